Context: an optimization exercise on an open-source flow, tuned for small area and a short achievable clock period. The choices shown serve that exercise and are no tape-out recipe.
Where RTL was checked, it was by simulation tests only, not by an equivalence proof against the original.
The runs stand in the order in which they began. Some may have run side by side, so a run need not build on the results above it, and the first need not be the original design.
The series may have gaps, and a smaller design here may also do less where the tests do not look.
The RTL of runs 2, 3 and 12 was laid out without a check of its function.
In runs 7, 8 and 10 to 25 the design's own scripts or RTL, not TritonCTS, make the clock network.
No driver is modelled on the clock port, so clock power and skew are understated where the tree is cut down; a real chip needs a root buffer or a tree.
Power and IR drop assume default switching activity.

**flow/run.sh**
```bash
#!/bin/bash
# synth_recipe.tcl (not shown) runs the flow's synth.tcl, then flattens the netlist and writes it again
# the make line also repeats each setting of config.mk as NAME=value (left out here)
make -C /OpenROAD-flow-scripts/flow DESIGN_CONFIG=/design/flow/config.mk WORK_HOME=/design/flow/orfs CLKGATE_MAP_FILE= SYNTH_SCRIPT=/design/flow/synth_recipe.tcl finish
```
**flow/config.mk**
```make
export PLATFORM = sky130hd
export DESIGN_NAME = SPI_Wrapper
export DESIGN_NICKNAME = SPI_Wrapper
export VERILOG_FILES = /design/flow/design.v
export SDC_FILE = /design/flow/constraint.sdc
export NUM_CORES = 4
export LEC_CHECK = 0
export CAP_MARGIN = 30
export CORE_MARGIN = 2
export CORE_UTILIZATION = 30
export SETUP_SLACK_MARGIN = 0.4
export SLEW_MARGIN = 30
```
**flow/constraint.sdc**
```tcl
create_clock -name core_clock -period 6.0 [get_ports {wclk}]
set_input_delay 1.2000 -clock core_clock [delete_from_list [all_inputs] [get_ports {wclk}]]
set_output_delay 1.2000 -clock core_clock [all_outputs]
set_load 0.01 [all_outputs]
```
**flow/design.v**
```verilog
module SPI_SLAVE (
    input            MOSI,
    input            SS_n,
    input            clk,
    input            rst_n,
    input      [7:0] rd_data,    
    output reg       MISO,
    output reg       act,        
    output reg [9:0] word
);
    localparam IC = 2'd0, WR = 2'd1, RA = 2'd2, RD = 2'd3;
    reg [1:0] mode;
    reg [4:0] k;
    reg       flag;              
    reg [7:0] dout;              
    always @(posedge clk)
        word <= {word[8:0], MOSI};
    always @(posedge clk or negedge rst_n) begin
        if (!rst_n) begin
            mode <= IC;
            k    <= 5'd3;
            flag <= 1'b0;
            act  <= 1'b0;
            MISO <= 1'b0;
            dout <= 8'd0;
        end else begin
            act  <= 1'b0;
            MISO <= 1'b0;
            if (act && word[9:8] == 2'b11)
                dout <= rd_data;
            if (SS_n) begin
                mode <= IC;
                k    <= 5'd3;
                if (mode == IC || mode == WR)
                    flag <= 1'b0;
            end else begin
                case (mode)
                    IC: begin
                        if (k == 5'd3) begin
                            k <= 5'd4;
                        end else begin
                            k    <= 5'd5;
                            mode <= MOSI ? (flag ? RD : RA) : WR;
                        end
                    end
                    WR, RA: begin
                        if (k != 5'd15)
                            k <= k + 5'd1;
                        if (mode == WR)
                            flag <= 1'b0;
                        if (k == 5'd14) begin
                            act <= 1'b1;
                            if (mode == RA)
                                flag <= 1'b1;
                        end
                    end
                    RD: begin
                        k <= (k == 5'd24) ? 5'd3 : k + 5'd1;
                        if (k == 5'd14) begin
                            act  <= 1'b1;
                            flag <= 1'b0;
                        end
                        if (k[4:3] == 2'b10)
                            MISO <= dout[k[2:0]];
                    end
                endcase
            end
        end
    end
endmodule
module RAM (
    input             clk,
    input             rst_n,
    input             act,
    input      [9:0]  din,
    output reg [7:0]  P
);
    localparam NR = 22;
    reg [1:0] c3, c4;
    reg [4:0] R;
    reg [1:0] H, lo;
    reg       z;             
    reg       pend;          
    reg [7:0] pdata;
    always @(posedge clk) begin
        c3 <= (c3[1]) ? 2'd0 : c3 + 2'd1;
        c4 <= c4 + 2'd1;
    end
    wire [5:0] x  = din[7:2];
    wire [11:0] x43 = x * 12'd43;
    wire [4:0] q  = x43[11:7];
    wire [1:0] hq = x - q * 2'd3;
    wire addr_op  = act && !din[8];
    wire write_op = act && din[9:8] == 2'b01;
    always @(posedge clk or negedge rst_n) begin
        if (!rst_n)
            z <= 1'b1;
        else if (act)
            z <= 1'b0;
    end
    always @(posedge clk) begin
        if (addr_op) begin
            R  <= q;
            H  <= hq;
            lo <= din[1:0];
        end else if (act && z) begin
            R  <= 5'd0;
            H  <= 2'd0;
            lo <= 2'd0;
        end
    end
    wire commit = pend && c4 == lo && (R == 5'd21 || c3 == H);
    always @(posedge clk) begin
        if (write_op)
            pdata <= din[7:0];
        if (write_op)
            pend <= 1'b1;
        else if (commit)
            pend <= 1'b0;
    end
    wire [8*NR-1:0] tap;
    genvar r;
    generate
        for (r = 0; r < NR; r = r + 1) begin : g_ring
            localparam L = (r == NR - 1) ? 4 : 12;
            reg [8*L-1:0] f;
            wire we = commit && R == r;
            always @(posedge clk)
                f <= {f[8*L-9:0], we ? pdata : f[8*L-1:8*L-8]};
            assign tap[8*r +: 8] = f[8*L-1:8*L-8];
        end
    endgenerate
    wire [4:0] eR  = z ? 5'd0 : R;
    wire [1:0] eH  = z ? 2'd0 : H;
    wire [1:0] elo = z ? 2'd0 : lo;
    wire cap = c4 == elo && (eR == 5'd21 || c3 == eH);
    wire hit = pend && (!z || (R == 5'd0 && H == 2'd0 && lo == 2'd0));
    wire [7:0] rd = tap[8*eR +: 8];
    always @(posedge clk) begin
        if (cap)
            P <= hit ? pdata : rd;
    end
endmodule
module SPI_Wrapper (
    input   MOSI,
    input   wclk,
    input   wrst_n,
    input   SS_n,
    output  MISO
);
    wire       act;
    wire [9:0] word;
    wire [7:0] rd_data;
    SPI_SLAVE SPI (
        .MOSI(MOSI),
        .SS_n(SS_n),
        .clk(wclk),
        .rst_n(wrst_n),
        .rd_data(rd_data),
        .MISO(MISO),
        .act(act),
        .word(word)
    );
    RAM Ram (
        .clk(wclk),
        .rst_n(wrst_n),
        .act(act),
        .din(word),
        .P(rd_data)
    );
endmodule
```
==> impl_metrics.yaml, run 1 <==
worst_setup_path:
  r2r_setup_slack_ns: 1.82
  timing.critical_path.from: "SPI.word[3]"
  endpoint: "Ram.H[1]"
  critPathMaxFanout: 9
  worst-setup-path-type: "flip-flop to flip-flop"
  rr_startpoint: "SPI.word[3]"
  critPathLaunchType: "flip-flop"
  worst_setup_path_end_kind: "flip-flop"
  worstPathArrival_ns: 4.78
  timing.critical_path.required_ns: 6.61
  reg2reg_depth: 17
  critical_path.reg2reg.endpoint: "Ram.H[1]"
logic_synthesis:
  synthCells: 2765
  flops_latches_synth: 2107
  synth_edf_count: 25
  yosys_warn_count: 2
  post_synth_num_cell_types: 65
  mappedNetlistNets: 2810
  synth-seq-area-share_pct: 88.5
  syn_area_per_cell_sq_um: 17.4
  synth_top_flop_cell: "sky130_fd_sc_hd__dfxtp_1"
  ys_async_sr_fraction_pct: 0.902
  synth.cell_area_sq_um: 48100
timing:
  min_period_over_period_pct: 69.6
  clock.fmax_mhz: 239
  relSlewSlack_pct: 33.1
  slew_violations: 0
  final-hold-violation-count: 0
  setup_total_negative_slack_ns: 0
  finClkSkew_ns: 0.0326
  setup_violations: 0
  rsz0062_at_grt: "no"
  timing_worst_slew_pin_value_ns: 1.00
  period_needed_ns: 4.18
floorplan:
  dieArea_sq_um: 163000
  floorplan.die.width_um: 404
  initial_core_utilization_pct: 30.3
  floorplan.io_pins: 5
  die_h_um: 404
  cell_rows: 146
  core_area_sq_um: 159000
route:
  total_wirelength_mm: 72.5
  detail_route.first_pass.iterations: 5
  detail_route.iter0.violations: 1074
  drc_violations_left: 0
  post_drt_via_cell_ratio: 3.70
  detail_route.wl_per_cell_um: 14.1
  detailroute.via_count: 19041
  final_antenna_net_count: 0
power:
  internal-power_uw: 21200
  power.density_nw_per_um2: 463
  switching_share_of_power_pct: 19.6
  totalPowerFinal_uw: 26400
  clock_share_of_power_pct: 45.7
  power.static_leakage_uw: 0.0226
  seq_power_share_pct: 53.2
  p_switching_uw: 5180
  ir_worst_vdd_uv: 267
  combPwrFrac_pct: 1.0
grt:
  grt_pass1_vias: 19001
  global_route.overflow_total: 0
  grt_pass1_wl_mm: 111
  antenna_violations_before_repair: 0
  grt_usage_pct: 8.94
  grt_max_degree: 51
clock_network:
  cts_buffers: 184
  post_cts_setup_buffers: 0
  cts_hold_repair.buffers: 0
  max-clock-path-buffers: 3
  clk_root_buf: "sky130_fd_sc_hd__clkbuf_16"
  clkSinkCount: 2107
  h-tree-depth: 4
  clk_pin_slew_ns: 0.07
  cts.repair.resized: 0
  cts_tree: "done"
  clkLatencyLatePin_ns: 0.77
cells_and_area:
  most-common-layout-cells: "sky130_fd_sc_hd__dfxtp_1 (2,063), sky130_fd_sc_hd__mux2_2 (200), sky130_fd_sc_hd__clkbuf_16 (187)"
  areaGrowthSynthToFinish_pct: 18.7
  multiInputGateArea_sq_um: 5190
  layout_commonest_cell: "sky130_fd_sc_hd__dfxtp_1"
  drive_above_1_share_pct: 18.2
  nNetsFinal: 2963
  fill_cells: 14639
  ff_latch_area_sq_um: 42500
flow_run:
  cap_violations: 0
placed_design:
  dp.final_hpwl_mm: 43.1
  port_buffers: 4
  gp_routability_congestion: 0.803
status:
  status: "finished clean"
min_path:
  holdCritPathClass: "flip-flop to flip-flop"
layer usage:
layer | GRT usage (%) | vias to the layer above | part of all wire [%]
li1 | - | 9375 | -
met1 | 12.5 | 9173 | 51
met2 | 13.3 | 335 | 43
met3 | 2.09 | 158 | 4.3
met4 | 3.52 | 0 | 2.5
met5 | 0 | - | 0
stage by stage:
stage / hold WS [ns] / std cells / worst slack [ns] / area, sq um / util, %
floorplan: 0.310 / 2765 / 2.21 / 48100 / -
global placement: 0.309 / 4803 / 1.81 / 50500 / 31.8
detailed placement: 0.312 / 4804 / 1.82 / 50600 / 31.9
CTS: 0.295 / 5141 / 1.79 / 57000 / 35.9
global route: 0.307 / 5141 / 1.54 / 57000 / 35.9
finish: 0.304 / 5142 / 1.82 / 57000 / 35.9
critical path: stages, from the launching register on:
cell	delay, ns
sky130_fd_sc_hd__dfxtp_1	0.52
sky130_fd_sc_hd__ha_1	0.29
sky130_fd_sc_hd__inv_1	0.07
sky130_fd_sc_hd__fa_1	0.41
sky130_fd_sc_hd__inv_1	0.08
sky130_fd_sc_hd__fa_1	0.41
sky130_fd_sc_hd__ha_1	0.33
sky130_fd_sc_hd__and3_1	0.19
sky130_fd_sc_hd__a221oi_1	0.29
sky130_fd_sc_hd__xnor2_1	0.23
sky130_fd_sc_hd__inv_1	0.08
sky130_fd_sc_hd__ha_1	0.30
sky130_fd_sc_hd__inv_1	0.05
sky130_fd_sc_hd__ha_1	0.16
sky130_fd_sc_hd__nor2_1	0.13
sky130_fd_sc_hd__xnor2_1	0.14
sky130_fd_sc_hd__xnor3_1	0.23
sky130_fd_sc_hd__nor2_1	0.11
cell families (layout without fill, tap and decap cells):
logic type	count (synthesis)	in the layout	synth area share, %
compound gates	132	132	1.91
xor+xnor	9	9	0.193
fa+ha+maj	41	41	1.13
buf+inv	79	383	0.716
flops	2107	2107	88.5
mux	246	246	5.70
other cells	0	1	0
simple gates	151	151	1.84
registers in the layout, summed over array words and instances, names as in the netlist:
| name | flops |
|---|---|
| Ram.g_ring.f | 2048 |
| SPI.word | 10 |
| Ram.P | 8 |
| Ram.pdata | 8 |
| SPI.dout | 8 |
| Ram.R | 5 |
| SPI.k | 5 |
| Ram.H | 2 |
| Ram.c3 | 2 |
| Ram.c4 | 2 |
| Ram.lo | 2 |
| SPI.mode | 2 |
| Ram.pend | 1 |
| Ram.z | 1 |
| SPI.MISO | 1 |
| SPI.act | 1 |
| SPI.flag | 1 |
cells in the mapped netlist, types with 6 or more instances:
cell type,count,area [sq um]
sky130_fd_sc_hd__a211oi_1,16,120
sky130_fd_sc_hd__a21oi_1,10,50.1
sky130_fd_sc_hd__a221oi_1,17,149
sky130_fd_sc_hd__a22oi_1,18,135
sky130_fd_sc_hd__a31oi_1,19,119
sky130_fd_sc_hd__and3b_1,8,70.1
sky130_fd_sc_hd__buf_2,17,85.1
sky130_fd_sc_hd__clkbuf_1,31,116
sky130_fd_sc_hd__dfrtp_1,16,400
sky130_fd_sc_hd__dfxtp_1,2063,41300
sky130_fd_sc_hd__edfxtp_1,25,751
sky130_fd_sc_hd__ha_1,37,463
sky130_fd_sc_hd__inv_1,26,97.6
sky130_fd_sc_hd__mux2_2,200,2250
sky130_fd_sc_hd__mux2i_1,44,440
sky130_fd_sc_hd__nand2_1,26,97.6
sky130_fd_sc_hd__nand2b_1,6,37.5
sky130_fd_sc_hd__nand3_1,12,60.1
sky130_fd_sc_hd__nor2_1,26,97.6
sky130_fd_sc_hd__nor2_2,22,138
sky130_fd_sc_hd__nor2b_1,13,81.3
sky130_fd_sc_hd__o21ai_0,25,125
sky130_fd_sc_hd__o32ai_1,8,70.1
layout make-up:
| type | instances | area share (%) |
|---|---|---|
| diodes | 1 | 0.00439 |
| well taps | 2072 | 4.55 |
| inverters | 26 | 0.171 |
| clock buffers | 255 | 9.25 |
| multi-input cells | 579 | 9.10 |
| clock inverters | 82 | 2.08 |
| repair buffers | 20 | 0.285 |
| flip-flops and latches | 2107 | 74.6 |
power by group through the flow:
| stage | combinational [uW] | clock, uW | sequential [uW] |
|---|---|---|---|
| detailed placement | 274 | 0 | 14400 |
| global route | 313 | 13000 | 14100 |
| floorplan | 222 | 0 | 14400 |
| finish | 274 | 12100 | 14100 |
| CTS | 274 | 12400 | 14100 |
| global placement | 271 | 0 | 14400 |
how the worst min path moves through the flow:
stage                                end  depth (start not counted)           startpoint  slack, ns
floorplan            Ram.g_ring[0].f[10]                          0   Ram.g_ring[0].f[2]       0.31
global placement     Ram.g_ring[7].f[71]                          0  Ram.g_ring[7].f[63]       0.31
detailed placement   Ram.g_ring[0].f[92]                          0  Ram.g_ring[0].f[84]       0.31
CTS                 Ram.g_ring[19].f[10]                          0  Ram.g_ring[19].f[2]       0.29
global route        Ram.g_ring[19].f[10]                          0  Ram.g_ring[19].f[2]       0.31
finish              Ram.g_ring[19].f[10]                          0  Ram.g_ring[19].f[2]       0.30
==> run 2: changes to the inputs <==
--- a/flow/design.v
+++ b/flow/design.v
@@ -87,9 +87,23 @@
         c4 <= c4 + 2'd1;
     end
     wire [5:0] x  = din[7:2];
-    wire [11:0] x43 = x * 12'd43;
-    wire [4:0] q  = x43[11:7];
-    wire [1:0] hq = x - q * 2'd3;
+    reg  [4:0] q;
+    reg  [1:0] hq;
+    always @(*) begin
+        if (x[1:0] != 2'd3) begin
+            q  = {1'b0, x[5:2]};
+            hq = x[1:0];
+        end else if (x[3:2] != 2'd3) begin
+            q  = {3'b100, x[5:4]};
+            hq = x[3:2];
+        end else if (x[5:4] != 2'd3) begin
+            q  = 5'd20;
+            hq = x[5:4];
+        end else begin
+            q  = 5'd21;
+            hq = 2'd0;
+        end
+    end
     wire addr_op  = act && !din[8];
     wire write_op = act && din[9:8] == 2'b01;
     always @(posedge clk or negedge rst_n) begin
@@ -130,12 +144,11 @@
             assign tap[8*r +: 8] = f[8*L-1:8*L-8];
         end
     endgenerate
-    wire [4:0] eR  = z ? 5'd0 : R;
-    wire [1:0] eH  = z ? 2'd0 : H;
-    wire [1:0] elo = z ? 2'd0 : lo;
-    wire cap = c4 == elo && (eR == 5'd21 || c3 == eH);
-    wire hit = pend && (!z || (R == 5'd0 && H == 2'd0 && lo == 2'd0));
-    wire [7:0] rd = tap[8*eR +: 8];
+    wire cap_raw = c4 == lo && (R == 5'd21 || c3 == H);
+    wire cap0    = c4 == 2'd0 && c3 == 2'd0;
+    wire cap     = z ? cap0 : cap_raw;
+    wire hit     = pend && (!z || (R == 5'd0 && H == 2'd0 && lo == 2'd0));
+    wire [7:0] rd = z ? tap[7:0] : tap[8*R +: 8];
     always @(posedge clk) begin
         if (cap)
             P <= hit ? pdata : rd;
--- a/flow/config.mk
+++ b/flow/config.mk
@@ -7,6 +7,9 @@
 export LEC_CHECK = 0
 export CAP_MARGIN = 30
 export CORE_MARGIN = 2
-export CORE_UTILIZATION = 30
-export SETUP_SLACK_MARGIN = 0.4
+export CORE_UTILIZATION = 50
+export CTS_BUF_LIST = sky130_fd_sc_hd__clkbuf_16
+export CTS_CLUSTER_DIAMETER = 80
+export CTS_CLUSTER_SIZE = 30
+export SETUP_SLACK_MARGIN = 3.5
 export SLEW_MARGIN = 30
==> impl_metrics.yaml, run 2 <==
status:
  status: "finished clean"
power:
  power.density_nw_per_um2: 400
  ir_worst_vdd_uv: 197
  totalPowerFinal_uw: 20700
  power.static_leakage_uw: 0.0205
timing:
  period_needed_ns: 2.45
  rsz0062_at_grt: "no"
  setup_total_negative_slack_ns: 0
  setup_violations: 0
  final-hold-violation-count: 0
  min_period_over_period_pct: 40.8
  finClkSkew_ns: 0.0430
  layout_setup_ws_ns: 3.55
  slew_violations: 0
  clock.fmax_mhz: 408
  timing_worst_slew_pin_value_ns: 0.952
  relSlewSlack_pct: 36.2
logic_synthesis:
  yosys.area.top_type: "sky130_fd_sc_hd__dfxtp_1"
  mappedNetlistNets: 2653
  synth.cell_area_sq_um: 47600
  most_common_cell_in_the_netlist: "sky130_fd_sc_hd__dfxtp_1"
  synth_top_flop_cell: "sky130_fd_sc_hd__dfxtp_1"
  synthTopCellsByArea: "sky130_fd_sc_hd__dfxtp_1 (87%), sky130_fd_sc_hd__mux2_2 (3.8%), sky130_fd_sc_hd__mux4_2 (1.6%)"
  post_synth_num_cell_types: 68
  ys_async_sr_fraction_pct: 0.902
  flops_latches_synth: 2107
  synthCells: 2639
  yosys_warn_count: 2
  most_frequent_cells_after_synthesis: "sky130_fd_sc_hd__dfxtp_1 (2,063), sky130_fd_sc_hd__mux2_2 (162), sky130_fd_sc_hd__mux2_1 (46)"
  synth_edf_count: 25
  syn_area_per_cell_sq_um: 18.0
  synth-seq-area-share_pct: 89.4
  synth_top_area_share_pct: 86.8
placed_design:
  dp_worst_setup_slack_ns: 2.62
  port_buffers: 4
  placement.cell_area_sq_um: 49100
  gp_routability_congestion: 0.878
  dp.final_hpwl_mm: 43.5
clock_network:
  clk_root_buf: "sky130_fd_sc_hd__clkbuf_16"
  cts_tree: "done"
  clkSinkCount: 2107
  cts_buffers: 82
  max-clock-path-buffers: 3
  h-tree-depth: 3
  cts_hold_repair.buffers: 0
  clkLatencyLatePin_ns: 0.69
  clk_pin_slew_ns: 0.12
floorplan:
  initial_core_utilization_pct: 50.2
  floorplan.io_pins: 5
  die_h_um: 313
  floorplan.die.width_um: 313
  dieArea_sq_um: 97700
  core_area_sq_um: 94700
  cell_rows: 113
grt:
  grt_pass1_vias: 17761
  grt_usage_pct: 14.4
  global_route.overflow_total: 0
  antenna_violations_before_repair: 0
  grt_pass1_wl_mm: 106
  grt_max_degree: 35
flow_run:
  cap_violations: 0
worst_setup_path:
  critPathLaunchType: "flip-flop"
  worst_setup_path_end_kind: "flip-flop"
  worst-setup-path-type: "flip-flop to flip-flop"
  timing.critical_path.required_ns: 6.45
  critPathMaxFanout: 14
  worstPathArrival_ns: 2.90
route:
  detailroute.via_count: 17638
  post_drt_via_cell_ratio: 4.42
  drc_violations_left: 0
  detail_route.wl_per_cell_um: 17.4
  detail_route.first_pass.iterations: 6
  final_antenna_net_count: 0
  total_wirelength_mm: 69.4
  detail_route.iter0.violations: 1192
cells_and_area:
  nNetsFinal: 2720
  most-common-layout-cells: "sky130_fd_sc_hd__dfxtp_1 (2,063), sky130_fd_sc_hd__mux2_2 (162), sky130_fd_sc_hd__clkbuf_16 (84)"
  areaGrowthSynthToFinish_pct: 8.68
  layout_top_registers: "Ram.g_ring.f: 2048 flops, SPI.word: 10 flops"
  final_area_sq_um: 51700
  registers.top_by_ff_count: "Ram.g_ring.f"
  layout_commonest_cell: "sky130_fd_sc_hd__dfxtp_1"
  drive_above_1_share_pct: 13.5
  largest_register_ff_count: 2048
min_path:
  holdCritPathClass: "flip-flop to flip-flop"
[run 2: cell types whose count changed after synthesis, moves of 17 or more]
cell and delta:
sky130_fd_sc_hd__o21ai_0 -18, sky130_fd_sc_hd__mux4_2 +32, sky130_fd_sc_hd__mux2_2 -38, sky130_fd_sc_hd__nor2_2 -21, sky130_fd_sc_hd__a22oi_1 -17, sky130_fd_sc_hd__mux2i_1 -36
sky130_fd_sc_hd__mux2_1 +46, sky130_fd_sc_hd__ha_1 -27
[run 2: final timing paths]
kind | from | end | slack (ns) | cells after the start
worst min-delay path | Ram.g_ring[14].f[57] | Ram.g_ring[14].f[65] | 0.31 | 0
max in group asynchronous | wrst_n | SPI.k[1] | 5.13 | 1
min in group asynchronous | wrst_n | SPI.dout[4] | 0.47 | 1
worst min register to register | Ram.g_ring[14].f[57] | Ram.g_ring[14].f[65] | 0.31 | 0
worst max-delay path | Ram.R[0] | Ram.P[5] | 3.55 | 6
worst max register to register | Ram.R[0] | Ram.P[5] | 3.55 | 6
[run 2: cell families after synthesis]
family / after synthesis / synth area share (%)
fa+ha+maj: 10 / 0.263
mux: 250 / 6.70
compound gates: 68 / 1.10
buf+inv: 67 / 0.636
flops: 2107 / 89.4
xor+xnor: 4 / 0.137
simple gates: 133 / 1.79
[run 2: through the flow]
| step | instances | hold WS (ns) | utilization [%] |
|---|---|---|---|
| final | 3988 | 0.310 | 54.6 |
| after global routing | 3986 | 0.308 | 54.6 |
| after CTS | 3981 | 0.305 | 54.5 |
| after detailed placement | 3871 | 0.312 | 51.8 |
| after global placement | 3870 | 0.309 | 51.8 |
| after floorplan | 2639 | 0.310 | - |
[run 2: cell type report]
type	count	area, sq um
repair buffers	34	367
multi-input cells	465	4890
flip-flops and latches	2107	42500
inverters	16	60.1
diodes	2	5.00
clock inverters	15	184
fillers	7380	43000
well taps	1265	1580
clock buffers	84	2100
[run 2: metal layers]
metal	vias up	global-route usage, %	share of wire, %
met4	0	5.12	2.9
met5	-	0	0
met3	140	2.93	4.4
met2	288	22.0	43
met1	8571	20.6	50
li1	8639	-	-
[run 2: worst max-delay path, stage by stage (launching register included)]
cell,delay (ns)
sky130_fd_sc_hd__edfxtp_1,0.47
sky130_fd_sc_hd__buf_4,0.17
sky130_fd_sc_hd__buf_6,0.18
sky130_fd_sc_hd__mux2_2,0.40
sky130_fd_sc_hd__a221oi_2,0.49
sky130_fd_sc_hd__o211ai_1,0.19
sky130_fd_sc_hd__a221o_1,0.33
[run 2: report_power, final]
| part | total [uW] | internal, uW | switching, uW | leakage, uW |
|---|---|---|---|---|
| registers | 14100 | 14000 | 32.5 | 0.0171 |
| logic | 146 | 61.8 | 84.2 | 0.00232 |
| clock network | 6500 | 2600 | 3900 | 0.00113 |
[run 2: what timing repair did]
action,CTS,global route
endpoints found under the setup margin,193,111
resized for setup,22,10
buffers inserted,11,5
cloned,0,0
pin swaps,6,0
==> run 3: changes to the inputs <==
--- a/flow/config.mk
+++ b/flow/config.mk
@@ -11,5 +11,5 @@
 export CTS_BUF_LIST = sky130_fd_sc_hd__clkbuf_16
 export CTS_CLUSTER_DIAMETER = 80
 export CTS_CLUSTER_SIZE = 30
-export SETUP_SLACK_MARGIN = 3.5
+export SETUP_SLACK_MARGIN = 4.0
 export SLEW_MARGIN = 30
==> impl_metrics.yaml, run 3 <==
status:
  status: "finished clean"
logic_synthesis:
  synth.cell_area_sq_um: 47600
  most_frequent_cells_after_synthesis: "sky130_fd_sc_hd__dfxtp_1 (2,063), sky130_fd_sc_hd__mux2_2 (162), sky130_fd_sc_hd__mux2_1 (46)"
  yosys.area.top_type: "sky130_fd_sc_hd__dfxtp_1"
  syn_area_per_cell_sq_um: 18.0
  synth_top_flop_cell: "sky130_fd_sc_hd__dfxtp_1"
  synth_top_area_share_pct: 86.8
  post_synth_num_cell_types: 68
  synthCells: 2639
  most_common_cell_in_the_netlist: "sky130_fd_sc_hd__dfxtp_1"
  synth_edf_count: 25
  flops_latches_synth: 2107
  yosys_warn_count: 2
  synth-seq-area-share_pct: 89.4
  synthTopCellsByArea: "sky130_fd_sc_hd__dfxtp_1 (87%), sky130_fd_sc_hd__mux2_2 (3.8%), sky130_fd_sc_hd__mux4_2 (1.6%)"
  mappedNetlistNets: 2653
  ys_async_sr_fraction_pct: 0.902
timing:
  setup_violations: 0
  min_period_over_period_pct: 40.5
  clock.fmax_mhz: 412
  timing_worst_slew_pin_value_ns: 0.860
  final-hold-violation-count: 0
  setup_total_negative_slack_ns: 0
  finClkSkew_ns: 0.0318
  rsz0062_at_grt: "yes"
  relSlewSlack_pct: 42.5
  slew_violations: 0
  period_needed_ns: 2.43
power:
  seq_power_share_pct: 68.0
  combPwrFrac_pct: 0.8
  clock_share_of_power_pct: 31.2
  power.static_leakage_uw: 0.0212
  ir_worst_vdd_uv: 246
  switching_share_of_power_pct: 19.1
  internal-power_uw: 16700
  power.density_nw_per_um2: 387
  p_switching_uw: 3950
clock_network:
  cts_buffers: 81
  clk_pin_slew_ns: 0.11
  h-tree-depth: 3
  clkLatencyLatePin_ns: 0.68
  cts_tree: "done"
  clkSinkCount: 2107
  max-clock-path-buffers: 3
  clk_root_buf: "sky130_fd_sc_hd__clkbuf_16"
  cts_hold_repair.buffers: 0
placed_design:
  dp.final_hpwl_mm: 42.8
  placement.cell_area_sq_um: 49100
  gp_routability_congestion: 0.823
  port_buffers: 4
grt:
  gr-max-usage-layer: "met1"
  grt_use_met1_pct: 22.4
  global_route.overflow_total: 0
  grt_usage_pct: 14.6
  grtUsageMet3_pct: 2.04
  grt_util_met2_pct: 21.4
  grt_pass1_vias: 17707
  grt_pass1_wl_mm: 108
  antenna_violations_before_repair: 0
  grt_max_degree: 32
route:
  detail_route.first_pass.iterations: 6
  post_drt_via_cell_ratio: 4.47
  detailroute.via_count: 18078
  drc_violations_left: 0
  total_wirelength_mm: 72.1
  detail_route.iter0.violations: 1281
  final_antenna_net_count: 0
  detail_route.wl_per_cell_um: 17.8
floorplan:
  die_h_um: 313
  floorplan.die.width_um: 313
  floorplan.io_pins: 5
  initial_core_utilization_pct: 50.2
  dieArea_sq_um: 97700
  core_area_sq_um: 94700
  cell_rows: 113
cells_and_area:
  drive_above_1_share_pct: 18.0
  largest_register_ff_count: 2048
  final_area_sq_um: 53400
  most-common-layout-cells: "sky130_fd_sc_hd__dfxtp_1 (2,063), sky130_fd_sc_hd__mux2_4 (128), sky130_fd_sc_hd__clkbuf_16 (88)"
  multiInputGateArea_sq_um: 5700
  layout_top_registers: "Ram.g_ring.f: 2048 flops, SPI.word: 10 flops"
  nNetsFinal: 2778
  areaGrowthSynthToFinish_pct: 12.1
  registers.top_by_ff_count: "Ram.g_ring.f"
  layout_commonest_cell: "sky130_fd_sc_hd__dfxtp_1"
  fill_cells: 7118
  ff_latch_area_sq_um: 42500
worst_setup_path:
  worstPathArrival_ns: 1.23
  endpoint: "MISO"
  critical_path_cell_count: 1
  timing.critical_path.max_delay_family: "flip-flops"
  worst-setup-path-type: "flip-flop to output pin"
  critPathBufInv: 1
  timing.critical_path.from: "SPI.MISO"
  critPathMaxFanout: 1
  critical_path.reg2reg.endpoint: "Ram.P[6]"
  worst_setup_path_end_kind: "output pin"
  timing.critical_path.required_ns: 4.80
  critPathSlowestCell: "sky130_fd_sc_hd__dfrtp_1"
  path_cells: "buf_2"
  cp_slowest_stage_delay_ns: 0.42
  rr_startpoint: "Ram.R[0]"
  reg2reg_depth: 6
  critPathLaunchType: "flip-flop"
  r2r_setup_slack_ns: 3.64
min_path:
  holdCritPathClass: "flip-flop to flip-flop"
  min_delay_path_depth: 0
flow_run:
  cap_violations: 0
[run 3: changes by cell type in the layout (fill, tap and decap cells not counted), sizes merged]
cell,before,now
buf,32,87
bufbuf,0,1
clkbuf,84,89
clkinv,4,2
[run 3: logic make-up (layout without fill, tap and decap cells)]
family	count (synthesis)	after routing	share of synthesized area (%)
AO/OA/AOI/OAI	68	68	1.10
XOR/XNOR	4	4	0.137
adder cells (fa/ha/maj)	10	10	0.263
buffers and inverters	67	208	0.636
flip-flops	2107	2107	89.4
multiplexers	250	250	6.70
other	0	2	0
AND/OR/NAND/NOR	133	133	1.79
[run 3: metrics by stage]
stage	setup slack (ns)	utilization (%)	hold WS, ns	power, uW	std cells
6_report	3.57	56.3	0.312	20700	4047
5_1_grt	3.53	56.3	0.323	21400	4045
4_1_cts	3.51	55.7	0.313	20900	4020
3_5_place_dp	3.13	51.8	0.312	14500	3871
3_3_place_gp	3.18	51.8	0.310	14500	3871
2_1_floorplan	4.02	-	0.310	14500	2639
[run 3: metal layers]
layer | vias to the layer above | wire [um]
met5 | - | 0
met4 | 0 | 2010
met3 | 146 | 2820
met2 | 343 | 30300
met1 | 8846 | 36900
li1 | 8743 | -
[run 3: worst min path at each step]
stage	start	endpoint
CTS	Ram.g_ring[14].f[70]	Ram.g_ring[14].f[78]
global route	Ram.g_ring[14].f[70]	Ram.g_ring[14].f[78]
finish	Ram.g_ring[19].f[59]	Ram.g_ring[19].f[67]
detailed placement	Ram.g_ring[11].f[83]	Ram.g_ring[11].f[91]
floorplan	Ram.g_ring[0].f[2]	Ram.g_ring[0].f[10]
global placement	Ram.g_ring[14].f[69]	Ram.g_ring[14].f[77]
[run 3: area by class of cell]
class | count | share of cell area [%]
tap | 1265 | 2.97
clock inverter | 13 | 0.183
antenna | 2 | 0.00938
clock buffer | 86 | 4.03
inverter | 16 | 0.113
timing repair buffer | 93 | 2.34
multi-input combinational | 465 | 10.7
sequential | 2107 | 79.7
[run 3: timing repair]
item                       in CTS  in global routing
pin swaps                      35                 30
setup endpoints to repair     198                169
gates cloned                    7                  2
resized for setup             172                 92
buffers inserted               43                 22
[run 3: worst reg2reg max path: cells and delay by family, from the launching register on]
family          cells  cell delay [ns]
buf+inv             2             0.36
compound gates      2             0.48
flops               1             0.45
mux                 2             0.83
[run 3: power by group through the flow]
stage          sequential [uW]  clock, uW  combinational (uW)
2_1_floorplan            14400          0                 110
3_3_place_gp             14400          0                 120
3_5_place_dp             14400          0                 139
4_1_cts                  14000       6650                 157
5_1_grt                  14100       7120                 186
6_report                 14000       6440                 170
==> run 4: changes to the inputs <==
==> flow/design.v (replaced) <==
module SPI_SLAVE (
    input            MOSI,
    input            SS_n,
    input            clk,
    input            rst_n,
    input      [7:0] rd_data,    
    output reg       MISO,
    output           pre,        
    output reg       act,        
    output reg [9:0] word
);
    localparam IC = 2'd0, WR = 2'd1, RA = 2'd2, RD = 2'd3;
    reg [1:0] mode;
    reg [4:0] k;
    reg       flag;              
    reg [7:0] dout;              
    assign pre = !SS_n && mode != IC && k == 5'd14;
    always @(posedge clk)
        word <= {word[8:0], MOSI};
    always @(posedge clk or negedge rst_n) begin
        if (!rst_n) begin
            mode <= IC;
            k    <= 5'd3;
            flag <= 1'b0;
            act  <= 1'b0;
            MISO <= 1'b0;
            dout <= 8'd0;
        end else begin
            act  <= pre;
            MISO <= 1'b0;
            if (act && word[9:8] == 2'b11)
                dout <= rd_data;
            if (SS_n) begin
                mode <= IC;
                k    <= 5'd3;
                if (mode == IC || mode == WR)
                    flag <= 1'b0;
            end else begin
                case (mode)
                    IC: begin
                        if (k == 5'd3) begin
                            k <= 5'd4;
                        end else begin
                            k    <= 5'd5;
                            mode <= MOSI ? (flag ? RD : RA) : WR;
                        end
                    end
                    WR, RA: begin
                        if (k != 5'd15)
                            k <= k + 5'd1;
                        if (mode == WR)
                            flag <= 1'b0;
                        else if (k == 5'd14)
                            flag <= 1'b1;
                    end
                    RD: begin
                        k <= (k == 5'd24) ? 5'd3 : k + 5'd1;
                        if (k == 5'd14)
                            flag <= 1'b0;
                        if (k[4:3] == 2'b10)
                            MISO <= dout[k[2:0]];
                    end
                endcase
            end
        end
    end
endmodule
module RAM (
    input             clk,
    input             rst_n,
    input             pre,       
    input             MOSI,
    input             act,       
    input      [9:0]  din,
    output reg [7:0]  P
);
    localparam NR = 22;
    reg [1:0] c3, c4;
    reg       rho;
    reg [4:0] R;
    reg [1:0] H, lo;
    reg       z;
    reg       pend;          
    reg       cmr;           
    reg       capr;          
    reg       cap0r;         
    reg [7:0] pdata;
    reg [7:0] T;             
    wire [1:0] n3 = c3[1] ? 2'd0 : c3 + 2'd1;
    wire [1:0] n4 = c4 + 2'd1;
    always @(posedge clk) begin
        c3  <= n3;
        c4  <= n4;
        rho <= rho ^ (n3 == 2'd0 && n4 == 2'd0);
    end
    wire [5:0] x = din[6:1];
    reg  [4:0] q;
    reg  [1:0] hq;
    always @(*) begin
        if (x[1:0] != 2'd3) begin
            q  = {1'b0, x[5:2]};
            hq = x[1:0];
        end else if (x[3:2] != 2'd3) begin
            q  = {3'b100, x[5:4]};
            hq = x[3:2];
        end else if (x[5:4] != 2'd3) begin
            q  = 5'd20;
            hq = x[5:4];
        end else begin
            q  = 5'd21;
            hq = 2'd0;
        end
    end
    always @(posedge clk) begin
        if (pre && !din[7]) begin
            R  <= q;
            H  <= hq;
            lo <= {din[0], MOSI};
        end else if (pre && z) begin
            R  <= 5'd0;
            H  <= 2'd0;
            lo <= 2'd0;
        end
    end
    always @(posedge clk or negedge rst_n) begin
        if (!rst_n)
            z <= 1'b1;
        else if (act)
            z <= 1'b0;
    end
    wire write_op = act && din[9:8] == 2'b01;
    wire pend_n   = write_op || (pend && !cmr);
    wire match_n  = n4 == lo && (R == 5'd21 || n3 == H);
    always @(posedge clk) begin
        if (write_op)
            pdata <= din[7:0];
        pend  <= pend_n;
        cmr   <= pend_n && match_n;
        capr  <= match_n;
        cap0r <= n3 == 2'd0 && n4 == 2'd0;
    end
    wire [8*NR-1:0] tap;
    wire [8*NR-1:0] tap1;
    wire [7:0] wd = pdata ^ {8{rho}};
    genvar r;
    generate
        for (r = 0; r < NR; r = r + 1) begin : g_ring
            localparam L = (r == NR - 1) ? 4 : 12;
            reg [8*L-1:0] f;
            wire we = cmr && R == r;
            wire [7:0] last = f[8*L-1:8*L-8];
            if (r == NR - 1) begin : g_plain
                always @(posedge clk)
                    f <= {f[8*L-9:0], we ? pdata : last};
            end else begin : g_inv
                always @(posedge clk)
                    f <= {f[8*L-9:0], ~(we ? wd : last)};
            end
            assign tap[8*r +: 8]  = last;
            assign tap1[8*r +: 8] = f[8*L-9:8*L-16];
        end
    endgenerate
    always @(posedge clk)
        T <= tap1[8*R +: 8];
    wire       rz  = R == 5'd0 && H == 2'd0 && lo == 2'd0;
    wire [7:0] tv  = T ^ {8{rho && R != 5'd21}};
    wire [7:0] t0v = tap[7:0] ^ {8{rho}};
    always @(posedge clk) begin
        if (z) begin
            if (cap0r)
                P <= (cmr && rz) ? pdata : t0v;
        end else begin
            if (capr)
                P <= cmr ? pdata : tv;
        end
    end
endmodule
module SPI_Wrapper (
    input   MOSI,
    input   wclk,
    input   wrst_n,
    input   SS_n,
    output  MISO
);
    wire       pre;
    wire       act;
    wire [9:0] word;
    wire [7:0] rd_data;
    SPI_SLAVE SPI (
        .MOSI(MOSI),
        .SS_n(SS_n),
        .clk(wclk),
        .rst_n(wrst_n),
        .rd_data(rd_data),
        .MISO(MISO),
        .pre(pre),
        .act(act),
        .word(word)
    );
    RAM Ram (
        .clk(wclk),
        .rst_n(wrst_n),
        .pre(pre),
        .MOSI(MOSI),
        .act(act),
        .din(word),
        .P(rd_data)
    );
endmodule
--- a/flow/config.mk
+++ b/flow/config.mk
@@ -7,9 +7,9 @@
 export LEC_CHECK = 0
 export CAP_MARGIN = 30
 export CORE_MARGIN = 2
-export CORE_UTILIZATION = 50
+export CORE_UTILIZATION = 70
 export CTS_BUF_LIST = sky130_fd_sc_hd__clkbuf_16
-export CTS_CLUSTER_DIAMETER = 80
+export CTS_CLUSTER_DIAMETER = 60
 export CTS_CLUSTER_SIZE = 30
-export SETUP_SLACK_MARGIN = 4.0
+export SETUP_SLACK_MARGIN = 3.75
 export SLEW_MARGIN = 30
==> impl_metrics.yaml, run 4 <==
grt:
  global_route.overflow_total: 0
  grt_use_met1_pct: 31.4
  gr-max-usage-layer: "met2"
  grt_max_degree: 32
  grt_util_met2_pct: 32.0
  grt_pass1_vias: 19337
  grtUsageMet3_pct: 3.38
  grt_usage_pct: 21.2
  antenna_violations_before_repair: 1
  grt_pass1_wl_mm: 112
clock_network:
  clk_root_buf: "sky130_fd_sc_hd__clkbuf_16"
  max-clock-path-buffers: 3
  clkLatencyLatePin_ns: 0.67
  clk_pin_slew_ns: 0.10
  cts_tree: "done"
  clkSinkCount: 2119
  cts_buffers: 86
  cts_hold_repair.buffers: 0
  h-tree-depth: 3
floorplan:
  floorplan.die.width_um: 265
  core_area_sq_um: 67300
  dieArea_sq_um: 70200
  initial_core_utilization_pct: 70.8
  die_h_um: 265
  floorplan.io_pins: 5
  cell_rows: 95
logic_synthesis:
  yosys.area.top_type: "sky130_fd_sc_hd__dfxtp_1"
  flops_latches_synth: 2119
  synth_top_flop_cell: "sky130_fd_sc_hd__dfxtp_1"
  synthCells: 2903
  synthTopCellsByArea: "sky130_fd_sc_hd__dfxtp_1 (87%), sky130_fd_sc_hd__edfxtp_1 (1.6%), sky130_fd_sc_hd__a21oi_1 (1.3%)"
  post_synth_num_cell_types: 64
  syn_area_per_cell_sq_um: 16.4
  synth_edf_count: 25
  ys_async_sr_fraction_pct: 0.897
  most_common_cell_in_the_netlist: "sky130_fd_sc_hd__dfxtp_1"
  synth_top_area_share_pct: 87.2
  yosys_warn_count: 2
  mappedNetlistNets: 2915
  most_frequent_cells_after_synthesis: "sky130_fd_sc_hd__dfxtp_1 (2,075), sky130_fd_sc_hd__nor2_1 (144), sky130_fd_sc_hd__a21oi_1 (124)"
  synth-seq-area-share_pct: 89.8
  synth.cell_area_sq_um: 47600
cells_and_area:
  registers.top_by_ff_count: "Ram.g_ring.f"
  nNetsFinal: 2975
  postLayoutCoreUtil_pct: 76.6
  layout_top_registers: "Ram.g_ring.f: 2048 flops, SPI.word: 10 flops"
  layout_commonest_cell: "sky130_fd_sc_hd__dfxtp_1"
  most-common-layout-cells: "sky130_fd_sc_hd__dfxtp_1 (2,075), sky130_fd_sc_hd__nor2_1 (142), sky130_fd_sc_hd__a21oi_1 (123)"
  drive_above_1_share_pct: 8.32
  largest_register_ff_count: 2048
  areaGrowthSynthToFinish_pct: 8.16
timing:
  final-hold-violation-count: 0
  rsz0062_at_grt: "yes"
  period_needed_ns: 2.37
  relSlewSlack_pct: 41.7
  setup_total_negative_slack_ns: 0
  min_period_over_period_pct: 39.4
  setup_violations: 0
  finClkSkew_ns: 0.0201
  timing_worst_slew_pin_value_ns: 0.863
  clock.fmax_mhz: 423
  slew_violations: 0
route:
  detailroute.via_count: 18868
  detail_route.iter0.violations: 1101
  drc_violations_left: 0
  detail_route.wl_per_cell_um: 18.7
  post_drt_via_cell_ratio: 4.88
  total_wirelength_mm: 72.2
  detail_route.first_pass.iterations: 7
  final_antenna_net_count: 0
worst_setup_path:
  path_cells: "buf_2"
  timing.critical_path.required_ns: 4.80
  critPathLaunchType: "flip-flop"
  worst-setup-path-type: "flip-flop to output pin"
  timing.critical_path.max_delay_family: "flip-flops"
  worstPathArrival_ns: 1.17
  worst_setup_path_end_kind: "output pin"
  critPathMaxFanout: 1
  cp_slowest_stage_delay_ns: 0.37
  critPathSlowestCell: "sky130_fd_sc_hd__dfrtp_1"
  critPathBufInv: 1
power:
  ir_worst_vdd_uv: 301
  power.density_nw_per_um2: 410
  totalPowerFinal_uw: 21100
  power.static_leakage_uw: 0.0205
placed_design:
  port_buffers: 4
  gp_routability_congestion: 0.804
  dp.final_hpwl_mm: 43.8
min_path:
  holdCritPathClass: "flip-flop to flip-flop"
status:
  status: "finished clean"
flow_run:
  cap_violations: 0
-- run 4: changes by cell type after synthesis, sizes merged, moves of 38 or more --
cell   before  now
o21ai       7   61
mux2i       8   46
nor2       17  145
nand2      36   93
a21oi       7  124
mux2      208   30
-- run 4: metrics by stage --
stage	setup slack (ns)	hold slack [ns]	cell area, sq um	instances
floorplan	3.77	0.310	47700	2903
global placement	2.94	0.309	48700	3728
detailed placement	2.91	0.312	48700	3728
CTS	3.55	0.325	51400	3860
global route	3.57	0.322	51500	3865
finish	3.63	0.320	51500	3866
-- run 4: path summary, 6_finish.rpt --
check | start | slack (ns) | cells past startpoint | to
setup / recovery | SPI.MISO | 3.63 | 1 | MISO
hold reg to reg | Ram.g_ring[18].f[54] | 0.32 | 0 | Ram.g_ring[18].f[62]
setup reg to reg | Ram.cmr | 3.81 | 5 | Ram.g_ring[11].f[4]
max in group asynchronous | wrst_n | 5.20 | 1 | SPI.k[0]
min in group asynchronous | wrst_n | 0.46 | 1 | SPI.dout[0]
hold / removal | Ram.g_ring[18].f[54] | 0.32 | 0 | Ram.g_ring[18].f[62]
-- run 4: metal layers --
| layer | vias to the layer above | wire length [um] | share of wire [%] |
|---|---|---|---|
| li1 | 9402 | - | - |
| met1 | 9033 | 35900 | 50 |
| met2 | 287 | 31400 | 44 |
| met3 | 144 | 2630 | 3.6 |
| met4 | 2 | 2170 | 3.0 |
| met5 | - | 103 | 0.14 |
-- run 4: what timing repair did --
| action | 4_1_cts | 5_1_grt |
|---|---|---|
| gates resized for setup | 29 | 13 |
| endpoints found under the setup margin | 197 | 60 |
| buffers inserted | 15 | 5 |
| endpoints found under the hold margin | 0 | 0 |
| pin swaps | 3 | 4 |
| gates cloned | 0 | 0 |
-- run 4: area by class of cell --
class | instances | area, sq um
clock inverter | 29 | 314
timing repair buffer | 44 | 373
inverter | 14 | 52.6
clock buffer | 88 | 2200
antenna | 1 | 2.50
fill | 3823 | 15800
sequential | 2119 | 42800
tap | 873 | 1090
multi-input combinational | 698 | 4720
-- run 4: logic make-up after synthesis --
logic type	Yosys count	share of synthesized area [%]
AOI/OAI and AO/OA	258	3.18
and+or+nand+nor	311	2.97
adders and majority gates	8	0.210
xor gates and xnor gates	27	0.496
DFF	2119	89.8
muxes	94	2.53
buffers and inverters	86	0.835
-- run 4: power by group --
group | internal (uW) | switching [uW]
combinational | 55.7 | 67.3
clock | 2800 | 4050
sequential | 14100 | 29.2
total | 17000 | 4150
==> run 5: changes to the inputs <==
==> flow/config.mk (replaced) <==
export PLATFORM = sky130hd
export DESIGN_NAME = SPI_Wrapper
export DESIGN_NICKNAME = SPI_Wrapper
export VERILOG_FILES = /design/flow/design.v
export SDC_FILE = /design/flow/constraint.sdc
export NUM_CORES = 4
export LEC_CHECK = 0
export CAP_MARGIN = 30
export CORE_MARGIN = 2
export CORE_UTILIZATION = 60
export CTS_BUF_LIST = sky130_fd_sc_hd__clkbuf_8
export CTS_CLUSTER_DIAMETER = 50
export CTS_CLUSTER_SIZE = 18
export SETUP_SLACK_MARGIN = 3.75
export SLEW_MARGIN = 30
==> impl_metrics.yaml, run 5 <==
status:
  status: "finished clean"
timing:
  final-hold-violation-count: 0
  setup_total_negative_slack_ns: 0
  setup_violations: 0
  min_period_over_period_pct: 41.2
  rsz0062_at_grt: "yes"
  slew_violations: 0
  clock.fmax_mhz: 404
  finClkSkew_ns: 0.0544
  relSlewSlack_pct: 39.7
  timing_worst_slew_pin_value_ns: 0.893
  period_needed_ns: 2.47
logic_synthesis:
  synth_xor_xnor_area_share_pct: 0.496
  synth_simple_gate_area_share_pct: 2.97
  synth-compound-area-share_pct: 3.18
  synth_edf_count: 25
  mappedNetlistNets: 2915
  most_common_cell_in_the_netlist: "sky130_fd_sc_hd__dfxtp_1"
  most_frequent_cells_after_synthesis: "sky130_fd_sc_hd__dfxtp_1 (2,075), sky130_fd_sc_hd__nor2_1 (144), sky130_fd_sc_hd__a21oi_1 (124)"
  ys_async_sr_fraction_pct: 0.897
  syn_area_per_cell_sq_um: 16.4
  share_of_synthesized_cell_area_in_full_adder_half_adder_and_majority_cells_pct: 0.210
  synth-seq-area-share_pct: 89.8
  yosys_warn_count: 2
  synth_top_family_by_area: "compound AO/OA/AOI/OAI gates"
  post_synth_num_cell_types: 64
  synthCells: 2903
  muxShareOfSynthArea_pct: 2.53
  yosys.area.top_type: "sky130_fd_sc_hd__dfxtp_1"
  synth_top_area_share_pct: 87.2
  flops_latches_synth: 2119
  synthTopCellsByArea: "sky130_fd_sc_hd__dfxtp_1 (87%), sky130_fd_sc_hd__edfxtp_1 (1.6%), sky130_fd_sc_hd__a21oi_1 (1.3%)"
  synth_top_flop_cell: "sky130_fd_sc_hd__dfxtp_1"
  synth.cell_area_sq_um: 47600
worst_setup_path:
  timing.critical_path.required_ns: 4.80
  worst-setup-path-type: "flip-flop to output pin"
  reg2reg_depth: 7
  worstPathArrival_ns: 1.27
  cp_slowest_stage_delay_ns: 0.37
  timing.critical_path.max_delay_family: "flip-flops"
  rr_startpoint: "Ram.R[0]"
  critPathMaxFanout: 1
  critPathSlowestCell: "sky130_fd_sc_hd__dfrtp_1"
  path_cells: "buf_2"
  critPathLaunchType: "flip-flop"
  r2r_setup_slack_ns: 3.74
  worst_setup_path_end_kind: "output pin"
  critical_path.reg2reg.endpoint: "Ram.T[4]"
  critPathBufInv: 1
clock_network:
  clkSinkCount: 2119
  h-tree-depth: 4
  cts_tree: "done"
  cts_buffers: 144
  clk_root_buf: "sky130_fd_sc_hd__clkbuf_8"
  max-clock-path-buffers: 3
  clkLatencyLatePin_ns: 0.81
  clk_pin_slew_ns: 0.11
floorplan:
  cell_rows: 103
  dieArea_sq_um: 81700
  initial_core_utilization_pct: 60.5
  floorplan.die.width_um: 286
  die_h_um: 286
  floorplan.io_pins: 5
  core_area_sq_um: 78700
route:
  total_wirelength_mm: 70.9
  detail_route.wl_per_cell_um: 17.2
  post_drt_via_cell_ratio: 4.63
  detailroute.via_count: 19080
  final_antenna_net_count: 0
  detail_route.first_pass.iterations: 5
  drc_violations_left: 0
  detail_route.iter0.violations: 1034
cells_and_area:
  drive_above_1_share_pct: 11.0
  layout_top_registers: "Ram.g_ring.f: 2048 flops, SPI.word: 10 flops"
  most-common-layout-cells: "sky130_fd_sc_hd__dfxtp_1 (2,074), sky130_fd_sc_hd__clkbuf_8 (154), sky130_fd_sc_hd__nor2_1 (142)"
  nNetsFinal: 3032
  layout_commonest_cell: "sky130_fd_sc_hd__dfxtp_1"
  multiInputGateArea_sq_um: 4760
  areaGrowthSynthToFinish_pct: 8.88
  registers.top_by_ff_count: "Ram.g_ring.f"
  postLayoutCoreUtil_pct: 65.9
  ff_latch_area_sq_um: 42800
  final_area_sq_um: 51900
  fill_cells: 5466
  largest_register_ff_count: 2048
placed_design:
  port_buffers: 4
  placement.cell_area_sq_um: 48900
  gp_routability_congestion: 0.775
  dp.final_hpwl_mm: 42.6
grt:
  antenna_violations_before_repair: 2
  grt_max_degree: 35
  grt_usage_pct: 17.8
  grt_pass1_wl_mm: 110
  global_route.overflow_total: 0
  grt_pass1_vias: 18977
flow_run:
  cap_violations: 0
power:
  ir_worst_vdd_uv: 278
  power.static_leakage_uw: 0.0206
  power.density_nw_per_um2: 404
min_path:
  holdCritPathClass: "flip-flop to flip-flop"
  min_delay_path_depth: 0
  worstHoldStart: "Ram.g_ring[3].f[14]"
  worst_min_delay_path_endpoint: "Ram.g_ring[3].f[22]"
-- run 5: cell counts after synthesis --
Identical to the previous run, type by type.
-- run 5: cells by family after synthesis --
| logic type | count (synthesis) |
|---|---|
| adders and majority gates | 8 |
| xor gates and xnor gates | 27 |
| DFF | 2119 |
| AOI/OAI and AO/OA | 258 |
| muxes | 94 |
| and+or+nand+nor | 311 |
| buffers and inverters | 86 |
-- run 5: worst max path at each step --
stage | startpoint | endpoint | slack, ns | cells past startpoint
finish | SPI.MISO | MISO | 3.53 | 1
global route | SPI.MISO | MISO | 3.44 | 1
CTS | SPI.MISO | MISO | 3.44 | 1
detailed placement | SS_n | Ram.R[2] | 2.89 | 3
global placement | SS_n | Ram.R[3] | 2.97 | 3
floorplan | SS_n | Ram.H[1] | 3.77 | 4
-- run 5: cell type report --
class	instances	area share (%)
well taps	1050	2.53
diodes	1	0.00482
clock buffers	154	4.09
multi-input cells	698	9.17
repair buffers	43	0.796
inverters	14	0.101
clock inverters	41	0.844
flip-flops and latches	2119	82.5
-- run 5: what timing repair did --
action | in CTS | in global routing
cloned | 0 | 1
resized for setup | 23 | 33
buffers inserted | 10 | 10
endpoints found under the hold margin | 0 | 0
pin swaps | 8 | 8
hold buffers | 0 | 0
endpoints found under the setup margin | 181 | 70
-- run 5: per-layer routing --
| metal | global-route usage (%) | up-vias | wire length, um |
|---|---|---|---|
| met5 | 0 | - | 0 |
| met4 | 6.56 | 0 | 1920 |
| met3 | 4.15 | 134 | 3140 |
| met2 | 26.2 | 309 | 30400 |
| met1 | 26.0 | 9109 | 35400 |
| li1 | - | 9528 | - |
-- run 5: power breakdown --
part | total, uW | switching (uW) | internal [uW]
combinational | 123 | 67.3 | 55.3
clock | 6680 | 4060 | 2620
sequential | 14100 | 29.1 | 14100
total | 20900 | 4160 | 16800
-- run 5: stage by stage --
step	hold slack, ns	setup WS [ns]	instances	total power [uW]
6_report	0.278	3.53	4120	20900
5_1_grt	0.296	3.44	4120	21700
4_1_cts	0.273	3.44	4108	21200
3_5_place_dp	0.312	2.89	3903	14600
2_1_floorplan	0.310	3.77	2903	14500
3_3_place_gp	0.310	2.97	3902	14600
==> run 6: changes to the inputs <==
==> flow/config.mk (replaced) <==
export PLATFORM = sky130hd
export DESIGN_NAME = SPI_Wrapper
export DESIGN_NICKNAME = SPI_Wrapper
export VERILOG_FILES = /design/flow/design.v
export SDC_FILE = /design/flow/constraint.sdc
export NUM_CORES = 4
export LEC_CHECK = 0
export CAP_MARGIN = 30
export CORE_MARGIN = 2
export CORE_UTILIZATION = 50
export CTS_BUF_LIST = sky130_fd_sc_hd__clkbuf_16
export CTS_CLUSTER_DIAMETER = 80
export CTS_CLUSTER_SIZE = 30
export SETUP_SLACK_MARGIN = 3.7
export SLEW_MARGIN = 30
==> impl_metrics.yaml, run 6 <==
status:
  status: "finished clean"
logic_synthesis:
  synth.cell_area_sq_um: 47600
  yosys.area.top_type: "sky130_fd_sc_hd__dfxtp_1"
  most_common_cell_in_the_netlist: "sky130_fd_sc_hd__dfxtp_1"
  synthCells: 2903
  flops_latches_synth: 2119
  synth-seq-area-share_pct: 89.8
  syn_area_per_cell_sq_um: 16.4
  synthTopCellsByArea: "sky130_fd_sc_hd__dfxtp_1 (87%), sky130_fd_sc_hd__edfxtp_1 (1.6%), sky130_fd_sc_hd__a21oi_1 (1.3%)"
  most_frequent_cells_after_synthesis: "sky130_fd_sc_hd__dfxtp_1 (2,075), sky130_fd_sc_hd__nor2_1 (144), sky130_fd_sc_hd__a21oi_1 (124)"
  mappedNetlistNets: 2915
  synth_edf_count: 25
  synth_top_area_share_pct: 87.2
  synth_top_flop_cell: "sky130_fd_sc_hd__dfxtp_1"
  post_synth_num_cell_types: 64
  ys_async_sr_fraction_pct: 0.897
  yosys_warn_count: 2
floorplan:
  die_h_um: 313
  floorplan.io_pins: 5
  floorplan.die.width_um: 313
  cell_rows: 113
  core_area_sq_um: 94700
  initial_core_utilization_pct: 50.3
  dieArea_sq_um: 97800
placed_design:
  gp_routability_congestion: 0.792
  dp.final_hpwl_mm: 43.3
  port_buffers: 4
min_path:
  min_delay_path_depth: 0
  holdCritPathClass: "flip-flop to flip-flop"
  worst_min_delay_path_endpoint: "Ram.g_ring[8].f[77]"
  worstHoldStart: "Ram.g_ring[8].f[69]"
timing:
  setup_total_negative_slack_ns: 0
  slew_violations: 0
  min_period_over_period_pct: 39.2
  fin_worst_hold_slack_ns: 0.320
  clock.fmax_mhz: 425
  rsz0062_at_grt: "yes"
  final-hold-violation-count: 0
  relSlewSlack_pct: 37.3
  period_needed_ns: 2.35
  timing_worst_slew_pin_value_ns: 0.929
  setup_violations: 0
  finClkSkew_ns: 0.0253
worst_setup_path:
  r2r_setup_slack_ns: 3.68
  worstPathArrival_ns: 1.15
  timing.critical_path.max_delay_family: "flip-flops"
  path_cells: "buf_2"
  rr_startpoint: "Ram.R[2]"
  critPathLaunchType: "flip-flop"
  critical_path.reg2reg.endpoint: "Ram.P[1]"
  critPathSlowestCell: "sky130_fd_sc_hd__dfrtp_1"
  timing.critical_path.required_ns: 4.80
  critPathBufInv: 1
  reg2reg_depth: 4
  worst_setup_path_end_kind: "output pin"
  cp_slowest_stage_delay_ns: 0.37
  worst-setup-path-type: "flip-flop to output pin"
  critPathMaxFanout: 1
route:
  final_antenna_net_count: 0
  post_drt_via_cell_ratio: 4.45
  m1WireLength_mm: 36.4
  total_wirelength_mm: 69.8
  drc_violations_left: 0
  met2_length_mm: 29.5
  detailroute.via_count: 18863
  detail_route.first_pass.iterations: 5
  top_signal_layer_used: "met4"
  dr_wl_met3_mm: 2.34
  detail_route.iter0.violations: 1165
  detail_route.wl_per_cell_um: 16.5
cells_and_area:
  most-common-layout-cells: "sky130_fd_sc_hd__dfxtp_1 (2,075), sky130_fd_sc_hd__nor2_1 (142), sky130_fd_sc_hd__a21oi_1 (123)"
  nNetsFinal: 2967
  largest_register_ff_count: 2048
  layout_top_registers: "Ram.g_ring.f: 2048 flops, SPI.word: 10 flops"
  registers.top_by_ff_count: "Ram.g_ring.f"
  drive_above_1_share_pct: 7.87
  layout_commonest_cell: "sky130_fd_sc_hd__dfxtp_1"
  areaGrowthSynthToFinish_pct: 8.52
grt:
  global_route.overflow_total: 0
  grt_usage_pct: 14.4
  grt_pass1_vias: 18452
  grt_pass1_wl_mm: 108
  grt_max_degree: 36
  antenna_violations_before_repair: 0
clock_network:
  cts_buffers: 81
  clkSinkCount: 2119
  h-tree-depth: 3
  cts_tree: "done"
  clk_pin_slew_ns: 0.10
  clk_root_buf: "sky130_fd_sc_hd__clkbuf_16"
  clkLatencyLatePin_ns: 0.67
  max-clock-path-buffers: 3
power:
  power.density_nw_per_um2: 400
  power.static_leakage_uw: 0.0203
  ir_worst_vdd_uv: 267
flow_run:
  cap_violations: 0
==> run 6: timing repair <==
action | CTS | global route
buffers inserted | 11 | 5
gates resized for setup | 28 | 21
endpoints found under the setup margin | 184 | 71
pin swaps | 4 | 2
hold buffers | 0 | 0
==> run 6: layout make-up <==
cell class                      count  area [sq um]
Sequential cell                  2119         42800
Clock buffer                       83          2080
Antenna cell                        1          2.50
Tap cell                         1265          1580
Inverter                           14          52.6
Fill cell                        7506         43000
Timing Repair Buffer               41           347
Multi-Input combinational cell    698          4720
Clock inverter                     17           146
==> run 6: cells by family (layout without fill, tap and decap cells) <==
| family | after synthesis | after routing | share of synthesized area (%) |
|---|---|---|---|
| mux | 94 | 94 | 2.53 |
| fa+ha+maj | 8 | 8 | 0.210 |
| simple gates | 311 | 311 | 2.97 |
| compound gates | 258 | 258 | 3.18 |
| other cells | 0 | 1 | 0 |
| xor+xnor | 27 | 27 | 0.496 |
| flops | 2119 | 2119 | 89.8 |
| buf+inv | 86 | 155 | 0.835 |
==> run 6: worst max path at each step <==
stage	end	cells after the start	start	slack, ns
detailed placement	Ram.H[1]	3	SS_n	2.86
CTS	MISO	1	SPI.MISO	3.59
global placement	Ram.R[0]	3	SS_n	2.98
floorplan	Ram.H[1]	4	SS_n	3.72
finish	MISO	1	SPI.MISO	3.65
global route	MISO	1	SPI.MISO	3.58
==> run 6: metrics by stage <==
stage          power [uW]  instances  setup slack (ns)  util, %  area [sq um]
2_1_floorplan       14500       2903              3.72        -         47700
3_3_place_gp        14600       4119              2.98     51.9         49100
3_5_place_dp        14600       4120              2.86     51.9         49100
4_1_cts             20900       4231              3.59     54.4         51600
5_1_grt             21400       4237              3.58     54.6         51700
6_report            20700       4238              3.65     54.6         51700
==> run 6: power by group <==
group          leakage, uW  total, uW  internal (uW)  switching, uW
Sequential          0.0174      14100          14100           28.4
Clock              0.00112       6410           2550           3860
Combinational      0.00183        122           55.8           65.8
==> run 6: per-layer routing <==
layer  global-route usage, %  vias to the layer above
met4                    3.98                        0
met5                       0                        -
met1                    21.9                     9144
li1                        -                     9364
met2                    21.2                      249
met3                    2.53                      106
==> run 7: changes to the inputs <==
==> flow/flow/run.sh (new file) <==
#!/bin/bash
# The standard layout, with the clock tree built by flow/cts_tree.tcl.
set -euo pipefail
here=$(pwd)
export PRE_CTS_TCL="$here/flow/cts_tree.tcl"
bash standard.sh > "$here/standard.log" 2>&1
==> flow/flow/cts_tree.tcl (new file) <==
# Sourced by ORFS's cts.tcl before clock tree synthesis (PRE_CTS_TCL).
# Replaces TritonCTS with a two-level tree: the clock port drives 4 root
# buffers; each root drives the leaf buffers of one quarter of the die; each
# leaf buffer drives about 32 nearby flip-flops. Sinks are split into groups
# of equal size by recursive bisection along the longer side, so every
# flip-flop sees the same two buffers and about the same load.

proc my_tree_bisect { items n } {
  if { $n <= 1 } { return [list $items] }
  set xs {}; set ys {}
  foreach p $items { lappend xs [lindex $p 1]; lappend ys [lindex $p 2] }
  set xs [lsort -integer $xs]; set ys [lsort -integer $ys]
  set key [expr { ([lindex $xs end] - [lindex $xs 0]) >= ([lindex $ys end] - [lindex $ys 0]) ? 1 : 2 }]
  set s [lsort -integer -index $key $items]
  set n1 [expr { $n / 2 }]
  set k [expr { int(round(double([llength $s]) * $n1 / $n)) }]
  return [concat [my_tree_bisect [lrange $s 0 [expr { $k - 1 }]] $n1] \
                 [my_tree_bisect [lrange $s $k end] [expr { $n - $n1 }]]]
}

proc my_tree_center { g } {
  set sx 0; set sy 0
  foreach p $g { incr sx [lindex $p 1]; incr sy [lindex $p 2] }
  set n [llength $g]
  return [list [expr { $sx / $n }] [expr { $sy / $n }]]
}

rename clock_tree_synthesis my_triton_cts
proc clock_tree_synthesis { args } {
  set leaf_size 32
  set nroot 4
  set buf sky130_fd_sc_hd__clkbuf_16
  set block [ord::get_db_block]
  set master [[ord::get_db] findMaster $buf]
  set src [lindex [get_property [lindex [all_clocks] 0] sources] 0]
  set clk [$block findNet [get_full_name $src]]
  set sinks {}
  foreach it [$clk getITerms] {
    set bb [[$it getInst] getBBox]
    lappend sinks [list $it [expr { ([$bb xMin] + [$bb xMax]) / 2 }] [expr { ([$bb yMin] + [$bb yMax]) / 2 }]]
  }
  set nleaf [expr { int(ceil(double([llength $sinks]) / $leaf_size)) }]
  set nleaf [expr { int(ceil(double($nleaf) / $nroot)) * $nroot }]
  set leaves {}
  set i 0
  foreach g [my_tree_bisect $sinks $nleaf] {
    lassign [my_tree_center $g] cx cy
    set inst [odb::dbInst_create $block $master "clkbuf_leaf_${i}_wclk"]
    $inst setLocation $cx $cy
    $inst setPlacementStatus PLACED
    set net [odb::dbNet_create $block "clknet_leaf_${i}_wclk"]
    $net setSigType CLOCK
    foreach p $g {
      set it [lindex $p 0]
      $it disconnect
      $it connect $net
    }
    [$inst findITerm X] connect $net
    lappend leaves [list $inst $cx $cy]
    incr i
  }
  set j 0
  foreach g [my_tree_bisect $leaves $nroot] {
    lassign [my_tree_center $g] cx cy
    set inst [odb::dbInst_create $block $master "clkbuf_root_${j}_wclk"]
    $inst setLocation $cx $cy
    $inst setPlacementStatus PLACED
    set net [odb::dbNet_create $block "clknet_root_${j}_wclk"]
    $net setSigType CLOCK
    foreach p $g { [[lindex $p 0] findITerm A] connect $net }
    [$inst findITerm X] connect $net
    [$inst findITerm A] connect $clk
    incr j
  }
  puts "bench clock tree: [llength $sinks] sinks, $nleaf leaf buffers, $nroot root buffers"
  set_propagated_clock [all_clocks]
}
==> flow/standard.sh (new file) <==
#!/bin/bash
# synth_recipe.tcl (not shown) runs the flow's synth.tcl, then flattens the netlist and writes it again
# the make line also repeats each setting of config.mk as NAME=value (left out here)
make -C /OpenROAD-flow-scripts/flow DESIGN_CONFIG=/design/flow/config.mk WORK_HOME=/design/flow/orfs CLKGATE_MAP_FILE= SYNTH_SCRIPT=/design/flow/synth_recipe.tcl "${@:-finish}"
removed: flow/run.sh
==> impl_metrics.yaml, run 7 <==
floorplan:
  floorplan.die.width_um: 313
  die_h_um: 313
  floorplan.io_pins: 5
  initial_core_utilization_pct: 50.3
  core_area_sq_um: 94700
  cell_rows: 113
  dieArea_sq_um: 97800
min_path:
  holdCritPathClass: "flip-flop to flip-flop"
  min_delay_path_depth: 0
  worst_min_delay_path_endpoint: "Ram.g_ring[9].f[67]"
  worstHoldStart: "Ram.g_ring[9].f[59]"
cells_and_area:
  layout_commonest_cell: "sky130_fd_sc_hd__dfxtp_1"
  fill_cells: 7556
  registers.top_by_ff_count: "Ram.g_ring.f"
  drive_above_1_share_pct: 6.84
  insertedDiodeCount: 0
  ff_latch_area_sq_um: 42800
  areaGrowthSynthToFinish_pct: 7.34
  multiInputGateArea_sq_um: 4640
  final_area_sq_um: 51100
  nNetsFinal: 2953
  postLayoutCoreUtil_pct: 54.0
  largest_register_ff_count: 2048
  finish.cell_count_without_fillers: 4204
  layout_top_registers: "Ram.g_ring.f: 2048 flops, SPI.word: 10 flops"
  most-common-layout-cells: "sky130_fd_sc_hd__dfxtp_1 (2,074), sky130_fd_sc_hd__nor2_1 (143), sky130_fd_sc_hd__a21oi_1 (123)"
worst_setup_path:
  timing.critical_path.required_ns: 6.24
  critPathBufInv: 1
  critPathSlowestCell: "sky130_fd_sc_hd__edfxtp_1"
  critPathMaxFanout: 17
  worst-setup-path-type: "flip-flop to flip-flop"
  timing.critical_path.max_delay_family: "simple AND/OR/NAND/NOR gates"
  cp_slowest_stage_delay_ns: 0.56
  worst_setup_path_end_kind: "flip-flop"
  critPathLaunchType: "flip-flop"
  r2r_setup_slack_ns: 3.66
  critical_path.reg2reg.endpoint: "Ram.P[7]"
  rr_startpoint: "Ram.R[0]"
  path_cells: "buf_4 > nor4b_4 > nand2_2 > o41ai_1 > a221oi_1"
  reg2reg_depth: 5
  worstPathArrival_ns: 2.58
flow_run:
  cap_violations: 0
logic_synthesis:
  syn_area_per_cell_sq_um: 16.4
  synth.cell_area_sq_um: 47600
  mappedNetlistNets: 2915
  yosys_warn_count: 2
  synth_edf_count: 25
  synthTopCellsByArea: "sky130_fd_sc_hd__dfxtp_1 (87%), sky130_fd_sc_hd__edfxtp_1 (1.6%), sky130_fd_sc_hd__a21oi_1 (1.3%)"
  synthCells: 2903
  synth-seq-area-share_pct: 89.8
  synth_top_area_share_pct: 87.2
  yosys.area.top_type: "sky130_fd_sc_hd__dfxtp_1"
  synth_top_flop_cell: "sky130_fd_sc_hd__dfxtp_1"
  most_frequent_cells_after_synthesis: "sky130_fd_sc_hd__dfxtp_1 (2,075), sky130_fd_sc_hd__nor2_1 (144), sky130_fd_sc_hd__a21oi_1 (124)"
  most_common_cell_in_the_netlist: "sky130_fd_sc_hd__dfxtp_1"
  flops_latches_synth: 2119
  post_synth_num_cell_types: 64
  ys_async_sr_fraction_pct: 0.897
grt:
  grt_usage_pct: 13.8
  grt_pass1_vias: 18068
  grt_max_degree: 36
  antenna_violations_before_repair: 0
  global_route.overflow_total: 0
  grt_pass1_wl_mm: 106
route:
  total_wirelength_mm: 68.8
  drc_violations_left: 0
  final_antenna_net_count: 0
  post_drt_via_cell_ratio: 4.42
  detailroute.via_count: 18586
  detail_route.iter0.violations: 1063
  detail_route.wl_per_cell_um: 16.4
  detail_route.first_pass.iterations: 4
timing:
  final-hold-violation-count: 0
  min_period_over_period_pct: 38.9
  rsz0062_at_grt: "yes"
  period_needed_ns: 2.34
  setup_total_negative_slack_ns: 0
  timing_worst_slew_pin_value_ns: 0.932
  setup_violations: 0
  finClkSkew_ns: 0.0186
  clock.fmax_mhz: 428
  relSlewSlack_pct: 37.0
  slew_violations: 0
placed_design:
  post-place-cells: 4120
  placement.cell_area_sq_um: 49100
  port_buffers: 4
  gp_routability_congestion: 0.792
  dp.final_hpwl_mm: 43.3
power:
  ir_worst_vdd_uv: 333
  power.density_nw_per_um2: 391
  power.static_leakage_uw: 0.0200
clock_network:
  clkLatencyLatePin_ns: 0.50
  clk_pin_slew_ns: 0.11
status:
  status: "finished clean"
run 7: cell counts after synthesis:
Identical to the previous run, type by type.
run 7: worst max path at each step:
stage	startpoint	endpoint	cells after the start
finish	Ram.R[0]	Ram.P[7]	5
global route	Ram.R[3]	Ram.P[6]	5
CTS	Ram.cmr	Ram.g_ring[2].f[4]	4
detailed placement	SS_n	Ram.H[1]	3
global placement	SS_n	Ram.R[0]	3
floorplan	SS_n	Ram.H[1]	4
run 7: timing repair:
| action | CTS | global route |
|---|---|---|
| buffers inserted | 9 | 2 |
| cloned | 0 | 0 |
| gates resized for setup | 26 | 11 |
| pin swaps | 5 | 1 |
| hold buffers | 0 | 0 |
| setup endpoints to repair | 188 | 64 |
run 7: layout make-up:
class / instances / share of cell area (%)
sequential: 2119 / 83.6
tap: 1265 / 3.10
buffer: 72 / 3.52
inverter: 14 / 0.103
multi-input combinational: 698 / 9.07
timing repair buffer: 36 / 0.565
run 7: cell families (layout without fill, tap and decap cells):
kind of cell,after synthesis,count (layout),share of synthesized area [%]
AOI/OAI and AO/OA,258,258,3.18
xor gates and xnor gates,27,27,0.496
adders and majority gates,8,8,0.210
buffers and inverters,86,122,0.835
DFF,2119,2119,89.8
muxes,94,94,2.53
and+or+nand+nor,311,311,2.97
run 7: where the power goes:
group | switching [uW] | internal (uW)
clock | 3610 | 2150
sequential | 28.3 | 14100
combinational | 66.1 | 55.5
total | 3700 | 16300
run 7: through the flow:
stage          setup slack [ns]  power (uW)  hold slack, ns
3_5_place_dp               2.86       14600           0.312
5_1_grt                    3.52       20700           0.335
6_report                   3.66       20000           0.328
4_1_cts                    3.69       20200           0.328
2_1_floorplan              3.72       14500           0.310
3_3_place_gp               2.98       14600           0.310
run 7: layer usage:
| layer | vias up | wire length, um | global-route usage (%) | share of wire, % |
|---|---|---|---|---|
| met5 | - | 0 | 0 | 0 |
| met4 | 0 | 1530 | 2.66 | 2.2 |
| met3 | 108 | 2150 | 1.30 | 3.1 |
| met2 | 223 | 29000 | 21.0 | 42 |
| met1 | 8943 | 36100 | 21.7 | 52 |
| li1 | 9312 | - | - | - |
==> run 8: changes to the inputs <==
--- a/flow/design.v
+++ b/flow/design.v
@@ -77,7 +77,8 @@
     localparam NR = 22;
     reg [1:0] c3, c4;
     reg       rho;
-    reg [4:0] R;
+    reg [3:0] ra;
+    reg [5:0] rb;
     reg [1:0] H, lo;
     reg       z;
     reg       pend;          
@@ -86,6 +87,7 @@
     reg       cap0r;         
     reg [7:0] pdata;
     reg [7:0] T;             
+    reg       rhoT;          
     wire [1:0] n3 = c3[1] ? 2'd0 : c3 + 2'd1;
     wire [1:0] n4 = c4 + 2'd1;
     always @(posedge clk) begin
@@ -113,15 +115,18 @@
     end
     always @(posedge clk) begin
         if (pre && !din[7]) begin
-            R  <= q;
+            ra <= 4'b0001 << q[1:0];
+            rb <= 6'b000001 << q[4:2];
             H  <= hq;
             lo <= {din[0], MOSI};
         end else if (pre && z) begin
-            R  <= 5'd0;
+            ra <= 4'b0001;
+            rb <= 6'b000001;
             H  <= 2'd0;
             lo <= 2'd0;
         end
     end
+    wire is21 = ra[1] && rb[5];
     always @(posedge clk or negedge rst_n) begin
         if (!rst_n)
             z <= 1'b1;
@@ -130,7 +135,7 @@
     end
     wire write_op = act && din[9:8] == 2'b01;
     wire pend_n   = write_op || (pend && !cmr);
-    wire match_n  = n4 == lo && (R == 5'd21 || n3 == H);
+    wire match_n  = n4 == lo && (is21 || n3 == H);
     always @(posedge clk) begin
         if (write_op)
             pdata <= din[7:0];
@@ -147,7 +152,7 @@
         for (r = 0; r < NR; r = r + 1) begin : g_ring
             localparam L = (r == NR - 1) ? 4 : 12;
             reg [8*L-1:0] f;
-            wire we = cmr && R == r;
+            wire we = cmr && ra[r % 4] && rb[r / 4];
             wire [7:0] last = f[8*L-1:8*L-8];
             if (r == NR - 1) begin : g_plain
                 always @(posedge clk)
@@ -160,10 +165,19 @@
             assign tap1[8*r +: 8] = f[8*L-9:8*L-16];
         end
     endgenerate
-    always @(posedge clk)
-        T <= tap1[8*R +: 8];
-    wire       rz  = R == 5'd0 && H == 2'd0 && lo == 2'd0;
-    wire [7:0] tv  = T ^ {8{rho && R != 5'd21}};
+    reg [7:0] tsel;
+    integer i;
+    always @(*) begin
+        tsel = 8'd0;
+        for (i = 0; i < NR; i = i + 1)
+            tsel = tsel | (tap1[8*i +: 8] & {8{ra[i % 4] && rb[i / 4]}});
+    end
+    always @(posedge clk) begin
+        T    <= tsel;
+        rhoT <= (rho ^ (n3 == 2'd0 && n4 == 2'd0)) && !is21;
+    end
+    wire       rz  = ra[0] && rb[0] && H == 2'd0 && lo == 2'd0;
+    wire [7:0] tv  = T ^ {8{rhoT}};
     wire [7:0] t0v = tap[7:0] ^ {8{rho}};
     always @(posedge clk) begin
         if (z) begin
==> impl_metrics.yaml, run 8 <==
placed_design:
  gp_routability_congestion: 0.796
  dp.final_hpwl_mm: 44.8
  port_buffers: 4
  dp_worst_setup_slack_ns: 2.74
cells_and_area:
  areaGrowthSynthToFinish_pct: 7.27
  layout_commonest_cell: "sky130_fd_sc_hd__dfxtp_1"
  fill_cells: 7476
  registers.top_by_ff_count: "Ram.g_ring.f"
  largest_register_ff_count: 2048
  drive_above_1_share_pct: 5.04
  layout_top_registers: "Ram.g_ring.f: 2048 flops, SPI.word: 10 flops"
  most-common-layout-cells: "sky130_fd_sc_hd__dfxtp_1 (2,076), sky130_fd_sc_hd__a21oi_1 (197), sky130_fd_sc_hd__nor2_1 (190)"
  nNetsFinal: 2950
power:
  ir_worst_vdd_uv: 246
  totalPowerFinal_uw: 20300
  power.static_leakage_uw: 0.0203
  power.density_nw_per_um2: 399
grt:
  grt_max_degree: 35
  grt_usage_pct: 14.7
  global_route.overflow_total: 0
  grt_pass1_wl_mm: 111
  grt_pass1_vias: 18452
  grt_util_met2_pct: 22.9
  grtUsageMet3_pct: 1.61
  gr-max-usage-layer: "met2"
  grt_use_met1_pct: 22.5
  antenna_violations_before_repair: 2
worst_setup_path:
  worstPathArrival_ns: 2.52
  critPathMaxFanout: 34
  cp_slowest_stage_delay_ns: 0.46
  crit_path_frequent_cell: "sky130_fd_sc_hd__mux2i_1"
  timing.critical_path.required_ns: 6.25
  critPathSlowestCell: "sky130_fd_sc_hd__and2_1"
  critPathLaunchType: "flip-flop"
  path_cells: "buf_4 > and2_1 > nand3_2 > mux2i_1 > mux2i_1"
  worst_setup_path_end_kind: "flip-flop"
  worst-setup-path-type: "flip-flop to flip-flop"
timing:
  final-hold-violation-count: 0
  finClkSkew_ns: 0.0304
  setup_total_negative_slack_ns: 0
  relSlewSlack_pct: 36.6
  slew_violations: 0
  rsz0062_at_grt: "yes"
  layout_setup_ws_ns: 3.73
  min_period_over_period_pct: 37.8
  setup_violations: 0
  period_needed_ns: 2.27
  timing_worst_slew_pin_value_ns: 0.949
  clock.fmax_mhz: 441
  fin_worst_hold_slack_ns: 0.319
logic_synthesis:
  yosys.area.top_type: "sky130_fd_sc_hd__dfxtp_1"
  ys_async_sr_fraction_pct: 0.894
  synth.cell_area_sq_um: 47400
  synth_edf_count: 30
  post_synth_num_cell_types: 64
  synthCells: 2907
  synthTopCellsByArea: "sky130_fd_sc_hd__dfxtp_1 (88%), sky130_fd_sc_hd__a21oi_1 (2.1%), sky130_fd_sc_hd__edfxtp_1 (1.9%)"
  most_frequent_cells_after_synthesis: "sky130_fd_sc_hd__dfxtp_1 (2,076), sky130_fd_sc_hd__a21oi_1 (197), sky130_fd_sc_hd__nor2_1 (190)"
  synth-seq-area-share_pct: 90.6
  syn_area_per_cell_sq_um: 16.3
  most_common_cell_in_the_netlist: "sky130_fd_sc_hd__dfxtp_1"
  flops_latches_synth: 2125
  yosys_warn_count: 2
  synth_top_flop_cell: "sky130_fd_sc_hd__dfxtp_1"
  synth_top_area_share_pct: 87.7
  mappedNetlistNets: 2919
clock_network:
  clk_pin_slew_ns: 0.11
  cts_hold_repair.buffers: 0
  clkLatencyLatePin_ns: 0.51
floorplan:
  die_h_um: 312
  floorplan.die.width_um: 312
  core_area_sq_um: 93600
  floorplan.io_pins: 5
  initial_core_utilization_pct: 50.6
  dieArea_sq_um: 97300
  cell_rows: 112
flow_run:
  cap_violations: 0
status:
  status: "finished clean"
route:
  total_wirelength_mm: 73.1
  detail_route.first_pass.iterations: 7
  detail_route.wl_per_cell_um: 17.4
  post_drt_via_cell_ratio: 4.50
  detailroute.via_count: 18872
  final_antenna_net_count: 0
  drc_violations_left: 0
  detail_route.iter0.violations: 1450
min_path:
  holdCritPathClass: "flip-flop to flip-flop"
run 8: cell families after synthesis:
group / synth area share (%)
flops: 90.6
compound gates: 4.15
simple gates: 2.76
buf+inv: 0.861
mux: 0.903
xor+xnor: 0.499
fa+ha+maj: 0.232
run 8: layer usage:
layer	part of all wire [%]	vias up	wire length (um)
met5	0.018	-	13
met4	2.1	2	1520
met3	3.8	103	2750
met2	43	295	31400
met1	51	9105	37400
li1	-	9367	-
run 8: critical path: cells and delay by family, from the launching register on:
kind          cells  cell delay, ns
mux               2            0.43
flops             1            0.33
simple gates      2            0.82
buf+inv           1            0.40
run 8: path summary, 6_finish.rpt:
kind                       cells after the start  slack (ns)           startpoint                   to
min                                            0        0.32  Ram.g_ring[6].f[76]  Ram.g_ring[6].f[84]
min reg2reg                                    0        0.32  Ram.g_ring[6].f[76]  Ram.g_ring[6].f[84]
min in group asynchronous                      1        0.62               wrst_n              SPI.act
max reg2reg                                    5        3.73              Ram.cmr             Ram.P[2]
max                                            5        3.73              Ram.cmr             Ram.P[2]
max in group asynchronous                      1        5.04               wrst_n                Ram.z
run 8: layout make-up:
type	count	area [sq um]	share of cell area [%]
Sequential cell	2125	42900	84.5
Tap cell	1254	1570	3.09
Buffer	72	1800	3.54
Inverter	16	60.1	0.118
Multi-Input combinational cell	689	4160	8.19
Antenna cell	1	2.50	0.00492
Timing Repair Buffer	34	308	0.605
run 8: stage by stage:
step	cell area, sq um	cells	util (%)
2_1_floorplan	47400	2907	-
3_3_place_gp	48900	4110	52.3
3_5_place_dp	48900	4110	52.3
4_1_cts	50800	4187	54.3
5_1_grt	50800	4190	54.3
6_report	50800	4191	54.3
run 8: where the power goes:
part	total, uW	switching [uW]	internal, uW
Clock	5800	3640	2150
Sequential	14300	51.5	14200
Combinational	186	105	81.2
Total	20300	3800	16500
run 8: what timing repair did:
action / 4_1_cts / 5_1_grt
setup endpoints to repair: 29 / 25
setup buffers: 5 / 3
pin swaps: 1 / 1
resized for setup: 7 / 4
==> run 9: changes to the inputs <==
==> flow/run.sh (new file) <==
#!/bin/bash
# synth_recipe.tcl (not shown) runs the flow's synth.tcl, then flattens the netlist and writes it again
# the make line also repeats each setting of config.mk as NAME=value (left out here)
make -C /OpenROAD-flow-scripts/flow DESIGN_CONFIG=/design/flow/config.mk WORK_HOME=/design/flow/orfs CLKGATE_MAP_FILE= SYNTH_SCRIPT=/design/flow/synth_recipe.tcl finish
removed: flow/flow/run.sh
removed: flow/flow/cts_tree.tcl
removed: flow/standard.sh
==> impl_metrics.yaml, run 9 <==
cells_and_area:
  largest_register_ff_count: 2048
  multiInputGateArea_sq_um: 4170
  registers.top_by_ff_count: "Ram.g_ring.f"
  areaGrowthSynthToFinish_pct: 8.38
  nNetsFinal: 2959
  layout_top_registers: "Ram.g_ring.f: 2048 flops, SPI.word: 10 flops"
  insertedDiodeCount: 0
  layout_commonest_cell: "sky130_fd_sc_hd__dfxtp_1"
  most-common-layout-cells: "sky130_fd_sc_hd__dfxtp_1 (2,076), sky130_fd_sc_hd__a21oi_1 (197), sky130_fd_sc_hd__nor2_1 (190)"
  drive_above_1_share_pct: 5.77
  ff_latch_area_sq_um: 42900
  fill_cells: 7426
flow_run:
  cap_violations: 0
timing:
  period_needed_ns: 2.34
  fin_worst_hold_slack_ns: 0.298
  min_period_over_period_pct: 39.0
  setup_total_negative_slack_ns: 0
  slew_violations: 0
  relSlewSlack_pct: 39.1
  timing_worst_slew_pin_value_ns: 0.911
  clock.fmax_mhz: 427
  setup_violations: 0
  finClkSkew_ns: 0.0280
  rsz0062_at_grt: "yes"
  final-hold-violation-count: 0
logic_synthesis:
  synth.cell_area_sq_um: 47400
  synth_edf_count: 30
  most_common_cell_in_the_netlist: "sky130_fd_sc_hd__dfxtp_1"
  most_frequent_cells_after_synthesis: "sky130_fd_sc_hd__dfxtp_1 (2,076), sky130_fd_sc_hd__a21oi_1 (197), sky130_fd_sc_hd__nor2_1 (190)"
  synth_simple_gate_area_share_pct: 2.76
  synth-seq-area-share_pct: 90.6
  ys_async_sr_fraction_pct: 0.894
  synth_top_flop_cell: "sky130_fd_sc_hd__dfxtp_1"
  muxShareOfSynthArea_pct: 0.903
  synthTopCellsByArea: "sky130_fd_sc_hd__dfxtp_1 (88%), sky130_fd_sc_hd__a21oi_1 (2.1%), sky130_fd_sc_hd__edfxtp_1 (1.9%)"
  synth_xor_xnor_area_share_pct: 0.499
  synth_top_family_by_area: "compound AO/OA/AOI/OAI gates"
  synthCells: 2907
  post_synth_num_cell_types: 64
  flops_latches_synth: 2125
  mappedNetlistNets: 2919
  yosys.area.top_type: "sky130_fd_sc_hd__dfxtp_1"
  synth-compound-area-share_pct: 4.15
  synth_top_area_share_pct: 87.7
  share_of_synthesized_cell_area_in_full_adder_half_adder_and_majority_cells_pct: 0.232
  syn_area_per_cell_sq_um: 16.3
  yosys_warn_count: 2
worst_setup_path:
  worst_setup_path_end_kind: "output pin"
  critPathBufInv: 1
  critPathLaunchType: "flip-flop"
  worst-setup-path-type: "flip-flop to output pin"
  timing.critical_path.from: "SPI.MISO"
  critPathSlowestCell: "sky130_fd_sc_hd__dfrtp_1"
  rr_startpoint: "Ram.rb[0]"
  cp_slowest_stage_delay_ns: 0.36
  timing.critical_path.max_delay_family: "flip-flops"
  critPathMaxFanout: 1
  timing.critical_path.required_ns: 4.80
  path_cells: "buf_2"
  worstPathArrival_ns: 1.14
clock_network:
  h-tree-depth: 3
  cts_buffers: 82
  clkSinkCount: 2125
  clkLatencyLatePin_ns: 0.65
  clk_root_buf: "sky130_fd_sc_hd__clkbuf_16"
  cts_tree: "done"
  max-clock-path-buffers: 3
  clk_pin_slew_ns: 0.10
grt:
  gr-max-usage-layer: "met2"
  grt_max_degree: 35
  antenna_violations_before_repair: 2
  grt_pass1_wl_mm: 114
  grt_pass1_vias: 18932
  grt_usage_pct: 15.3
  grtUsageMet3_pct: 2.35
  grt_use_met1_pct: 22.6
  global_route.overflow_total: 0
  grt_util_met2_pct: 23.4
route:
  post_drt_via_cell_ratio: 4.52
  detail_route.wl_per_cell_um: 17.6
  detailroute.via_count: 19058
  detail_route.iter0.violations: 1415
  drc_violations_left: 0
  detail_route.first_pass.iterations: 5
  final_antenna_net_count: 0
  total_wirelength_mm: 74.3
placed_design:
  dp.final_hpwl_mm: 44.8
  gp_routability_congestion: 0.796
  port_buffers: 4
floorplan:
  floorplan.die.width_um: 312
  floorplan.io_pins: 5
  cell_rows: 112
  core_area_sq_um: 93600
  initial_core_utilization_pct: 50.6
  dieArea_sq_um: 97300
  die_h_um: 312
power:
  ir_worst_vdd_uv: 201
  power.density_nw_per_um2: 410
  power.static_leakage_uw: 0.0206
min_path:
  worstHoldStart: "Ram.g_ring[15].f[25]"
  holdCritPathClass: "flip-flop to flip-flop"
status:
  status: "finished clean"
## run 9: kinds of logic after synthesis
family | count (synthesis)
DFF | 2125
buffers and inverters | 93
adders and majority gates | 9
and+or+nand+nor | 296
muxes | 38
xor gates and xnor gates | 27
AOI/OAI and AO/OA | 319
## run 9: timing repair
item                                    CTS  global route
buffers inserted                          6             1
hold buffers                              0             0
resized for setup                         6             8
pin swaps                                 1             1
endpoints found under the setup margin   17            52
## run 9: area by class of cell
class                   count  share of cell area, %
multi-input cells         689                   8.12
repair buffers             33                  0.616
flip-flops and latches   2125                   83.6
clock buffers              87                   4.24
well taps                1254                   3.05
clock inverters            12                  0.258
inverters                  16                  0.117
## run 9: path summary, 6_finish.rpt
check | end | slack [ns] | cells past startpoint
max | MISO | 3.66 | 1
min | Ram.g_ring[15].f[33] | 0.30 | 0
max reg2reg | Ram.T[2] | 3.79 | 4
min reg2reg | Ram.g_ring[15].f[33] | 0.30 | 0
max in group asynchronous | SPI.k[0] | 5.19 | 1
min in group asynchronous | SPI.act | 0.47 | 1
## run 9: power breakdown
| group | leakage (uW) | total, uW | internal, uW | switching [uW] |
|---|---|---|---|---|
| combinational | 0.00183 | 176 | 75.6 | 100 |
| clock | 0.00115 | 6590 | 2690 | 3900 |
| sequential | 0.0176 | 14300 | 14200 | 56.2 |
## run 9: metal layers
metal	wire length (um)	part of all wire [%]	vias up
met4	1780	2.4	0
met1	37700	51	9223
li1	-	-	9400
met5	0	0	-
met3	2840	3.8	116
met2	31900	43	319
## run 9: through the flow
step | util (%) | cells | worst slack (ns) | power (uW) | instance area (sq um)
final | 54.9 | 4216 | 3.66 | 21100 | 51400
after global routing | 54.9 | 4216 | 3.60 | 21800 | 51400
after CTS | 54.8 | 4215 | 3.61 | 21200 | 51300
after detailed placement | 52.3 | 4110 | 2.74 | 14800 | 48900
after global placement | 52.3 | 4110 | 2.81 | 14800 | 48900
after floorplan | - | 2907 | 3.74 | 14700 | 47400
==> run 10: changes to the inputs <==
==> flow/flow/run.sh (new file) <==
#!/bin/bash
# The standard layout, with the clock tree built by flow/cts_tree.tcl.
set -euo pipefail
here=$(pwd)
export PRE_CTS_TCL="$here/flow/cts_tree.tcl"
bash standard.sh > "$here/standard.log" 2>&1
==> flow/flow/cts_tree.tcl: back to that of run 7 <==
==> flow/standard.sh (new file) <==
#!/bin/bash
# synth_recipe.tcl (not shown) runs the flow's synth.tcl, then flattens the netlist and writes it again
# the make line also repeats each setting of config.mk as NAME=value (left out here)
make -C /OpenROAD-flow-scripts/flow DESIGN_CONFIG=/design/flow/config.mk WORK_HOME=/design/flow/orfs CLKGATE_MAP_FILE= SYNTH_SCRIPT=/design/flow/synth_recipe.tcl "${@:-finish}"
--- a/flow/config.mk
+++ b/flow/config.mk
@@ -8,8 +8,5 @@
 export CAP_MARGIN = 30
 export CORE_MARGIN = 2
 export CORE_UTILIZATION = 50
-export CTS_BUF_LIST = sky130_fd_sc_hd__clkbuf_16
-export CTS_CLUSTER_DIAMETER = 80
-export CTS_CLUSTER_SIZE = 30
-export SETUP_SLACK_MARGIN = 3.7
+export SETUP_SLACK_MARGIN = 4.1
 export SLEW_MARGIN = 30
removed: flow/run.sh
==> impl_metrics.yaml, run 10 <==
timing:
  final-hold-violation-count: 0
  slew_violations: 0
  relSlewSlack_pct: 37.9
  min_period_over_period_pct: 37.4
  clock.fmax_mhz: 445
  rsz0062_at_grt: "yes"
  period_needed_ns: 2.25
  setup_total_negative_slack_ns: 0
  setup_violations: 0
  finClkSkew_ns: 0.0396
  layout_setup_ws_ns: 3.75
  fin_worst_hold_slack_ns: 0.312
  timing_worst_slew_pin_value_ns: 0.928
power:
  p_switching_uw: 3820
  combPwrFrac_pct: 1.1
  ir_worst_vdd_uv: 266
  switching_share_of_power_pct: 18.8
  power.density_nw_per_um2: 394
  power.static_leakage_uw: 0.0206
  seq_power_share_pct: 70.3
  totalPowerFinal_uw: 20300
  clock_share_of_power_pct: 28.5
  internal-power_uw: 16500
logic_synthesis:
  post_synth_num_cell_types: 64
  flops_latches_synth: 2125
  synthCells: 2907
  synthTopCellsByArea: "sky130_fd_sc_hd__dfxtp_1 (88%), sky130_fd_sc_hd__a21oi_1 (2.1%), sky130_fd_sc_hd__edfxtp_1 (1.9%)"
  synth-seq-area-share_pct: 90.6
  ys_async_sr_fraction_pct: 0.894
  mappedNetlistNets: 2919
  synth.cell_area_sq_um: 47400
  yosys_warn_count: 2
  most_frequent_cells_after_synthesis: "sky130_fd_sc_hd__dfxtp_1 (2,076), sky130_fd_sc_hd__a21oi_1 (197), sky130_fd_sc_hd__nor2_1 (190)"
  syn_area_per_cell_sq_um: 16.3
  synth_edf_count: 30
  synth_top_flop_cell: "sky130_fd_sc_hd__dfxtp_1"
  yosys.area.top_type: "sky130_fd_sc_hd__dfxtp_1"
  synth_top_area_share_pct: 87.7
  most_common_cell_in_the_netlist: "sky130_fd_sc_hd__dfxtp_1"
cells_and_area:
  layout_top_registers: "Ram.g_ring.f: 2048 flops, SPI.word: 10 flops"
  fill_cells: 7456
  registers.top_by_ff_count: "Ram.g_ring.f"
  nNetsFinal: 2988
  drive_above_1_share_pct: 7.57
  largest_register_ff_count: 2048
  areaGrowthSynthToFinish_pct: 8.82
  layout_commonest_cell: "sky130_fd_sc_hd__dfxtp_1"
  most-common-layout-cells: "sky130_fd_sc_hd__dfxtp_1 (2,076), sky130_fd_sc_hd__a21oi_1 (194), sky130_fd_sc_hd__nor2_1 (190)"
clock_network:
  clkLatencyLatePin_ns: 0.52
  clk_pin_slew_ns: 0.12
grt:
  grt_usage_pct: 15.1
  global_route.overflow_total: 0
  grt_pass1_vias: 18643
  grt_max_degree: 35
  antenna_violations_before_repair: 1
  grt_pass1_wl_mm: 113
floorplan:
  floorplan.die.width_um: 312
  dieArea_sq_um: 97300
  core_area_sq_um: 93600
  die_h_um: 312
  floorplan.io_pins: 5
  initial_core_utilization_pct: 50.6
  cell_rows: 112
placed_design:
  gp_routability_congestion: 0.849
  dp_worst_setup_slack_ns: 2.83
  dp.final_hpwl_mm: 45.9
  port_buffers: 4
worst_setup_path:
  critPathLaunchType: "flip-flop"
  critPathMaxFanout: 4
  timing.critical_path.required_ns: 6.38
  reg2reg_depth: 5
  rr_startpoint: "Ram.ra[1]"
  worst_setup_path_end_kind: "flip-flop"
  endpoint: "Ram.T[7]"
  timing.critical_path.from: "Ram.ra[1]"
  critical_path.reg2reg.endpoint: "Ram.T[7]"
  worst-setup-path-type: "flip-flop to flip-flop"
  worstPathArrival_ns: 2.63
  r2r_setup_slack_ns: 3.75
route:
  detailroute.via_count: 19183
  detail_route.wl_per_cell_um: 17.9
  m1WireLength_mm: 38.1
  met2_length_mm: 33.1
  top_signal_layer_used: "met4"
  drc_violations_left: 0
  post_drt_via_cell_ratio: 4.53
  total_wirelength_mm: 75.7
  dr_wl_met3_mm: 2.66
  detail_route.first_pass.iterations: 6
  final_antenna_net_count: 0
  detail_route.iter0.violations: 1327
status:
  status: "finished clean"
flow_run:
  cap_violations: 0
min_path:
  holdCritPathClass: "flip-flop to flip-flop"
==> run 10: cell counts after synthesis <==
Identical to the previous run, type by type.
==> run 10: worst min-delay path by stage <==
stage / cells past startpoint / slack [ns] / end / startpoint
4_1_cts: 0 / 0.31 / Ram.g_ring[18].f[67] / Ram.g_ring[18].f[59]
5_1_grt: 0 / 0.31 / Ram.g_ring[18].f[67] / Ram.g_ring[18].f[59]
2_1_floorplan: 0 / 0.31 / Ram.g_ring[0].f[10] / Ram.g_ring[0].f[2]
6_report: 0 / 0.31 / Ram.g_ring[18].f[67] / Ram.g_ring[18].f[59]
3_3_place_gp: 0 / 0.31 / Ram.g_ring[4].f[29] / Ram.g_ring[4].f[21]
3_5_place_dp: 0 / 0.31 / Ram.g_ring[11].f[8] / Ram.g_ring[11].f[0]
==> run 10: what timing repair did <==
item | 4_1_cts | 5_1_grt
hold buffers | 0 | 0
buffers inserted | 19 | 21
endpoints found under the setup margin | 216 | 110
gates cloned | 2 | 2
pin swaps | 17 | 20
resized for setup | 59 | 43
==> run 10: per-layer routing <==
metal,track usage [%],vias to the layer above
met5,0,-
li1,-,9464
met3,1.43,111
met1,22.7,9320
met2,23.5,288
met4,3.50,0
==> run 10: metrics by stage <==
step	std cells	utilization (%)	area, sq um
floorplan	2907	-	47500
global placement	4112	52.3	48900
detailed placement	4112	52.3	48900
CTS	4205	54.7	51200
global route	4228	55.1	51600
finish	4231	55.1	51600
==> run 10: worst max-delay path, stage by stage, from the launching register on <==
cell,delay [ns]
sky130_fd_sc_hd__edfxtp_1,0.52
sky130_fd_sc_hd__buf_12,0.19
sky130_fd_sc_hd__a22o_1,0.21
sky130_fd_sc_hd__a222oi_1,0.43
sky130_fd_sc_hd__nand4_1,0.33
sky130_fd_sc_hd__or3_1,0.42
==> run 10: cells by family after synthesis <==
group	count (synthesis)	synth area share (%)
AOI/OAI and AO/OA	319	4.15
and+or+nand+nor	296	2.76
DFF	2125	90.6
muxes	38	0.903
adders and majority gates	9	0.232
xor gates and xnor gates	27	0.499
buffers and inverters	93	0.861
==> run 10: cell type report <==
cell class	count	area, sq um	area share (%)
Antenna cell	3	7.51	0.0146
Buffer	72	1800	3.49
Tap cell	1254	1570	3.04
Inverter	16	60.1	0.116
Sequential cell	2125	42900	83.3
Multi-Input combinational cell	689	4440	8.60
Timing Repair Buffer	72	762	1.48
==> run 10: power by group through the flow <==
stage	logic [uW]	registers [uW]	clock network, uW
CTS	198	14300	5940
detailed placement	175	14600	0
global placement	166	14600	0
floorplan	140	14600	0
finish	233	14300	5800
global route	254	14300	6430
==> run 11: changes to the inputs <==
--- a/flow/config.mk
+++ b/flow/config.mk
@@ -8,5 +8,5 @@
 export CAP_MARGIN = 30
 export CORE_MARGIN = 2
 export CORE_UTILIZATION = 50
-export SETUP_SLACK_MARGIN = 4.1
+export SETUP_SLACK_MARGIN = 3.9
 export SLEW_MARGIN = 30
==> impl_metrics.yaml, run 11 <==
route:
  detail_route.first_pass.iterations: 5
  final_antenna_net_count: 0
  met2_length_mm: 32.0
  post_drt_via_cell_ratio: 4.47
  detailroute.via_count: 18786
  top_signal_layer_used: "met4"
  drc_violations_left: 0
  m1WireLength_mm: 37.2
  detail_route.iter0.violations: 1284
  dr_wl_met3_mm: 2.68
  total_wirelength_mm: 73.4
  detail_route.wl_per_cell_um: 17.5
power:
  power.density_nw_per_um2: 397
  seq_power_share_pct: 70.5
  combPwrFrac_pct: 0.9
  ir_worst_vdd_uv: 252
  internal-power_uw: 16500
  power.static_leakage_uw: 0.0204
  clock_share_of_power_pct: 28.6
  switching_share_of_power_pct: 18.7
  p_switching_uw: 3790
cells_and_area:
  nNetsFinal: 2961
  layout_commonest_cell: "sky130_fd_sc_hd__dfxtp_1"
  postLayoutCoreUtil_pct: 54.5
  most-common-layout-cells: "sky130_fd_sc_hd__dfxtp_1 (2,076), sky130_fd_sc_hd__a21oi_1 (196), sky130_fd_sc_hd__nor2_1 (190)"
  areaGrowthSynthToFinish_pct: 7.71
  registers.top_by_ff_count: "Ram.g_ring.f"
  drive_above_1_share_pct: 5.90
  layout_top_registers: "Ram.g_ring.f: 2048 flops, SPI.word: 10 flops"
  largest_register_ff_count: 2048
  final_area_sq_um: 51100
placed_design:
  port_buffers: 4
  placement.cell_area_sq_um: 48900
  dp.final_hpwl_mm: 44.9
  gp_routability_congestion: 0.789
flow_run:
  cap_violations: 0
clock_network:
  clk_pin_slew_ns: 0.11
  clkLatencyLatePin_ns: 0.51
timing:
  finClkSkew_ns: 0.0310
  min_period_over_period_pct: 36.9
  final-hold-violation-count: 0
  slew_violations: 0
  rsz0062_at_grt: "yes"
  fin_worst_hold_slack_ns: 0.316
  setup_total_negative_slack_ns: 0
  timing_worst_slew_pin_value_ns: 0.828
  clock.fmax_mhz: 452
  period_needed_ns: 2.21
  relSlewSlack_pct: 44.8
  setup_violations: 0
floorplan:
  floorplan.die.width_um: 312
  cell_rows: 112
  initial_core_utilization_pct: 50.6
  dieArea_sq_um: 97300
  floorplan.io_pins: 5
  core_area_sq_um: 93600
  die_h_um: 312
min_path:
  holdCritPathClass: "flip-flop to flip-flop"
  min_delay_path_depth: 0
logic_synthesis:
  syn_area_per_cell_sq_um: 16.3
  mappedNetlistNets: 2919
  yosys.area.top_type: "sky130_fd_sc_hd__dfxtp_1"
  synthCells: 2907
  post_synth_num_cell_types: 64
  most_common_cell_in_the_netlist: "sky130_fd_sc_hd__dfxtp_1"
  yosys_warn_count: 2
  ys_async_sr_fraction_pct: 0.894
  synth-seq-area-share_pct: 90.6
  most_frequent_cells_after_synthesis: "sky130_fd_sc_hd__dfxtp_1 (2,076), sky130_fd_sc_hd__a21oi_1 (197), sky130_fd_sc_hd__nor2_1 (190)"
  synth_edf_count: 30
  synthTopCellsByArea: "sky130_fd_sc_hd__dfxtp_1 (88%), sky130_fd_sc_hd__a21oi_1 (2.1%), sky130_fd_sc_hd__edfxtp_1 (1.9%)"
  synth_top_flop_cell: "sky130_fd_sc_hd__dfxtp_1"
  flops_latches_synth: 2125
  synth_top_area_share_pct: 87.7
  synth.cell_area_sq_um: 47400
worst_setup_path:
  critPathLaunchType: "flip-flop"
  critPathBufInv: 1
  timing.critical_path.required_ns: 4.80
  timing.critical_path.max_delay_family: "flip-flops"
  cp_slowest_stage_delay_ns: 0.37
  reg2reg_depth: 5
  critPathSlowestCell: "sky130_fd_sc_hd__dfrtp_1"
  worst_setup_path_end_kind: "output pin"
  worstPathArrival_ns: 1.01
  critPathMaxFanout: 1
  path_cells: "buf_2"
  worst-setup-path-type: "flip-flop to output pin"
  critical_path_cell_count: 1
grt:
  global_route.overflow_total: 0
  grt_max_degree: 35
  grt_pass1_vias: 18374
  antenna_violations_before_repair: 2
  grt_usage_pct: 14.7
  grt_pass1_wl_mm: 111
status:
  status: "finished clean"
==> run 11: area by class of cell <==
class	instances	area (sq um)
flip-flops and latches	2125	42900
fillers	7455	42600
multi-input cells	689	4240
plain buffers	72	1800
well taps	1254	1570
repair buffers	45	433
inverters	16	60.1
diodes	2	5.00
==> run 11: cells by family after synthesis <==
logic type | count (synthesis) | synth area share [%]
muxes | 38 | 0.903
AOI/OAI and AO/OA | 319 | 4.15
xor gates and xnor gates | 27 | 0.499
buffers and inverters | 93 | 0.861
DFF | 2125 | 90.6
adders and majority gates | 9 | 0.232
and+or+nand+nor | 296 | 2.76
==> run 11: metrics by stage <==
stage          power, uW  worst slack (ns)  cells
5_1_grt            20900              3.74   4201
3_5_place_dp       14800              2.87   4112
3_3_place_gp       14800              2.96   4112
4_1_cts            20400              3.75   4196
2_1_floorplan      14700              3.90   2907
6_report           20300              3.79   4203
==> run 11: final timing paths <==
| check | slack, ns | start | endpoint |
|---|---|---|---|
| worst max-delay path | 3.79 | SPI.MISO | MISO |
| max in group asynchronous | 5.06 | wrst_n | SPI.k[0] |
| min in group asynchronous | 0.61 | wrst_n | SPI.k[3] |
| worst max register to register | 3.84 | Ram.rb[1] | Ram.T[6] |
| worst min register to register | 0.32 | Ram.g_ring[17].f[15] | Ram.g_ring[17].f[23] |
| worst min-delay path | 0.32 | Ram.g_ring[17].f[15] | Ram.g_ring[17].f[23] |
==> run 11: worst reg2reg max path: cells and delay by family, from the launching register on <==
family                 cells  cell delay, ns
AOI/OAI and AO/OA          4            1.31
buffers and inverters      1            0.20
DFF                        1            0.51
==> run 11: timing repair <==
item / 4_1_cts / 5_1_grt
cloned: 1 / 1
gates resized for setup: 21 / 22
hold buffers: 0 / 0
setup endpoints to repair: 70 / 71
pin swaps: 6 / 9
buffers inserted: 11 / 4
==> run 11: metal layers <==
metal / up-vias / GRT usage (%)
met5: - / 0
met4: 0 / 2.49
met3: 93 / 1.56
met2: 280 / 23.1
met1: 9020 / 22.4
li1: 9393 / -
==> run 11: power groups by stage <==
stage | Clock (uW) | Sequential (uW) | Combinational (uW)
6_report | 5790 | 14300 | 186
5_1_grt | 6430 | 14300 | 206
4_1_cts | 5940 | 14300 | 177
3_5_place_dp | 0 | 14600 | 167
3_3_place_gp | 0 | 14600 | 159
2_1_floorplan | 0 | 14600 | 134
==> run 12: changes to the inputs <==
--- a/flow/design.v
+++ b/flow/design.v
@@ -14,7 +14,8 @@
     reg [4:0] k;
     reg       flag;              
     reg [7:0] dout;              
-    assign pre = !SS_n && mode != IC && k == 5'd14;
+    reg       at14;              
+    assign pre = !SS_n && at14;
     always @(posedge clk)
         word <= {word[8:0], MOSI};
     always @(posedge clk or negedge rst_n) begin
@@ -22,11 +23,13 @@
             mode <= IC;
             k    <= 5'd3;
             flag <= 1'b0;
+            at14 <= 1'b0;
             act  <= 1'b0;
             MISO <= 1'b0;
             dout <= 8'd0;
         end else begin
             act  <= pre;
+            at14 <= !SS_n && mode != IC && k == 5'd13;
             MISO <= 1'b0;
             if (act && word[9:8] == 2'b11)
                 dout <= rd_data;
@@ -182,10 +185,10 @@
     always @(posedge clk) begin
         if (z) begin
             if (cap0r)
-                P <= (cmr && rz) ? pdata : t0v;
+                P <= (pend && rz) ? pdata : t0v;
         end else begin
             if (capr)
-                P <= cmr ? pdata : tv;
+                P <= pend ? pdata : tv;
         end
     end
 endmodule
==> impl_metrics.yaml, run 12 <==
timing:
  setup_total_negative_slack_ns: 0
  timing_worst_slew_pin_value_ns: 0.886
  period_needed_ns: 2.23
  min_period_over_period_pct: 37.2
  final-hold-violation-count: 0
  finClkSkew_ns: 0.0329
  relSlewSlack_pct: 40.8
  setup_violations: 0
  slew_violations: 0
  clock.fmax_mhz: 448
  rsz0062_at_grt: "yes"
floorplan:
  floorplan.io_pins: 5
  cell_rows: 112
  floorplan.die.width_um: 312
  die_h_um: 312
  initial_core_utilization_pct: 50.6
  core_area_sq_um: 93600
  dieArea_sq_um: 97200
logic_synthesis:
  most_common_cell_in_the_netlist: "sky130_fd_sc_hd__dfxtp_1"
  synth.cell_area_sq_um: 47400
  muxShareOfSynthArea_pct: 0.903
  syn_area_per_cell_sq_um: 16.3
  share_of_synthesized_cell_area_in_full_adder_half_adder_and_majority_cells_pct: 0.238
  synth_top_area_share_pct: 87.7
  synth_top_flop_cell: "sky130_fd_sc_hd__dfxtp_1"
  most_frequent_cells_after_synthesis: "sky130_fd_sc_hd__dfxtp_1 (2,076), sky130_fd_sc_hd__nor2_1 (199), sky130_fd_sc_hd__a21oi_1 (198)"
  synth-seq-area-share_pct: 90.7
  mappedNetlistNets: 2923
  synth_top_family_by_area: "compound AO/OA/AOI/OAI gates"
  flops_latches_synth: 2126
  synth_xor_xnor_area_share_pct: 0.499
  synthCells: 2910
  synth_edf_count: 30
  synth-compound-area-share_pct: 4.16
  synth_simple_gate_area_share_pct: 2.58
  ys_async_sr_fraction_pct: 0.941
  yosys.area.top_type: "sky130_fd_sc_hd__dfxtp_1"
  yosys_warn_count: 2
  post_synth_num_cell_types: 55
  synthTopCellsByArea: "sky130_fd_sc_hd__dfxtp_1 (88%), sky130_fd_sc_hd__a21oi_1 (2.1%), sky130_fd_sc_hd__edfxtp_1 (1.9%)"
route:
  final_antenna_net_count: 0
  detailroute.via_count: 19005
  detail_route.first_pass.iterations: 5
  drc_violations_left: 0
  detail_route.iter0.violations: 1311
  detail_route.wl_per_cell_um: 17.7
  post_drt_via_cell_ratio: 4.52
  total_wirelength_mm: 74.3
worst_setup_path:
  critPathLaunchType: "flip-flop"
  path_cells: "buf_2"
  timing.critical_path.required_ns: 4.80
  critPathSlowestCell: "sky130_fd_sc_hd__dfrtp_1"
  worst_setup_path_end_kind: "output pin"
  worstPathArrival_ns: 1.03
  critPathMaxFanout: 1
  timing.critical_path.max_delay_family: "flip-flops"
  worst-setup-path-type: "flip-flop to output pin"
  critPathBufInv: 1
  cp_slowest_stage_delay_ns: 0.38
cells_and_area:
  final_area_sq_um: 51100
  areaGrowthSynthToFinish_pct: 7.83
  multiInputGateArea_sq_um: 4190
  layout_commonest_cell: "sky130_fd_sc_hd__dfxtp_1"
  drive_above_1_share_pct: 5.90
  registers.top_by_ff_count: "Ram.g_ring.f"
  ff_latch_area_sq_um: 43000
  insertedDiodeCount: 0
  layout_top_registers: "Ram.g_ring.f: 2048 flops, SPI.word: 10 flops"
  postLayoutCoreUtil_pct: 54.6
  fill_cells: 7414
  most-common-layout-cells: "sky130_fd_sc_hd__dfxtp_1 (2,073), sky130_fd_sc_hd__nor2_1 (198), sky130_fd_sc_hd__a21oi_1 (196)"
  nNetsFinal: 2964
  largest_register_ff_count: 2048
grt:
  grt_pass1_vias: 18559
  grt_max_degree: 33
  global_route.overflow_total: 0
  grt_usage_pct: 15.0
  antenna_violations_before_repair: 3
  grt_pass1_wl_mm: 113
power:
  power.density_nw_per_um2: 394
  ir_worst_vdd_uv: 253
  p_switching_uw: 3750
  seq_power_share_pct: 70.5
  power.static_leakage_uw: 0.0203
  combPwrFrac_pct: 0.7
  clock_share_of_power_pct: 28.8
  internal-power_uw: 16400
  switching_share_of_power_pct: 18.6
placed_design:
  gp_routability_congestion: 0.810
  port_buffers: 4
  placement.cell_area_sq_um: 48900
  dp.final_hpwl_mm: 45.5
clock_network:
  clk_pin_slew_ns: 0.11
  clkLatencyLatePin_ns: 0.52
  cts_hold_repair.buffers: 0
flow_run:
  cap_violations: 0
min_path:
  holdCritPathClass: "flip-flop to flip-flop"
status:
  status: "finished clean"
-- run 12: cell types whose count changed after synthesis, moves of 5 or more --
cell and change:
sky130_fd_sc_hd__a22o_1 -12, sky130_fd_sc_hd__clkbuf_1 +5, sky130_fd_sc_hd__and3_1 -8, sky130_fd_sc_hd__nor2_1 +9, sky130_fd_sc_hd__a22oi_1 +9, sky130_fd_sc_hd__nand2_1 +5, sky130_fd_sc_hd__buf_2 -6
-- run 12: path summary, 6_finish.rpt --
| check | start | to | slack, ns | depth (start not counted) |
|---|---|---|---|---|
| min in group asynchronous | wrst_n | SPI.MISO | 0.62 | 1 |
| worst max-delay path | SPI.MISO | MISO | 3.77 | 1 |
| max in group asynchronous | wrst_n | SPI.k[1] | 5.04 | 1 |
| worst min-delay path | Ram.g_ring[13].f[23] | Ram.g_ring[13].f[31] | 0.31 | 0 |
| worst max register to register | Ram.ra[2] | Ram.T[0] | 3.85 | 4 |
| worst min register to register | Ram.g_ring[13].f[23] | Ram.g_ring[13].f[31] | 0.31 | 0 |
-- run 12: what timing repair did --
| item | in CTS | in global routing |
|---|---|---|
| pin swaps | 7 | 1 |
| resized for setup | 29 | 21 |
| endpoints found under the setup margin | 189 | 85 |
| gates cloned | 1 | 0 |
| setup buffers | 18 | 3 |
-- run 12: per-layer routing --
layer | GRT usage, % | routed length (um)
met2 | 23.0 | 31800
met3 | 1.31 | 2680
met1 | 22.7 | 37400
met5 | 0 | 0
met4 | 4.25 | 2470
-- run 12: metrics by stage --
stage | hold slack [ns] | power [uW] | cells | setup slack [ns]
6_report | 0.311 | 20100 | 4203 | 3.77
5_1_grt | 0.331 | 20800 | 4203 | 3.72
4_1_cts | 0.320 | 20300 | 4200 | 3.73
3_5_place_dp | 0.312 | 14600 | 4109 | 2.61
3_3_place_gp | 0.310 | 14600 | 4108 | 2.67
2_1_floorplan | 0.310 | 14600 | 2910 | 3.84
-- run 12: cell type report --
class | instances | share of cell area (%)
multi-input cells | 686 | 8.21
plain buffers | 72 | 3.53
flip-flops and latches | 2126 | 84.1
inverters | 20 | 0.147
repair buffers | 45 | 0.914
well taps | 1254 | 3.07
-- run 12: kinds of logic (layout without fill, tap and decap cells) --
| group | Yosys count | after routing |
|---|---|---|
| fa+ha+maj | 9 | 9 |
| compound gates | 320 | 320 |
| xor+xnor | 27 | 27 |
| simple gates | 292 | 292 |
| buf+inv | 98 | 137 |
| flops | 2126 | 2126 |
| mux | 38 | 38 |
-- run 12: power groups by stage --
stage	Clock, uW	Combinational (uW)	Sequential [uW]
after floorplan	0	104	14500
after global placement	0	121	14500
after detailed placement	0	123	14500
after CTS	5940	124	14200
after global routing	6430	150	14200
final	5790	134	14200
==> run 13: changes to the inputs <==
--- a/flow/design.v
+++ b/flow/design.v
@@ -86,6 +86,7 @@
     reg       z;
     reg       pend;          
     reg       cmr;           
+    reg       ncmr;          
     reg       capr;          
     reg       cap0r;         
     reg [7:0] pdata;
@@ -144,6 +145,7 @@
             pdata <= din[7:0];
         pend  <= pend_n;
         cmr   <= pend_n && match_n;
+        ncmr  <= !(pend_n && match_n);
         capr  <= match_n;
         cap0r <= n3 == 2'd0 && n4 == 2'd0;
     end
@@ -155,14 +157,15 @@
         for (r = 0; r < NR; r = r + 1) begin : g_ring
             localparam L = (r == NR - 1) ? 4 : 12;
             reg [8*L-1:0] f;
-            wire we = cmr && ra[r % 4] && rb[r / 4];
+            wire we   = cmr && ra[r % 4] && rb[r / 4];
+            wire we_n = ncmr || !ra[r % 4] || !rb[r / 4];
             wire [7:0] last = f[8*L-1:8*L-8];
             if (r == NR - 1) begin : g_plain
                 always @(posedge clk)
                     f <= {f[8*L-9:0], we ? pdata : last};
             end else begin : g_inv
                 always @(posedge clk)
-                    f <= {f[8*L-9:0], ~(we ? wd : last)};
+                    f <= {f[8*L-9:0], ~((last | {8{we}}) & (wd | {8{we_n}}))};
             end
             assign tap[8*r +: 8]  = last;
             assign tap1[8*r +: 8] = f[8*L-9:8*L-16];
--- a/flow/config.mk
+++ b/flow/config.mk
@@ -5,8 +5,8 @@
 export SDC_FILE = /design/flow/constraint.sdc
 export NUM_CORES = 4
 export LEC_CHECK = 0
-export CAP_MARGIN = 30
+export CAP_MARGIN = 20
 export CORE_MARGIN = 2
 export CORE_UTILIZATION = 50
 export SETUP_SLACK_MARGIN = 3.9
-export SLEW_MARGIN = 30
+export SLEW_MARGIN = 20
==> impl_metrics.yaml, run 13 <==
cells_and_area:
  registers.top_by_ff_count: "Ram.g_ring.f"
  layout_top_registers: "Ram.g_ring.f: 2048 flops, SPI.word: 10 flops"
  nNetsFinal: 2809
  drive_above_1_share_pct: 5.26
  largest_register_ff_count: 2048
  most-common-layout-cells: "sky130_fd_sc_hd__dfxtp_1 (2,074), sky130_fd_sc_hd__o22ai_1 (177), sky130_fd_sc_hd__clkbuf_16 (72)"
  areaGrowthSynthToFinish_pct: 7.12
  layout_commonest_cell: "sky130_fd_sc_hd__dfxtp_1"
placed_design:
  gp_routability_congestion: 0.851
  port_buffers: 4
  dp.final_hpwl_mm: 52.0
  dp_worst_setup_slack_ns: 3.11
floorplan:
  core_area_sq_um: 93500
  die_h_um: 311
  cell_rows: 112
  floorplan.die.width_um: 311
  initial_core_utilization_pct: 50.5
  dieArea_sq_um: 96900
  floorplan.io_pins: 5
logic_synthesis:
  mappedNetlistNets: 2795
  synthTopCellsByArea: "sky130_fd_sc_hd__dfxtp_1 (88%), sky130_fd_sc_hd__o22ai_1 (2.3%), sky130_fd_sc_hd__edfxtp_1 (1.9%)"
  most_frequent_cells_after_synthesis: "sky130_fd_sc_hd__dfxtp_1 (2,077), sky130_fd_sc_hd__o22ai_1 (177), sky130_fd_sc_hd__clkbuf_1 (68)"
  most_common_cell_in_the_netlist: "sky130_fd_sc_hd__dfxtp_1"
  yosys_warn_count: 2
  syn_area_per_cell_sq_um: 17.0
  post_synth_num_cell_types: 60
  synth.cell_area_sq_um: 47200
  ys_async_sr_fraction_pct: 0.940
  synthCells: 2782
  synth_top_area_share_pct: 88.1
  yosys.area.top_type: "sky130_fd_sc_hd__dfxtp_1"
  flops_latches_synth: 2127
  synth-seq-area-share_pct: 91.1
  synth_top_flop_cell: "sky130_fd_sc_hd__dfxtp_1"
  synth_edf_count: 30
power:
  power.density_nw_per_um2: 399
  switching_share_of_power_pct: 18.7
  ir_worst_vdd_uv: 287
  clock_share_of_power_pct: 28.8
  seq_power_share_pct: 70.5
  combPwrFrac_pct: 0.7
  internal-power_uw: 16400
  power.static_leakage_uw: 0.0199
  p_switching_uw: 3770
min_path:
  holdCritPathClass: "flip-flop to flip-flop"
  worst_min_delay_path_endpoint: "Ram.g_ring[1].f[72]"
  worstHoldStart: "Ram.g_ring[1].f[64]"
  min_delay_path_depth: 0
route:
  met2_length_mm: 33.7
  dr_wl_met3_mm: 3.95
  detail_route.iter0.violations: 1407
  detailroute.via_count: 19066
  m1WireLength_mm: 39.4
  drc_violations_left: 0
  final_antenna_net_count: 0
  detail_route.first_pass.iterations: 7
  detail_route.wl_per_cell_um: 19.6
  total_wirelength_mm: 79.4
  post_drt_via_cell_ratio: 4.71
  top_signal_layer_used: "met5"
status:
  status: "finished clean"
worst_setup_path:
  critical_path.reg2reg.endpoint: "Ram.g_ring[17].f[5]"
  worstPathArrival_ns: 1.02
  rr_startpoint: "Ram.rho"
  worst_setup_path_end_kind: "output pin"
  worst-setup-path-type: "flip-flop to output pin"
  timing.critical_path.max_delay_family: "flip-flops"
  timing.critical_path.required_ns: 4.80
  path_cells: "buf_2"
  r2r_setup_slack_ns: 3.94
  critPathMaxFanout: 1
  cp_slowest_stage_delay_ns: 0.38
  critPathSlowestCell: "sky130_fd_sc_hd__dfrtp_1"
  reg2reg_depth: 4
  critPathBufInv: 1
  critical_path_cell_count: 1
  critPathLaunchType: "flip-flop"
timing:
  layout_setup_ws_ns: 3.78
  clock.fmax_mhz: 450
  final-hold-violation-count: 0
  setup_total_negative_slack_ns: 0
  slew_violations: 0
  finClkSkew_ns: 0.0330
  rsz0062_at_grt: "yes"
  relSlewSlack_pct: 38.2
  timing_worst_slew_pin_value_ns: 0.923
  min_period_over_period_pct: 37.0
  fin_worst_hold_slack_ns: 0.311
  period_needed_ns: 2.22
  setup_violations: 0
flow_run:
  cap_violations: 0
clock_network:
  clkLatencyLatePin_ns: 0.52
  cts_hold_repair.buffers: 0
  clk_pin_slew_ns: 0.12
grt:
  grt_max_degree: 38
  grt_usage_pct: 15.9
  grt_pass1_vias: 18165
  antenna_violations_before_repair: 10
  grt_pass1_wl_mm: 116
  global_route.overflow_total: 0
[run 13: cell types whose count changed after synthesis, sizes merged, moves of 17 or more]
cell,delta
a22oi,-20
o22ai,+170
and3,+23
buf,-17
nor2,-175
a21oi,-171
clkbuf,+27
[run 13: cells by family (layout without fill, tap and decap cells)]
logic type      Yosys count  count (layout)  share of synthesized area [%]
flops                  2127            2127                           91.1
compound gates          320             320                           4.65
simple gates            154             154                           1.72
buf+inv                 107             119                          0.915
mux                      38              38                          0.909
xor+xnor                 27              27                          0.501
fa+ha+maj                 9               9                          0.239
other cells               0               2                              0
[run 13: how the worst max path moves through the flow]
stage                  start   endpoint  slack [ns]
floorplan               SS_n   SPI.flag        3.86
global placement        SS_n  Ram.ra[1]        3.09
detailed placement      SS_n  Ram.ra[1]        3.11
CTS                 SPI.MISO       MISO        3.73
global route        SPI.MISO       MISO        3.70
finish              SPI.MISO       MISO        3.78
[run 13: power by group through the flow]
stage | Clock [uW] | Sequential, uW | Combinational (uW)
floorplan | 0 | 14500 | 126
global placement | 0 | 14500 | 156
detailed placement | 0 | 14500 | 151
CTS | 5930 | 14200 | 152
global route | 6410 | 14200 | 166
finish | 5800 | 14200 | 151
[run 13: final cells by class]
| type | count | area [sq um] |
|---|---|---|
| Buffer | 72 | 1800 |
| Fill cell | 7380 | 42900 |
| Timing Repair Buffer | 28 | 262 |
| Multi-Input combinational cell | 548 | 3850 |
| Tap cell | 1254 | 1570 |
| Inverter | 19 | 78.8 |
| Antenna cell | 2 | 5.00 |
| Sequential cell | 2127 | 43000 |
[run 13: timing repair]
action                                  CTS  global route
endpoints found under the setup margin  155            28
resized for setup                        15            17
pin swaps                                 0             1
setup buffers                             7             0
gates cloned                              0             0
[run 13: routing by layer]
metal | vias up | global-route usage, %
li1 | 9143 | -
met1 | 9362 | 24.0
met3 | 127 | 2.03
met2 | 432 | 24.2
met4 | 2 | 4.08
met5 | - | 0
[run 13: through the flow]
stage,total power [uW],cell area (sq um),util (%),cells
CTS,20300,50500,54.0,4048
floorplan,14600,47200,-,2782
finish,20200,50600,54.1,4050
detailed placement,14700,48600,52.0,3969
global route,20800,50600,54.1,4048
global placement,14700,48600,52.0,3969
==> run 14: changes to the inputs <==
--- a/flow/flow/cts_tree.tcl
+++ b/flow/flow/cts_tree.tcl
@@ -1,7 +1,7 @@
 # Sourced by ORFS's cts.tcl before clock tree synthesis (PRE_CTS_TCL).
 # Replaces TritonCTS with a two-level tree: the clock port drives 4 root
 # buffers; each root drives the leaf buffers of one quarter of the die; each
-# leaf buffer drives about 32 nearby flip-flops. Sinks are split into groups
+# leaf buffer drives about 28 nearby flip-flops. Sinks are split into groups
 # of equal size by recursive bisection along the longer side, so every
 # flip-flop sees the same two buffers and about the same load.
 
@@ -27,11 +27,11 @@
 
 rename clock_tree_synthesis my_triton_cts
 proc clock_tree_synthesis { args } {
-  set leaf_size 32
+  set leaf_size 28
   set nroot 4
-  set buf sky130_fd_sc_hd__clkbuf_16
   set block [ord::get_db_block]
-  set master [[ord::get_db] findMaster $buf]
+  set master [[ord::get_db] findMaster sky130_fd_sc_hd__clkbuf_16]
+  set lmaster [[ord::get_db] findMaster sky130_fd_sc_hd__clkbuf_16]
   set src [lindex [get_property [lindex [all_clocks] 0] sources] 0]
   set clk [$block findNet [get_full_name $src]]
   set sinks {}
@@ -45,7 +45,7 @@
   set i 0
   foreach g [my_tree_bisect $sinks $nleaf] {
     lassign [my_tree_center $g] cx cy
-    set inst [odb::dbInst_create $block $master "clkbuf_leaf_${i}_wclk"]
+    set inst [odb::dbInst_create $block $lmaster "clkbuf_leaf_${i}_wclk"]
     $inst setLocation $cx $cy
     $inst setPlacementStatus PLACED
     set net [odb::dbNet_create $block "clknet_leaf_${i}_wclk"]
--- a/flow/config.mk
+++ b/flow/config.mk
@@ -5,8 +5,8 @@
 export SDC_FILE = /design/flow/constraint.sdc
 export NUM_CORES = 4
 export LEC_CHECK = 0
-export CAP_MARGIN = 20
+export CAP_MARGIN = 30
 export CORE_MARGIN = 2
 export CORE_UTILIZATION = 50
 export SETUP_SLACK_MARGIN = 3.9
-export SLEW_MARGIN = 20
+export SLEW_MARGIN = 30
==> impl_metrics.yaml, run 14 <==
grt:
  grt_pass1_vias: 18235
  antenna_violations_before_repair: 11
  grt_pass1_wl_mm: 117
  grtUsageMet3_pct: 1.70
  gr-max-usage-layer: "met1"
  grt_use_met1_pct: 24.3
  grt_max_degree: 38
  grt_usage_pct: 15.9
  grt_util_met2_pct: 24.3
  global_route.overflow_total: 0
timing:
  relSlewSlack_pct: 43.7
  finClkSkew_ns: 0.0427
  final-hold-violation-count: 0
  fin_worst_hold_slack_ns: 0.296
  clock.fmax_mhz: 448
  timing_worst_slew_pin_value_ns: 0.844
  rsz0062_at_grt: "yes"
  setup_total_negative_slack_ns: 0
  setup_violations: 0
  min_period_over_period_pct: 37.2
  period_needed_ns: 2.23
  slew_violations: 0
worst_setup_path:
  cp_slowest_stage_delay_ns: 0.37
  critPathMaxFanout: 1
  timing.critical_path.required_ns: 4.80
  critPathBufInv: 1
  critPathSlowestCell: "sky130_fd_sc_hd__dfrtp_1"
  worst_setup_path_end_kind: "output pin"
  timing.critical_path.max_delay_family: "flip-flops"
  path_cells: "buf_2"
  critPathLaunchType: "flip-flop"
  worst-setup-path-type: "flip-flop to output pin"
  worstPathArrival_ns: 1.03
route:
  final_antenna_net_count: 0
  post_drt_via_cell_ratio: 4.70
  detailroute.via_count: 19072
  total_wirelength_mm: 79.5
  detail_route.wl_per_cell_um: 19.6
  drc_violations_left: 0
  detail_route.first_pass.iterations: 7
  detail_route.iter0.violations: 1591
logic_synthesis:
  synth-seq-area-share_pct: 91.1
  syn_area_per_cell_sq_um: 17.0
  post_synth_num_cell_types: 60
  synth_top_flop_cell: "sky130_fd_sc_hd__dfxtp_1"
  synthCells: 2782
  synthTopCellsByArea: "sky130_fd_sc_hd__dfxtp_1 (88%), sky130_fd_sc_hd__o22ai_1 (2.3%), sky130_fd_sc_hd__edfxtp_1 (1.9%)"
  most_common_cell_in_the_netlist: "sky130_fd_sc_hd__dfxtp_1"
  most_frequent_cells_after_synthesis: "sky130_fd_sc_hd__dfxtp_1 (2,077), sky130_fd_sc_hd__o22ai_1 (177), sky130_fd_sc_hd__clkbuf_1 (68)"
  synth.cell_area_sq_um: 47200
  ys_async_sr_fraction_pct: 0.940
  synth_top_area_share_pct: 88.1
  mappedNetlistNets: 2795
  yosys.area.top_type: "sky130_fd_sc_hd__dfxtp_1"
  synth_edf_count: 30
  yosys_warn_count: 2
  flops_latches_synth: 2127
flow_run:
  cap_violations: 0
cells_and_area:
  nNetsFinal: 2818
  finish.cell_count_without_fillers: 4059
  areaGrowthSynthToFinish_pct: 7.56
  postLayoutCoreUtil_pct: 54.3
  registers.top_by_ff_count: "Ram.g_ring.f"
  layout_commonest_cell: "sky130_fd_sc_hd__dfxtp_1"
  largest_register_ff_count: 2048
  drive_above_1_share_pct: 5.60
  most-common-layout-cells: "sky130_fd_sc_hd__dfxtp_1 (2,074), sky130_fd_sc_hd__o22ai_1 (177), sky130_fd_sc_hd__clkbuf_16 (80)"
  layout_top_registers: "Ram.g_ring.f: 2048 flops, SPI.word: 10 flops"
min_path:
  holdCritPathClass: "flip-flop to flip-flop"
floorplan:
  die_h_um: 311
  initial_core_utilization_pct: 50.5
  floorplan.die.width_um: 311
  cell_rows: 112
  floorplan.io_pins: 5
  core_area_sq_um: 93500
  dieArea_sq_um: 96900
power:
  ir_worst_vdd_uv: 277
  power.density_nw_per_um2: 402
  totalPowerFinal_uw: 20400
  power.static_leakage_uw: 0.0200
placed_design:
  port_buffers: 4
  dp.final_hpwl_mm: 52.0
  gp_routability_congestion: 0.851
  post-place-cells: 3969
clock_network:
  clk_pin_slew_ns: 0.11
  clkLatencyLatePin_ns: 0.53
status:
  status: "finished clean"
==> run 14: cell counts after synthesis <==
Identical to the previous run, type by type.
==> run 14: report_power, final <==
part | total (uW) | internal [uW] | switching [uW] | leakage (uW)
Combinational | 150 | 64.0 | 86.4 | 0.00155
Clock | 6050 | 2370 | 3680 | 0.000986
Sequential | 14200 | 14200 | 35.5 | 0.0174
Total | 20400 | 16600 | 3800 | 0.0200
==> run 14: final cells by class <==
type | instances | area (sq um)
Multi-Input combinational cell | 548 | 3860
Tap cell | 1254 | 1570
Inverter | 19 | 78.8
Sequential cell | 2127 | 43000
Buffer | 80 | 2000
Fill cell | 7357 | 42700
Timing Repair Buffer | 29 | 260
Antenna cell | 2 | 5.00
==> run 14: final timing paths <==
path	slack, ns	to	from	cells past startpoint
worst min-delay path	0.30	Ram.g_ring[0].f[41]	Ram.g_ring[0].f[33]	0
worst max register to register	3.92	Ram.g_ring[17].f[5]	Ram.rho	4
min in group asynchronous	0.60	SPI.at14	wrst_n	1
worst min register to register	0.30	Ram.g_ring[0].f[41]	Ram.g_ring[0].f[33]	0
max in group asynchronous	5.04	Ram.z	wrst_n	1
worst max-delay path	3.77	MISO	SPI.MISO	1
==> run 14: metal layers <==
metal | up-vias | wire (um) | share of wire, %
met4 | 2 | 2470 | 3.1
met3 | 133 | 4000 | 5.0
met2 | 474 | 33700 | 42
li1 | 9150 | - | -
met1 | 9313 | 39200 | 49
met5 | - | 13 | 0.016
==> run 14: cell families after synthesis <==
group	after synthesis	share of synthesized area (%)
AO/OA/AOI/OAI	320	4.65
buffers and inverters	107	0.915
AND/OR/NAND/NOR	154	1.72
multiplexers	38	0.909
adder cells (fa/ha/maj)	9	0.239
XOR/XNOR	27	0.501
flip-flops	2127	91.1
==> run 14: repair_timing <==
item                                    in CTS  in global routing
endpoints found under the hold margin        0                  0
hold buffers                                 0                  0
pin swaps                                    0                  2
buffers inserted                             7                  1
endpoints found under the setup margin     154                 25
resized for setup                           18                 13
==> run 14: per-stage QoR <==
stage / area, sq um / setup slack, ns
2_1_floorplan: 47200 / 3.86
3_3_place_gp: 48600 / 3.09
3_5_place_dp: 48600 / 3.11
4_1_cts: 50700 / 3.73
5_1_grt: 50800 / 3.70
6_report: 50800 / 3.77
==> run 15: changes to the inputs <==
--- a/flow/flow/cts_tree.tcl
+++ b/flow/flow/cts_tree.tcl
@@ -1,7 +1,7 @@
 # Sourced by ORFS's cts.tcl before clock tree synthesis (PRE_CTS_TCL).
 # Replaces TritonCTS with a two-level tree: the clock port drives 4 root
 # buffers; each root drives the leaf buffers of one quarter of the die; each
-# leaf buffer drives about 28 nearby flip-flops. Sinks are split into groups
+# leaf buffer drives about 32 nearby flip-flops. Sinks are split into groups
 # of equal size by recursive bisection along the longer side, so every
 # flip-flop sees the same two buffers and about the same load.
 
@@ -27,11 +27,11 @@
 
 rename clock_tree_synthesis my_triton_cts
 proc clock_tree_synthesis { args } {
-  set leaf_size 28
+  set leaf_size 32
   set nroot 4
+  set buf sky130_fd_sc_hd__clkbuf_16
   set block [ord::get_db_block]
-  set master [[ord::get_db] findMaster sky130_fd_sc_hd__clkbuf_16]
-  set lmaster [[ord::get_db] findMaster sky130_fd_sc_hd__clkbuf_16]
+  set master [[ord::get_db] findMaster $buf]
   set src [lindex [get_property [lindex [all_clocks] 0] sources] 0]
   set clk [$block findNet [get_full_name $src]]
   set sinks {}
@@ -45,7 +45,7 @@
   set i 0
   foreach g [my_tree_bisect $sinks $nleaf] {
     lassign [my_tree_center $g] cx cy
-    set inst [odb::dbInst_create $block $lmaster "clkbuf_leaf_${i}_wclk"]
+    set inst [odb::dbInst_create $block $master "clkbuf_leaf_${i}_wclk"]
     $inst setLocation $cx $cy
     $inst setPlacementStatus PLACED
     set net [odb::dbNet_create $block "clknet_leaf_${i}_wclk"]
==> impl_metrics.yaml, run 15 <==
cells_and_area:
  postLayoutCoreUtil_pct: 54.1
  nNetsFinal: 2809
  largest_register_ff_count: 2048
  registers.top_by_ff_count: "Ram.g_ring.f"
  drive_above_1_share_pct: 5.30
  layout_top_registers: "Ram.g_ring.f: 2048 flops, SPI.word: 10 flops"
  areaGrowthSynthToFinish_pct: 7.11
  most-common-layout-cells: "sky130_fd_sc_hd__dfxtp_1 (2,074), sky130_fd_sc_hd__o22ai_1 (177), sky130_fd_sc_hd__clkbuf_16 (72)"
  layout_commonest_cell: "sky130_fd_sc_hd__dfxtp_1"
  fill_cells: 7381
placed_design:
  dp.final_hpwl_mm: 52.0
  port_buffers: 4
  gp_routability_congestion: 0.851
  dp_worst_setup_slack_ns: 3.11
timing:
  finClkSkew_ns: 0.0328
  fin_worst_hold_slack_ns: 0.311
  rsz0062_at_grt: "yes"
  timing_worst_slew_pin_value_ns: 0.791
  relSlewSlack_pct: 47.1
  setup_total_negative_slack_ns: 0
  min_period_over_period_pct: 37.0
  final-hold-violation-count: 0
  layout_setup_ws_ns: 3.78
  slew_violations: 0
  period_needed_ns: 2.22
  clock.fmax_mhz: 450
  setup_violations: 0
logic_synthesis:
  synth-seq-area-share_pct: 91.1
  synth_edf_count: 30
  yosys.area.top_type: "sky130_fd_sc_hd__dfxtp_1"
  synthTopCellsByArea: "sky130_fd_sc_hd__dfxtp_1 (88%), sky130_fd_sc_hd__o22ai_1 (2.3%), sky130_fd_sc_hd__edfxtp_1 (1.9%)"
  post_synth_num_cell_types: 60
  yosys_warn_count: 2
  synth_top_flop_cell: "sky130_fd_sc_hd__dfxtp_1"
  ys_async_sr_fraction_pct: 0.940
  synthCells: 2782
  mappedNetlistNets: 2795
  most_common_cell_in_the_netlist: "sky130_fd_sc_hd__dfxtp_1"
  syn_area_per_cell_sq_um: 17.0
  synth.cell_area_sq_um: 47200
  most_frequent_cells_after_synthesis: "sky130_fd_sc_hd__dfxtp_1 (2,077), sky130_fd_sc_hd__o22ai_1 (177), sky130_fd_sc_hd__clkbuf_1 (68)"
  flops_latches_synth: 2127
  synth_top_area_share_pct: 88.1
worst_setup_path:
  worst-setup-path-type: "flip-flop to output pin"
  critPathLaunchType: "flip-flop"
  rr_startpoint: "Ram.rho"
  timing.critical_path.max_delay_family: "flip-flops"
  timing.critical_path.required_ns: 4.80
  critPathBufInv: 1
  path_cells: "buf_2"
  reg2reg_depth: 4
  worst_setup_path_end_kind: "output pin"
  critPathSlowestCell: "sky130_fd_sc_hd__dfrtp_1"
  critical_path_cell_count: 1
  worstPathArrival_ns: 1.02
  critPathMaxFanout: 1
  r2r_setup_slack_ns: 3.94
  cp_slowest_stage_delay_ns: 0.38
  critical_path.reg2reg.endpoint: "Ram.g_ring[17].f[5]"
grt:
  grt_pass1_wl_mm: 116
  antenna_violations_before_repair: 10
  grt_max_degree: 38
  grt_pass1_vias: 18165
  global_route.overflow_total: 0
  grt_usage_pct: 15.9
route:
  final_antenna_net_count: 0
  post_drt_via_cell_ratio: 4.71
  detail_route.iter0.violations: 1407
  detail_route.first_pass.iterations: 7
  drc_violations_left: 0
  total_wirelength_mm: 79.4
  detail_route.wl_per_cell_um: 19.6
  detailroute.via_count: 19069
status:
  status: "finished clean"
power:
  power.density_nw_per_um2: 399
  totalPowerFinal_uw: 20200
  power.static_leakage_uw: 0.0199
  ir_worst_vdd_uv: 287
floorplan:
  dieArea_sq_um: 96900
  die_h_um: 311
  initial_core_utilization_pct: 50.5
  floorplan.die.width_um: 311
  core_area_sq_um: 93500
  floorplan.io_pins: 5
  cell_rows: 112
min_path:
  holdCritPathClass: "flip-flop to flip-flop"
  worstHoldStart: "Ram.g_ring[1].f[64]"
  min_delay_path_depth: 0
  worst_min_delay_path_endpoint: "Ram.g_ring[1].f[72]"
flow_run:
  cap_violations: 0
clock_network:
  clk_pin_slew_ns: 0.12
  clkLatencyLatePin_ns: 0.52
  cts_hold_repair.buffers: 0
-- run 15: layout make-up --
class | instances | area [sq um] | share of cell area [%]
Antenna cell | 2 | 5.00 | 0.00990
Buffer | 72 | 1800 | 3.56
Inverter | 19 | 78.8 | 0.156
Multi-Input combinational cell | 548 | 3850 | 7.62
Sequential cell | 2127 | 43000 | 85.0
Tap cell | 1254 | 1570 | 3.10
Timing Repair Buffer | 28 | 256 | 0.507
-- run 15: how the worst max path moves through the flow --
stage,start,to,slack [ns]
floorplan,SS_n,SPI.flag,3.86
global placement,SS_n,Ram.ra[1],3.09
detailed placement,SS_n,Ram.ra[1],3.11
CTS,SPI.MISO,MISO,3.73
global route,SPI.MISO,MISO,3.70
finish,SPI.MISO,MISO,3.78
-- run 15: per-layer routing --
metal,global-route usage (%),vias up,part of all wire [%]
li1,-,9142,-
met1,24.0,9371,50
met2,24.2,427,42
met3,2.03,127,4.9
met4,4.08,2,3.0
met5,0,-,0.010
-- run 15: cell families after synthesis --
kind of cell	synth area share, %
XOR/XNOR	0.501
multiplexers	0.909
AND/OR/NAND/NOR	1.72
flip-flops	91.1
AO/OA/AOI/OAI	4.65
buffers and inverters	0.915
adder cells (fa/ha/maj)	0.239
-- run 15: report_power, final --
group / switching, uW / internal, uW
clock: 3640 / 2150
sequential: 36.4 / 14200
combinational: 86.6 / 63.9
total: 3770 / 16400
-- run 15: metrics by stage --
| stage | cell area (sq um) | instances |
|---|---|---|
| floorplan | 47200 | 2782 |
| global placement | 48600 | 3969 |
| detailed placement | 48600 | 3969 |
| CTS | 50500 | 4048 |
| global route | 50600 | 4048 |
| finish | 50600 | 4050 |
-- run 15: timing repair --
item	in CTS	in global routing
setup buffers	7	0
gates resized for setup	15	17
setup endpoints to repair	155	28
pin swaps	0	1
==> run 16: changes to the inputs <==
--- a/flow/flow/cts_tree.tcl
+++ b/flow/flow/cts_tree.tcl
@@ -3,7 +3,8 @@
 # buffers; each root drives the leaf buffers of one quarter of the die; each
 # leaf buffer drives about 32 nearby flip-flops. Sinks are split into groups
 # of equal size by recursive bisection along the longer side, so every
-# flip-flop sees the same two buffers and about the same load.
+# flip-flop sees the same two buffers and about the same load. A group that
+# spans more than 80 um is split again.
 
 proc my_tree_bisect { items n } {
   if { $n <= 1 } { return [list $items] }
@@ -18,6 +19,26 @@
                  [my_tree_bisect [lrange $s $k end] [expr { $n - $n1 }]]]
 }
 
+proc my_tree_hp { g } {
+  set xs {}; set ys {}
+  foreach p $g { lappend xs [lindex $p 1]; lappend ys [lindex $p 2] }
+  set xs [lsort -integer $xs]; set ys [lsort -integer $ys]
+  return [expr { [lindex $xs end] - [lindex $xs 0] + [lindex $ys end] - [lindex $ys 0] }]
+}
+
+# Split any group wider than hp_max (half-perimeter, dbu) in two.
+proc my_tree_split { groups hp_max } {
+  set out {}
+  foreach g $groups {
+    if { [llength $g] >= 8 && [my_tree_hp $g] > $hp_max } {
+      set out [concat $out [my_tree_split [my_tree_bisect $g 2] $hp_max]]
+    } else {
+      lappend out $g
+    }
+  }
+  return $out
+}
+
 proc my_tree_center { g } {
   set sx 0; set sy 0
   foreach p $g { incr sx [lindex $p 1]; incr sy [lindex $p 2] }
@@ -29,9 +50,9 @@
 proc clock_tree_synthesis { args } {
   set leaf_size 32
   set nroot 4
-  set buf sky130_fd_sc_hd__clkbuf_16
   set block [ord::get_db_block]
-  set master [[ord::get_db] findMaster $buf]
+  set master [[ord::get_db] findMaster sky130_fd_sc_hd__clkbuf_16]
+  set lmaster [[ord::get_db] findMaster sky130_fd_sc_hd__clkbuf_16]
   set src [lindex [get_property [lindex [all_clocks] 0] sources] 0]
   set clk [$block findNet [get_full_name $src]]
   set sinks {}
@@ -43,9 +64,12 @@
   set nleaf [expr { int(ceil(double($nleaf) / $nroot)) * $nroot }]
   set leaves {}
   set i 0
-  foreach g [my_tree_bisect $sinks $nleaf] {
+  set hp_max [expr { 80 * [$block getDbUnitsPerMicron] }]
+  set groups [my_tree_split [my_tree_bisect $sinks $nleaf] $hp_max]
+  set nleaf [llength $groups]
+  foreach g $groups {
     lassign [my_tree_center $g] cx cy
-    set inst [odb::dbInst_create $block $master "clkbuf_leaf_${i}_wclk"]
+    set inst [odb::dbInst_create $block $lmaster "clkbuf_leaf_${i}_wclk"]
     $inst setLocation $cx $cy
     $inst setPlacementStatus PLACED
     set net [odb::dbNet_create $block "clknet_leaf_${i}_wclk"]
==> impl_metrics.yaml, run 16 <==
timing:
  setup_violations: 0
  fin_worst_hold_slack_ns: 0.290
  clock.fmax_mhz: 468
  relSlewSlack_pct: 46.3
  slew_violations: 0
  min_period_over_period_pct: 35.6
  setup_total_negative_slack_ns: 0
  rsz0062_at_grt: "yes"
  final-hold-violation-count: 0
  timing_worst_slew_pin_value_ns: 0.805
  period_needed_ns: 2.14
  finClkSkew_ns: 0.0644
floorplan:
  core_area_sq_um: 93500
  floorplan.io_pins: 5
  cell_rows: 112
  floorplan.die.width_um: 311
  initial_core_utilization_pct: 50.5
  die_h_um: 311
  dieArea_sq_um: 96900
route:
  post_drt_via_cell_ratio: 4.68
  dr_wl_met3_mm: 4.04
  detailroute.via_count: 19007
  detail_route.first_pass.iterations: 7
  detail_route.iter0.violations: 1417
  detail_route.wl_per_cell_um: 19.6
  top_signal_layer_used: "met5"
  final_antenna_net_count: 0
  drc_violations_left: 0
  m1WireLength_mm: 39.2
  met2_length_mm: 33.8
  total_wirelength_mm: 79.4
logic_synthesis:
  post_synth_num_cell_types: 60
  synth_top_area_share_pct: 88.1
  synthTopCellsByArea: "sky130_fd_sc_hd__dfxtp_1 (88%), sky130_fd_sc_hd__o22ai_1 (2.3%), sky130_fd_sc_hd__edfxtp_1 (1.9%)"
  synth_top_flop_cell: "sky130_fd_sc_hd__dfxtp_1"
  synth_edf_count: 30
  most_common_cell_in_the_netlist: "sky130_fd_sc_hd__dfxtp_1"
  synth-seq-area-share_pct: 91.1
  yosys.area.top_type: "sky130_fd_sc_hd__dfxtp_1"
  most_frequent_cells_after_synthesis: "sky130_fd_sc_hd__dfxtp_1 (2,077), sky130_fd_sc_hd__o22ai_1 (177), sky130_fd_sc_hd__clkbuf_1 (68)"
  ys_async_sr_fraction_pct: 0.940
  flops_latches_synth: 2127
  synth.cell_area_sq_um: 47200
  syn_area_per_cell_sq_um: 17.0
  synthCells: 2782
  yosys_warn_count: 2
  mappedNetlistNets: 2795
worst_setup_path:
  critPathSlowestCell: "sky130_fd_sc_hd__dfrtp_1"
  worstPathArrival_ns: 0.94
  timing.critical_path.required_ns: 4.80
  worst_setup_path_end_kind: "output pin"
  timing.critical_path.max_delay_family: "flip-flops"
  path_cells: "clkbuf_2"
  worst-setup-path-type: "flip-flop to output pin"
  rr_startpoint: "Ram.rb[4]"
  critPathBufInv: 1
  timing.critical_path.from: "SPI.MISO"
  cp_slowest_stage_delay_ns: 0.35
  critPathLaunchType: "flip-flop"
  critPathMaxFanout: 1
status:
  status: "finished clean"
grt:
  grt_pass1_vias: 18239
  grt_max_degree: 38
  antenna_violations_before_repair: 10
  global_route.overflow_total: 0
  grt_usage_pct: 15.9
  grt_pass1_wl_mm: 117
placed_design:
  gp_routability_congestion: 0.851
  dp.final_hpwl_mm: 52.0
  port_buffers: 4
min_path:
  holdCritPathClass: "flip-flop to flip-flop"
  worstHoldStart: "Ram.g_ring[9].f[43]"
cells_and_area:
  registers.top_by_ff_count: "Ram.g_ring.f"
  nNetsFinal: 2816
  areaGrowthSynthToFinish_pct: 7.44
  layout_commonest_cell: "sky130_fd_sc_hd__dfxtp_1"
  drive_above_1_share_pct: 5.46
  most-common-layout-cells: "sky130_fd_sc_hd__dfxtp_1 (2,074), sky130_fd_sc_hd__o22ai_1 (177), sky130_fd_sc_hd__clkbuf_16 (78)"
  largest_register_ff_count: 2048
  layout_top_registers: "Ram.g_ring.f: 2048 flops, SPI.word: 10 flops"
clock_network:
  clkLatencyLatePin_ns: 0.54
  clk_pin_slew_ns: 0.10
power:
  power.static_leakage_uw: 0.0199
  ir_worst_vdd_uv: 293
  power.density_nw_per_um2: 401
flow_run:
  cap_violations: 0
## run 16: cell counts after synthesis
No cell type changed its count.
## run 16: power breakdown
part / internal (uW) / switching [uW]
clock: 2310 / 3680
sequential: 14200 / 36.2
combinational: 63.9 / 86.3
## run 16: timing repair
item | in CTS | in global routing
gates resized for setup | 12 | 14
endpoints found under the setup margin | 146 | 20
buffers inserted | 8 | 0
hold buffers | 0 | 0
endpoints found under the hold margin | 0 | 0
pin swaps | 0 | 1
## run 16: cell families (layout without fill, tap and decap cells)
group	Yosys count	count (layout)	synth area share [%]
simple gates	154	154	1.72
mux	38	38	0.909
xor+xnor	27	27	0.501
fa+ha+maj	9	9	0.239
compound gates	320	320	4.65
other cells	0	3	0
buf+inv	107	126	0.915
flops	2127	2127	91.1
## run 16: area by class of cell
class	instances	area, sq um
antenna	3	7.51
buffer	78	1950
fill	7374	42800
inverter	19	71.3
multi-input combinational	548	3850
sequential	2127	43000
tap	1254	1570
timing repair buffer	29	269
## run 16: path summary, 6_finish.rpt
check	endpoint	slack (ns)	cells past startpoint
worst max-delay path	MISO	3.86	1
worst min-delay path	Ram.g_ring[9].f[51]	0.29	0
worst max register to register	Ram.T[0]	3.94	4
worst min register to register	Ram.g_ring[9].f[51]	0.29	0
max in group asynchronous	SPI.k[1]	4.96	1
min in group asynchronous	SPI.dout[4]	0.64	1
## run 16: worst register-to-register path: stages (launching register included)
cell,delay (ns)
sky130_fd_sc_hd__edfxtp_1,0.54
sky130_fd_sc_hd__buf_12,0.20
sky130_fd_sc_hd__a222oi_1,0.71
sky130_fd_sc_hd__o2111ai_1,0.17
sky130_fd_sc_hd__or3_1,0.33
## run 16: routing by layer
layer / global-route usage, % / vias to the layer above
met3: 2.17 / 134
met2: 24.2 / 409
li1: - / 9155
met1: 24.0 / 9305
met4: 4.30 / 4
met5: 0 / -
## run 16: stage by stage
step / total power (uW) / setup WS [ns] / util (%) / area (sq um) / std cells
final: 20400 / 3.86 / 54.3 / 50700 / 4058
after global routing: 21000 / 3.81 / 54.2 / 50700 / 4055
after CTS: 20500 / 3.67 / 54.2 / 50700 / 4055
after detailed placement: 14700 / 3.11 / 52.0 / 48600 / 3969
after global placement: 14700 / 3.09 / 52.0 / 48600 / 3969
after floorplan: 14600 / 3.86 / - / 47200 / 2782
==> run 17: changes to the inputs <==
==> flow/flow/cts_tree.tcl: back to that of run 7 <==
--- a/flow/config.mk
+++ b/flow/config.mk
@@ -7,6 +7,6 @@
 export LEC_CHECK = 0
 export CAP_MARGIN = 30
 export CORE_MARGIN = 2
-export CORE_UTILIZATION = 50
+export CORE_UTILIZATION = 70
 export SETUP_SLACK_MARGIN = 3.9
 export SLEW_MARGIN = 30
==> impl_metrics.yaml, run 17 <==
logic_synthesis:
  syn_area_per_cell_sq_um: 17.0
  mappedNetlistNets: 2795
  synth.cell_area_sq_um: 47200
  synth_top_area_share_pct: 88.1
  synth-seq-area-share_pct: 91.1
  ys_async_sr_fraction_pct: 0.940
  yosys.area.top_type: "sky130_fd_sc_hd__dfxtp_1"
  most_common_cell_in_the_netlist: "sky130_fd_sc_hd__dfxtp_1"
  post_synth_num_cell_types: 60
  synth_top_flop_cell: "sky130_fd_sc_hd__dfxtp_1"
  synth_edf_count: 30
  flops_latches_synth: 2127
  synthTopCellsByArea: "sky130_fd_sc_hd__dfxtp_1 (88%), sky130_fd_sc_hd__o22ai_1 (2.3%), sky130_fd_sc_hd__edfxtp_1 (1.9%)"
  most_frequent_cells_after_synthesis: "sky130_fd_sc_hd__dfxtp_1 (2,077), sky130_fd_sc_hd__o22ai_1 (177), sky130_fd_sc_hd__clkbuf_1 (68)"
  yosys_warn_count: 2
  synthCells: 2782
timing:
  final-hold-violation-count: 0
  rsz0062_at_grt: "yes"
  setup_violations: 0
  min_period_over_period_pct: 37.1
  slew_violations: 0
  setup_total_negative_slack_ns: 0
  relSlewSlack_pct: 39.2
  layout_setup_ws_ns: 3.78
  period_needed_ns: 2.22
  timing_worst_slew_pin_value_ns: 0.911
  clock.fmax_mhz: 450
  finClkSkew_ns: 0.0343
floorplan:
  initial_core_utilization_pct: 70.5
  cell_rows: 95
  floorplan.io_pins: 5
  core_area_sq_um: 66900
  die_h_um: 264
  dieArea_sq_um: 69500
  floorplan.die.width_um: 264
grt:
  antenna_violations_before_repair: 2
  grt_pass1_vias: 18836
  grt_pass1_wl_mm: 119
  grt_max_degree: 38
  global_route.overflow_total: 0
  grt_usage_pct: 23.0
flow_run:
  cap_violations: 0
route:
  detail_route.wl_per_cell_um: 22.3
  detail_route.iter0.violations: 1726
  detail_route.first_pass.iterations: 9
  total_wirelength_mm: 82.1
  post_drt_via_cell_ratio: 5.23
  detailroute.via_count: 19275
  final_antenna_net_count: 0
  drc_violations_left: 0
placed_design:
  dp_worst_setup_slack_ns: 3.14
  port_buffers: 4
  dp.final_hpwl_mm: 50.7
  gp_routability_congestion: 0.838
power:
  clock_share_of_power_pct: 28.9
  switching_share_of_power_pct: 18.8
  p_switching_uw: 3790
  power.density_nw_per_um2: 401
  internal-power_uw: 16400
  seq_power_share_pct: 70.4
  power.static_leakage_uw: 0.0200
  ir_worst_vdd_uv: 340
  combPwrFrac_pct: 0.7
clock_network:
  clkLatencyLatePin_ns: 0.51
  clk_pin_slew_ns: 0.12
  cts_hold_repair.buffers: 0
worst_setup_path:
  path_cells: "buf_2"
  timing.critical_path.required_ns: 4.80
  timing.critical_path.max_delay_family: "flip-flops"
  critPathSlowestCell: "sky130_fd_sc_hd__dfrtp_1"
  critPathMaxFanout: 1
  worst_setup_path_end_kind: "output pin"
  critPathLaunchType: "flip-flop"
  critPathBufInv: 1
  cp_slowest_stage_delay_ns: 0.38
  worstPathArrival_ns: 1.02
  worst-setup-path-type: "flip-flop to output pin"
cells_and_area:
  registers.top_by_ff_count: "Ram.g_ring.f"
  layout_commonest_cell: "sky130_fd_sc_hd__dfxtp_1"
  nNetsFinal: 2827
  most-common-layout-cells: "sky130_fd_sc_hd__dfxtp_1 (2,075), sky130_fd_sc_hd__o22ai_1 (177), sky130_fd_sc_hd__clkbuf_16 (75)"
  drive_above_1_share_pct: 6.01
  layout_top_registers: "Ram.g_ring.f: 2048 flops, SPI.word: 10 flops"
  fill_cells: 3954
  largest_register_ff_count: 2048
  areaGrowthSynthToFinish_pct: 6.58
min_path:
  holdCritPathClass: "flip-flop to flip-flop"
status:
  status: "finished clean"
## run 17: cell counts after synthesis
No cell type changed its count.
## run 17: power groups by stage
stage / Sequential (uW) / Clock, uW / Combinational (uW)
after floorplan: 14500 / 0 / 126
after global placement: 14500 / 0 / 148
after detailed placement: 14500 / 0 / 148
after CTS: 14200 / 5880 / 149
after global routing: 14200 / 6340 / 169
final: 14200 / 5820 / 150
## run 17: cells by family (layout without fill, tap and decap cells)
| family | after synthesis | count (layout) | share of synthesized area, % |
|---|---|---|---|
| XOR/XNOR | 27 | 27 | 0.501 |
| flip-flops | 2127 | 2127 | 91.1 |
| AO/OA/AOI/OAI | 320 | 320 | 4.65 |
| AND/OR/NAND/NOR | 154 | 154 | 1.72 |
| adder cells (fa/ha/maj) | 9 | 9 | 0.239 |
| multiplexers | 38 | 38 | 0.909 |
| buffers and inverters | 107 | 137 | 0.915 |
| other | 0 | 1 | 0 |
## run 17: metrics by stage
stage / utilization (%) / area [sq um] / power, uW / cells / hold slack, ns
after floorplan: - / 47200 / 14600 / 2782 / 0.310
after global placement: 71.9 / 48100 / 14700 / 3589 / 0.310
after detailed placement: 71.9 / 48100 / 14700 / 3589 / 0.312
after CTS: 74.8 / 50100 / 20200 / 3669 / 0.316
after global routing: 75.2 / 50300 / 20700 / 3685 / 0.325
final: 75.2 / 50300 / 20200 / 3686 / 0.308
## run 17: routing by layer
metal,routed length (um),track usage (%),up-vias
met4,2250,4.93,0
met2,36500,36.4,529
met5,0,0,-
met3,4740,2.68,135
li1,-,-,9191
met1,38600,34.8,9420
## run 17: final cells by class
cell class / count / area [sq um] / share of cell area [%]
Timing Repair Buffer: 46 / 475 / 0.945
Antenna cell: 1 / 2.50 / 0.00497
Buffer: 72 / 1800 / 3.58
Multi-Input combinational cell: 548 / 3870 / 7.69
Sequential cell: 2127 / 43000 / 85.5
Tap cell: 873 / 1090 / 2.17
Inverter: 19 / 72.6 / 0.144
## run 17: repair_timing
action / 4_1_cts / 5_1_grt
setup endpoints to repair: 155 / 39
cloned: 0 / 3
gates resized for setup: 27 / 17
pin swaps: 2 / 2
setup buffers: 8 / 13
endpoints found under the hold margin: 0 / 0
## run 17: path summary, 6_finish.rpt
check | cells after the start | end | slack [ns] | start
max in group asynchronous | 1 | SPI.k[1] | 5.03 | wrst_n
min in group asynchronous | 1 | SPI.mode[1] | 0.62 | wrst_n
worst min-delay path | 0 | Ram.g_ring[1].f[82] | 0.31 | Ram.g_ring[1].f[74]
worst min register to register | 0 | Ram.g_ring[1].f[82] | 0.31 | Ram.g_ring[1].f[74]
worst max register to register | 5 | Ram.T[4] | 3.95 | Ram.ra[0]
worst max-delay path | 1 | MISO | 3.78 | SPI.MISO
==> run 18: changes to the inputs <==
--- a/flow/config.mk
+++ b/flow/config.mk
@@ -7,6 +7,6 @@
 export LEC_CHECK = 0
 export CAP_MARGIN = 30
 export CORE_MARGIN = 2
-export CORE_UTILIZATION = 70
-export SETUP_SLACK_MARGIN = 3.9
+export CORE_UTILIZATION = 50
+export SETUP_SLACK_MARGIN = 3.8
 export SLEW_MARGIN = 30
==> impl_metrics.yaml, run 18 <==
floorplan:
  dieArea_sq_um: 96900
  floorplan.io_pins: 5
  die_h_um: 311
  initial_core_utilization_pct: 50.5
  cell_rows: 112
  floorplan.die.width_um: 311
  core_area_sq_um: 93500
timing:
  period_needed_ns: 2.21
  finClkSkew_ns: 0.0335
  final-hold-violation-count: 0
  relSlewSlack_pct: 38.5
  clock.fmax_mhz: 452
  setup_violations: 0
  timing_worst_slew_pin_value_ns: 0.921
  min_period_over_period_pct: 36.9
  rsz0062_at_grt: "yes"
  setup_total_negative_slack_ns: 0
  slew_violations: 0
min_path:
  worstHoldStart: "Ram.g_ring[0].f[23]"
  min_delay_path_depth: 0
  holdCritPathClass: "flip-flop to flip-flop"
  worst_min_delay_path_endpoint: "Ram.g_ring[0].f[31]"
route:
  post_drt_via_cell_ratio: 4.68
  detail_route.first_pass.iterations: 7
  detail_route.wl_per_cell_um: 19.4
  detail_route.iter0.violations: 1472
  final_antenna_net_count: 0
  total_wirelength_mm: 78.6
  drc_violations_left: 0
  detailroute.via_count: 18925
worst_setup_path:
  worstPathArrival_ns: 1.01
  path_cells: "buf_2"
  cp_slowest_stage_delay_ns: 0.38
  worst_setup_path_end_kind: "output pin"
  timing.critical_path.max_delay_family: "flip-flops"
  rr_startpoint: "Ram.rb[4]"
  reg2reg_depth: 5
  critPathMaxFanout: 1
  critPathLaunchType: "flip-flop"
  critical_path.reg2reg.endpoint: "Ram.T[1]"
  critPathSlowestCell: "sky130_fd_sc_hd__dfrtp_1"
  worst-setup-path-type: "flip-flop to output pin"
  critPathBufInv: 1
  timing.critical_path.required_ns: 4.80
  r2r_setup_slack_ns: 3.88
grt:
  gr-max-usage-layer: "met1"
  global_route.overflow_total: 0
  antenna_violations_before_repair: 1
  grtUsageMet3_pct: 1.71
  grt_use_met1_pct: 24.0
  grt_max_degree: 38
  grt_util_met2_pct: 24.0
  grt_pass1_wl_mm: 115
  grt_usage_pct: 15.7
  grt_pass1_vias: 18000
placed_design:
  gp_routability_congestion: 0.846
  port_buffers: 4
  dp.final_hpwl_mm: 51.0
clock_network:
  clk_pin_slew_ns: 0.12
  cts_hold_repair.buffers: 0
  clkLatencyLatePin_ns: 0.51
logic_synthesis:
  synth.cell_area_sq_um: 47200
  synth_top_area_share_pct: 88.1
  most_common_cell_in_the_netlist: "sky130_fd_sc_hd__dfxtp_1"
  synth-seq-area-share_pct: 91.1
  yosys.area.top_type: "sky130_fd_sc_hd__dfxtp_1"
  synthCells: 2782
  syn_area_per_cell_sq_um: 17.0
  synthTopCellsByArea: "sky130_fd_sc_hd__dfxtp_1 (88%), sky130_fd_sc_hd__o22ai_1 (2.3%), sky130_fd_sc_hd__edfxtp_1 (1.9%)"
  post_synth_num_cell_types: 60
  synth_top_flop_cell: "sky130_fd_sc_hd__dfxtp_1"
  ys_async_sr_fraction_pct: 0.940
  yosys_warn_count: 2
  flops_latches_synth: 2127
  most_frequent_cells_after_synthesis: "sky130_fd_sc_hd__dfxtp_1 (2,077), sky130_fd_sc_hd__o22ai_1 (177), sky130_fd_sc_hd__clkbuf_1 (68)"
  synth_edf_count: 30
  mappedNetlistNets: 2795
power:
  power.density_nw_per_um2: 399
  power.static_leakage_uw: 0.0198
  switching_share_of_power_pct: 18.7
  p_switching_uw: 3770
  clock_share_of_power_pct: 28.8
  totalPowerFinal_uw: 20200
  combPwrFrac_pct: 0.8
  internal-power_uw: 16400
  seq_power_share_pct: 70.5
  ir_worst_vdd_uv: 257
cells_and_area:
  areaGrowthSynthToFinish_pct: 6.93
  most-common-layout-cells: "sky130_fd_sc_hd__dfxtp_1 (2,075), sky130_fd_sc_hd__o22ai_1 (177), sky130_fd_sc_hd__clkbuf_16 (72)"
  layout_top_registers: "Ram.g_ring.f: 2048 flops, SPI.word: 10 flops"
  largest_register_ff_count: 2048
  registers.top_by_ff_count: "Ram.g_ring.f"
  nNetsFinal: 2805
  drive_above_1_share_pct: 4.91
  layout_commonest_cell: "sky130_fd_sc_hd__dfxtp_1"
  postLayoutCoreUtil_pct: 54.0
flow_run:
  cap_violations: 0
status:
  status: "finished clean"
==> run 18: layer usage <==
layer	wire, um	up-vias	share of wire, %
met4	2210	0	2.8
li1	-	9153	-
met5	0	-	0
met3	3480	123	4.4
met2	33700	379	43
met1	39300	9270	50
==> run 18: how the worst max path moves through the flow <==
stage / slack, ns / from / cells after the start / to
2_1_floorplan: 3.81 / SS_n / 5 / SPI.flag
6_report: 3.79 / SPI.MISO / 1 / MISO
5_1_grt: 3.73 / SPI.MISO / 1 / MISO
3_5_place_dp: 3.12 / SS_n / 6 / Ram.ra[1]
4_1_cts: 3.74 / SPI.MISO / 1 / MISO
3_3_place_gp: 3.12 / SS_n / 6 / Ram.ra[1]
==> run 18: metrics by stage <==
step / setup slack (ns) / std cells / hold WS [ns] / instance area (sq um)
global route: 3.73 / 4044 / 0.325 / 50500
finish: 3.79 / 4048 / 0.302 / 50500
floorplan: 3.81 / 2782 / 0.310 / 47200
global placement: 3.12 / 3971 / 0.310 / 48600
detailed placement: 3.12 / 3971 / 0.312 / 48600
CTS: 3.74 / 4044 / 0.319 / 50400
==> run 18: final cells by class <==
class | count | area [sq um]
Buffer | 72 | 1800
Inverter | 19 | 75.1
Timing Repair Buffer | 24 | 208
Tap cell | 1254 | 1570
Fill cell | 7376 | 43000
Multi-Input combinational cell | 548 | 3820
Antenna cell | 4 | 10.0
Sequential cell | 2127 | 43000
==> run 18: cells by family after synthesis <==
family          synth area share [%]
xor+xnor                       0.501
flops                           91.1
buf+inv                        0.915
fa+ha+maj                      0.239
simple gates                    1.72
compound gates                  4.65
mux                            0.909
==> run 18: repair_timing <==
item,CTS,global route
pin swaps,0,1
buffers inserted,1,0
setup endpoints to repair,96,12
resized for setup,12,9
==> run 18: power groups by stage <==
stage / clock network, uW / logic [uW] / registers [uW]
finish: 5800 / 154 / 14200
global route: 6420 / 173 / 14200
CTS: 5930 / 153 / 14200
detailed placement: 0 / 153 / 14500
global placement: 0 / 159 / 14500
floorplan: 0 / 124 / 14500
==> run 19: changes to the inputs <==
--- a/flow/config.mk
+++ b/flow/config.mk
@@ -5,6 +5,7 @@
 export SDC_FILE = /design/flow/constraint.sdc
 export NUM_CORES = 4
 export LEC_CHECK = 0
+export ABC_AREA = 1
 export CAP_MARGIN = 30
 export CORE_MARGIN = 2
 export CORE_UTILIZATION = 50
==> impl_metrics.yaml, run 19 <==
logic_synthesis:
  mappedNetlistNets: 3104
  synth_top_area_share_pct: 87.0
  yosys_warn_count: 2
  synth_top_flop_cell: "sky130_fd_sc_hd__dfxtp_1"
  ys_async_sr_fraction_pct: 0.940
  flops_latches_synth: 2127
  yosys.area.top_type: "sky130_fd_sc_hd__dfxtp_1"
  most_frequent_cells_after_synthesis: "sky130_fd_sc_hd__dfxtp_1 (2,077), sky130_fd_sc_hd__nand2_1 (268), sky130_fd_sc_hd__o22ai_1 (169)"
  synth-seq-area-share_pct: 89.9
  syn_area_per_cell_sq_um: 15.5
  post_synth_num_cell_types: 35
  most_common_cell_in_the_netlist: "sky130_fd_sc_hd__dfxtp_1"
  synthCells: 3091
  synth_edf_count: 30
  synthTopCellsByArea: "sky130_fd_sc_hd__dfxtp_1 (87%), sky130_fd_sc_hd__o22ai_1 (2.2%), sky130_fd_sc_hd__nand2_1 (2.1%)"
  synth.cell_area_sq_um: 47800
grt:
  antenna_violations_before_repair: 0
  grt_pass1_vias: 19791
  grt_pass1_wl_mm: 118
  grt_max_degree: 39
  global_route.overflow_total: 0
  grt_usage_pct: 15.7
worst_setup_path:
  critPathLaunchType: "flip-flop"
  timing.critical_path.required_ns: 4.80
  timing.critical_path.max_delay_family: "flip-flops"
  timing.critical_path.from: "SPI.MISO"
  worst_setup_path_end_kind: "output pin"
  critPathMaxFanout: 1
  worstPathArrival_ns: 1.04
  worst-setup-path-type: "flip-flop to output pin"
  critPathBufInv: 1
  path_cells: "buf_2"
  rr_startpoint: "Ram.rho"
  cp_slowest_stage_delay_ns: 0.38
  critPathSlowestCell: "sky130_fd_sc_hd__dfrtp_1"
power:
  power.density_nw_per_um2: 395
  combPwrFrac_pct: 0.8
  ir_worst_vdd_uv: 268
  p_switching_uw: 3820
  seq_power_share_pct: 70.4
  power.static_leakage_uw: 0.0206
  clock_share_of_power_pct: 28.8
  totalPowerFinal_uw: 20200
  switching_share_of_power_pct: 18.9
  internal-power_uw: 16400
flow_run:
  cap_violations: 0
clock_network:
  clk_pin_slew_ns: 0.11
  cts_hold_repair.buffers: 0
  clkLatencyLatePin_ns: 0.52
route:
  final_antenna_net_count: 0
  post_drt_via_cell_ratio: 4.55
  detailroute.via_count: 19991
  drc_violations_left: 0
  detail_route.iter0.violations: 1373
  detail_route.wl_per_cell_um: 17.8
  detail_route.first_pass.iterations: 7
  total_wirelength_mm: 78.1
floorplan:
  die_h_um: 313
  floorplan.io_pins: 5
  cell_rows: 113
  dieArea_sq_um: 98100
  initial_core_utilization_pct: 50.4
  core_area_sq_um: 94900
  floorplan.die.width_um: 313
timing:
  slew_violations: 0
  setup_total_negative_slack_ns: 0
  min_period_over_period_pct: 37.3
  finClkSkew_ns: 0.0366
  setup_violations: 0
  final-hold-violation-count: 0
  relSlewSlack_pct: 43.2
  timing_worst_slew_pin_value_ns: 0.851
  period_needed_ns: 2.24
  rsz0062_at_grt: "yes"
  clock.fmax_mhz: 446
cells_and_area:
  nNetsFinal: 3146
  registers.top_by_ff_count: "Ram.g_ring.f"
  postLayoutCoreUtil_pct: 54.0
  most-common-layout-cells: "sky130_fd_sc_hd__dfxtp_1 (2,076), sky130_fd_sc_hd__nand2_1 (268), sky130_fd_sc_hd__o22ai_1 (169)"
  insertedDiodeCount: 0
  largest_register_ff_count: 2048
  areaGrowthSynthToFinish_pct: 7.09
  drive_above_1_share_pct: 4.95
  layout_top_registers: "Ram.g_ring.f: 2048 flops, SPI.word: 10 flops"
  layout_commonest_cell: "sky130_fd_sc_hd__dfxtp_1"
  final_area_sq_um: 51200
min_path:
  worstHoldStart: "Ram.g_ring[16].f[77]"
  holdCritPathClass: "flip-flop to flip-flop"
placed_design:
  dp.final_hpwl_mm: 49.1
  port_buffers: 4
  gp_routability_congestion: 0.798
  placement.cell_area_sq_um: 49300
status:
  status: "finished clean"
-- run 19: changes by cell type in the layout (fill, tap and decap cells not counted), moves of 32 or more --
| cell | change |
|---|---|
| sky130_fd_sc_hd__a22oi_1 | -32 |
| sky130_fd_sc_hd__inv_1 | +67 |
| sky130_fd_sc_hd__nand2_1 | +234 |
| sky130_fd_sc_hd__nand3_1 | +123 |
| sky130_fd_sc_hd__nor2_1 | +75 |
-- run 19: path summary, 6_finish.rpt --
path                       slack (ns)              endpoint  cells after the start
max                              3.76                  MISO                      1
min                              0.31  Ram.g_ring[16].f[85]                      0
max reg2reg                      3.95   Ram.g_ring[15].f[5]                      3
min reg2reg                      0.31  Ram.g_ring[16].f[85]                      0
max in group asynchronous        5.02                 Ram.z                      1
min in group asynchronous        0.62              SPI.flag                      1
-- run 19: routing by layer --
layer | global-route usage (%) | up-vias | wire length [um]
met5 | 0 | - | 0
met4 | 4.88 | 0 | 3000
met2 | 24.3 | 338 | 33300
met1 | 23.2 | 9616 | 38700
met3 | 1.70 | 154 | 3100
li1 | - | 9883 | -
-- run 19: area by class of cell --
class / count / area (sq um)
inverters: 89 / 337
fillers: 7629 / 43700
plain buffers: 72 / 1800
well taps: 1265 / 1580
repair buffers: 27 / 203
flip-flops and latches: 2127 / 43000
multi-input cells: 816 / 4280
-- run 19: kinds of logic (layout without fill, tap and decap cells) --
logic type	count (synthesis)	count (layout)	share of synthesized area, %
AOI/OAI and AO/OA	220	220	2.77
xor gates and xnor gates	28	28	0.552
adders and majority gates	9	9	0.236
buffers and inverters	148	188	1.39
DFF	2127	2127	89.9
muxes	5	5	0.118
and+or+nand+nor	554	554	5.01
-- run 19: metrics by stage --
step | worst slack (ns) | instances | hold WS, ns
floorplan | 3.81 | 3091 | 0.310
global placement | 3.10 | 4319 | 0.310
detailed placement | 3.04 | 4319 | 0.312
CTS | 3.72 | 4394 | 0.317
global route | 3.71 | 4396 | 0.317
finish | 3.76 | 4396 | 0.310
-- run 19: power by group through the flow --
stage	clock network (uW)	registers [uW]	logic, uW
2_1_floorplan	0	14500	134
3_3_place_gp	0	14500	175
3_5_place_dp	0	14500	172
4_1_cts	5940	14200	173
5_1_grt	6420	14200	199
6_report	5820	14200	170
-- run 19: repair_timing --
item | in CTS | in global routing
endpoints found under the setup margin | 43 | 7
setup buffers | 3 | 2
pin swaps | 0 | 1
resized for setup | 7 | 2
==> run 20: changes to the inputs <==
--- a/flow/config.mk
+++ b/flow/config.mk
@@ -5,9 +5,9 @@
 export SDC_FILE = /design/flow/constraint.sdc
 export NUM_CORES = 4
 export LEC_CHECK = 0
-export ABC_AREA = 1
 export CAP_MARGIN = 30
 export CORE_MARGIN = 2
 export CORE_UTILIZATION = 50
+export GPL_TIMING_DRIVEN = 0
 export SETUP_SLACK_MARGIN = 3.8
 export SLEW_MARGIN = 30
==> impl_metrics.yaml, run 20 <==
placed_design:
  gp_routability_congestion: 0.921
  port_buffers: 4
  dp.final_hpwl_mm: 54.1
  placement.cell_area_sq_um: 48900
min_path:
  holdCritPathClass: "flip-flop to flip-flop"
  worstHoldStart: "Ram.g_ring[5].f[0]"
logic_synthesis:
  yosys_warn_count: 2
  most_common_cell_in_the_netlist: "sky130_fd_sc_hd__dfxtp_1"
  synth_top_area_share_pct: 88.1
  syn_area_per_cell_sq_um: 17.0
  most_frequent_cells_after_synthesis: "sky130_fd_sc_hd__dfxtp_1 (2,077), sky130_fd_sc_hd__o22ai_1 (177), sky130_fd_sc_hd__clkbuf_1 (68)"
  synth_edf_count: 30
  mappedNetlistNets: 2795
  synth.cell_area_sq_um: 47200
  synthTopCellsByArea: "sky130_fd_sc_hd__dfxtp_1 (88%), sky130_fd_sc_hd__o22ai_1 (2.3%), sky130_fd_sc_hd__edfxtp_1 (1.9%)"
  synthCells: 2782
  post_synth_num_cell_types: 60
  ys_async_sr_fraction_pct: 0.940
  synth_top_flop_cell: "sky130_fd_sc_hd__dfxtp_1"
  flops_latches_synth: 2127
  yosys.area.top_type: "sky130_fd_sc_hd__dfxtp_1"
  synth-seq-area-share_pct: 91.1
grt:
  grt_pass1_vias: 18782
  global_route.overflow_total: 0
  antenna_violations_before_repair: 0
  grt_pass1_wl_mm: 121
  grt_max_degree: 33
  grt_usage_pct: 16.6
clock_network:
  cts_hold_repair.buffers: 0
  clk_pin_slew_ns: 0.11
  clkLatencyLatePin_ns: 0.52
power:
  totalPowerFinal_uw: 20200
  power.static_leakage_uw: 0.0201
  power.density_nw_per_um2: 395
  ir_worst_vdd_uv: 272
route:
  detailroute.via_count: 19414
  detail_route.iter0.violations: 1446
  drc_violations_left: 0
  detail_route.wl_per_cell_um: 20.0
  post_drt_via_cell_ratio: 4.70
  final_antenna_net_count: 0
  detail_route.first_pass.iterations: 6
  total_wirelength_mm: 82.5
timing:
  min_period_over_period_pct: 37.3
  clock.fmax_mhz: 446
  setup_violations: 0
  finClkSkew_ns: 0.0312
  final-hold-violation-count: 0
  timing_worst_slew_pin_value_ns: 1.06
  setup_total_negative_slack_ns: 0
  relSlewSlack_pct: 29.1
  rsz0062_at_grt: "yes"
  period_needed_ns: 2.24
  slew_violations: 0
cells_and_area:
  fill_cells: 7429
  final_area_sq_um: 51100
  registers.top_by_ff_count: "Ram.g_ring.f"
  nNetsFinal: 2888
  most-common-layout-cells: "sky130_fd_sc_hd__dfxtp_1 (2,077), sky130_fd_sc_hd__o22ai_1 (174), sky130_fd_sc_hd__clkbuf_16 (74)"
  areaGrowthSynthToFinish_pct: 8.18
  largest_register_ff_count: 2048
  layout_commonest_cell: "sky130_fd_sc_hd__dfxtp_1"
  layout_top_registers: "Ram.g_ring.f: 2048 flops, SPI.word: 10 flops"
  drive_above_1_share_pct: 6.96
worst_setup_path:
  critPathLaunchType: "flip-flop"
  timing.critical_path.max_delay_family: "compound AO/OA/AOI/OAI gates"
  cp_slowest_stage_delay_ns: 0.57
  critPathMaxFanout: 7
  worst-setup-path-type: "flip-flop to flip-flop"
  path_cells: "buf_8 > clkbuf_16 > a222oi_1 > o22ai_1 > a2111oi_2 > nand3_1"
  rr_startpoint: "Ram.rb[0]"
  critPathBufInv: 2
  critPathSlowestCell: "sky130_fd_sc_hd__a222oi_1"
  timing.critical_path.required_ns: 6.37
  worstPathArrival_ns: 2.61
  worst_setup_path_end_kind: "flip-flop"
  timing.critical_path.from: "Ram.rb[0]"
floorplan:
  die_h_um: 311
  core_area_sq_um: 93500
  floorplan.die.width_um: 311
  floorplan.io_pins: 5
  initial_core_utilization_pct: 50.5
  cell_rows: 112
  dieArea_sq_um: 96900
flow_run:
  cap_violations: 0
status:
  status: "finished clean"
run 20: worst paths after layout:
path	end	slack [ns]	cells after the start
setup / recovery	Ram.T[5]	3.76	6
hold reg to reg	Ram.g_ring[5].f[8]	0.31	0
min in group asynchronous	SPI.mode[1]	0.62	1
hold / removal	Ram.g_ring[5].f[8]	0.31	0
setup reg to reg	Ram.T[5]	3.76	6
max in group asynchronous	Ram.z	5.02	1
run 20: layout make-up:
cell class | count | area [sq um] | share of cell area, %
flip-flops and latches | 2127 | 43000 | 84.2
multi-input cells | 548 | 3890 | 7.62
plain buffers | 160 | 2370 | 4.64
well taps | 1254 | 1570 | 3.07
repair buffers | 19 | 165 | 0.323
inverters | 19 | 72.6 | 0.142
diodes | 5 | 12.5 | 0.0245
run 20: metal layers:
metal  up-vias  track usage (%)  wire length, um
met3       141             2.21             4420
met5         -                0                0
met2       443             25.3            35400
met1      9512             24.9            40000
li1       9318                -                -
met4         0             4.80             2680
run 20: report_power, final:
part           total (uW)  switching, uW  internal (uW)
sequential          14200           24.9          14200
clock                5800           3650           2150
combinational         164           97.8           66.6
total               20200           3770          16400
run 20: through the flow:
stage | std cells | worst slack [ns] | hold slack [ns] | util (%)
global route | 4127 | 3.73 | 0.320 | 54.6
finish | 4132 | 3.76 | 0.309 | 54.6
floorplan | 2782 | 3.81 | 0.310 | -
detailed placement | 4041 | 3.06 | 0.312 | 52.3
CTS | 4117 | 3.75 | 0.313 | 54.5
global placement | 4040 | 3.02 | 0.310 | 52.2
run 20: cells by family after synthesis:
group,after synthesis,share of synthesized area [%]
adders and majority gates,9,0.239
and+or+nand+nor,154,1.72
AOI/OAI and AO/OA,320,4.65
xor gates and xnor gates,27,0.501
DFF,2127,91.1
buffers and inverters,107,0.915
muxes,38,0.909
run 20: timing repair:
| item | 4_1_cts | 5_1_grt |
|---|---|---|
| endpoints found under the setup margin | 206 | 35 |
| pin swaps | 10 | 10 |
| buffers inserted | 4 | 9 |
| gates resized for setup | 72 | 34 |
==> run 21: changes to the inputs <==
--- a/flow/flow/cts_tree.tcl
+++ b/flow/flow/cts_tree.tcl
@@ -1,7 +1,7 @@
 # Sourced by ORFS's cts.tcl before clock tree synthesis (PRE_CTS_TCL).
 # Replaces TritonCTS with a two-level tree: the clock port drives 4 root
-# buffers; each root drives the leaf buffers of one quarter of the die; each
-# leaf buffer drives about 32 nearby flip-flops. Sinks are split into groups
+# buffers (buf_16); each root drives the leaf buffers of one quarter of the
+# die; each leaf buffer (buf_12) drives about 28 nearby flip-flops. Sinks are split into groups
 # of equal size by recursive bisection along the longer side, so every
 # flip-flop sees the same two buffers and about the same load.
 
@@ -27,11 +27,11 @@
 
 rename clock_tree_synthesis my_triton_cts
 proc clock_tree_synthesis { args } {
-  set leaf_size 32
+  set leaf_size 28
   set nroot 4
-  set buf sky130_fd_sc_hd__clkbuf_16
   set block [ord::get_db_block]
-  set master [[ord::get_db] findMaster $buf]
+  set master [[ord::get_db] findMaster sky130_fd_sc_hd__buf_16]
+  set lmaster [[ord::get_db] findMaster sky130_fd_sc_hd__buf_12]
   set src [lindex [get_property [lindex [all_clocks] 0] sources] 0]
   set clk [$block findNet [get_full_name $src]]
   set sinks {}
@@ -45,7 +45,7 @@
   set i 0
   foreach g [my_tree_bisect $sinks $nleaf] {
     lassign [my_tree_center $g] cx cy
-    set inst [odb::dbInst_create $block $master "clkbuf_leaf_${i}_wclk"]
+    set inst [odb::dbInst_create $block $lmaster "clkbuf_leaf_${i}_wclk"]
     $inst setLocation $cx $cy
     $inst setPlacementStatus PLACED
     set net [odb::dbNet_create $block "clknet_leaf_${i}_wclk"]
--- a/flow/config.mk
+++ b/flow/config.mk
@@ -8,6 +8,5 @@
 export CAP_MARGIN = 30
 export CORE_MARGIN = 2
 export CORE_UTILIZATION = 50
-export GPL_TIMING_DRIVEN = 0
 export SETUP_SLACK_MARGIN = 3.8
 export SLEW_MARGIN = 30
==> impl_metrics.yaml, run 21 <==
status:
  status: "finished clean"
floorplan:
  floorplan.io_pins: 5
  core_area_sq_um: 93500
  die_h_um: 311
  floorplan.die.width_um: 311
  dieArea_sq_um: 96900
  initial_core_utilization_pct: 50.5
  cell_rows: 112
timing:
  timing_worst_slew_pin_value_ns: 0.937
  clock.fmax_mhz: 454
  rsz0062_at_grt: "yes"
  setup_total_negative_slack_ns: 0
  final-hold-violation-count: 0
  relSlewSlack_pct: 37.5
  setup_violations: 0
  slew_violations: 0
  layout_setup_ws_ns: 3.80
  min_period_over_period_pct: 36.7
  period_needed_ns: 2.20
  finClkSkew_ns: 0.0428
logic_synthesis:
  synth_top_area_share_pct: 88.1
  synth_top_flop_cell: "sky130_fd_sc_hd__dfxtp_1"
  yosys.area.top_type: "sky130_fd_sc_hd__dfxtp_1"
  synth.cell_area_sq_um: 47200
  synthCells: 2782
  synth-seq-area-share_pct: 91.1
  ys_async_sr_fraction_pct: 0.940
  synth_edf_count: 30
  yosys_warn_count: 2
  most_common_cell_in_the_netlist: "sky130_fd_sc_hd__dfxtp_1"
  syn_area_per_cell_sq_um: 17.0
  mappedNetlistNets: 2795
  flops_latches_synth: 2127
  synthTopCellsByArea: "sky130_fd_sc_hd__dfxtp_1 (88%), sky130_fd_sc_hd__o22ai_1 (2.3%), sky130_fd_sc_hd__edfxtp_1 (1.9%)"
  most_frequent_cells_after_synthesis: "sky130_fd_sc_hd__dfxtp_1 (2,077), sky130_fd_sc_hd__o22ai_1 (177), sky130_fd_sc_hd__clkbuf_1 (68)"
  post_synth_num_cell_types: 60
worst_setup_path:
  critPathSlowestCell: "sky130_fd_sc_hd__dfrtp_1"
  worstPathArrival_ns: 1.00
  critPathBufInv: 1
  critPathLaunchType: "flip-flop"
  timing.critical_path.required_ns: 4.80
  path_cells: "buf_2"
  worst_setup_path_end_kind: "output pin"
  timing.critical_path.max_delay_family: "flip-flops"
  worst-setup-path-type: "flip-flop to output pin"
  cp_slowest_stage_delay_ns: 0.38
  critPathMaxFanout: 1
route:
  detailroute.via_count: 18952
  drc_violations_left: 0
  post_drt_via_cell_ratio: 4.67
  detail_route.iter0.violations: 1417
  detail_route.first_pass.iterations: 7
  detail_route.wl_per_cell_um: 19.5
  total_wirelength_mm: 79.2
  final_antenna_net_count: 0
cells_and_area:
  areaGrowthSynthToFinish_pct: 6.76
  layout_commonest_cell: "sky130_fd_sc_hd__dfxtp_1"
  nNetsFinal: 2818
  most-common-layout-cells: "sky130_fd_sc_hd__dfxtp_1 (2,075), sky130_fd_sc_hd__o22ai_1 (177), sky130_fd_sc_hd__buf_12 (77)"
  largest_register_ff_count: 2048
  multiInputGateArea_sq_um: 3820
  drive_above_1_share_pct: 5.39
  layout_top_registers: "Ram.g_ring.f: 2048 flops, SPI.word: 10 flops"
  ff_latch_area_sq_um: 43000
  registers.top_by_ff_count: "Ram.g_ring.f"
  fill_cells: 7416
power:
  totalPowerFinal_uw: 20200
  power.density_nw_per_um2: 401
  ir_worst_vdd_uv: 326
  power.static_leakage_uw: 0.0198
clock_network:
  clkLatencyLatePin_ns: 0.49
  clk_pin_slew_ns: 0.12
  cts_hold_repair.buffers: 0
placed_design:
  port_buffers: 4
  gp_routability_congestion: 0.846
  dp.final_hpwl_mm: 51.0
  dp_worst_setup_slack_ns: 3.12
grt:
  grt_pass1_wl_mm: 116
  grt_max_degree: 38
  antenna_violations_before_repair: 1
  grt_usage_pct: 15.8
  grt_pass1_vias: 18147
  global_route.overflow_total: 0
flow_run:
  cap_violations: 0
min_path:
  holdCritPathClass: "flip-flop to flip-flop"
## run 21: final timing paths
kind,start,endpoint,slack (ns),cells after the start
worst max-delay path,SPI.MISO,MISO,3.80,1
worst min-delay path,Ram.g_ring[0].f[23],Ram.g_ring[0].f[31],0.31,0
worst max register to register,Ram.ra[3],Ram.T[2],3.84,6
worst min register to register,Ram.g_ring[0].f[23],Ram.g_ring[0].f[31],0.31,0
max in group asynchronous,wrst_n,SPI.k[1],4.99,1
min in group asynchronous,wrst_n,SPI.at14,0.65,1
## run 21: stage by stage
step	cells	hold WS [ns]	util, %	area, sq um
floorplan	2782	0.310	-	47200
global placement	3971	0.310	52.0	48600
detailed placement	3971	0.312	52.0	48600
CTS	4052	0.308	53.8	50300
global route	4057	0.319	53.9	50400
finish	4062	0.312	53.9	50400
## run 21: area by class of cell
class	count	share of cell area [%]
Sequential cell	2127	85.3
Timing Repair Buffer	29	0.588
Antenna cell	5	0.0248
Tap cell	1254	3.11
Multi-Input combinational cell	548	7.59
Inverter	19	0.144
Buffer	80	3.24
## run 21: what timing repair did
item                                    in CTS  in global routing
buffers inserted                             1                  3
pin swaps                                    0                  1
endpoints found under the setup margin     102                 11
gates resized for setup                     14                 13
gates cloned                                 0                  2
## run 21: power breakdown
group	leakage, uW	internal [uW]	switching (uW)
sequential	0.0174	14200	38.0
combinational	0.00157	65.0	89.7
clock	0.000765	2110	3760
total	0.0198	16300	3890
## run 21: routing by layer
metal  track usage (%)  up-vias  share of wire (%)
li1                  -     9191                  -
met1              24.2     9254                 50
met2              23.9      374                 43
met3              1.60      133                3.9
met4              4.13        0                3.1
met5                 0        -                  0
## run 21: kinds of logic after synthesis
kind of cell,count (synthesis),synth area share (%)
buffers and inverters,107,0.915
AOI/OAI and AO/OA,320,4.65
xor gates and xnor gates,27,0.501
adders and majority gates,9,0.239
muxes,38,0.909
DFF,2127,91.1
and+or+nand+nor,154,1.72
==> run 22: changes to the inputs <==
--- a/flow/config.mk
+++ b/flow/config.mk
@@ -7,6 +7,6 @@
 export LEC_CHECK = 0
 export CAP_MARGIN = 30
 export CORE_MARGIN = 2
-export CORE_UTILIZATION = 50
+export CORE_UTILIZATION = 55
 export SETUP_SLACK_MARGIN = 3.8
 export SLEW_MARGIN = 30
==> impl_metrics.yaml, run 22 <==
status:
  status: "finished clean"
min_path:
  holdCritPathClass: "flip-flop to flip-flop"
logic_synthesis:
  synthCells: 2782
  synthTopCellsByArea: "sky130_fd_sc_hd__dfxtp_1 (88%), sky130_fd_sc_hd__o22ai_1 (2.3%), sky130_fd_sc_hd__edfxtp_1 (1.9%)"
  most_common_cell_in_the_netlist: "sky130_fd_sc_hd__dfxtp_1"
  synth-seq-area-share_pct: 91.1
  flops_latches_synth: 2127
  syn_area_per_cell_sq_um: 17.0
  ys_async_sr_fraction_pct: 0.940
  post_synth_num_cell_types: 60
  synth_top_flop_cell: "sky130_fd_sc_hd__dfxtp_1"
  synth.cell_area_sq_um: 47200
  yosys_warn_count: 2
  yosys.area.top_type: "sky130_fd_sc_hd__dfxtp_1"
  synth_edf_count: 30
  mappedNetlistNets: 2795
  most_frequent_cells_after_synthesis: "sky130_fd_sc_hd__dfxtp_1 (2,077), sky130_fd_sc_hd__o22ai_1 (177), sky130_fd_sc_hd__clkbuf_1 (68)"
  synth_top_area_share_pct: 88.1
placed_design:
  port_buffers: 4
  gp_routability_congestion: 0.850
  dp.final_hpwl_mm: 51.2
  placement.cell_area_sq_um: 48500
worst_setup_path:
  worst_setup_path_end_kind: "output pin"
  worstPathArrival_ns: 1.01
  timing.critical_path.max_delay_family: "flip-flops"
  critPathBufInv: 1
  timing.critical_path.required_ns: 4.80
  path_cells: "buf_2"
  worst-setup-path-type: "flip-flop to output pin"
  critPathMaxFanout: 1
  critPathSlowestCell: "sky130_fd_sc_hd__dfrtp_1"
  critPathLaunchType: "flip-flop"
  cp_slowest_stage_delay_ns: 0.38
cells_and_area:
  final_area_sq_um: 50200
  layout_commonest_cell: "sky130_fd_sc_hd__dfxtp_1"
  layout_top_registers: "Ram.g_ring.f: 2048 flops, SPI.word: 10 flops"
  most-common-layout-cells: "sky130_fd_sc_hd__dfxtp_1 (2,075), sky130_fd_sc_hd__o22ai_1 (177), sky130_fd_sc_hd__buf_12 (77)"
  registers.top_by_ff_count: "Ram.g_ring.f"
  drive_above_1_share_pct: 5.49
  largest_register_ff_count: 2048
  nNetsFinal: 2818
  areaGrowthSynthToFinish_pct: 6.40
route:
  total_wirelength_mm: 79.2
  detail_route.first_pass.iterations: 9
  post_drt_via_cell_ratio: 4.81
  final_antenna_net_count: 0
  drc_violations_left: 0
  detailroute.via_count: 19002
  detail_route.iter0.violations: 1239
  detail_route.wl_per_cell_um: 20.1
floorplan:
  floorplan.die.width_um: 297
  initial_core_utilization_pct: 55.4
  floorplan.io_pins: 5
  die_h_um: 297
  core_area_sq_um: 85100
  dieArea_sq_um: 88200
  cell_rows: 107
timing:
  rsz0062_at_grt: "yes"
  relSlewSlack_pct: 43.5
  final-hold-violation-count: 0
  clock.fmax_mhz: 453
  finClkSkew_ns: 0.0276
  period_needed_ns: 2.21
  min_period_over_period_pct: 36.8
  timing_worst_slew_pin_value_ns: 0.844
  setup_violations: 0
  slew_violations: 0
  setup_total_negative_slack_ns: 0
grt:
  grt_pass1_vias: 18369
  grt_max_degree: 38
  global_route.overflow_total: 0
  grt_pass1_wl_mm: 118
  antenna_violations_before_repair: 6
  grt_usage_pct: 17.7
power:
  combPwrFrac_pct: 0.8
  switching_share_of_power_pct: 19.2
  ir_worst_vdd_uv: 333
  power.density_nw_per_um2: 402
  clock_share_of_power_pct: 29.0
  p_switching_uw: 3870
  power.static_leakage_uw: 0.0197
  internal-power_uw: 16300
  seq_power_share_pct: 70.3
clock_network:
  clk_pin_slew_ns: 0.11
  cts_hold_repair.buffers: 0
  clkLatencyLatePin_ns: 0.49
flow_run:
  cap_violations: 0
-- run 22: path summary, 6_finish.rpt --
kind                                      start                   end  slack (ns)  cells past startpoint
setup / recovery                       SPI.MISO                  MISO        3.79                      1
hold / removal             Ram.g_ring[17].f[20]  Ram.g_ring[17].f[28]        0.31                      0
setup reg to reg                      Ram.ra[1]              Ram.T[4]        3.88                      5
hold reg to reg            Ram.g_ring[17].f[20]  Ram.g_ring[17].f[28]        0.31                      0
max in group asynchronous                wrst_n                 Ram.z        5.01                      1
min in group asynchronous                wrst_n           SPI.mode[1]        0.65                      1
-- run 22: final cells by class --
class	instances	area [sq um]
fill	6482	34900
antenna	2	5.00
multi-input combinational	548	3850
timing repair buffer	29	244
sequential	2127	43000
tap	1144	1430
inverter	19	75.1
buffer	80	1630
-- run 22: worst register-to-register path, stage by stage (launching register included) --
cell and delay [ns]:
sky130_fd_sc_hd__edfxtp_1 0.45, sky130_fd_sc_hd__buf_4 0.26, sky130_fd_sc_hd__a222oi_1 0.68, sky130_fd_sc_hd__o22ai_1 0.23
sky130_fd_sc_hd__nor3_2 0.22, sky130_fd_sc_hd__o211ai_1 0.13
-- run 22: cell families after synthesis --
family	after synthesis	share of synthesized area [%]
muxes	38	0.909
xor gates and xnor gates	27	0.501
and+or+nand+nor	154	1.72
adders and majority gates	9	0.239
DFF	2127	91.1
AOI/OAI and AO/OA	320	4.65
buffers and inverters	107	0.915
-- run 22: what timing repair did --
item	4_1_cts	5_1_grt
gates cloned	0	0
resized for setup	15	8
setup endpoints to repair	133	27
buffers inserted	4	3
pin swaps	1	0
-- run 22: layer usage --
| metal | share of wire, % | GRT usage, % | up-vias |
|---|---|---|---|
| met3 | 4.6 | 2.27 | 134 |
| met2 | 42 | 26.7 | 394 |
| li1 | - | - | 9176 |
| met5 | 0 | 0 | - |
| met4 | 3.1 | 4.63 | 0 |
| met1 | 50 | 27.0 | 9298 |
-- run 22: power by group through the flow --
| stage | clock (uW) | sequential [uW] | combinational (uW) |
|---|---|---|---|
| after floorplan | 0 | 14500 | 124 |
| after global placement | 0 | 14500 | 154 |
| after detailed placement | 0 | 14500 | 152 |
| after CTS | 6020 | 14200 | 153 |
| after global routing | 6500 | 14200 | 172 |
| final | 5860 | 14200 | 153 |
-- run 22: through the flow --
stage	cells	total power (uW)	hold slack (ns)	setup slack (ns)	util, %
finish	3949	20200	0.314	3.79	59.0
global route	3947	20900	0.322	3.74	59.0
CTS	3944	20400	0.310	3.74	58.9
detailed placement	3860	14700	0.312	3.09	56.9
global placement	3860	14700	0.310	3.09	56.9
floorplan	2782	14600	0.310	3.81	-
==> run 23: changes to the inputs <==
--- a/flow/config.mk
+++ b/flow/config.mk
@@ -7,6 +7,6 @@
 export LEC_CHECK = 0
 export CAP_MARGIN = 30
 export CORE_MARGIN = 2
-export CORE_UTILIZATION = 55
-export SETUP_SLACK_MARGIN = 3.8
+export CORE_UTILIZATION = 50
+export SETUP_SLACK_MARGIN = 3.85
 export SLEW_MARGIN = 30
==> impl_metrics.yaml, run 23 <==
status:
  status: "finished clean"
floorplan:
  initial_core_utilization_pct: 50.5
  dieArea_sq_um: 96900
  floorplan.die.width_um: 311
  floorplan.io_pins: 5
  cell_rows: 112
  die_h_um: 311
  core_area_sq_um: 93500
worst_setup_path:
  r2r_setup_slack_ns: 3.84
  worst_setup_path_end_kind: "output pin"
  reg2reg_depth: 5
  critPathLaunchType: "flip-flop"
  timing.critical_path.max_delay_family: "flip-flops"
  timing.critical_path.required_ns: 4.80
  critPathBufInv: 1
  critPathMaxFanout: 1
  critical_path.reg2reg.endpoint: "Ram.T[0]"
  worst-setup-path-type: "flip-flop to output pin"
  cp_slowest_stage_delay_ns: 0.40
  rr_startpoint: "Ram.ra[3]"
  critPathSlowestCell: "sky130_fd_sc_hd__dfrtp_1"
  worstPathArrival_ns: 1.01
  path_cells: "clkbuf_2"
logic_synthesis:
  synth.cell_area_sq_um: 47200
  most_common_cell_in_the_netlist: "sky130_fd_sc_hd__dfxtp_1"
  ys_async_sr_fraction_pct: 0.940
  yosys.area.top_type: "sky130_fd_sc_hd__dfxtp_1"
  synth_top_area_share_pct: 88.1
  most_frequent_cells_after_synthesis: "sky130_fd_sc_hd__dfxtp_1 (2,077), sky130_fd_sc_hd__o22ai_1 (177), sky130_fd_sc_hd__clkbuf_1 (68)"
  synth-seq-area-share_pct: 91.1
  yosys_warn_count: 2
  syn_area_per_cell_sq_um: 17.0
  post_synth_num_cell_types: 60
  flops_latches_synth: 2127
  synthCells: 2782
  mappedNetlistNets: 2795
  synth_top_flop_cell: "sky130_fd_sc_hd__dfxtp_1"
  synthTopCellsByArea: "sky130_fd_sc_hd__dfxtp_1 (88%), sky130_fd_sc_hd__o22ai_1 (2.3%), sky130_fd_sc_hd__edfxtp_1 (1.9%)"
  synth_edf_count: 30
placed_design:
  dp_worst_setup_slack_ns: 3.07
  placement.cell_area_sq_um: 48600
  gp_routability_congestion: 0.839
  port_buffers: 4
  dp.final_hpwl_mm: 51.2
  post-place-cells: 3972
route:
  detailroute.via_count: 19089
  detail_route.wl_per_cell_um: 19.9
  final_antenna_net_count: 0
  detail_route.first_pass.iterations: 6
  drc_violations_left: 0
  total_wirelength_mm: 81.1
  detail_route.iter0.violations: 1545
  post_drt_via_cell_ratio: 4.68
flow_run:
  cap_violations: 0
min_path:
  holdCritPathClass: "flip-flop to flip-flop"
  min_delay_path_depth: 0
  worst_min_delay_path_endpoint: "Ram.g_ring[0].f[26]"
  worstHoldStart: "Ram.g_ring[0].f[18]"
timing:
  layout_setup_ws_ns: 3.79
  setup_total_negative_slack_ns: 0
  period_needed_ns: 2.21
  timing_worst_slew_pin_value_ns: 0.857
  clock.fmax_mhz: 453
  finClkSkew_ns: 0.0291
  min_period_over_period_pct: 36.8
  relSlewSlack_pct: 42.7
  rsz0062_at_grt: "yes"
  setup_violations: 0
  slew_violations: 0
  final-hold-violation-count: 0
cells_and_area:
  layout_top_registers: "Ram.g_ring.f: 2048 flops, SPI.word: 10 flops"
  layout_commonest_cell: "sky130_fd_sc_hd__dfxtp_1"
  ff_latch_area_sq_um: 43000
  final_area_sq_um: 50600
  nNetsFinal: 2839
  multiInputGateArea_sq_um: 3850
  largest_register_ff_count: 2048
  registers.top_by_ff_count: "Ram.g_ring.f"
  postLayoutCoreUtil_pct: 54.2
  most-common-layout-cells: "sky130_fd_sc_hd__dfxtp_1 (2,075), sky130_fd_sc_hd__o22ai_1 (177), sky130_fd_sc_hd__buf_12 (81)"
  finish.cell_count_without_fillers: 4081
  areaGrowthSynthToFinish_pct: 7.30
  drive_above_1_share_pct: 6.30
  fill_cells: 7452
clock_network:
  clk_pin_slew_ns: 0.11
  clkLatencyLatePin_ns: 0.48
  cts_hold_repair.buffers: 0
grt:
  grt_max_degree: 37
  global_route.overflow_total: 0
  grt_pass1_vias: 18241
  antenna_violations_before_repair: 7
  grt_pass1_wl_mm: 116
  grt_usage_pct: 15.8
power:
  power.static_leakage_uw: 0.0199
  ir_worst_vdd_uv: 304
  power.density_nw_per_um2: 399
==> run 23: cell counts after synthesis <==
No cell type changed its count.
==> run 23: repair_timing <==
item	in CTS	in global routing
gates resized for setup	17	22
endpoints found under the setup margin	138	27
pin swaps	1	10
gates cloned	0	5
setup buffers	1	20
==> run 23: how the worst max path moves through the flow <==
stage	from	endpoint	slack [ns]	depth (start not counted)
floorplan	SS_n	SPI.flag	3.86	5
global placement	SS_n	Ram.ra[1]	3.06	6
detailed placement	SS_n	Ram.ra[1]	3.07	6
CTS	SPI.MISO	MISO	3.60	1
global route	SPI.MISO	MISO	3.74	1
finish	SPI.MISO	MISO	3.79	1
==> run 23: layout make-up <==
type                       instances  share of cell area [%]
sequential                      2127                    84.9
multi-input combinational        548                    7.60
buffer                            80                    3.22
tap                             1254                    3.10
timing repair buffer              50                    1.04
inverter                          19                   0.141
antenna                            3                  0.0148
==> run 23: power breakdown <==
part	switching [uW]	leakage (uW)	internal [uW]	total, uW
clock network	3730	0.000765	2110	5840
registers	34.0	0.0174	14200	14200
logic	90.8	0.00171	64.7	155
==> run 23: logic make-up after synthesis <==
logic type | share of synthesized area, %
fa+ha+maj | 0.239
mux | 0.909
compound gates | 4.65
buf+inv | 0.915
simple gates | 1.72
flops | 91.1
xor+xnor | 0.501
==> run 23: stage by stage <==
step	power [uW]	hold slack (ns)
6_report	20200	0.315
2_1_floorplan	14600	0.310
3_3_place_gp	14700	0.310
3_5_place_dp	14700	0.312
4_1_cts	20400	0.322
5_1_grt	20900	0.331
==> run 23: layer usage <==
layer	GRT usage, %	share of wire (%)	routed length (um)	up-vias
met5	0	0	0	-
met4	4.85	3.4	2780	0
met3	2.33	5.5	4440	136
met2	23.8	42	34400	435
met1	23.7	49	39400	9293
li1	-	-	-	9225
==> run 24: changes to the inputs <==
--- a/flow/design.v
+++ b/flow/design.v
@@ -183,16 +183,12 @@
         rhoT <= (rho ^ (n3 == 2'd0 && n4 == 2'd0)) && !is21;
     end
     wire       rz  = ra[0] && rb[0] && H == 2'd0 && lo == 2'd0;
-    wire [7:0] tv  = T ^ {8{rhoT}};
-    wire [7:0] t0v = tap[7:0] ^ {8{rho}};
-    always @(posedge clk) begin
-        if (z) begin
-            if (cap0r)
-                P <= (pend && rz) ? pdata : t0v;
-        end else begin
-            if (capr)
-                P <= pend ? pdata : tv;
-        end
+    wire [7:0] sv  = z ? tap[7:0] : T;
+    wire       sp  = z ? rho : rhoT;
+    wire       hit = pend && (!z || rz);
+    always @(posedge clk) begin
+        if (z ? cap0r : capr)
+            P <= hit ? pdata : sv ^ {8{sp}};
     end
 endmodule
 module SPI_Wrapper (
--- a/flow/config.mk
+++ b/flow/config.mk
@@ -8,5 +8,5 @@
 export CAP_MARGIN = 30
 export CORE_MARGIN = 2
 export CORE_UTILIZATION = 50
-export SETUP_SLACK_MARGIN = 3.85
+export SETUP_SLACK_MARGIN = 3.8
 export SLEW_MARGIN = 30
==> impl_metrics.yaml, run 24 <==
min_path:
  holdCritPathClass: "flip-flop to flip-flop"
  worstHoldStart: "Ram.g_ring[5].f[26]"
  min_delay_path_depth: 0
  worst_min_delay_path_endpoint: "Ram.g_ring[5].f[34]"
cells_and_area:
  drive_above_1_share_pct: 5.39
  most-common-layout-cells: "sky130_fd_sc_hd__dfxtp_1 (2,076), sky130_fd_sc_hd__o22ai_1 (172), sky130_fd_sc_hd__buf_12 (76)"
  final_area_sq_um: 50200
  registers.top_by_ff_count: "Ram.g_ring.f"
  layout_commonest_cell: "sky130_fd_sc_hd__dfxtp_1"
  nNetsFinal: 2797
  areaGrowthSynthToFinish_pct: 6.63
  largest_register_ff_count: 2048
  finish.cell_count_without_fillers: 4040
  layout_top_registers: "Ram.g_ring.f: 2048 flops, SPI.word: 10 flops"
  postLayoutCoreUtil_pct: 53.8
worst_setup_path:
  critPathLaunchType: "input port"
  critPathSlowestCell: "sky130_fd_sc_hd__dlygate4sd2_1"
  worst_setup_path_end_kind: "flip-flop"
  path_cells: "dlygate4sd2_1 > nand2b_4 > inv_1 > nand2b_1 > nor3_1 > a32o_1"
  critical_path.reg2reg.endpoint: "Ram.T[5]"
  r2r_setup_slack_ns: 3.87
  rr_startpoint: "Ram.ra[0]"
  critPathMaxFanout: 11
  cp_slowest_stage_delay_ns: 0.45
  timing.critical_path.required_ns: 6.24
  worst-setup-path-type: "input port to flip-flop"
  reg2reg_depth: 4
  worstPathArrival_ns: 2.44
floorplan:
  dieArea_sq_um: 96700
  core_area_sq_um: 93300
  floorplan.io_pins: 5
  die_h_um: 311
  floorplan.die.width_um: 311
  cell_rows: 112
  initial_core_utilization_pct: 50.5
clock_network:
  cts_hold_repair.buffers: 0
  clk_pin_slew_ns: 0.11
  clkLatencyLatePin_ns: 0.48
logic_synthesis:
  ys_async_sr_fraction_pct: 0.940
  most_common_cell_in_the_netlist: "sky130_fd_sc_hd__dfxtp_1"
  post_synth_num_cell_types: 62
  yosys.area.top_type: "sky130_fd_sc_hd__dfxtp_1"
  synth-seq-area-share_pct: 91.2
  yosys_warn_count: 2
  syn_area_per_cell_sq_um: 17.1
  synthTopCellsByArea: "sky130_fd_sc_hd__dfxtp_1 (88%), sky130_fd_sc_hd__o22ai_1 (2.3%), sky130_fd_sc_hd__edfxtp_1 (1.9%)"
  synthCells: 2758
  flops_latches_synth: 2127
  most_frequent_cells_after_synthesis: "sky130_fd_sc_hd__dfxtp_1 (2,077), sky130_fd_sc_hd__o22ai_1 (172), sky130_fd_sc_hd__clkbuf_1 (53)"
  synth.cell_area_sq_um: 47100
  synth_top_area_share_pct: 88.2
  mappedNetlistNets: 2771
  synth_edf_count: 30
  synth_top_flop_cell: "sky130_fd_sc_hd__dfxtp_1"
power:
  seq_power_share_pct: 70.3
  clock_share_of_power_pct: 28.9
  power.density_nw_per_um2: 402
  power.static_leakage_uw: 0.0196
  p_switching_uw: 3860
  switching_share_of_power_pct: 19.1
  combPwrFrac_pct: 0.8
  ir_worst_vdd_uv: 256
  internal-power_uw: 16300
route:
  dr_wl_met3_mm: 3.04
  detail_route.first_pass.iterations: 5
  total_wirelength_mm: 78.0
  final_antenna_net_count: 0
  m1WireLength_mm: 38.4
  met2_length_mm: 34.4
  detail_route.iter0.violations: 1251
  detailroute.via_count: 18805
  drc_violations_left: 0
  post_drt_via_cell_ratio: 4.65
  detail_route.wl_per_cell_um: 19.3
  top_signal_layer_used: "met4"
timing:
  layout_setup_ws_ns: 3.80
  relSlewSlack_pct: 34.5
  timing_worst_slew_pin_value_ns: 0.981
  clock.fmax_mhz: 454
  final-hold-violation-count: 0
  rsz0062_at_grt: "yes"
  setup_violations: 0
  period_needed_ns: 2.20
  setup_total_negative_slack_ns: 0
  min_period_over_period_pct: 36.7
  slew_violations: 0
  finClkSkew_ns: 0.0247
placed_design:
  dp_worst_setup_slack_ns: 3.07
  placement.cell_area_sq_um: 48600
  post-place-cells: 3951
  gp_routability_congestion: 0.808
  dp.final_hpwl_mm: 50.1
  port_buffers: 4
grt:
  grt_usage_pct: 15.8
  grt_pass1_vias: 18402
  antenna_violations_before_repair: 5
  grt_max_degree: 38
  grt_pass1_wl_mm: 117
  global_route.overflow_total: 0
flow_run:
  cap_violations: 0
status:
  status: "finished clean"
run 24: what timing repair did:
item / 4_1_cts / 5_1_grt
resized for setup: 2 / 6
buffers inserted: 2 / 3
setup endpoints to repair: 32 / 29
pin swaps: 0 / 1
run 24: power groups by stage:
stage	Sequential, uW	Combinational, uW	Clock, uW
floorplan	14500	124	0
global placement	14500	154	0
finish	14200	154	5840
detailed placement	14500	153	0
global route	14200	172	6500
CTS	14200	154	6020
run 24: logic make-up (layout without fill, tap and decap cells):
family	count (synthesis)	count (layout)	synth area share, %
DFF	2127	2127	91.2
AOI/OAI and AO/OA	313	313	4.64
and+or+nand+nor	150	150	1.72
buffers and inverters	101	125	0.858
muxes	39	39	0.961
xor gates and xnor gates	19	19	0.353
adders and majority gates	9	9	0.239
other	0	4	0
run 24: layer usage:
layer,vias to the layer above,track usage [%]
met5,-,0
met4,0,3.68
li1,9103,-
met1,9239,23.7
met3,115,1.64
met2,348,24.8
run 24: final cells by class:
type | instances | area, sq um
antenna | 4 | 10.0
buffer | 80 | 1630
fill | 7434 | 43100
inverter | 19 | 71.3
multi-input combinational | 530 | 3780
sequential | 2127 | 43000
tap | 1254 | 1570
timing repair buffer | 26 | 198
run 24: critical path, delay by kind of cell:
kind / cells / cell delay [ns]
compound gates: 1 / 0.24
buf+inv: 2 / 0.51
simple gates: 3 / 0.49
run 24: stage by stage:
step                total power, uW  hold WS [ns]
floorplan                     14600         0.310
global placement              14700         0.309
detailed placement            14700         0.312
CTS                           20400         0.312
global route                  20900         0.323
finish                        20200         0.321
run 24: how the worst max path moves through the flow:
stage,startpoint,depth (start not counted),to
after global placement,SS_n,6,Ram.ra[1]
after floorplan,SS_n,5,SPI.flag
after detailed placement,SS_n,6,Ram.ra[1]
after CTS,SPI.MISO,1,MISO
final,SS_n,6,Ram.ra[1]
after global routing,SPI.MISO,1,MISO
==> run 25: changes to the inputs <==
--- a/flow/config.mk
+++ b/flow/config.mk
@@ -7,6 +7,6 @@
 export LEC_CHECK = 0
 export CAP_MARGIN = 30
 export CORE_MARGIN = 2
-export CORE_UTILIZATION = 50
+export CORE_UTILIZATION = 55
 export SETUP_SLACK_MARGIN = 3.8
 export SLEW_MARGIN = 30
==> impl_metrics.yaml, run 25 <==
grt:
  grt_pass1_vias: 18167
  antenna_violations_before_repair: 1
  grt_usage_pct: 17.7
  grt_max_degree: 38
  grt_pass1_wl_mm: 116
  global_route.overflow_total: 0
logic_synthesis:
  post_synth_num_cell_types: 62
  synth-seq-area-share_pct: 91.2
  mappedNetlistNets: 2771
  flops_latches_synth: 2127
  synth_top_flop_cell: "sky130_fd_sc_hd__dfxtp_1"
  yosys_warn_count: 2
  yosys.area.top_type: "sky130_fd_sc_hd__dfxtp_1"
  synth_edf_count: 30
  most_common_cell_in_the_netlist: "sky130_fd_sc_hd__dfxtp_1"
  synthTopCellsByArea: "sky130_fd_sc_hd__dfxtp_1 (88%), sky130_fd_sc_hd__o22ai_1 (2.3%), sky130_fd_sc_hd__edfxtp_1 (1.9%)"
  synth_top_area_share_pct: 88.2
  synth.cell_area_sq_um: 47100
  synthCells: 2758
  syn_area_per_cell_sq_um: 17.1
  most_frequent_cells_after_synthesis: "sky130_fd_sc_hd__dfxtp_1 (2,077), sky130_fd_sc_hd__o22ai_1 (172), sky130_fd_sc_hd__clkbuf_1 (53)"
  ys_async_sr_fraction_pct: 0.940
route:
  detail_route.first_pass.iterations: 6
  detailroute.via_count: 18801
  drc_violations_left: 0
  detail_route.iter0.violations: 1274
  final_antenna_net_count: 0
  detail_route.wl_per_cell_um: 19.9
  post_drt_via_cell_ratio: 4.79
  total_wirelength_mm: 78.3
cells_and_area:
  layout_top_registers: "Ram.g_ring.f: 2048 flops, SPI.word: 10 flops"
  most-common-layout-cells: "sky130_fd_sc_hd__dfxtp_1 (2,076), sky130_fd_sc_hd__o22ai_1 (172), sky130_fd_sc_hd__buf_12 (76)"
  registers.top_by_ff_count: "Ram.g_ring.f"
  areaGrowthSynthToFinish_pct: 6.33
  largest_register_ff_count: 2048
  drive_above_1_share_pct: 5.46
  nNetsFinal: 2798
  layout_commonest_cell: "sky130_fd_sc_hd__dfxtp_1"
  fill_cells: 6444
timing:
  slew_violations: 0
  min_period_over_period_pct: 36.4
  layout_setup_ws_ns: 3.82
  final-hold-violation-count: 0
  timing_worst_slew_pin_value_ns: 0.957
  clock.fmax_mhz: 458
  period_needed_ns: 2.18
  setup_violations: 0
  relSlewSlack_pct: 36.1
  rsz0062_at_grt: "yes"
  finClkSkew_ns: 0.0368
  setup_total_negative_slack_ns: 0
min_path:
  holdCritPathClass: "flip-flop to flip-flop"
  worstHoldStart: "Ram.g_ring[13].f[47]"
  worst_min_delay_path_endpoint: "Ram.g_ring[13].f[55]"
  min_delay_path_depth: 0
power:
  power.static_leakage_uw: 0.0196
  totalPowerFinal_uw: 20200
  power.density_nw_per_um2: 403
  ir_worst_vdd_uv: 313
placed_design:
  dp.final_hpwl_mm: 49.1
  gp_routability_congestion: 0.788
  dp_worst_setup_slack_ns: 3.14
  port_buffers: 4
worst_setup_path:
  critPathBufInv: 1
  timing.critical_path.required_ns: 4.80
  critPathMaxFanout: 1
  r2r_setup_slack_ns: 3.88
  critPathSlowestCell: "sky130_fd_sc_hd__dfrtp_1"
  cp_slowest_stage_delay_ns: 0.37
  reg2reg_depth: 5
  timing.critical_path.max_delay_family: "flip-flops"
  rr_startpoint: "Ram.rb[1]"
  worstPathArrival_ns: 0.98
  worst-setup-path-type: "flip-flop to output pin"
  critical_path.reg2reg.endpoint: "Ram.T[1]"
  critPathLaunchType: "flip-flop"
  worst_setup_path_end_kind: "output pin"
  path_cells: "buf_2"
clock_network:
  clk_pin_slew_ns: 0.11
  clkLatencyLatePin_ns: 0.49
  cts_hold_repair.buffers: 0
floorplan:
  dieArea_sq_um: 88000
  initial_core_utilization_pct: 55.4
  die_h_um: 297
  floorplan.io_pins: 5
  core_area_sq_um: 85000
  cell_rows: 107
  floorplan.die.width_um: 297
flow_run:
  cap_violations: 0
status:
  status: "finished clean"
run 25: cell counts after synthesis:
No cell type changed its count.
run 25: worst max-delay path by stage:
| stage | start | to | slack, ns | cells past startpoint |
|---|---|---|---|---|
| after floorplan | SS_n | SPI.flag | 3.81 | 5 |
| after global placement | SS_n | Ram.ra[1] | 3.15 | 6 |
| after detailed placement | SS_n | Ram.ra[0] | 3.14 | 4 |
| after CTS | SPI.MISO | MISO | 3.69 | 1 |
| after global routing | SPI.MISO | MISO | 3.77 | 1 |
| final | SPI.MISO | MISO | 3.82 | 1 |
run 25: layer usage:
| layer | GRT usage, % | part of all wire, % | routed length, um |
|---|---|---|---|
| met2 | 28.0 | 44 | 34700 |
| met3 | 1.82 | 3.8 | 3010 |
| met1 | 26.6 | 49 | 38600 |
| met4 | 3.89 | 2.6 | 2070 |
| met5 | 0 | 0 | 0 |
run 25: cells by family (layout without fill, tap and decap cells):
group,Yosys count,count (layout),share of synthesized area [%]
AO/OA/AOI/OAI,313,313,4.64
AND/OR/NAND/NOR,150,150,1.72
multiplexers,39,39,0.961
other,0,1,0
XOR/XNOR,19,19,0.353
adder cells (fa/ha/maj),9,9,0.239
buffers and inverters,101,126,0.858
flip-flops,2127,2127,91.2
run 25: repair_timing:
action,in CTS,in global routing
resized for setup,6,3
endpoints found under the setup margin,35,16
pin swaps,1,0
buffers inserted,2,3
run 25: per-stage QoR:
stage | hold slack, ns | util, % | cell area, sq um | cells
after floorplan | 0.310 | - | 47100 | 2758
after global placement | 0.310 | 57.0 | 48400 | 3842
after detailed placement | 0.312 | 57.0 | 48400 | 3842
after CTS | 0.310 | 58.9 | 50100 | 3924
after global routing | 0.325 | 58.9 | 50100 | 3927
final | 0.312 | 58.9 | 50100 | 3928
run 25: final cells by class:
type	count	area, sq um	share of cell area [%]
flip-flops and latches	2127	43000	85.8
multi-input cells	530	3770	7.53
plain buffers	80	1630	3.26
well taps	1144	1430	2.86
repair buffers	27	205	0.410
inverters	19	71.3	0.142
diodes	1	2.50	0.00499
run 25: power by group:
group          total [uW]  internal (uW)  switching (uW)
sequential          14200          14200            34.9
combinational         151           64.2            86.7
clock                5860           2110            3750

==> port drivers added, routing unchanged <==
No port has a modelled driver above. Below, the same layouts with a new extraction and two added sets of constraints.
Step 1, drivers: a clkbuf_16 drives wclk and a buf_2 each remaining input, both assumed.
Step 2 also shifts input and output timing later by t, the mid clock arrival at the registers, as if the neighbouring blocks saw the same clock.
a / b / c = no drivers / after step 1 / after step 2; a / b = the first two.
| run | t (ns) | slack for setup (ns) | hold slack, ns | slew at the worst register clock pin (ns) |
|---|---|---|---|---|
| run 1 | 0.817 | 1.823 / 1.823 / 1.823 | 0.304 / 0.304 / 0.304 | 0.07 / 0.07 |
| run 2 | 0.727 | 3.552 / 3.552 / 3.374 | 0.310 / 0.310 / 0.310 | 0.12 / 0.12 |
| run 3 | 0.728 | 3.573 / 3.505 / 3.335 | 0.312 / 0.312 / 0.312 | 0.11 / 0.11 |
| run 4 | 0.728 | 3.633 / 3.565 / 3.309 | 0.320 / 0.320 / 0.320 | 0.11 / 0.11 |
| run 5 | 0.846 | 3.526 / 3.462 / 3.007 | 0.278 / 0.278 / 0.278 | 0.11 / 0.11 |
| run 6 | 0.726 | 3.647 / 3.580 / 3.372 | 0.320 / 0.320 / 0.320 | 0.11 / 0.11 |
| run 7 | 0.633 | 3.664 / 3.662 / 3.441 | 0.328 / 0.328 / 0.328 | 0.11 / 0.11 |
| run 8 | 0.639 | 3.732 / 3.650 / 3.248 | 0.319 / 0.319 / 0.319 | 0.11 / 0.11 |
| run 9 | 0.715 | 3.660 / 3.594 / 3.371 | 0.298 / 0.298 / 0.298 | 0.11 / 0.11 |
| run 10 | 0.645 | 3.753 / 3.638 / 3.606 | 0.312 / 0.312 / 0.312 | 0.12 / 0.12 |
| run 11 | 0.641 | 3.789 / 3.646 / 3.485 | 0.316 / 0.316 / 0.316 | 0.11 / 0.11 |
| run 12 | 0.636 | 3.767 / 3.630 / 3.526 | 0.311 / 0.311 / 0.311 | 0.11 / 0.11 |
| run 13 | 0.643 | 3.777 / 3.640 / 3.622 | 0.311 / 0.311 / 0.311 | 0.12 / 0.12 |
| run 14 | 0.655 | 3.767 / 3.618 / 3.629 | 0.296 / 0.296 / 0.296 | 0.11 / 0.11 |
| run 15 | 0.641 | 3.777 / 3.641 / 3.622 | 0.311 / 0.311 / 0.311 | 0.12 / 0.12 |
| run 16 | 0.636 | 3.863 / 3.725 / 3.587 | 0.290 / 0.290 / 0.290 | 0.12 / 0.12 |
| run 17 | 0.625 | 3.777 / 3.644 / 3.652 | 0.308 / 0.308 / 0.308 | 0.12 / 0.12 |
| run 18 | 0.639 | 3.787 / 3.645 / 3.382 | 0.302 / 0.302 / 0.302 | 0.12 / 0.12 |
| run 19 | 0.647 | 3.759 / 3.617 / 3.352 | 0.310 / 0.310 / 0.310 | 0.11 / 0.11 |
| run 20 | 0.645 | 3.759 / 3.640 / 3.595 | 0.309 / 0.309 / 0.309 | 0.12 / 0.12 |
| run 21 | 0.629 | 3.796 / 3.639 / 3.393 | 0.312 / 0.313 / 0.313 | 0.12 / 0.12 |
| run 22 | 0.629 | 3.791 / 3.636 / 3.397 | 0.314 / 0.314 / 0.314 | 0.11 / 0.11 |
| run 23 | 0.621 | 3.791 / 3.638 / 3.627 | 0.315 / 0.316 / 0.316 | 0.11 / 0.11 |
| run 24 | 0.629 | 3.798 / 3.667 / 3.304 | 0.321 / 0.321 / 0.321 | 0.11 / 0.11 |
| run 25 | 0.627 | 3.817 / 3.659 / 3.418 | 0.312 / 0.312 / 0.312 | 0.11 / 0.11 |
After both steps every run listed still meets setup and hold. The setup slack of run 5, which loses most, moves by -0.064 ns with the drivers and by -0.519 ns with both steps.
